This is an optimization exercise on Yosys and OpenROAD, whose aim is small area, a short achievable clock period and few clock cycles per item, not a production implementation.
Where RTL was checked, it was by simulation tests only, not by an equivalence proof against the original.
Order is by start time. A run may have started before the one above it ended, and the first run may already hold edits.
The series may have gaps, and a smaller design here may also do less where the tests do not look.
The RTL of runs 4 to 6, 9, 17 and 18 was laid out without a check of its function.

**flow/design.v**
```verilog
module lzc #(
  parameter int unsigned WIDTH = 2,
  parameter bit          MODE  = 1'b0,   
  parameter int unsigned CNT_WIDTH = (WIDTH > 1) ? $clog2(WIDTH) : 1
) (
  input  logic [WIDTH-1:0]     in_i,
  output logic [CNT_WIDTH-1:0] cnt_o,
  output logic                 empty_o
);
  always_comb begin
    cnt_o = '0;
    if (MODE) begin
      for (int i = 0; i < WIDTH; i++) begin
        if (in_i[i]) cnt_o = CNT_WIDTH'(WIDTH - 1 - i);
      end
    end else begin
      for (int i = WIDTH - 1; i >= 0; i--) begin
        if (in_i[i]) cnt_o = CNT_WIDTH'(i);
      end
    end
  end
  assign empty_o = ~(|in_i);
endmodule
module stream_arbiter #(
  parameter int unsigned DW    = 32,
  parameter int unsigned N_INP = 2
) (
  input  logic                   clk_i,
  input  logic                   rst_ni,
  input  logic [N_INP*DW-1:0]    inp_data_i,
  input  logic [N_INP-1:0]       inp_valid_i,
  output logic [N_INP-1:0]       inp_ready_o,
  output logic [DW-1:0]          oup_data_o,
  output logic                   oup_valid_o,
  input  logic                   oup_ready_i
);
  logic lock_q, lock_d;    
  logic sel_q;             
  logic sel;
  assign sel = lock_q ? sel_q : inp_valid_i[1];
  assign oup_valid_o = inp_valid_i[sel];
  assign oup_data_o  = sel ? inp_data_i[2*DW-1:DW] : inp_data_i[DW-1:0];
  assign inp_ready_o[0] = oup_ready_i & ~sel;
  assign inp_ready_o[1] = oup_ready_i & sel;
  assign lock_d = oup_valid_o & ~oup_ready_i;
  always_ff @(posedge clk_i or negedge rst_ni) begin
    if (!rst_ni) begin
      lock_q <= 1'b0;
      sel_q  <= 1'b0;
    end else begin
      lock_q <= lock_d;
      sel_q  <= sel;
    end
  end
endmodule
module snitch_shared_muldiv #(
  parameter int unsigned IdWidth = 8,
  parameter int unsigned DataWidth = 32
) (
  input  logic                clk_i,
  input  logic                rst_ni,
  input  logic  [31:0]        acc_qaddr_i,   
  input  logic  [IdWidth-1:0] acc_qid_i,
  input  logic  [31:0]        acc_qdata_op_i,   
  input  logic [DataWidth-1:0] acc_qdata_arga_i,
  input  logic [DataWidth-1:0] acc_qdata_argb_i,
  input  logic [DataWidth-1:0] acc_qdata_argc_i,
  input  logic                acc_qvalid_i,
  output logic                acc_qready_o,
  output logic [DataWidth-1:0] acc_pdata_o,
  output logic [IdWidth-1:0]  acc_pid_o,
  output logic                acc_perror_o,
  output logic                acc_pvalid_o,
  input  logic                acc_pready_i
);
  typedef struct packed {
    logic [31:0] result;
    logic [IdWidth-1:0] id;
  } result_t;
  logic div_valid_op, div_ready_op;
  logic mul_valid_op, mul_ready_op;
  logic mul_valid, mul_ready;
  logic div_valid, div_ready;
  result_t div, mul, oup;
  always_comb begin
    mul_valid_op = 1'b0;
    div_valid_op = 1'b0;
    acc_qready_o = 1'b0;
    acc_perror_o = 1'b0;
    unique casez (acc_qdata_op_i)
      32'b0000001??????????000?????0110011  , 32'b0000001??????????001?????0110011  , 32'b0000001??????????010?????0110011  , 32'b0000001??????????011?????0110011  : begin
        mul_valid_op = acc_qvalid_i;
        acc_qready_o = mul_ready_op;
      end
      32'b0000001??????????100?????0110011  , 32'b0000001??????????101?????0110011  , 32'b0000001??????????110?????0110011  , 32'b0000001??????????111?????0110011  : begin
        div_valid_op = acc_qvalid_i;
        acc_qready_o = div_ready_op;
      end
      default: ;
    endcase
  end
  snitch_shared_muldiv_multiplier #(
    .Width     (32),
    .IdWidth   (IdWidth)
  ) i_multiplier (
    .clk_i,
    .rst_ni,
    .id_i       (acc_qid_i),
    .operator_i (acc_qdata_op_i),
    .operand_a_i(acc_qdata_arga_i[31:0]),
    .operand_b_i(acc_qdata_argb_i[31:0]),
    .valid_i    (mul_valid_op),
    .ready_o    (mul_ready_op),
    .result_o   (mul.result),
    .valid_o    (mul_valid),
    .ready_i    (mul_ready),
    .id_o       (mul.id)
  );
  snitch_shared_muldiv_serdiv #(
    .WIDTH     (32),
    .IdWidth   (IdWidth)
  ) i_div (
    .clk_i     (clk_i),
    .rst_ni    (rst_ni),
    .id_i      (acc_qid_i),
    .operator_i(acc_qdata_op_i),
    .op_a_i    (acc_qdata_arga_i[31:0]),
    .op_b_i    (acc_qdata_argb_i[31:0]),
    .in_vld_i  (div_valid_op),
    .in_rdy_o  (div_ready_op),
    .out_vld_o (div_valid),
    .out_rdy_i (div_ready),
    .id_o      (div.id),
    .res_o     (div.result)
  );
  stream_arbiter #(
    .DW    (32 + IdWidth),
    .N_INP (2)
  ) i_stream_arbiter (
    .clk_i,
    .rst_ni     (rst_ni),
    .inp_data_i ({div, mul}),
    .inp_valid_i({div_valid, mul_valid}),
    .inp_ready_o({div_ready, mul_ready}),
    .oup_data_o (oup),
    .oup_valid_o(acc_pvalid_o),
    .oup_ready_i(acc_pready_i)
  );
  assign acc_pdata_o = DataWidth'(oup.result);
  assign acc_pid_o   = oup.id;
endmodule
module snitch_shared_muldiv_multiplier #(
  parameter int unsigned Width   = 64,
  parameter int unsigned IdWidth = 5
) (
  input  logic               clk_i,
  input  logic               rst_ni,
  input  logic [IdWidth-1:0] id_i,
  input  logic [       31:0] operator_i,
  input  logic [  Width-1:0] operand_a_i,
  input  logic [  Width-1:0] operand_b_i,
  input  logic               valid_i,
  output logic               ready_o,
  output logic [  Width-1:0] result_o,
  output logic               valid_o,
  input  logic               ready_i,
  output logic [IdWidth-1:0] id_o
);
  logic [IdWidth-1:0] id_q;
  logic valid_d, valid_q;
  logic select_upper_q, select_upper_d;
  logic [2*Width-1:0] result_d, result_q;
  logic sign_a, sign_b;
  assign ready_o = ~valid_o | ready_i;
  always_comb begin
    sign_a = 1'b0;
    sign_b = 1'b0;
    unique casez (operator_i)
      32'b0000001??????????001?????0110011  : begin
        sign_a = 1'b1;
        sign_b = 1'b1;
        select_upper_d = 1'b1;
      end
      32'b0000001??????????011?????0110011  : begin
        select_upper_d = 1'b1;
      end
      32'b0000001??????????010?????0110011  : begin
        sign_a = 1'b1;
        select_upper_d = 1'b1;
      end
      default: begin   
        select_upper_d = 1'b0;
      end
    endcase
  end
  assign result_d = $signed(
      {operand_a_i[Width-1] & sign_a, operand_a_i}
  ) * $signed(
      {operand_b_i[Width-1] & sign_b, operand_b_i}
  );
  always_comb begin
    result_o = result_q[Width-1:0];
    if (select_upper_q) begin
      result_o = result_q[2*Width-1:Width];
    end
  end
  always_comb begin
    valid_d = valid_q;
    if (valid_q & ready_i) valid_d = 0;
    if (valid_i & ready_o) valid_d = 1;
  end
  always_ff @(posedge clk_i or negedge rst_ni) begin
    if (!rst_ni) valid_q <= '0;
    else valid_q <= valid_d;
  end
  always_ff @(posedge clk_i or negedge rst_ni) begin
    if (!rst_ni) id_q <= '0;
    else if (valid_i & ready_o) id_q <= id_i;
  end
  always_ff @(posedge clk_i or negedge rst_ni) begin
    if (!rst_ni) result_q <= '0;
    else if (valid_i & ready_o) result_q <= result_d;
  end
  always_ff @(posedge clk_i or negedge rst_ni) begin
    if (!rst_ni) select_upper_q <= '0;
    else if (valid_i & ready_o) select_upper_q <= select_upper_d;
  end
  assign id_o = id_q;
  assign valid_o = valid_q;
endmodule
module snitch_shared_muldiv_serdiv #(
  parameter int unsigned WIDTH   = 64,
  parameter int unsigned IdWidth = 5
) (
  input  logic               clk_i,
  input  logic               rst_ni,
  input  logic [IdWidth-1:0] id_i,
  input  logic [       31:0] operator_i,
  input  logic [  WIDTH-1:0] op_a_i,
  input  logic [  WIDTH-1:0] op_b_i,
  input  logic               in_vld_i,
  output logic               in_rdy_o,
  output logic               out_vld_o,
  input  logic               out_rdy_i,
  output logic [IdWidth-1:0] id_o,
  output logic [  WIDTH-1:0] res_o
);
  logic signed_op;
  logic rem;
  always_comb begin
    signed_op = 1'b0;
    rem = 1'b0;
    unique casez (operator_i)
      32'b0000001??????????100?????0110011  : begin
        signed_op = 1'b1;
      end
      32'b0000001??????????101?????0110011  : begin
      end
      32'b0000001??????????110?????0110011  : begin
        signed_op = 1'b1;
        rem = 1'b1;
      end
      32'b0000001??????????111?????0110011  : begin
        rem = 1'b1;
      end
      default: ;
    endcase
  end
  typedef enum logic [1:0] {
    IDLE,
    DIVIDE,
    FINISH
  } state_e;
  state_e state_d, state_q;
  logic [WIDTH-1:0] res_q, res_d;
  logic [WIDTH-1:0] op_a_q, op_a_d;
  logic [WIDTH-1:0] op_b_q, op_b_d;
  logic op_a_sign, op_b_sign;
  logic op_b_zero, op_b_zero_q, op_b_zero_d;
  logic [IdWidth-1:0] id_q, id_d;
  logic rem_sel_d, rem_sel_q;
  logic comp_inv_d, comp_inv_q;
  logic res_inv_d, res_inv_q;
  logic [WIDTH-1:0] add_mux;
  logic [WIDTH-1:0] add_out;
  logic [WIDTH-1:0] add_tmp;
  logic [WIDTH-1:0] b_mux;
  logic [WIDTH-1:0] out_mux;
  localparam int unsigned SHIFT_W  = $clog2(WIDTH+1);
  localparam int unsigned DSHIFT_W = $clog2(WIDTH+1) + 1;
  logic [$clog2(WIDTH+1)-1:0] cnt_q, cnt_d;
  logic cnt_zero;
  logic [WIDTH-1:0] lzc_a_input, lzc_b_input, op_b;
  logic [$clog2(WIDTH)-1:0] lzc_a_result, lzc_b_result;
  logic [$clog2(WIDTH+1)-1:0] shift_a;
  logic [  $clog2(WIDTH+1):0] div_shift;
  logic a_reg_en, b_reg_en, res_reg_en, ab_comp, pm_sel, load_en;
  logic lzc_a_no_one, lzc_b_no_one;
  logic div_res_zero_d, div_res_zero_q;
  assign op_b_zero   = (op_b_i == 0);
  assign op_a_sign   = op_a_i[$high(op_a_i)];
  assign op_b_sign   = op_b_i[$high(op_b_i)];
  assign lzc_a_input = (signed_op & op_a_sign) ? {~op_a_i[WIDTH-2:0], 1'b0} : op_a_i;
  assign lzc_b_input = (signed_op & op_b_sign) ? ~op_b_i : op_b_i;
  lzc #(
    .MODE (1),   
    .WIDTH(WIDTH)
  ) i_lzc_a (
    .in_i   (lzc_a_input),
    .cnt_o  (lzc_a_result),
    .empty_o(lzc_a_no_one)
  );
  lzc #(
    .MODE (1),   
    .WIDTH(WIDTH)
  ) i_lzc_b (
    .in_i   (lzc_b_input),
    .cnt_o  (lzc_b_result),
    .empty_o(lzc_b_no_one)
  );
  assign shift_a = (lzc_a_no_one) ? ((signed_op & op_a_sign) ? SHIFT_W'(WIDTH - 1) : SHIFT_W'(WIDTH))
                                   : SHIFT_W'(lzc_a_result);
  assign div_shift = (lzc_b_no_one) ? DSHIFT_W'(WIDTH)
                                   : DSHIFT_W'(lzc_b_result) - DSHIFT_W'(shift_a);
  assign op_b = op_b_i <<< $unsigned(div_shift);
  assign div_res_zero_d = (load_en) ? ($signed(div_shift) < 0) : div_res_zero_q;
  assign pm_sel = load_en & ~(signed_op & (op_a_sign ^ op_b_sign));
  assign add_mux = (load_en) ? op_a_i : op_b_q;
  assign b_mux = (load_en) ? op_b : {comp_inv_q, (op_b_q[$high(op_b_q):1])};
  assign out_mux = (rem_sel_q) ? op_a_q : res_q;
  assign res_o = (res_inv_q) ? -$signed(out_mux) : out_mux;
  assign ab_comp = ((op_a_q == op_b_q)
          | ((op_a_q > op_b_q) ^ comp_inv_q)) & ((|op_a_q) | op_b_zero_q);
  assign add_tmp = (load_en) ? 0 : op_a_q;
  assign add_out = (pm_sel) ? add_tmp + add_mux : add_tmp - $signed(add_mux);
  assign cnt_zero = (cnt_q == 0);
  assign cnt_d = (load_en) ? SHIFT_W'(div_shift) : (~cnt_zero) ? cnt_q - SHIFT_W'(1) : cnt_q;
  always_comb begin : p_fsm
    state_d    = state_q;
    in_rdy_o   = 1'b0;
    out_vld_o  = 1'b0;
    load_en    = 1'b0;
    a_reg_en   = 1'b0;
    b_reg_en   = 1'b0;
    res_reg_en = 1'b0;
    unique case (state_q)
      IDLE: begin
        in_rdy_o = 1'b1;
        if (in_vld_i) begin
          a_reg_en = 1'b1;
          b_reg_en = 1'b1;
          load_en  = 1'b1;
          state_d  = DIVIDE;
        end
      end
      DIVIDE: begin
        if (!div_res_zero_q) begin
          a_reg_en   = ab_comp;
          b_reg_en   = 1'b1;
          res_reg_en = 1'b1;
        end
        if (div_res_zero_q) begin
          out_vld_o = 1'b1;
          state_d   = FINISH;
          if (out_rdy_i) begin
            state_d = IDLE;
          end
        end else if (cnt_zero) begin
          state_d = FINISH;
        end
      end
      FINISH: begin
        out_vld_o = 1'b1;
        if (out_rdy_i) begin
          state_d = IDLE;
        end
      end
      default: state_d = IDLE;
    endcase
  end
  assign rem_sel_d = (load_en) ? rem : rem_sel_q;
  assign comp_inv_d = (load_en) ? signed_op & op_b_sign : comp_inv_q;
  assign op_b_zero_d = (load_en) ? op_b_zero : op_b_zero_q;
  assign res_inv_d = (load_en) ?
          (~op_b_zero | rem) & signed_op & (op_a_sign ^ op_b_sign) : res_inv_q;
  assign id_d = (load_en) ? id_i : id_q;
  assign id_o = id_q;
  assign op_a_d = (a_reg_en) ? add_out : op_a_q;
  assign op_b_d = (b_reg_en) ? b_mux : op_b_q;
  assign res_d = (load_en) ? '0 : (res_reg_en) ? {res_q[$high(res_q)-1:0], ab_comp} : res_q;
  always_ff @(posedge clk_i or negedge rst_ni) begin
    if (!rst_ni) state_q <= IDLE;
    else state_q <= state_d;
  end
  always_ff @(posedge clk_i or negedge rst_ni) begin
    if (!rst_ni) op_a_q <= '0;
    else op_a_q <= op_a_d;
  end
  always_ff @(posedge clk_i or negedge rst_ni) begin
    if (!rst_ni) op_b_q <= '0;
    else op_b_q <= op_b_d;
  end
  always_ff @(posedge clk_i or negedge rst_ni) begin
    if (!rst_ni) res_q <= '0;
    else res_q <= res_d;
  end
  always_ff @(posedge clk_i or negedge rst_ni) begin
    if (!rst_ni) cnt_q <= '0;
    else cnt_q <= cnt_d;
  end
  always_ff @(posedge clk_i or negedge rst_ni) begin
    if (!rst_ni) id_q <= '0;
    else id_q <= id_d;
  end
  always_ff @(posedge clk_i or negedge rst_ni) begin
    if (!rst_ni) rem_sel_q <= '0;
    else rem_sel_q <= rem_sel_d;
  end
  always_ff @(posedge clk_i or negedge rst_ni) begin
    if (!rst_ni) comp_inv_q <= '0;
    else comp_inv_q <= comp_inv_d;
  end
  always_ff @(posedge clk_i or negedge rst_ni) begin
    if (!rst_ni) res_inv_q <= '0;
    else res_inv_q <= res_inv_d;
  end
  always_ff @(posedge clk_i or negedge rst_ni) begin
    if (!rst_ni) op_b_zero_q <= '0;
    else op_b_zero_q <= op_b_zero_d;
  end
  always_ff @(posedge clk_i or negedge rst_ni) begin
    if (!rst_ni) div_res_zero_q <= '0;
    else div_res_zero_q <= div_res_zero_d;
  end
endmodule
```
**flow/run.sh**
```bash
#!/bin/bash
# synth_recipe.tcl (not shown) runs the flow's synth.tcl, then flattens the netlist and writes it again
# the make line also repeats each setting of config.mk as NAME=value (left out here)
make -C /OpenROAD-flow-scripts/flow DESIGN_CONFIG=/design/flow/config.mk WORK_HOME=/design/flow/orfs CLKGATE_MAP_FILE= SYNTH_SCRIPT=/design/flow/synth_recipe.tcl finish
```
**flow/config.mk**
```make
export PLATFORM = sky130hd
export DESIGN_NAME = snitch_shared_muldiv
export DESIGN_NICKNAME = snitch_shared_muldiv
export VERILOG_FILES = /design/flow/design.v
export SDC_FILE = /design/flow/constraint.sdc
export NUM_CORES = 4
export LEC_CHECK = 0
export CAP_MARGIN = 20
export CORE_MARGIN = 2
export CORE_UTILIZATION = 40
export SLEW_MARGIN = 20
```
**flow/constraint.sdc**
```tcl
create_clock -name core_clock -period 11.0 [get_ports {clk_i}]
set_input_delay 2.2000 -clock core_clock [delete_from_list [all_inputs] [get_ports {clk_i}]]
set_output_delay 2.2000 -clock core_clock [all_outputs]
set_load 0.01 [all_outputs]
```
==> results_dict.tcl, run 1 <==
set metrics [dict create \
    status "no timing/DRC/antenna violations" \
    post_synth_xor_area_fraction_pct 2.61 \
    gp_congestion 0.960 \
    grt_max_degree 99 \
    num-nets-final 8006 \
    finalWirelength_mm 188 \
    rr_startpoint "i_div.state_q[1]$_DFFE_PN0P_" \
    post-route-worst-setup-slack_ns 0.489 \
    placeableCoreArea_sq_um 136000 \
    gr-usage-met3_pct 4.96 \
    termination_of_the_worst_setup_path "i_multiplier.result_q[58]$_DFFE_PN0P_" \
    critPathMaxStageDelay_ns 0.63 \
    yosys.area.top_type "sky130_fd_sc_hd__fa_1" \
    clk_pin_slew_ns 0.08 \
    max-slew-margin-rel_pct 32.2 \
    tightest_slew_ns 0.988 \
    synthFlopType "sky130_fd_sc_hd__dfrtp_1" \
    arrival_ns 10.86 \
    std_cell_rows 135 \
    synth-simple-area-share_pct 17.7 \
    grtUsageTotal_pct 27.2 \
    clock-root-buffer "sky130_fd_sc_hd__clkbuf_16" \
    maxSlewViolCount 0 \
    clock_tree.buffer_depth 2 \
    grt_first_pass_wirelength_mm 290 \
    synth_top_area_share_pct 41.2 \
    ff_latch_area_sq_um 4830 \
    critical_path.startpoint "acc_qdata_op_i[31]" \
    largest_family_of_logic_cells_by_synthesized_area "adder cells" \
    cts_made_buffers 17 \
    h-tree-depth 4 \
    wl_per_cell_um 22.9 \
    area_of_the_multi_input_gates_sq_um 44400 \
    boundaryPins 215 \
    antenna_found_initial 12 \
    synth.most_common_cell "sky130_fd_sc_hd__nand2_1" \
    cts_tree "built" \
    gr-max-usage-layer "met2" \
    timing.final.hold_violations 0 \
    synth_area_leaders "sky130_fd_sc_hd__fa_1 41%, sky130_fd_sc_hd__dfrtp_1 8.8%, sky130_fd_sc_hd__nand2_1 8.4%" \
    drt_first_iter_violations 4172 \
    routed_via_density 5.53 \
    yosys_warnings 5 \
    setup_clock_skew_after_layout_ns 0.0196 \
    hold_class "reg2reg" \
    synth_compound_area_share_pct 9.82 \
    dieArea_sq_um 140000 \
    cap_viol_max_count 0 \
    avgSynthCellArea_sq_um 8.58 \
    cts-resized-gates 0 \
    maxClockFrequency_mhz 95.1 \
    worstSkewPairLatency_ns 0.51 \
    cts_hold_buffers_added 0 \
    overflow 0 \
    grt_use_met1_pct 37.1 \
    timing.critical_path.required_ns 11.35 \
    netlist_top_cells_count "1220 x sky130_fd_sc_hd__nand2_1, 1127 x sky130_fd_sc_hd__fa_1, 1069 x sky130_fd_sc_hd__inv_1" \
    number_of_remaining_drc_errors 0 \
    grt_pass1_vias 46800 \
    syn_inst 6375 \
    floorplan.die.height_um 374 \
    globalRouteMet2Util_pct 43.5 \
    dp_hpwl_mm 150 \
    synth.cell_area_sq_um 54700 \
    vias 45400 \
    async_reset_ff_share_pct 100 \
    timing.final.crit_period_ns 10.51 \
    synthDistinctLibCells 98 \
    r2r.worst_path.cells 23 \
    crit_slowest_cell "sky130_fd_sc_hd__fa_1" \
    crit_path_end_kind "flip-flop" \
    grt_setup_unrepaired "no" \
    crit_path_frequent_cell "sky130_fd_sc_hd__fa_1" \
    synth_seq_cells 193 \
    layout-drive-gt1-share_pct 7.68 \
    area_growth_pct 8.61 \
    setup_viol_count_final 0 \
    synth_seq_area_share_pct 8.83 \
    timing.reg2reg.setup_slack_ns 5.27 \
    layout_worst_path_cycle_share_pct 95.6 \
    sink_count_of_the_clock_tree 193 \
    detail_route.first_pass.iterations 6 \
    synth.area.mux_share_pct 3.03 \
    ant_nets 0 \
    postCtsSetupRepairBufs 0 \
    n_fill_cell 13300 \
    crit_fanout 18 \
    criticalPathCategory "in2reg" \
    port-buffer-count 134 \
    floorplan.die.width_um 374 \
    r2r_end "i_div.op_a_q[30]$_DFFE_PN0P_" \
    yosys.area_share.adder_pct 47.8 \
    synth-edff-count 0 \
    worst_setup_path_start_kind "primary input" \
    floorplan.initialDensity_pct 40.3 \
    mappedNetlistNets 7962 \
    pre_cts_setup_slack_ns -0.0374 \
]
## final cells by class
cell class	count	area share, %
diodes	4	0.0168
multi-input cells	4709	74.7
flip-flops and latches	193	8.13
inverters	1070	6.76
well taps	1781	3.75
repair buffers	428	5.66
clock buffers	21	0.792
clock inverters	11	0.236
## cell usage in the layout, fill, tap and decap left out, types with 13 or more instances in the layout
cell,synthesis,final
sky130_fd_sc_hd__o211ai_1,20,20
sky130_fd_sc_hd__ha_1,288,288
sky130_fd_sc_hd__clkbuf_16,0,17
sky130_fd_sc_hd__inv_1,1069,1069
sky130_fd_sc_hd__fa_1,1127,1127
sky130_fd_sc_hd__nor3_1,71,70
sky130_fd_sc_hd__xnor2_1,102,102
sky130_fd_sc_hd__a21o_1,58,58
sky130_fd_sc_hd__mux2_2,49,49
sky130_fd_sc_hd__dfrtp_1,193,191
sky130_fd_sc_hd__nor2_1,204,203
sky130_fd_sc_hd__o21ai_1,16,16
sky130_fd_sc_hd__nand3_1,64,63
sky130_fd_sc_hd__buf_4,3,283
sky130_fd_sc_hd__o22ai_1,14,14
sky130_fd_sc_hd__nor2b_1,48,47
sky130_fd_sc_hd__a31oi_1,36,36
sky130_fd_sc_hd__o31ai_1,28,28
sky130_fd_sc_hd__o21a_1,21,21
sky130_fd_sc_hd__o21bai_1,13,13
sky130_fd_sc_hd__a21oi_1,226,225
sky130_fd_sc_hd__nand4_1,45,45
sky130_fd_sc_hd__a211oi_1,24,24
sky130_fd_sc_hd__or3_1,18,17
sky130_fd_sc_hd__nand2_1,1220,1220
sky130_fd_sc_hd__nand2b_1,43,42
sky130_fd_sc_hd__and3_1,31,31
sky130_fd_sc_hd__buf_2,22,58
sky130_fd_sc_hd__nor4_1,40,40
sky130_fd_sc_hd__and2_1,263,263
sky130_fd_sc_hd__xor2_1,61,61
sky130_fd_sc_hd__mux2i_1,107,107
sky130_fd_sc_hd__clkdlybuf4s50_1,0,77
sky130_fd_sc_hd__o21ai_0,275,275
## worst min-delay path by stage
stage	start	endpoint	slack [ns]	cells past startpoint
detailed placement	i_div.id_q[4]$_DFFE_PN0P_	i_div.id_q[4]$_DFFE_PN0P_	0.45	2
floorplan	i_multiplier.result_q[0]$_DFFE_PN0P_	i_multiplier.result_q[0]$_DFFE_PN0P_	0.43	2
global placement	i_div.id_q[2]$_DFFE_PN0P_	i_div.id_q[2]$_DFFE_PN0P_	0.44	2
finish	i_multiplier.id_q[1]$_DFFE_PN0P_	i_multiplier.id_q[1]$_DFFE_PN0P_	0.47	2
global route	i_multiplier.id_q[6]$_DFFE_PN0P_	i_multiplier.id_q[6]$_DFFE_PN0P_	0.49	2
CTS	i_multiplier.result_q[4]$_DFFE_PN0P_	i_multiplier.result_q[4]$_DFFE_PN0P_	0.47	2
## sequential cells by signal (all words and copies together) (netlist names)
name,flops
i_div.op_a_q,32
i_div.op_b_zero_q,1
i_multiplier.id_q,8
i_stream_arbiter.lock_q,1
i_multiplier.result_q,64
i_div.div_res_zero_q,1
i_div.cnt_q,6
i_div.comp_inv_q,1
i_multiplier.valid_q,1
i_div.op_b_q,32
i_div.rem_sel_q,1
i_multiplier.select_upper_q,1
i_div.id_q,8
i_div.res_q,32
i_div.state_q,2
i_div.res_inv_q,1
i_stream_arbiter.sel_q,1
## stage by stage
stage	hold slack, ns	TNS, ns	cell area, sq um	instances	utilization [%]
after floorplan	0.431	0	54700	6375	-
after detailed placement	0.453	-0.0651	58800	8180	43.3
after global routing	0.492	0	59400	8213	43.8
after CTS	0.472	0	59400	8212	43.8
final	0.470	0	59400	8217	43.8
after global placement	0.443	-0.0493	58800	8178	43.3
## layer usage
layer  vias up  share of wire (%)
met3       286                8.9
li1      19900                  -
met5         -              0.012
met4         4                3.8
met2      2003                 46
met1     23200                 41
## logic make-up (layout without fill, tap and decap cells)
family,Yosys count,count (layout)
and+or+nand+nor,2111,2111
buffers and inverters,1473,1530
adders and majority gates,1415,1415
AOI/OAI and AO/OA,861,861
DFF,193,193
xor gates and xnor gates,163,163
muxes,158,158
other,1,5
## critical path: cells and delay by family
| kind | cells | cell delay, ns |
|---|---|---|
| AND/OR/NAND/NOR | 5 | 1.05 |
| AO/OA/AOI/OAI | 10 | 1.96 |
| buffers and inverters | 5 | 1.03 |
| XOR/XNOR | 1 | 0.17 |
| adder cells (fa/ha/maj) | 9 | 4.41 |
Testbench counts, summed over its fixed seeds: cycles 36,269, ops 8,000.
Power of run 1 is left out: the tool's default activity adds up to more than one toggle a clock period on the data nets, which glitch-free logic cannot reach.
==> run 2, diff against run 1 <==
==> flow/design.v (replaced) <==
module lzc #(
  parameter int unsigned WIDTH = 2,
  parameter bit          MODE  = 1'b0,   
  parameter int unsigned CNT_WIDTH = (WIDTH > 1) ? $clog2(WIDTH) : 1
) (
  input  logic [WIDTH-1:0]     in_i,
  output logic [CNT_WIDTH-1:0] cnt_o,
  output logic                 empty_o
);
  always_comb begin
    cnt_o = '0;
    if (MODE) begin
      for (int i = 0; i < WIDTH; i++) begin
        if (in_i[i]) cnt_o = CNT_WIDTH'(WIDTH - 1 - i);
      end
    end else begin
      for (int i = WIDTH - 1; i >= 0; i--) begin
        if (in_i[i]) cnt_o = CNT_WIDTH'(i);
      end
    end
  end
  assign empty_o = ~(|in_i);
endmodule
module stream_arbiter #(
  parameter int unsigned DW    = 32,
  parameter int unsigned N_INP = 2
) (
  input  logic                   clk_i,
  input  logic                   rst_ni,
  input  logic [N_INP*DW-1:0]    inp_data_i,
  input  logic [N_INP-1:0]       inp_valid_i,
  output logic [N_INP-1:0]       inp_ready_o,
  output logic [DW-1:0]          oup_data_o,
  output logic                   oup_valid_o,
  input  logic                   oup_ready_i
);
  logic lock_q, lock_d;    
  logic sel_q;             
  logic sel;
  assign sel = lock_q ? sel_q : inp_valid_i[1];
  assign oup_valid_o = inp_valid_i[sel];
  assign oup_data_o  = sel ? inp_data_i[2*DW-1:DW] : inp_data_i[DW-1:0];
  assign inp_ready_o[0] = oup_ready_i & ~sel;
  assign inp_ready_o[1] = oup_ready_i & sel;
  assign lock_d = oup_valid_o & ~oup_ready_i;
  always_ff @(posedge clk_i or negedge rst_ni) begin
    if (!rst_ni) begin
      lock_q <= 1'b0;
      sel_q  <= 1'b0;
    end else begin
      lock_q <= lock_d;
      sel_q  <= sel;
    end
  end
endmodule
module snitch_shared_muldiv #(
  parameter int unsigned IdWidth = 8,
  parameter int unsigned DataWidth = 32
) (
  input  logic                 clk_i,
  input  logic                 rst_ni,
  input  logic [31:0]          acc_qaddr_i,   
  input  logic [IdWidth-1:0]   acc_qid_i,
  input  logic [31:0]          acc_qdata_op_i,   
  input  logic [DataWidth-1:0] acc_qdata_arga_i,
  input  logic [DataWidth-1:0] acc_qdata_argb_i,
  input  logic [DataWidth-1:0] acc_qdata_argc_i,
  input  logic                 acc_qvalid_i,
  output logic                 acc_qready_o,
  output logic [DataWidth-1:0] acc_pdata_o,
  output logic [IdWidth-1:0]   acc_pid_o,
  output logic                 acc_perror_o,
  output logic                 acc_pvalid_o,
  input  logic                 acc_pready_i
);
  logic st_nega_q, st_norm_q, st_dstep_q, st_mstep_q, st_fix_q, st_resp_q;
  logic idle;
  assign idle = ~(st_nega_q | st_norm_q | st_dstep_q | st_mstep_q | st_fix_q | st_resp_q);
  logic [2:0] f3;
  assign f3 = acc_qdata_op_i[14:12];
  logic in_div, in_sdiv, in_negA, in_negB, in_msa;
  assign in_div  = f3[2];
  assign in_sdiv = f3[2] & ~f3[0];                  
  assign in_negA = in_sdiv & acc_qdata_arga_i[31];
  assign in_negB = in_sdiv & acc_qdata_argb_i[31];
  assign in_msa  = (f3 == 3'b001) | (f3 == 3'b010);  
  logic xtra_q;   
  logic div_q, rem_q, negA_q, negB_q, outH_q, mext_q, bzero_q;
  logic [IdWidth-1:0] id_q;
  logic [33:0] H_q;    
  logic [31:0] L_q;    
  logic [32:0] M_q;    
  logic        bprev_q;
  logic [4:0]  cnt_q;
  logic        xsel_h, xsel_l, invx;
  logic        yone, ytwo, invy, cin;
  logic [34:0] xop, yop, sum;
  assign xop = ({35{xsel_h}} & {H_q[33], H_q}) | ({35{xsel_l}} & {3'b000, L_q});
  assign yop = ({35{yone}} & {{2{M_q[32]}}, M_q}) | ({35{ytwo}} & {M_q[32], M_q, 1'b0});
  assign sum = (xop ^ {35{invx}}) + (yop ^ {35{invy}}) + {34'b0, cin};
  logic b1, b0, bneg, bone, btwo;
  assign b1   = L_q[1] & ~xtra_q;
  assign b0   = L_q[0] & ~xtra_q;
  assign bneg = b1;
  assign bone = b0 ^ bprev_q;
  assign btwo = (b1 & ~b0 & ~bprev_q) | (~b1 & b0 & bprev_q);
  logic [31:0] lzb_in;
  logic [4:0]  za, zb;
  logic        za_empty, zb_empty;
  logic [5:0]  sdiff;
  logic        bzero;
  assign lzb_in = L_q ^ {32{negB_q}};
  lzc #(.WIDTH(32), .MODE(1'b1)) i_lzc_a (.in_i(H_q[31:0]), .cnt_o(za), .empty_o(za_empty));
  lzc #(.WIDTH(32), .MODE(1'b1)) i_lzc_b (.in_i(lzb_in), .cnt_o(zb), .empty_o(zb_empty));
  logic [4:0] zb_eff;
  assign zb_eff = zb_empty ? 5'd31 : zb;
  assign bzero  = zb_empty & ~negB_q;
  assign sdiff = {1'b0, zb_eff} - (za_empty ? 6'd32 : {1'b0, za});
  logic [32:0] dshift;
  assign dshift = {negB_q, L_q} << sdiff[4:0];
  logic last_cnt;
  assign last_cnt = (cnt_q == 5'd0);
  always_comb begin
    xsel_h = 1'b0; xsel_l = 1'b0; invx = 1'b0;
    yone = 1'b0; ytwo = 1'b0; invy = 1'b0; cin = 1'b0;
    if (st_mstep_q) begin
      xsel_h = 1'b1;
      yone = bone; ytwo = btwo; invy = bneg; cin = bneg;
    end else if (st_dstep_q) begin
      xsel_h = 1'b1;
      yone = 1'b1; invy = ~negB_q; cin = ~negB_q;
    end else if (st_nega_q) begin
      xsel_h = 1'b1; invx = 1'b1; cin = 1'b1;
    end else if (st_fix_q) begin
      if (!rem_q) begin
        if (bzero_q) begin
          invy = 1'b1;   
        end else begin
          xsel_l = 1'b1; invx = negA_q ^ negB_q; cin = negA_q ^ negB_q;
        end
      end else begin
        xsel_h = 1'b1; invx = negA_q; cin = negA_q;
      end
    end
  end
  assign acc_qready_o = idle;
  assign acc_pvalid_o = st_resp_q;
  assign acc_perror_o = 1'b0;
  assign acc_pid_o    = id_q;
  assign acc_pdata_o  = outH_q ? H_q[31:0] : L_q;
  logic accept;
  assign accept = idle & acc_qvalid_i;
  logic qbit;
  assign qbit = ~sum[34];
  logic n_nega, n_norm, n_dstep, n_mstep, n_fix, n_resp;
  always_comb begin
    n_nega = 1'b0; n_norm = 1'b0; n_dstep = 1'b0; n_mstep = 1'b0; n_fix = 1'b0; n_resp = 1'b0;
    if (idle) begin
      if (acc_qvalid_i) begin
        if (!in_div) n_mstep = 1'b1;
        else if (in_negA) n_nega = 1'b1;
        else n_norm = 1'b1;
      end
    end
    if (st_nega_q) n_norm = 1'b1;
    if (st_norm_q) begin
      if (bzero) n_fix = div_q | negA_q;
      else if (sdiff[5]) n_fix = rem_q & negA_q;
      else n_dstep = 1'b1;
      if (!(n_fix | n_dstep)) n_resp = 1'b1;
    end
    if (st_dstep_q) begin
      if (!last_cnt) n_dstep = 1'b1;
      else if (rem_q ? negA_q : (negA_q ^ negB_q)) n_fix = 1'b1;
      else n_resp = 1'b1;
    end
    if (st_mstep_q) begin
      if (~xtra_q & (~last_cnt | mext_q)) n_mstep = 1'b1;
      else n_resp = 1'b1;
    end
    if (st_fix_q) n_resp = 1'b1;
    if (st_resp_q & ~acc_pready_i) n_resp = 1'b1;
  end
  always_ff @(posedge clk_i or negedge rst_ni) begin
    if (!rst_ni) begin
      st_nega_q <= 1'b0; st_norm_q <= 1'b0; st_dstep_q <= 1'b0;
      st_mstep_q <= 1'b0; st_fix_q <= 1'b0; st_resp_q <= 1'b0;
    end else begin
      st_nega_q <= n_nega; st_norm_q <= n_norm; st_dstep_q <= n_dstep;
      st_mstep_q <= n_mstep; st_fix_q <= n_fix; st_resp_q <= n_resp;
    end
  end
  always_ff @(posedge clk_i) begin
    if (idle) begin
      id_q    <= acc_qid_i;
      div_q   <= in_div;
      rem_q   <= f3[1];
      negA_q  <= in_negA;
      negB_q  <= in_negB;
      outH_q  <= (~in_div & (f3[1:0] != 2'b00)) | (in_div & f3[1]);
      mext_q  <= ~in_div & f3[1] & acc_qdata_argb_i[31];
      H_q     <= {{2{in_negA}}, acc_qdata_arga_i & {32{in_div}}};
      L_q     <= acc_qdata_argb_i;
      M_q     <= {acc_qdata_arga_i[31] & in_msa, acc_qdata_arga_i};
      bprev_q <= 1'b0;
      xtra_q  <= 1'b0;
      cnt_q   <= 5'd15;
    end
    if (st_nega_q) H_q <= sum[33:0];
    if (st_norm_q) begin
      M_q     <= dshift;
      L_q     <= '0;
      cnt_q   <= sdiff[4:0];
      bzero_q <= bzero;
    end
    if (st_dstep_q) begin
      if (qbit) H_q <= sum[33:0];
      L_q   <= {L_q[30:0], qbit};
      M_q   <= {M_q[32], M_q[32:1]};
      cnt_q <= cnt_q - 5'd1;
    end
    if (st_mstep_q) begin
      if (xtra_q) begin
        H_q     <= sum[33:0];
      end else begin
        H_q     <= {sum[34], sum[34:2]};
        L_q     <= {sum[1:0], L_q[31:2]};
        bprev_q <= L_q[1];
        cnt_q   <= cnt_q - 5'd1;
        if (last_cnt) xtra_q <= 1'b1;
      end
    end
    if (st_fix_q) begin
      if (!rem_q) L_q <= sum[31:0];
      else H_q <= sum[33:0];
    end
  end
endmodule
==> results_dict.tcl, run 2 <==
set metrics [dict create \
    timing.final.crit_period_ns 7.03 \
    synthFlopType "sky130_fd_sc_hd__dfxtp_1" \
    synth.cell_area_sq_um 13100 \
    drt_first_iter_violations 1601 \
    yosys_warnings 2 \
    tightest_slew_ns 1.01 \
    crit_path_end_kind "flip-flop" \
    floorplan.initialDensity_pct 40.3 \
    route.top_layer_used "met4" \
    crit_path_cell_trace "buf_4 -> clkinv_1 -> nor2_2 -> a21oi_1 -> a21o_2 -> xor2_1 -> fa_1 -> fa_1 -> a21o_1 -> a21oi_1 -> o21bai_1 -> a21oi_1 -> o21bai_1 -> a21o_1 -> nand4_1 -> and2_1 -> o31ai_2 -> a31o_4 -> a21oi_4 -> buf_4 -> mux2_2 -> a211oi_1" \
    syn_inst 1731 \
    worstSkewPairLatency_ns 0.45 \
    synth-edff-count 48 \
    antenna_found_initial 0 \
    area_growth_pct 15.6 \
    rr_startpoint "st_mstep_q$_DFF_PN0_" \
    grt_setup_unrepaired "no" \
    vias 14000 \
    layout-drive-gt1-share_pct 8.60 \
    placeableCoreArea_sq_um 32400 \
    max-slew-margin-rel_pct 32.4 \
    n_antenna_cell 0 \
    timing.reg2reg.setup_slack_ns 3.97 \
    largest_register_ff_count 34 \
    std_cell_rows 66 \
    maxSlewViolCount 0 \
    clock_tree.buffer_depth 2 \
    floorplan.die.width_um 185 \
    routed_via_density 6.39 \
    final_common_cell "sky130_fd_sc_hd__nand2_1" \
    biggest_registers_after_layout "H_q (34), M_q (33), L_q (32)" \
    detail_route.first_pass.iterations 6 \
    wl_per_cell_um 25.1 \
    cts-resized-gates 0 \
    cap_viol_max_count 0 \
    setup_viol_count_final 0 \
    synth.most_common_cell "sky130_fd_sc_hd__nand2_1" \
    num-nets-final 1958 \
    dieArea_sq_um 34100 \
    worst_setup_path_start_kind "flip-flop" \
    async_reset_ff_share_pct 4.72 \
    number_of_remaining_drc_errors 0 \
    cts_hold_buffers_added 0 \
    cts_tree "built" \
    grt_first_pass_wirelength_mm 80.9 \
    criticalPathCategory "reg2reg" \
    synth_area_leaders "sky130_fd_sc_hd__dfxtp_1 11%, sky130_fd_sc_hd__edfxtp_1 11%, sky130_fd_sc_hd__nand2_1 7.5%" \
    clk_pin_slew_ns 0.07 \
    critPathMaxStageDelay_ns 0.61 \
    worst-path-buf-inv 3 \
    wl_met2_mm 22.9 \
    avgSynthCellArea_sq_um 7.54 \
    yosys.area.top_type "sky130_fd_sc_hd__dfxtp_1" \
    cts_made_buffers 17 \
    r2r_end "H_q[17]$_DFF_P_" \
    met3_wirelength_mm 5.25 \
    dp_hpwl_mm 40.9 \
    netlist_top_cells_count "260 x sky130_fd_sc_hd__nand2_1, 133 x sky130_fd_sc_hd__nor2_1, 132 x sky130_fd_sc_hd__a21oi_1" \
    floorplan.die.height_um 185 \
    gp_congestion 0.973 \
    grt_pass1_vias 12700 \
    postCtsSetupRepairBufs 0 \
    grtUsageTotal_pct 32.1 \
    crit_slowest_cell "sky130_fd_sc_hd__clkinv_1" \
    arrival_ns 7.38 \
    status "no timing/DRC/antenna violations" \
    overflow 0 \
    h-tree-depth 4 \
    timing.final.hold_violations 0 \
    mappedNetlistNets 1946 \
    worstHoldStart "cnt_q[0]$_DFF_P_" \
    synthDistinctLibCells 70 \
    ant_nets 0 \
    crit_path_frequent_cell "sky130_fd_sc_hd__a21oi_1" \
    registers.top_by_ff_count "H_q" \
    tns_ns 0 \
    cpLargestDelayFamily "compound AO/OA/AOI/OAI gates" \
    holdPathEnd "cnt_q[0]$_DFF_P_" \
    layout.cells.most_common_list "259 x sky130_fd_sc_hd__nand2_1, 131 x sky130_fd_sc_hd__a21oi_1, 130 x sky130_fd_sc_hd__nor2_1" \
    setup_clock_skew_after_layout_ns 0.0248 \
    worst_hold_path_depth 1 \
    synth_top_area_share_pct 11.2 \
    sink_count_of_the_clock_tree 127 \
    boundaryPins 215 \
    drt-met1-wl_mm 23.1 \
    hold_class "reg2reg" \
    timing.critical_path.required_ns 11.35 \
    finalCoreUtilization_pct 46.6 \
    grt_max_degree 84 \
    synth_seq_area_share_pct 23.4 \
    port-buffer-count 120 \
    clock-root-buffer "sky130_fd_sc_hd__clkbuf_16" \
    maxClockFrequency_mhz 142 \
    r2r.worst_path.cells 22 \
    finalWirelength_mm 55.2 \
    crit_fanout 34 \
    layout_worst_path_cycle_share_pct 63.9 \
    synth_seq_cells 127 \
]
[run 2: layer usage]
| metal | up-vias | track usage [%] |
|---|---|---|
| li1 | 6381 | - |
| met1 | 6719 | 44.7 |
| met2 | 816 | 46.4 |
| met3 | 124 | 4.49 |
| met4 | 0 | 20.5 |
| met5 | - | 0 |
[run 2: layout make-up]
cell class,count,area [sq um]
fill,3341,17300
timing repair buffer,151,1430
clock buffer,18,439
inverter,46,174
tap,442,553
multi-input combinational,1400,9250
clock inverter,14,181
sequential,127,3050
[run 2: worst max-delay path by stage]
| stage | cells past startpoint | endpoint | startpoint |
|---|---|---|---|
| final | 22 | H_q[17]$_DFF_P_ | st_mstep_q$_DFF_PN0_ |
| after global placement | 25 | H_q[17]$_DFF_P_ | negB_q$_DFFE_PP_ |
| after detailed placement | 25 | H_q[17]$_DFF_P_ | negB_q$_DFFE_PP_ |
| after global routing | 25 | H_q[17]$_DFF_P_ | negB_q$_DFFE_PP_ |
| after CTS | 25 | H_q[17]$_DFF_P_ | negB_q$_DFFE_PP_ |
| after floorplan | 25 | H_q[17]$_DFF_P_ | negB_q$_DFFE_PP_ |
[run 2: cells by family (layout without fill, tap and decap cells)]
| group | after synthesis | in the layout | share of synthesized area [%] |
|---|---|---|---|
| buf+inv | 204 | 229 | 6.15 |
| fa+ha+maj | 43 | 43 | 4.29 |
| other cells | 1 | 1 | 0.0287 |
| compound gates | 578 | 578 | 29.3 |
| simple gates | 558 | 558 | 18.6 |
| xor+xnor | 111 | 111 | 7.45 |
| mux | 109 | 109 | 10.8 |
| flops | 127 | 127 | 23.4 |
[run 2: worst register-to-register path, cell delays in order, from the launching register on]
cell	delay (ns)
sky130_fd_sc_hd__dfrtp_1	0.32
sky130_fd_sc_hd__buf_4	0.33
sky130_fd_sc_hd__clkinv_1	0.62
sky130_fd_sc_hd__nor2_2	0.30
sky130_fd_sc_hd__a21oi_1	0.11
sky130_fd_sc_hd__a21o_2	0.55
sky130_fd_sc_hd__xor2_1	0.33
sky130_fd_sc_hd__fa_1	0.51
sky130_fd_sc_hd__fa_1	0.48
sky130_fd_sc_hd__a21o_1	0.19
sky130_fd_sc_hd__a21oi_1	0.25
sky130_fd_sc_hd__o21bai_1	0.14
sky130_fd_sc_hd__a21oi_1	0.25
sky130_fd_sc_hd__o21bai_1	0.10
sky130_fd_sc_hd__a21o_1	0.22
sky130_fd_sc_hd__nand4_1	0.11
sky130_fd_sc_hd__and2_1	0.23
sky130_fd_sc_hd__o31ai_2	0.19
sky130_fd_sc_hd__a31o_4	0.32
sky130_fd_sc_hd__a21oi_4	0.39
sky130_fd_sc_hd__buf_4	0.42
sky130_fd_sc_hd__mux2_2	0.39
sky130_fd_sc_hd__a211oi_1	0.19
[run 2: through the flow]
step	setup slack [ns]	area [sq um]	cells	hold WS (ns)
2_1_floorplan	5.82	13100	1731	0.466
3_3_place_gp	4.27	14500	2166	0.495
3_5_place_dp	4.19	14500	2166	0.500
4_1_cts	4.15	15100	2198	0.510
5_1_grt	3.66	15100	2198	0.534
6_report	3.97	15100	2198	0.516
Testbench counts for the RTL of run 2, summed over its fixed seeds: cycles 109,603, ops 8,000.
Power of run 2 is left out for the same reason.
==> run 3, diff against run 2 <==
==> flow/flow/run.sh (new file) <==
#!/bin/bash
set -e
sed 's/SETUP_SLACK_MARGIN=[0-9.]*/SETUP_SLACK_MARGIN=8/' standard.sh > standard_m.sh
bash standard_m.sh > standard.log 2>&1
==> flow/standard.sh (new file) <==
#!/bin/bash
# synth_recipe.tcl (not shown) runs the flow's synth.tcl, then flattens the netlist and writes it again
# the make line also repeats each setting of config.mk as NAME=value (left out here)
make -C /OpenROAD-flow-scripts/flow DESIGN_CONFIG=/design/flow/config.mk WORK_HOME=/design/flow/orfs CLKGATE_MAP_FILE= SYNTH_SCRIPT=/design/flow/synth_recipe.tcl "${@:-finish}"
--- a/flow/config.mk
+++ b/flow/config.mk
@@ -8,4 +8,5 @@
 export CAP_MARGIN = 20
 export CORE_MARGIN = 2
 export CORE_UTILIZATION = 40
+export SETUP_SLACK_MARGIN = 5
 export SLEW_MARGIN = 20
removed: flow/run.sh
==> results_dict.tcl, run 3 <==
set metrics [dict create \
    area_of_the_multi_input_gates_sq_um 11100 \
    layout.cells.most_common_list "247 x sky130_fd_sc_hd__nand2_1, 115 x sky130_fd_sc_hd__buf_4, 114 x sky130_fd_sc_hd__nor2_1" \
    tns_ns 0 \
    criticalPathCategory "reg2reg" \
    mappedNetlistNets 1946 \
    floorplan.die.width_um 185 \
    yosys_warnings 2 \
    overflow 0 \
    worst_setup_path_start_kind "flip-flop" \
    dp_hpwl_mm 40.2 \
    dieArea_sq_um 34100 \
    holdPathEnd "bprev_q$_DFF_P_" \
    placeableCoreArea_sq_um 32400 \
    clk_pin_slew_ns 0.07 \
    synth_top_area_share_pct 11.2 \
    boundaryPins 215 \
    routed_via_density 6.62 \
    synth-edff-count 48 \
    finalCoreUtilization_pct 59.8 \
    h-tree-depth 4 \
    finalWirelength_mm 65.4 \
    placed_cell_area_sq_um 14700 \
    synthDistinctLibCells 70 \
    timing.reg2reg.setup_slack_ns 5.63 \
    std_cell_rows 66 \
    r2r.worst_path.cells 23 \
    avgSynthCellArea_sq_um 7.54 \
    layout-drive-gt1-share_pct 32.1 \
    number_of_remaining_drc_errors 0 \
    post-route-worst-setup-slack_ns 5.63 \
    grt_setup_unrepaired "yes" \
    synth_area_leaders "sky130_fd_sc_hd__dfxtp_1 11%, sky130_fd_sc_hd__edfxtp_1 11%, sky130_fd_sc_hd__nand2_1 7.5%" \
    maxSlewViolCount 0 \
    async_reset_ff_share_pct 4.72 \
    yosys.area.top_type "sky130_fd_sc_hd__dfxtp_1" \
    n_fill_cell 2852 \
    tightest_slew_ns 1.19 \
    largest_register_ff_count 34 \
    syn_inst 1731 \
    final_design_area_no_fill_sq_um 19300 \
    registers.top_by_ff_count "H_q" \
    cap_viol_max_count 0 \
    rr_startpoint "negB_q$_DFFE_PP_" \
    timing.critical_path.required_ns 11.19 \
    synth.cell_area_sq_um 13100 \
    drt_first_iter_violations 2295 \
    crit_path_end_kind "flip-flop" \
    worstHoldStart "bprev_q$_DFF_P_" \
    worst_hold_path_depth 2 \
    cts_made_buffers 17 \
    critPathMaxStageDelay_ns 0.51 \
    ant_nets 0 \
    timing.final.hold_violations 0 \
    hold_class "reg2reg" \
    synth_seq_area_share_pct 23.4 \
    clock-root-buffer "sky130_fd_sc_hd__clkbuf_16" \
    status "no timing/DRC/antenna violations" \
    gp_congestion 0.970 \
    synthFlopType "sky130_fd_sc_hd__dfxtp_1" \
    sink_count_of_the_clock_tree 127 \
    timing.final.crit_period_ns 5.37 \
    clock_tree.buffer_depth 2 \
    port-buffer-count 120 \
    pre_cts_setup_slack_ns 4.24 \
    synth_seq_cells 127 \
    netlist_top_cells_count "260 x sky130_fd_sc_hd__nand2_1, 133 x sky130_fd_sc_hd__nor2_1, 132 x sky130_fd_sc_hd__a21oi_1" \
    crit_slowest_cell "sky130_fd_sc_hd__fa_2" \
    setup_clock_skew_after_layout_ns 0.0174 \
    ff_latch_area_sq_um 3100 \
    max-slew-margin-rel_pct 20.5 \
    grt_pass1_vias 14500 \
    vias 15800 \
    setup_viol_count_final 0 \
    cts_tree "built" \
    floorplan.initialDensity_pct 40.3 \
    layout_worst_path_cycle_share_pct 48.8 \
    crit_fanout 6 \
    detail_route.first_pass.iterations 6 \
    crit_path_cell_trace "buf_12 -> buf_4 -> buf_4 -> and3_4 -> o32ai_4 -> a22oi_2 -> o22ai_2 -> a21oi_2 -> o21bai_1 -> a2111oi_1 -> a41o_1 -> nor3_2 -> a21oi_2 -> a2111oi_2 -> ha_2 -> fa_2 -> buf_12 -> buf_16 -> mux4_2 -> mux2i_2 -> mux2i_1 -> a221o_1 -> mux2_2" \
    maxClockFrequency_mhz 186 \
    worstSkewPairLatency_ns 0.44 \
    final_common_cell "sky130_fd_sc_hd__nand2_1" \
    cts_hold_buffers_added 0 \
    biggest_registers_after_layout "H_q (34), M_q (33), L_q (32)" \
    r2r_end "M_q[19]$_DFFE_PP_" \
    floorplan.die.height_um 185 \
    area_growth_pct 48.3 \
    wl_per_cell_um 27.5 \
    grtUsageTotal_pct 36.7 \
    num-nets-final 2141 \
    antenna_found_initial 2 \
    grt_max_degree 63 \
    synth.most_common_cell "sky130_fd_sc_hd__nand2_1" \
    grt_first_pass_wirelength_mm 92.4 \
    arrival_ns 5.55 \
]
[run 3: how the worst max path moves through the flow]
stage,start,cells after the start,endpoint
2_1_floorplan,negB_q$_DFFE_PP_,21,M_q[18]$_DFFE_PP_
3_5_place_dp,st_mstep_q$_DFF_PN0_,23,H_q[17]$_DFF_P_
5_1_grt,negB_q$_DFFE_PP_,27,M_q[28]$_DFFE_PP_
4_1_cts,negB_q$_DFFE_PP_,22,M_q[19]$_DFFE_PP_
3_3_place_gp,st_mstep_q$_DFF_PN0_,23,H_q[17]$_DFF_P_
6_report,negB_q$_DFFE_PP_,23,M_q[19]$_DFFE_PP_
[run 3: per-stage QoR]
stage               hold WS, ns  instances
finish                    0.509       2382
global route              0.554       2381
CTS                       0.498       2323
detailed placement        0.480       2163
global placement          0.472       2163
floorplan                 0.453       1731
[run 3: layer usage]
| metal | global-route usage [%] | wire length [um] | share of wire, % | up-vias |
|---|---|---|---|---|
| li1 | - | - | - | 6756 |
| met1 | 48.4 | 24800 | 38 | 7551 |
| met2 | 55.3 | 27800 | 42 | 1199 |
| met3 | 8.28 | 8110 | 12 | 262 |
| met4 | 20.6 | 4710 | 7.2 | 2 |
| met5 | 0 | 13 | 0.020 | - |
[run 3: timing repair]
item	in CTS	in global routing
pin swaps	55	100
setup buffers	108	52
resized for setup	491	200
gates cloned	20	6
endpoints found under the setup margin	203	168
hold endpoints to repair	0	0
[run 3: cell families after synthesis]
kind of cell | Yosys count | share of synthesized area (%)
other cells | 1 | 0.0287
fa+ha+maj | 43 | 4.29
simple gates | 558 | 18.6
mux | 109 | 10.8
xor+xnor | 111 | 7.45
compound gates | 578 | 29.3
buf+inv | 204 | 6.15
flops | 127 | 23.4
[run 3: final cells by class]
| class | instances | share of cell area (%) |
|---|---|---|
| repair inverters | 2 | 0.0905 |
| clock buffers | 17 | 2.20 |
| inverters | 46 | 1.08 |
| repair buffers | 332 | 19.8 |
| diodes | 1 | 0.0129 |
| well taps | 442 | 2.86 |
| multi-input cells | 1400 | 57.1 |
| flip-flops and latches | 127 | 16.0 |
| clock inverters | 15 | 0.802 |
[run 3: worst max-delay path, delay by kind of cell (launching register included)]
family                     cells  cell delay [ns]
AOI/OAI and AO/OA             10             1.82
adders and majority gates      2             0.78
buffers and inverters          5             0.77
DFF                            1             0.45
muxes                          4             0.98
and+or+nand+nor                2             0.28
Power of run 3 is left out for the same reason.
==> run 4, diff against run 3 <==
==> flow/design.v (replaced) <==
module lzc #(
  parameter int unsigned WIDTH = 2,
  parameter bit          MODE  = 1'b0,   
  parameter int unsigned CNT_WIDTH = (WIDTH > 1) ? $clog2(WIDTH) : 1
) (
  input  logic [WIDTH-1:0]     in_i,
  output logic [CNT_WIDTH-1:0] cnt_o,
  output logic                 empty_o
);
  always_comb begin
    cnt_o = '0;
    if (MODE) begin
      for (int i = 0; i < WIDTH; i++) begin
        if (in_i[i]) cnt_o = CNT_WIDTH'(WIDTH - 1 - i);
      end
    end else begin
      for (int i = WIDTH - 1; i >= 0; i--) begin
        if (in_i[i]) cnt_o = CNT_WIDTH'(i);
      end
    end
  end
  assign empty_o = ~(|in_i);
endmodule
module stream_arbiter #(
  parameter int unsigned DW    = 32,
  parameter int unsigned N_INP = 2
) (
  input  logic                   clk_i,
  input  logic                   rst_ni,
  input  logic [N_INP*DW-1:0]    inp_data_i,
  input  logic [N_INP-1:0]       inp_valid_i,
  output logic [N_INP-1:0]       inp_ready_o,
  output logic [DW-1:0]          oup_data_o,
  output logic                   oup_valid_o,
  input  logic                   oup_ready_i
);
  logic lock_q, lock_d;    
  logic sel_q;             
  logic sel;
  assign sel = lock_q ? sel_q : inp_valid_i[1];
  assign oup_valid_o = inp_valid_i[sel];
  assign oup_data_o  = sel ? inp_data_i[2*DW-1:DW] : inp_data_i[DW-1:0];
  assign inp_ready_o[0] = oup_ready_i & ~sel;
  assign inp_ready_o[1] = oup_ready_i & sel;
  assign lock_d = oup_valid_o & ~oup_ready_i;
  always_ff @(posedge clk_i or negedge rst_ni) begin
    if (!rst_ni) begin
      lock_q <= 1'b0;
      sel_q  <= 1'b0;
    end else begin
      lock_q <= lock_d;
      sel_q  <= sel;
    end
  end
endmodule
module snitch_shared_muldiv #(
  parameter int unsigned IdWidth = 8,
  parameter int unsigned DataWidth = 32
) (
  input  logic                 clk_i,
  input  logic                 rst_ni,
  input  logic [31:0]          acc_qaddr_i,   
  input  logic [IdWidth-1:0]   acc_qid_i,
  input  logic [31:0]          acc_qdata_op_i,   
  input  logic [DataWidth-1:0] acc_qdata_arga_i,
  input  logic [DataWidth-1:0] acc_qdata_argb_i,
  input  logic [DataWidth-1:0] acc_qdata_argc_i,
  input  logic                 acc_qvalid_i,
  output logic                 acc_qready_o,
  output logic [DataWidth-1:0] acc_pdata_o,
  output logic [IdWidth-1:0]   acc_pid_o,
  output logic                 acc_perror_o,
  output logic                 acc_pvalid_o,
  input  logic                 acc_pready_i
);
  logic st_nega_q, st_norm_q, st_shift_q, st_dstep_q, st_mstep_q, st_fix_q, st_resp_q;
  logic idle;
  assign idle = ~(st_nega_q | st_norm_q | st_shift_q | st_dstep_q | st_mstep_q |
                  st_fix_q | st_resp_q);
  logic [2:0] f3;
  assign f3 = acc_qdata_op_i[14:12];
  logic in_div, in_sdiv, in_negA, in_negB;
  assign in_div  = f3[2];
  assign in_sdiv = f3[2] & ~f3[0];                         
  assign in_negA = in_sdiv & acc_qdata_arga_i[31];
  assign in_negB = in_sdiv & acc_qdata_argb_i[31];
  logic div_q, rem_q, negA_q, negB_q, sa_q, sb_q, outh_q, bzero_q, xtra_q, mext_q;
  logic [IdWidth-1:0] id_q;
  logic [33:0] H_q;    
  logic [31:0] L_q;    
  logic [32:0] M_q;    
  logic        bprev_q;
  logic [4:0]  cnt_q;  
  logic [4:0]  ksh_q;  
  logic        xsel_h, xsel_l, invx, yone, ytwo, invy, cin;
  logic        n_xh, n_xl, n_invx, n_one, n_two, n_invy, n_cin;
  logic [34:0] xop, yop, sum;
  assign xop = ({35{xsel_h}} & {H_q[33], H_q}) | ({35{xsel_l}} & {3'b000, L_q});
  assign yop = ({35{yone}} & {{2{M_q[32]}}, M_q}) | ({35{ytwo}} & {M_q[32], M_q, 1'b0});
  assign sum = (xop ^ {35{invx}}) + (yop ^ {35{invy}}) + {34'b0, cin};
  logic        xa, xb;
  logic [4:0]  za, zb;
  logic        za_empty, zb_empty;
  assign xa = ~div_q & sa_q & H_q[31];
  assign xb = div_q ? negB_q : (sb_q & L_q[31]);
  lzc #(.WIDTH(32), .MODE(1'b1)) i_lzc_a (.in_i(H_q[31:0] ^ {32{xa}}), .cnt_o(za), .empty_o(za_empty));
  lzc #(.WIDTH(32), .MODE(1'b1)) i_lzc_b (.in_i(L_q ^ {32{xb}}), .cnt_o(zb), .empty_o(zb_empty));
  logic [5:0] za6, zb6;
  assign za6 = za_empty ? 6'd32 : {1'b0, za};
  assign zb6 = zb_empty ? 6'd32 : {1'b0, zb};
  logic [5:0] sdiff;
  logic       bzero;
  assign sdiff = (zb_empty ? 6'd31 : {1'b0, zb}) - za6;
  assign bzero = zb_empty & ~negB_q;
  logic       swap;
  logic [5:0] zmin;
  logic [4:0] ndig;     
  assign swap = za6 > zb6;
  assign zmin = swap ? za6 : zb6;
  assign ndig = 5'((6'd34 - zmin) >> 1);
  logic       nfull;    
  assign nfull = (zmin < 6'd3);
  logic [31:0] fhi, flo, fout;
  logic [4:0]  fk;
  assign fk  = ksh_q;
  always_comb begin
    if (st_shift_q) begin             
      fhi = {1'b0, L_q[31:1]};
      flo = {L_q[0], 31'b0};
    end else if (outh_q) begin        
      fhi = {32{H_q[33]}};
      flo = H_q[31:0];
    end else begin                    
      fhi = H_q[31:0];
      flo = L_q;
    end
  end
  logic [47:0] f16;
  logic [39:0] f8;
  logic [35:0] f4;
  logic [33:0] f2;
  assign f16  = fk[4] ? {fhi, flo[31:16]}       : {fhi[15:0], flo};
  assign f8   = fk[3] ? f16[47:8]               : f16[39:0];
  assign f4   = fk[2] ? f8[39:4]                : f8[35:0];
  assign f2   = fk[1] ? f4[35:2]                : f4[33:0];
  assign fout = fk[0] ? f2[32:1]                : f2[31:0];
  logic last_cnt;
  assign last_cnt = (cnt_q == 5'd0);
  logic negq;
  assign negq = negA_q ^ negB_q;
  assign acc_qready_o = idle;
  assign acc_pvalid_o = st_resp_q;
  assign acc_perror_o = 1'b0;
  assign acc_pid_o    = id_q;
  assign acc_pdata_o  = fout;
  logic qbit;
  assign qbit = ~sum[34];
  logic n_nega, n_norm, n_shift, n_dstep, n_mstep, n_fix, n_resp;
  logic [31:0] l_next;
  logic        nb1, nb0, nbp;
  always_comb begin
    n_xh = 1'b0; n_xl = 1'b0; n_invx = 1'b0; n_one = 1'b0; n_two = 1'b0; n_invy = 1'b0; n_cin = 1'b0;
    if (st_norm_q) begin
      l_next = swap ? H_q[31:0] : L_q;
      nb1 = l_next[1]; nb0 = l_next[0]; nbp = 1'b0;
    end else begin
      l_next = L_q;
      nb1 = L_q[3] & ~last_cnt; nb0 = L_q[2] & ~last_cnt; nbp = L_q[1];
    end
    if (n_mstep) begin
      n_xh = 1'b1; n_invy = nb1; n_cin = nb1;
      n_one = nb0 ^ nbp;
      n_two = (nb1 & ~nb0 & ~nbp) | (~nb1 & nb0 & nbp);
    end
    if (n_dstep) begin
      n_xh = 1'b1; n_one = 1'b1; n_invy = ~negB_q; n_cin = ~negB_q;
    end
    if (n_nega) begin
      n_xh = 1'b1; n_invx = 1'b1; n_cin = 1'b1;
    end
    if (n_fix) begin
      if (rem_q) begin
        n_xh = 1'b1; n_invx = negA_q; n_cin = negA_q;
      end else if (st_norm_q & bzero) begin
        n_invy = 1'b1;   
      end else begin
        n_xl = 1'b1; n_invx = 1'b1; n_cin = 1'b1;
      end
    end
  end
  always_comb begin
    n_nega = 1'b0; n_norm = 1'b0; n_shift = 1'b0; n_dstep = 1'b0;
    n_mstep = 1'b0; n_fix = 1'b0; n_resp = 1'b0;
    if (idle & acc_qvalid_i) begin
      if (in_negA) n_nega = 1'b1;
      else n_norm = 1'b1;
    end
    if (st_nega_q) n_norm = 1'b1;
    if (st_norm_q) begin
      if (!div_q) n_mstep = 1'b1;
      else if (bzero) begin
        if (rem_q ? negA_q : 1'b1) n_fix = 1'b1;
        else n_resp = 1'b1;
      end else if (sdiff[5]) begin
        if (rem_q & negA_q) n_fix = 1'b1;
        else n_resp = 1'b1;
      end else n_shift = 1'b1;
    end
    if (st_shift_q) n_dstep = 1'b1;
    if (st_dstep_q) begin
      if (!last_cnt) n_dstep = 1'b1;
      else if (rem_q ? negA_q : negq) n_fix = 1'b1;
      else n_resp = 1'b1;
    end
    if (st_mstep_q) begin
      if (~xtra_q & (~last_cnt | mext_q)) n_mstep = 1'b1;
      else n_resp = 1'b1;
    end
    if (st_fix_q) n_resp = 1'b1;
    if (st_resp_q & ~acc_pready_i) n_resp = 1'b1;
  end
  always_ff @(posedge clk_i) begin
    xsel_h <= n_xh; xsel_l <= n_xl; invx <= n_invx;
    yone <= n_one; ytwo <= n_two; invy <= n_invy; cin <= n_cin;
  end
  always_ff @(posedge clk_i or negedge rst_ni) begin
    if (!rst_ni) begin
      st_nega_q <= 1'b0; st_norm_q <= 1'b0; st_shift_q <= 1'b0; st_dstep_q <= 1'b0;
      st_mstep_q <= 1'b0; st_fix_q <= 1'b0; st_resp_q <= 1'b0;
    end else begin
      st_nega_q <= n_nega; st_norm_q <= n_norm; st_shift_q <= n_shift; st_dstep_q <= n_dstep;
      st_mstep_q <= n_mstep; st_fix_q <= n_fix; st_resp_q <= n_resp;
    end
  end
  always_ff @(posedge clk_i) begin
    if (idle) begin
      id_q    <= acc_qid_i;
      div_q   <= in_div;
      rem_q   <= f3[1];
      negA_q  <= in_negA;
      negB_q  <= in_negB;
      sa_q    <= ~f3[1] | ~f3[0];                  
      sb_q    <= ~f3[1];                           
      outh_q  <= in_div ? f3[1] : (f3[1] | f3[0]);   
      H_q     <= {{2{in_negA}}, acc_qdata_arga_i};
      L_q     <= acc_qdata_argb_i;
      M_q     <= {acc_qdata_arga_i[31] & (~f3[1] | ~f3[0]), acc_qdata_arga_i};
    end
    if (st_nega_q) H_q <= sum[33:0];
    if (st_norm_q) begin
      if (div_q) begin
        cnt_q   <= sdiff[4:0];
        ksh_q   <= (bzero | sdiff[5]) ? 5'd0 : ~sdiff[4:0];
        bzero_q <= bzero;
        if (bzero | sdiff[5]) L_q <= '0;
      end else begin
        cnt_q   <= nfull ? 5'd15 : ndig - 5'd1;
        ksh_q   <= nfull ? 5'd0 : {4'(5'd16 - ndig), 1'b0};
        mext_q  <= (zmin == 6'd0);
        xtra_q  <= 1'b0;
        bprev_q <= 1'b0;
        H_q     <= '0;
        if (swap) begin
          L_q <= H_q[31:0];
          M_q <= {L_q[31] & sb_q, L_q};
        end
      end
    end
    if (st_shift_q) begin
      M_q <= {negB_q, fout};
      L_q <= '0;
      ksh_q <= 5'd0;
    end
    if (st_dstep_q) begin
      if (qbit) H_q <= sum[33:0];
      L_q   <= {L_q[30:0], qbit};
      M_q   <= {M_q[32], M_q[32:1]};
      cnt_q <= cnt_q - 5'd1;
    end
    if (st_mstep_q) begin
      if (xtra_q) begin
        H_q <= sum[33:0];
      end else begin
        H_q     <= {sum[34], sum[34:2]};
        L_q     <= {sum[1:0], L_q[31:2]};
        bprev_q <= L_q[1];
        cnt_q   <= cnt_q - 5'd1;
        if (last_cnt) xtra_q <= 1'b1;
      end
    end
    if (st_fix_q) begin
      if (rem_q) H_q <= sum[33:0];
      else L_q <= sum[31:0];
    end
  end
endmodule
==> flow/run.sh (new file) <==
#!/bin/bash
# synth_recipe.tcl (not shown) runs the flow's synth.tcl, then flattens the netlist and writes it again
# the make line also repeats each setting of config.mk as NAME=value (left out here)
make -C /OpenROAD-flow-scripts/flow DESIGN_CONFIG=/design/flow/config.mk WORK_HOME=/design/flow/orfs CLKGATE_MAP_FILE= SYNTH_SCRIPT=/design/flow/synth_recipe.tcl finish
removed: flow/flow/run.sh
removed: flow/standard.sh
==> results_dict.tcl, run 4 <==
set metrics [dict create \
    gp_congestion 0.980 \
    worst-path-buf-inv 2 \
    critPathMaxStageDelay_ns 0.56 \
    largest_family_of_logic_cells_by_synthesized_area "compound AO/OA/AOI/OAI gates" \
    final_common_cell "sky130_fd_sc_hd__nand2_1" \
    hold_class "reg2reg" \
    floorplan.die.height_um 205 \
    synth.most_common_cell "sky130_fd_sc_hd__nand2_1" \
    clock_tree.buffer_depth 2 \
    synth_compound_area_share_pct 33.7 \
    cpLargestDelayFamily "multiplexers" \
    cap_viol_max_count 0 \
    cts_hold_buffers_added 0 \
    crit_path_cell_trace "buf_12 -> and2_2 -> a21o_1 -> mux4_2 -> mux2i_1 -> mux2i_1 -> mux2_2 -> nand2_1 -> o21ai_0 -> clkdlybuf4s50_1" \
    setup_viol_count_final 0 \
    yosys.area.top_type "sky130_fd_sc_hd__dfxtp_1" \
    layout_worst_path_cycle_share_pct 54.4 \
    dp_hpwl_mm 55.4 \
    tightest_slew_ns 1.13 \
    worstSkewPairLatency_ns 0.47 \
    boundaryPins 215 \
    synthDistinctLibCells 96 \
    maxSlewViolCount 0 \
    netlist_top_cells_count "342 x sky130_fd_sc_hd__nand2_1, 214 x sky130_fd_sc_hd__a21oi_1, 181 x sky130_fd_sc_hd__clkbuf_1" \
    port-buffer-count 120 \
    grt_first_pass_wirelength_mm 109 \
    crit_path_frequent_cell "sky130_fd_sc_hd__mux2i_1" \
    detail_route.first_pass.iterations 6 \
    avgSynthCellArea_sq_um 7.09 \
    post_synth_xor_area_fraction_pct 5.77 \
    largest_register_ff_count 34 \
    registers.top_by_ff_count "H_q" \
    grt_max_degree 85 \
    status "no timing/DRC/antenna violations" \
    synth.cell_area_sq_um 16200 \
    timing.reg2reg.setup_slack_ns 5.13 \
    area_growth_pct 14.0 \
    std_cell_rows 73 \
    async_reset_ff_share_pct 5.00 \
    synth_area_leaders "sky130_fd_sc_hd__dfxtp_1 14%, sky130_fd_sc_hd__mux2i_1 9.4%, sky130_fd_sc_hd__nand2_1 7.9%" \
    grt_setup_unrepaired "yes" \
    number_of_remaining_drc_errors 0 \
    finalWirelength_mm 75.6 \
    synth-edff-count 17 \
    crit_fanout 56 \
    synth_seq_cells 140 \
    crit_slowest_cell "sky130_fd_sc_hd__clkdlybuf4s50_1" \
    antenna_found_initial 1 \
    floorplan.die.width_um 205 \
    grtUsageTotal_pct 34.9 \
    placeableCoreArea_sq_um 39800 \
    drt_first_iter_violations 2470 \
    yosys.area_share.adder_pct 4.14 \
    h-tree-depth 4 \
    clock-root-buffer "sky130_fd_sc_hd__clkbuf_16" \
    route.top_layer_used "met5" \
    arrival_ns 3.79 \
    synth_top_area_share_pct 14.3 \
    ant_nets 0 \
    syn_inst 2288 \
    wl_per_cell_um 26.9 \
    timing.critical_path.required_ns 8.80 \
    num-nets-final 2491 \
    setup_clock_skew_after_layout_ns 0.0183 \
    synth.area.mux_share_pct 11.0 \
    wl_met2_mm 31.6 \
    layout.cells.most_common_list "340 x sky130_fd_sc_hd__nand2_1, 214 x sky130_fd_sc_hd__a21oi_1, 168 x sky130_fd_sc_hd__o21ai_0" \
    dieArea_sq_um 42200 \
    sink_count_of_the_clock_tree 140 \
    crit_path_end_kind "output pin" \
    overflow 0 \
    yosys_warnings 2 \
    criticalPathCategory "reg2out" \
    cts_made_buffers 17 \
    synthFlopType "sky130_fd_sc_hd__dfxtp_1" \
    synth-simple-area-share_pct 19.8 \
    routed_via_density 6.63 \
    worst_setup_path_start_kind "flip-flop" \
    floorplan.initialDensity_pct 40.7 \
    layout-drive-gt1-share_pct 8.15 \
    drt-met1-wl_mm 31.5 \
    maxClockFrequency_mhz 167 \
    n_antenna_cell 0 \
    cts_tree "built" \
    grt_pass1_vias 16900 \
    fin_cells 2806 \
    synth_seq_area_share_pct 18.6 \
    timing.final.crit_period_ns 5.99 \
    met3_wirelength_mm 8.77 \
    n_fill_cell 4122 \
    clk_pin_slew_ns 0.07 \
    vias 18600 \
    mappedNetlistNets 2511 \
    tns_ns 0 \
    biggest_registers_after_layout "H_q (34), M_q (33), L_q (32)" \
    max-slew-margin-rel_pct 24.8 \
    place_inst 2755 \
    timing.final.hold_violations 0 \
]
-- run 4: final cells by class --
type	instances	area (sq um)	share of cell area, %
multi-input cells	1854	12200	66.0
flip-flops and latches	140	3030	16.4
repair buffers	180	1700	9.18
well taps	525	657	3.55
clock buffers	21	470	2.55
inverters	74	290	1.57
clock inverters	11	131	0.711
repair inverters	1	7.51	0.0406
-- run 4: what timing repair did --
| item | in CTS | in global routing |
|---|---|---|
| setup buffers | 9 | 7 |
| setup endpoints to repair | 39 | 45 |
| endpoints found under the hold margin | 0 | 0 |
| gates cloned | 1 | 2 |
| gates resized for setup | 19 | 31 |
-- run 4: layer usage --
metal | global-route usage, % | up-vias
met1 | 48.4 | 8825
met5 | 0 | -
li1 | - | 8391
met4 | 16.3 | 2
met2 | 51.2 | 1184
met3 | 7.70 | 205
-- run 4: worst reg2reg max path, delay by kind of cell, from the launching register on --
kind / cells / cell delay, ns
flip-flops: 1 / 0.61
AO/OA/AOI/OAI: 9 / 1.99
XOR/XNOR: 1 / 0.16
adder cells (fa/ha/maj): 3 / 0.75
buffers and inverters: 5 / 0.54
AND/OR/NAND/NOR: 5 / 1.72
-- run 4: final timing paths --
kind | start | to | depth (start not counted)
min in group asynchronous | rst_ni | st_shift_q$_DFF_PN0_ | 1
worst min-delay path | M_q[5]$_DFF_P_ | M_q[4]$_DFF_P_ | 2
max in group asynchronous | rst_ni | st_dstep_q$_DFF_PN0_ | 1
worst max-delay path | outh_q$_DFFE_PP_ | acc_pdata_o[17] | 10
worst max register to register | div_q$_DFFE_PP_ | cnt_q[2]$_DFF_P_ | 23
worst min register to register | M_q[5]$_DFF_P_ | M_q[4]$_DFF_P_ | 2
-- run 4: logic make-up (layout without fill, tap and decap cells) --
logic type | Yosys count | in the layout
other | 1 | 1
multiplexers | 173 | 173
flip-flops | 140 | 140
buffers and inverters | 296 | 287
XOR/XNOR | 106 | 106
AO/OA/AOI/OAI | 823 | 823
AND/OR/NAND/NOR | 697 | 699
adder cells (fa/ha/maj) | 52 | 52
-- run 4: per-stage QoR --
stage | area (sq um) | setup slack [ns] | util, % | hold WS (ns)
5_1_grt | 18500 | 4.93 | 46.4 | 0.533
2_1_floorplan | 16200 | 6.17 | - | 0.452
3_3_place_gp | 17600 | 4.62 | 44.2 | 0.488
6_report | 18500 | 5.01 | 46.4 | 0.506
4_1_cts | 18300 | 5.04 | 46.0 | 0.504
3_5_place_dp | 17600 | 4.63 | 44.2 | 0.494
Power of run 4 is left out for the same reason.
==> run 5, diff against run 4 <==
==> flow/flow/run.sh (new file) <==
#!/bin/bash
set -e
sed 's/SETUP_SLACK_MARGIN=[0-9.]*/SETUP_SLACK_MARGIN=6.5/' standard.sh > standard_m.sh
bash standard_m.sh > standard.log 2>&1
==> flow/standard.sh (new file) <==
#!/bin/bash
# synth_recipe.tcl (not shown) runs the flow's synth.tcl, then flattens the netlist and writes it again
# the make line also repeats each setting of config.mk as NAME=value (left out here)
make -C /OpenROAD-flow-scripts/flow DESIGN_CONFIG=/design/flow/config.mk WORK_HOME=/design/flow/orfs CLKGATE_MAP_FILE= SYNTH_SCRIPT=/design/flow/synth_recipe.tcl "${@:-finish}"
removed: flow/run.sh
==> results_dict.tcl, run 5 <==
set metrics [dict create \
    status "no timing/DRC/antenna violations" \
    timing.final.hold_violations 0 \
    async_reset_ff_share_pct 5.00 \
    routed_via_density 6.88 \
    ff_latch_area_sq_um 3070 \
    vias 20700 \
    finalWirelength_mm 90.0 \
    met3_wirelength_mm 12.2 \
    synth_area_leaders "sky130_fd_sc_hd__dfxtp_1 14%, sky130_fd_sc_hd__mux2i_1 9.4%, sky130_fd_sc_hd__nand2_1 7.9%" \
    wl_per_cell_um 29.9 \
    std_cell_rows 73 \
    synth-edff-count 17 \
    clock-root-buffer "sky130_fd_sc_hd__clkbuf_16" \
    cts_tree "built" \
    number_of_remaining_drc_errors 0 \
    arrival_ns 3.24 \
    layout-drive-gt1-share_pct 28.4 \
    synthFlopType "sky130_fd_sc_hd__dfxtp_1" \
    tns_ns 0 \
    worst_setup_path_start_kind "flip-flop" \
    num-nets-final 2697 \
    floorplan.die.height_um 205 \
    largest_register_ff_count 34 \
    cts_made_buffers 17 \
    final_common_cell "sky130_fd_sc_hd__nand2_1" \
    route.top_layer_used "met4" \
    wl_met2_mm 36.9 \
    yosys_warnings 2 \
    mappedNetlistNets 2511 \
    area_of_the_multi_input_gates_sq_um 13900 \
    synthDistinctLibCells 96 \
    grt_max_degree 71 \
    syn_inst 2288 \
    r2r.worst_path.cells 24 \
    grt_pass1_vias 19300 \
    placeableCoreArea_sq_um 39800 \
    biggest_registers_after_layout "H_q (34), M_q (33), L_q (32)" \
    netlist_top_cells_count "342 x sky130_fd_sc_hd__nand2_1, 214 x sky130_fd_sc_hd__a21oi_1, 181 x sky130_fd_sc_hd__clkbuf_1" \
    boundaryPins 215 \
    worstHoldStart "M_q[7]$_DFF_P_" \
    synth.most_common_cell "sky130_fd_sc_hd__nand2_1" \
    floorplan.initialDensity_pct 40.7 \
    n_fill_cell 3635 \
    detail_route.first_pass.iterations 8 \
    timing.reg2reg.setup_slack_ns 6.08 \
    crit_fanout 8 \
    port-buffer-count 120 \
    ant_nets 0 \
    finalCoreUtilization_pct 56.0 \
    dp_hpwl_mm 59.2 \
    h-tree-depth 4 \
    registers.top_by_ff_count "H_q" \
    maxClockFrequency_mhz 184 \
    layout.cells.most_common_list "309 x sky130_fd_sc_hd__nand2_1, 203 x sky130_fd_sc_hd__buf_4, 168 x sky130_fd_sc_hd__a21oi_1" \
    yosys.area.top_type "sky130_fd_sc_hd__dfxtp_1" \
    crit_path_end_kind "output pin" \
    tightest_slew_ns 1.19 \
    layout_worst_path_cycle_share_pct 49.4 \
    synth_seq_area_share_pct 18.6 \
    gp_congestion 1.03 \
    critical_path.startpoint "outh_q$_DFFE_PP_" \
    avgSynthCellArea_sq_um 7.09 \
    synth_seq_cells 140 \
    clk_pin_slew_ns 0.08 \
    rr_startpoint "div_q$_DFFE_PP_" \
    setup_viol_count_final 0 \
    grt_setup_unrepaired "yes" \
    drt_first_iter_violations 3267 \
    timing.final.crit_period_ns 5.44 \
    synth_top_area_share_pct 14.3 \
    drt-met1-wl_mm 32.3 \
    overflow 0 \
    grt_first_pass_wirelength_mm 126 \
    criticalPathCategory "reg2out" \
    r2r_end "cnt_q[3]$_DFF_P_" \
    sink_count_of_the_clock_tree 140 \
    area_growth_pct 37.6 \
    cap_viol_max_count 0 \
    termination_of_the_worst_setup_path "acc_pdata_o[23]" \
    floorplan.die.width_um 205 \
    max-slew-margin-rel_pct 20.5 \
    grtUsageTotal_pct 40.4 \
    timing.critical_path.required_ns 8.80 \
    synth.cell_area_sq_um 16200 \
    maxSlewViolCount 0 \
    dieArea_sq_um 42200 \
    antenna_found_initial 4 \
    worstSkewPairLatency_ns 0.48 \
    clock_tree.buffer_depth 2 \
    hold_class "reg2reg" \
    setup_clock_skew_after_layout_ns 0.0212 \
]
-- run 5: worst min-delay path by stage --
stage	cells past startpoint	to	slack, ns
2_1_floorplan	2	M_q[2]$_DFF_P_	0.45
3_3_place_gp	2	M_q[30]$_DFF_P_	0.48
3_5_place_dp	2	M_q[30]$_DFF_P_	0.48
4_1_cts	2	M_q[6]$_DFF_P_	0.49
5_1_grt	2	M_q[30]$_DFF_P_	0.53
6_report	2	M_q[6]$_DFF_P_	0.49
-- run 5: metal layers --
metal / vias to the layer above / GRT usage [%]
li1: 8810 / -
met1: 9812 / 49.2
met2: 1620 / 59.5
met3: 499 / 12.3
met4: 0 / 31.0
met5: - / 0
-- run 5: cell type report --
class,count,area share (%)
flip-flops and latches,140,13.8
inverters,74,1.43
clock inverters,13,0.589
multi-input cells,1855,62.3
repair inverters,1,0.0337
repair buffers,385,16.9
clock buffers,19,1.99
diodes,3,0.0337
well taps,525,2.94
-- run 5: logic make-up after synthesis --
logic type | count (synthesis) | synth area share, %
AOI/OAI and AO/OA | 823 | 33.7
and+or+nand+nor | 697 | 19.8
buffers and inverters | 296 | 7.05
muxes | 173 | 11.0
DFF | 140 | 18.6
xor gates and xnor gates | 106 | 5.77
adders and majority gates | 52 | 4.14
other | 1 | 0.0231
-- run 5: stage by stage --
step	instance area, sq um	setup WS, ns	instances	hold WS [ns]
2_1_floorplan	16300	6.39	2288	0.452
3_3_place_gp	17800	4.60	2770	0.484
3_5_place_dp	17800	4.57	2770	0.485
4_1_cts	21200	5.68	2974	0.494
5_1_grt	22300	5.52	3013	0.528
6_report	22300	5.56	3015	0.494
-- run 5: critical path: stages, from the launching register on --
cell	delay [ns]
sky130_fd_sc_hd__edfxtp_1	0.39
sky130_fd_sc_hd__buf_6	0.15
sky130_fd_sc_hd__buf_12	0.15
sky130_fd_sc_hd__clkinvlp_4	0.23
sky130_fd_sc_hd__buf_4	0.23
sky130_fd_sc_hd__a21oi_1	0.18
sky130_fd_sc_hd__o21ai_0	0.13
sky130_fd_sc_hd__mux2i_1	0.27
sky130_fd_sc_hd__nand2_1	0.11
sky130_fd_sc_hd__o21ai_2	0.12
sky130_fd_sc_hd__mux2i_2	0.12
sky130_fd_sc_hd__mux2i_1	0.25
sky130_fd_sc_hd__buf_4	0.17
sky130_fd_sc_hd__mux2i_2	0.08
sky130_fd_sc_hd__buf_2	0.17
-- run 5: what timing repair did --
item,CTS,global route
pin swaps,73,62
resized for setup,521,166
hold buffers,0,0
cloned,17,7
endpoints found under the setup margin,152,148
buffers inserted,155,31
Power of run 5 is left out for the same reason.
==> run 6, diff against run 5 <==
--- a/flow/design.v
+++ b/flow/design.v
@@ -77,49 +77,64 @@
   logic idle;
   assign idle = ~(st_nega_q | st_norm_q | st_shift_q | st_dstep_q | st_mstep_q |
                   st_fix_q | st_resp_q);
-  logic [2:0] f3;
-  assign f3 = acc_qdata_op_i[14:12];
-  logic in_div, in_sdiv, in_negA, in_negB;
+  logic [2:0]  f3;
+  logic [31:0] a_i, b_i;
+  assign f3  = acc_qdata_op_i[14:12];
+  assign a_i = acc_qdata_arga_i;
+  assign b_i = acc_qdata_argb_i;
+  logic in_div, in_sdiv, in_negA, in_negB, in_sa, in_sb;
   assign in_div  = f3[2];
   assign in_sdiv = f3[2] & ~f3[0];                         
-  assign in_negA = in_sdiv & acc_qdata_arga_i[31];
-  assign in_negB = in_sdiv & acc_qdata_argb_i[31];
-  logic div_q, rem_q, negA_q, negB_q, sa_q, sb_q, outh_q, bzero_q, xtra_q, mext_q;
+  assign in_negA = in_sdiv & a_i[31];
+  assign in_negB = in_sdiv & b_i[31];
+  assign in_sa   = ~f3[1] | ~f3[0];                        
+  assign in_sb   = ~f3[1];                                 
+  logic div_q, rem_q, negA_q, negB_q, outh_q, bzero_q, xtra_q, mext_q;
   logic [IdWidth-1:0] id_q;
   logic [33:0] H_q;    
   logic [31:0] L_q;    
   logic [32:0] M_q;    
-  logic        bprev_q;
   logic [4:0]  cnt_q;  
   logic [4:0]  ksh_q;  
-  logic        xsel_h, xsel_l, invx, yone, ytwo, invy, cin;
-  logic        n_xh, n_xl, n_invx, n_one, n_two, n_invy, n_cin;
-  logic [34:0] xop, yop, sum;
-  assign xop = ({35{xsel_h}} & {H_q[33], H_q}) | ({35{xsel_l}} & {3'b000, L_q});
-  assign yop = ({35{yone}} & {{2{M_q[32]}}, M_q}) | ({35{ytwo}} & {M_q[32], M_q, 1'b0});
-  assign sum = (xop ^ {35{invx}}) + (yop ^ {35{invy}}) + {34'b0, cin};
-  logic        xa, xb;
+  logic        xsel_h, xsel_l, invx, one0, two0, inv0, cin0, one1, two1, inv1;
+  logic        n_xh, n_xl, n_invx, n_one0, n_two0, n_inv0, n_cin0, n_one1, n_two1, n_inv1;
+  logic [36:0] xop, y0, y1, csa_s, csa_c, sum;
+  logic [36:0] msx;
+  assign msx = {{4{M_q[32]}}, M_q};
+  assign xop = (({37{xsel_h}} & {{3{H_q[33]}}, H_q}) | ({37{xsel_l}} & {5'b0, L_q})) ^ {37{invx}};
+  assign y0  = (({37{one0}} & msx) | ({37{two0}} & {msx[35:0], 1'b0})) ^ {37{inv0}};
+  assign y1  = (({37{one1}} & {msx[34:0], 2'b0}) | ({37{two1}} & {msx[33:0], 3'b0})) ^ {37{inv1}};
+  assign csa_s = xop ^ y0 ^ y1;
+  assign csa_c = {(xop[35:0] & y0[35:0]) | (xop[35:0] & y1[35:0]) | (y0[35:0] & y1[35:0]), inv1};
+  assign sum = csa_s + csa_c + {36'b0, cin0};
+  logic [31:0] sz_a, sz_b;
+  logic        sz_div, sz_negB, xa, xb;
+  assign sz_a    = idle ? a_i : H_q[31:0];
+  assign sz_b    = idle ? b_i : L_q;
+  assign sz_div  = idle ? in_div : 1'b1;
+  assign sz_negB = idle ? in_negB : negB_q;
+  assign xa = idle & ~in_div & in_sa & a_i[31];
+  assign xb = sz_div ? sz_negB : (in_sb & b_i[31]);
   logic [4:0]  za, zb;
   logic        za_empty, zb_empty;
-  assign xa = ~div_q & sa_q & H_q[31];
-  assign xb = div_q ? negB_q : (sb_q & L_q[31]);
-  lzc #(.WIDTH(32), .MODE(1'b1)) i_lzc_a (.in_i(H_q[31:0] ^ {32{xa}}), .cnt_o(za), .empty_o(za_empty));
-  lzc #(.WIDTH(32), .MODE(1'b1)) i_lzc_b (.in_i(L_q ^ {32{xb}}), .cnt_o(zb), .empty_o(zb_empty));
+  lzc #(.WIDTH(32), .MODE(1'b1)) i_lzc_a (.in_i(sz_a ^ {32{xa}}), .cnt_o(za), .empty_o(za_empty));
+  lzc #(.WIDTH(32), .MODE(1'b1)) i_lzc_b (.in_i(sz_b ^ {32{xb}}), .cnt_o(zb), .empty_o(zb_empty));
   logic [5:0] za6, zb6;
   assign za6 = za_empty ? 6'd32 : {1'b0, za};
   assign zb6 = zb_empty ? 6'd32 : {1'b0, zb};
   logic [5:0] sdiff;
-  logic       bzero;
+  logic       bzero, qzero;
   assign sdiff = (zb_empty ? 6'd31 : {1'b0, zb}) - za6;
-  assign bzero = zb_empty & ~negB_q;
+  assign bzero = zb_empty & ~sz_negB;
+  assign qzero = bzero | sdiff[5];
   logic       swap;
   logic [5:0] zmin;
-  logic [4:0] ndig;     
-  assign swap = za6 > zb6;
-  assign zmin = swap ? za6 : zb6;
-  assign ndig = 5'((6'd34 - zmin) >> 1);
-  logic       nfull;    
-  assign nfull = (zmin < 6'd3);
+  logic [3:0] nstep;    
+  assign swap  = za6 > zb6;
+  assign zmin  = swap ? za6 : zb6;
+  assign nstep = (zmin < 6'd3) ? 4'd8 : 4'((6'd36 - zmin) >> 2);
+  logic [31:0] mplier;
+  assign mplier = swap ? a_i : b_i;
   logic [31:0] fhi, flo, fout;
   logic [4:0]  fk;
   assign fk  = ksh_q;
@@ -154,58 +169,28 @@
   assign acc_pid_o    = id_q;
   assign acc_pdata_o  = fout;
   logic qbit;
-  assign qbit = ~sum[34];
+  assign qbit = ~sum[36];
   logic n_nega, n_norm, n_shift, n_dstep, n_mstep, n_fix, n_resp;
-  logic [31:0] l_next;
-  logic        nb1, nb0, nbp;
-  always_comb begin
-    n_xh = 1'b0; n_xl = 1'b0; n_invx = 1'b0; n_one = 1'b0; n_two = 1'b0; n_invy = 1'b0; n_cin = 1'b0;
-    if (st_norm_q) begin
-      l_next = swap ? H_q[31:0] : L_q;
-      nb1 = l_next[1]; nb0 = l_next[0]; nbp = 1'b0;
-    end else begin
-      l_next = L_q;
-      nb1 = L_q[3] & ~last_cnt; nb0 = L_q[2] & ~last_cnt; nbp = L_q[1];
-    end
-    if (n_mstep) begin
-      n_xh = 1'b1; n_invy = nb1; n_cin = nb1;
-      n_one = nb0 ^ nbp;
-      n_two = (nb1 & ~nb0 & ~nbp) | (~nb1 & nb0 & nbp);
-    end
-    if (n_dstep) begin
-      n_xh = 1'b1; n_one = 1'b1; n_invy = ~negB_q; n_cin = ~negB_q;
-    end
-    if (n_nega) begin
-      n_xh = 1'b1; n_invx = 1'b1; n_cin = 1'b1;
-    end
-    if (n_fix) begin
-      if (rem_q) begin
-        n_xh = 1'b1; n_invx = negA_q; n_cin = negA_q;
-      end else if (st_norm_q & bzero) begin
-        n_invy = 1'b1;   
-      end else begin
-        n_xl = 1'b1; n_invx = 1'b1; n_cin = 1'b1;
-      end
-    end
-  end
+  logic d_rem, d_negA;
+  assign d_rem  = idle ? f3[1] : rem_q;
+  assign d_negA = ~idle & negA_q;
   always_comb begin
     n_nega = 1'b0; n_norm = 1'b0; n_shift = 1'b0; n_dstep = 1'b0;
     n_mstep = 1'b0; n_fix = 1'b0; n_resp = 1'b0;
-    if (idle & acc_qvalid_i) begin
-      if (in_negA) n_nega = 1'b1;
-      else n_norm = 1'b1;
-    end
-    if (st_nega_q) n_norm = 1'b1;
-    if (st_norm_q) begin
-      if (!div_q) n_mstep = 1'b1;
-      else if (bzero) begin
-        if (rem_q ? negA_q : 1'b1) n_fix = 1'b1;
+    if ((idle & acc_qvalid_i & in_div & ~in_negA) | st_norm_q) begin
+      if (bzero) begin
+        if (d_rem ? d_negA : 1'b1) n_fix = 1'b1;
         else n_resp = 1'b1;
       end else if (sdiff[5]) begin
-        if (rem_q & negA_q) n_fix = 1'b1;
+        if (d_rem & d_negA) n_fix = 1'b1;
         else n_resp = 1'b1;
       end else n_shift = 1'b1;
     end
+    if (idle & acc_qvalid_i) begin
+      if (in_negA) n_nega = 1'b1;
+      else if (!in_div) n_mstep = 1'b1;
+    end
+    if (st_nega_q) n_norm = 1'b1;
     if (st_shift_q) n_dstep = 1'b1;
     if (st_dstep_q) begin
       if (!last_cnt) n_dstep = 1'b1;
@@ -219,9 +204,47 @@
     if (st_fix_q) n_resp = 1'b1;
     if (st_resp_q & ~acc_pready_i) n_resp = 1'b1;
   end
+  logic [4:0] nb;   
+  logic       fix_rem, fix_negA, fix_bzero;
+  assign fix_rem   = idle ? f3[1] : rem_q;
+  assign fix_negA  = idle ? in_negA : negA_q;
+  assign fix_bzero = (idle | st_norm_q) & bzero;
+  always_comb begin
+    n_xh = 1'b0; n_xl = 1'b0; n_invx = 1'b0;
+    n_one0 = 1'b0; n_two0 = 1'b0; n_inv0 = 1'b0; n_cin0 = 1'b0;
+    n_one1 = 1'b0; n_two1 = 1'b0; n_inv1 = 1'b0;
+    if (idle) nb = {mplier[3:0], 1'b0};
+    else if (last_cnt) nb = {4'b0000, L_q[3]};    
+    else nb = L_q[7:3];
+    if (n_mstep) begin
+      n_xh   = 1'b1;
+      n_inv0 = nb[2]; n_cin0 = nb[2];
+      n_one0 = nb[1] ^ nb[0];
+      n_two0 = (nb[2] & ~nb[1] & ~nb[0]) | (~nb[2] & nb[1] & nb[0]);
+      n_inv1 = nb[4];
+      n_one1 = nb[3] ^ nb[2];
+      n_two1 = (nb[4] & ~nb[3] & ~nb[2]) | (~nb[4] & nb[3] & nb[2]);
+    end
+    if (n_dstep) begin
+      n_xh = 1'b1; n_one0 = 1'b1; n_inv0 = ~negB_q; n_cin0 = ~negB_q;
+    end
+    if (n_nega) begin
+      n_xh = 1'b1; n_invx = 1'b1; n_cin0 = 1'b1;
+    end
+    if (n_fix) begin
+      if (fix_rem) begin
+        n_xh = 1'b1; n_invx = fix_negA; n_cin0 = fix_negA;
+      end else if (fix_bzero) begin
+        n_inv0 = 1'b1;   
+      end else begin
+        n_xl = 1'b1; n_invx = 1'b1; n_cin0 = 1'b1;
+      end
+    end
+  end
   always_ff @(posedge clk_i) begin
     xsel_h <= n_xh; xsel_l <= n_xl; invx <= n_invx;
-    yone <= n_one; ytwo <= n_two; invy <= n_invy; cin <= n_cin;
+    one0 <= n_one0; two0 <= n_two0; inv0 <= n_inv0; cin0 <= n_cin0;
+    one1 <= n_one1; two1 <= n_two1; inv1 <= n_inv1;
   end
   always_ff @(posedge clk_i or negedge rst_ni) begin
     if (!rst_ni) begin
@@ -239,33 +262,30 @@
       rem_q   <= f3[1];
       negA_q  <= in_negA;
       negB_q  <= in_negB;
-      sa_q    <= ~f3[1] | ~f3[0];                  
-      sb_q    <= ~f3[1];                           
       outh_q  <= in_div ? f3[1] : (f3[1] | f3[0]);   
-      H_q     <= {{2{in_negA}}, acc_qdata_arga_i};
-      L_q     <= acc_qdata_argb_i;
-      M_q     <= {acc_qdata_arga_i[31] & (~f3[1] | ~f3[0]), acc_qdata_arga_i};
-    end
-    if (st_nega_q) H_q <= sum[33:0];
-    if (st_norm_q) begin
-      if (div_q) begin
+      if (in_div) begin
+        H_q     <= {{2{in_negA}}, a_i};
+        L_q     <= (qzero & ~in_negA) ? 32'b0 : b_i;
         cnt_q   <= sdiff[4:0];
-        ksh_q   <= (bzero | sdiff[5]) ? 5'd0 : ~sdiff[4:0];
+        ksh_q   <= qzero ? 5'd0 : ~sdiff[4:0];
         bzero_q <= bzero;
-        if (bzero | sdiff[5]) L_q <= '0;
       end else begin
-        cnt_q   <= nfull ? 5'd15 : ndig - 5'd1;
-        ksh_q   <= nfull ? 5'd0 : {4'(5'd16 - ndig), 1'b0};
+        H_q     <= '0;
+        L_q     <= mplier;
+        M_q     <= swap ? {b_i[31] & in_sb, b_i} : {a_i[31] & in_sa, a_i};
+        cnt_q   <= {1'b0, nstep - 4'd1};
+        ksh_q   <= {3'(4'd8 - nstep), 2'b00};
         mext_q  <= (zmin == 6'd0);
         xtra_q  <= 1'b0;
-        bprev_q <= 1'b0;
-        H_q     <= '0;
-        if (swap) begin
-          L_q <= H_q[31:0];
-          M_q <= {L_q[31] & sb_q, L_q};
-        end
       end
     end
+    if (st_nega_q) H_q <= sum[33:0];
+    if (st_norm_q) begin
+      cnt_q   <= sdiff[4:0];
+      ksh_q   <= qzero ? 5'd0 : ~sdiff[4:0];
+      bzero_q <= bzero;
+      if (qzero) L_q <= '0;
+    end
     if (st_shift_q) begin
       M_q <= {negB_q, fout};
       L_q <= '0;
@@ -281,9 +301,8 @@
       if (xtra_q) begin
         H_q <= sum[33:0];
       end else begin
-        H_q     <= {sum[34], sum[34:2]};
-        L_q     <= {sum[1:0], L_q[31:2]};
-        bprev_q <= L_q[1];
+        H_q     <= {sum[36], sum[36:4]};
+        L_q     <= {sum[3:0], L_q[31:4]};
         cnt_q   <= cnt_q - 5'd1;
         if (last_cnt) xtra_q <= 1'b1;
       end
==> flow/run.sh (new file) <==
#!/bin/bash
# synth_recipe.tcl (not shown) runs the flow's synth.tcl, then flattens the netlist and writes it again
# the make line also repeats each setting of config.mk as NAME=value (left out here)
make -C /OpenROAD-flow-scripts/flow DESIGN_CONFIG=/design/flow/config.mk WORK_HOME=/design/flow/orfs CLKGATE_MAP_FILE= SYNTH_SCRIPT=/design/flow/synth_recipe.tcl finish
--- a/flow/config.mk
+++ b/flow/config.mk
@@ -5,6 +5,7 @@
 export SDC_FILE = /design/flow/constraint.sdc
 export NUM_CORES = 4
 export LEC_CHECK = 0
+export ABC_AREA = 1
 export CAP_MARGIN = 20
 export CORE_MARGIN = 2
 export CORE_UTILIZATION = 40
removed: flow/flow/run.sh
removed: flow/standard.sh
==> results_dict.tcl, run 6 <==
set metrics [dict create \
    clock-root-buffer "sky130_fd_sc_hd__clkbuf_16" \
    cts_tree "built" \
    largest_register_ff_count 34 \
    maxClockFrequency_mhz 149 \
    maxSlewViolCount 0 \
    placed_cell_area_sq_um 19300 \
    synth-edff-count 43 \
    synthDistinctLibCells 58 \
    clock_tree.buffer_depth 2 \
    timing.final.hold_violations 0 \
    layout.cells.most_common_list "469 x sky130_fd_sc_hd__nand2_1, 361 x sky130_fd_sc_hd__inv_1, 239 x sky130_fd_sc_hd__o21ai_0" \
    r2r_end "ksh_q[3]$_SDFFE_PP0N_" \
    sink_count_of_the_clock_tree 140 \
    yosys.area.top_type "sky130_fd_sc_hd__o21ai_0" \
    ant_nets 0 \
    setup_viol_count_final 0 \
    synth_compound_area_share_pct 31.1 \
    cap_viol_max_count 0 \
    layout_worst_path_cycle_share_pct 61.1 \
    floorplan.die.height_um 215 \
    grt_first_pass_wirelength_mm 138 \
    detail_route.first_pass.iterations 6 \
    syn_inst 2780 \
    final_design_area_no_fill_sq_um 23700 \
    synth.most_common_cell "sky130_fd_sc_hd__nand2_1" \
    synth_area_leaders "sky130_fd_sc_hd__o21ai_0 11%, sky130_fd_sc_hd__nand2_1 11%, sky130_fd_sc_hd__dfxtp_1 10%" \
    synth.cell_area_sq_um 17700 \
    timing.final.crit_period_ns 6.72 \
    worstHoldStart "cnt_q[4]$_DFF_P_" \
    synth_seq_cells 140 \
    finalWirelength_mm 98.2 \
    registers.top_by_ff_count "H_q" \
    grt_setup_unrepaired "yes" \
    grt_pass1_vias 20300 \
    number_of_remaining_drc_errors 0 \
    grt_max_degree 72 \
    dp_hpwl_mm 70.4 \
    biggest_registers_after_layout "H_q (34), M_q (33), L_q (32)" \
    boundaryPins 215 \
    routed_via_density 6.21 \
    timing.critical_path.required_ns 11.37 \
    overflow 0 \
    std_cell_rows 77 \
    antenna_found_initial 3 \
    wl_per_cell_um 27.6 \
    r2r.worst_path.cells 32 \
    worstSkewPairLatency_ns 0.47 \
    floorplan.initialDensity_pct 40.3 \
    tightest_slew_ns 1.28 \
    synth-simple-area-share_pct 18.0 \
    worst_hold_path_depth 2 \
    drt_first_iter_violations 3009 \
    status "no timing/DRC/antenna violations" \
    timing.hold.ws_ns 0.491 \
    arrival_ns 7.09 \
    cts_hold_buffers_added 0 \
    holdPathEnd "cnt_q[4]$_DFF_P_" \
    setup_clock_skew_after_layout_ns 0.0198 \
    placeableCoreArea_sq_um 44000 \
    mappedNetlistNets 3039 \
    cts_made_buffers 17 \
    timing.reg2reg.setup_slack_ns 4.41 \
    floorplan.die.width_um 215 \
    final_common_cell "sky130_fd_sc_hd__nand2_1" \
    grtUsageTotal_pct 40.8 \
    tns_ns 0 \
    max-slew-margin-rel_pct 14.7 \
    post_synth_xor_area_fraction_pct 9.97 \
    crit_fanout 6 \
    rr_startpoint "st_norm_q$_DFF_PN0_" \
    largest_family_of_logic_cells_by_synthesized_area "compound AO/OA/AOI/OAI gates" \
    num-nets-final 3210 \
    layout-drive-gt1-share_pct 20.9 \
    synth.area.mux_share_pct 1.86 \
    h-tree-depth 4 \
    port-buffer-count 120 \
    synth_top_area_share_pct 11.2 \
    crit_path_end_kind "flip-flop" \
    worst_setup_path_start_kind "primary input" \
    finalCoreUtilization_pct 53.8 \
    synth_seq_area_share_pct 18.4 \
    clk_pin_slew_ns 0.07 \
    dieArea_sq_um 46100 \
    yosys.area_share.adder_pct 7.74 \
    avgSynthCellArea_sq_um 6.38 \
    netlist_top_cells_count "507 x sky130_fd_sc_hd__nand2_1, 398 x sky130_fd_sc_hd__o21ai_0, 385 x sky130_fd_sc_hd__inv_1" \
    synthFlopType "sky130_fd_sc_hd__dfxtp_1" \
    yosys_warnings 2 \
    gp_congestion 1.02 \
    async_reset_ff_share_pct 5.00 \
    area_growth_pct 33.5 \
    criticalPathCategory "in2reg" \
    hold_class "reg2reg" \
    vias 22100 \
]
[run 6: cell count changes in the layout (fill, tap and decap cells not counted), moves of 66 or more]
cell / before / now
sky130_fd_sc_hd__nand2_1: 309 / 469
sky130_fd_sc_hd__o21ai_0: 120 / 239
sky130_fd_sc_hd__o21ai_1: 29 / 143
sky130_fd_sc_hd__xor2_1: 14 / 145
sky130_fd_sc_hd__inv_1: 57 / 361
sky130_fd_sc_hd__buf_4: 203 / 129
sky130_fd_sc_hd__mux2i_1: 84 / 18
sky130_fd_sc_hd__o22ai_1: 22 / 104
[run 6: worst max path at each step]
stage                          from                    end  cells after the start
3_5_place_dp     acc_qdata_op_i[14]        L_q[11]$_DFF_P_                     47
6_report       acc_qdata_argb_i[12]  ksh_q[3]$_SDFFE_PP0N_                     26
3_3_place_gp     acc_qdata_op_i[12]        L_q[11]$_DFF_P_                     47
2_1_floorplan    acc_qdata_op_i[12]         L_q[1]$_DFF_P_                     54
5_1_grt         acc_qdata_arga_i[3]  ksh_q[3]$_SDFFE_PP0N_                     48
4_1_cts          acc_qdata_op_i[13]  ksh_q[3]$_SDFFE_PP0N_                     53
[run 6: kinds of logic after synthesis]
family	count (synthesis)
multiplexers	33
other	1
flip-flops	140
adder cells (fa/ha/maj)	87
AO/OA/AOI/OAI	955
XOR/XNOR	202
AND/OR/NAND/NOR	784
buffers and inverters	578
[run 6: what timing repair did]
action | CTS | global route
buffers inserted | 93 | 53
pin swaps | 122 | 105
gates cloned | 14 | 7
endpoints found under the setup margin | 155 | 154
gates resized for setup | 453 | 305
[run 6: critical path, cell delays in order]
cell and delay (ns):
sky130_fd_sc_hd__clkdlybuf4s50_1 0.55, sky130_fd_sc_hd__o21ai_0 0.37, sky130_fd_sc_hd__xor2_1 0.22, sky130_fd_sc_hd__nand2_1 0.10, sky130_fd_sc_hd__nor2_1 0.14, sky130_fd_sc_hd__inv_1 0.07, sky130_fd_sc_hd__nor2_1 0.13, sky130_fd_sc_hd__inv_1 0.06
sky130_fd_sc_hd__nor2_1 0.32, sky130_fd_sc_hd__inv_2 0.09, sky130_fd_sc_hd__nor2_4 0.18, sky130_fd_sc_hd__inv_1 0.15, sky130_fd_sc_hd__ha_1 0.33, sky130_fd_sc_hd__nand2_1 0.10, sky130_fd_sc_hd__nor2_1 0.20, sky130_fd_sc_hd__nand3_4 0.32
sky130_fd_sc_hd__nand2_8 0.22, sky130_fd_sc_hd__buf_12 0.13, sky130_fd_sc_hd__nand2_2 0.05, sky130_fd_sc_hd__o21ai_4 0.10, sky130_fd_sc_hd__nand4_1 0.21, sky130_fd_sc_hd__nand2_4 0.13, sky130_fd_sc_hd__nand2_4 0.08, sky130_fd_sc_hd__ha_4 0.29
sky130_fd_sc_hd__a21oi_2 0.06, sky130_fd_sc_hd__a221oi_2 0.29
[run 6: layer usage]
| metal | wire length [um] | vias to the layer above | global-route usage (%) |
|---|---|---|---|
| li1 | - | 9798 | - |
| met1 | 37000 | 10500 | 50.5 |
| met2 | 41800 | 1430 | 62.7 |
| met3 | 9640 | 366 | 7.66 |
| met4 | 9830 | 2 | 31.6 |
| met5 | 15 | - | 0 |
[run 6: metrics by stage]
step           worst slack (ns)  instances
3_5_place_dp               2.11       3356
3_3_place_gp               2.07       3356
2_1_floorplan              4.74       2780
4_1_cts                    4.46       3495
6_report                   4.28       3558
5_1_grt                    4.04       3556
[run 6: cell type report]
cell class | instances | area, sq um
Timing Repair inverter | 2 | 15.0
Clock inverter | 15 | 129
Sequential cell | 140 | 3280
Antenna cell | 2 | 5.00
Inverter | 402 | 1570
Timing Repair Buffer | 314 | 3250
Clock buffer | 17 | 425
Fill cell | 4337 | 20300
Multi-Input combinational cell | 2074 | 14300
Tap cell | 592 | 741
Power of run 6 is left out for the same reason.
==> run 7, diff against run 6 <==
--- a/flow/design.v
+++ b/flow/design.v
@@ -77,19 +77,14 @@
   logic idle;
   assign idle = ~(st_nega_q | st_norm_q | st_shift_q | st_dstep_q | st_mstep_q |
                   st_fix_q | st_resp_q);
-  logic [2:0]  f3;
-  logic [31:0] a_i, b_i;
-  assign f3  = acc_qdata_op_i[14:12];
-  assign a_i = acc_qdata_arga_i;
-  assign b_i = acc_qdata_argb_i;
-  logic in_div, in_sdiv, in_negA, in_negB, in_sa, in_sb;
+  logic [2:0] f3;
+  assign f3 = acc_qdata_op_i[14:12];
+  logic in_div, in_sdiv, in_negA, in_negB;
   assign in_div  = f3[2];
   assign in_sdiv = f3[2] & ~f3[0];                         
-  assign in_negA = in_sdiv & a_i[31];
-  assign in_negB = in_sdiv & b_i[31];
-  assign in_sa   = ~f3[1] | ~f3[0];                        
-  assign in_sb   = ~f3[1];                                 
-  logic div_q, rem_q, negA_q, negB_q, outh_q, bzero_q, xtra_q, mext_q;
+  assign in_negA = in_sdiv & acc_qdata_arga_i[31];
+  assign in_negB = in_sdiv & acc_qdata_argb_i[31];
+  logic div_q, rem_q, negA_q, negB_q, sa_q, sb_q, outh_q, bzero_q, xtra_q, mext_q;
   logic [IdWidth-1:0] id_q;
   logic [33:0] H_q;    
   logic [31:0] L_q;    
@@ -107,34 +102,26 @@
   assign csa_s = xop ^ y0 ^ y1;
   assign csa_c = {(xop[35:0] & y0[35:0]) | (xop[35:0] & y1[35:0]) | (y0[35:0] & y1[35:0]), inv1};
   assign sum = csa_s + csa_c + {36'b0, cin0};
-  logic [31:0] sz_a, sz_b;
-  logic        sz_div, sz_negB, xa, xb;
-  assign sz_a    = idle ? a_i : H_q[31:0];
-  assign sz_b    = idle ? b_i : L_q;
-  assign sz_div  = idle ? in_div : 1'b1;
-  assign sz_negB = idle ? in_negB : negB_q;
-  assign xa = idle & ~in_div & in_sa & a_i[31];
-  assign xb = sz_div ? sz_negB : (in_sb & b_i[31]);
+  logic        xa, xb;
   logic [4:0]  za, zb;
   logic        za_empty, zb_empty;
-  lzc #(.WIDTH(32), .MODE(1'b1)) i_lzc_a (.in_i(sz_a ^ {32{xa}}), .cnt_o(za), .empty_o(za_empty));
-  lzc #(.WIDTH(32), .MODE(1'b1)) i_lzc_b (.in_i(sz_b ^ {32{xb}}), .cnt_o(zb), .empty_o(zb_empty));
+  assign xa = ~div_q & sa_q & H_q[31];
+  assign xb = div_q ? negB_q : (sb_q & L_q[31]);
+  lzc #(.WIDTH(32), .MODE(1'b1)) i_lzc_a (.in_i(H_q[31:0] ^ {32{xa}}), .cnt_o(za), .empty_o(za_empty));
+  lzc #(.WIDTH(32), .MODE(1'b1)) i_lzc_b (.in_i(L_q ^ {32{xb}}), .cnt_o(zb), .empty_o(zb_empty));
   logic [5:0] za6, zb6;
   assign za6 = za_empty ? 6'd32 : {1'b0, za};
   assign zb6 = zb_empty ? 6'd32 : {1'b0, zb};
   logic [5:0] sdiff;
-  logic       bzero, qzero;
+  logic       bzero;
   assign sdiff = (zb_empty ? 6'd31 : {1'b0, zb}) - za6;
-  assign bzero = zb_empty & ~sz_negB;
-  assign qzero = bzero | sdiff[5];
+  assign bzero = zb_empty & ~negB_q;
   logic       swap;
   logic [5:0] zmin;
   logic [3:0] nstep;    
   assign swap  = za6 > zb6;
   assign zmin  = swap ? za6 : zb6;
   assign nstep = (zmin < 6'd3) ? 4'd8 : 4'((6'd36 - zmin) >> 2);
-  logic [31:0] mplier;
-  assign mplier = swap ? a_i : b_i;
   logic [31:0] fhi, flo, fout;
   logic [4:0]  fk;
   assign fk  = ksh_q;
@@ -171,49 +158,12 @@
   logic qbit;
   assign qbit = ~sum[36];
   logic n_nega, n_norm, n_shift, n_dstep, n_mstep, n_fix, n_resp;
-  logic d_rem, d_negA;
-  assign d_rem  = idle ? f3[1] : rem_q;
-  assign d_negA = ~idle & negA_q;
-  always_comb begin
-    n_nega = 1'b0; n_norm = 1'b0; n_shift = 1'b0; n_dstep = 1'b0;
-    n_mstep = 1'b0; n_fix = 1'b0; n_resp = 1'b0;
-    if ((idle & acc_qvalid_i & in_div & ~in_negA) | st_norm_q) begin
-      if (bzero) begin
-        if (d_rem ? d_negA : 1'b1) n_fix = 1'b1;
-        else n_resp = 1'b1;
-      end else if (sdiff[5]) begin
-        if (d_rem & d_negA) n_fix = 1'b1;
-        else n_resp = 1'b1;
-      end else n_shift = 1'b1;
-    end
-    if (idle & acc_qvalid_i) begin
-      if (in_negA) n_nega = 1'b1;
-      else if (!in_div) n_mstep = 1'b1;
-    end
-    if (st_nega_q) n_norm = 1'b1;
-    if (st_shift_q) n_dstep = 1'b1;
-    if (st_dstep_q) begin
-      if (!last_cnt) n_dstep = 1'b1;
-      else if (rem_q ? negA_q : negq) n_fix = 1'b1;
-      else n_resp = 1'b1;
-    end
-    if (st_mstep_q) begin
-      if (~xtra_q & (~last_cnt | mext_q)) n_mstep = 1'b1;
-      else n_resp = 1'b1;
-    end
-    if (st_fix_q) n_resp = 1'b1;
-    if (st_resp_q & ~acc_pready_i) n_resp = 1'b1;
-  end
   logic [4:0] nb;   
-  logic       fix_rem, fix_negA, fix_bzero;
-  assign fix_rem   = idle ? f3[1] : rem_q;
-  assign fix_negA  = idle ? in_negA : negA_q;
-  assign fix_bzero = (idle | st_norm_q) & bzero;
   always_comb begin
     n_xh = 1'b0; n_xl = 1'b0; n_invx = 1'b0;
     n_one0 = 1'b0; n_two0 = 1'b0; n_inv0 = 1'b0; n_cin0 = 1'b0;
     n_one1 = 1'b0; n_two1 = 1'b0; n_inv1 = 1'b0;
-    if (idle) nb = {mplier[3:0], 1'b0};
+    if (st_norm_q) nb = {swap ? H_q[3:0] : L_q[3:0], 1'b0};
     else if (last_cnt) nb = {4'b0000, L_q[3]};    
     else nb = L_q[7:3];
     if (n_mstep) begin
@@ -232,15 +182,46 @@
       n_xh = 1'b1; n_invx = 1'b1; n_cin0 = 1'b1;
     end
     if (n_fix) begin
-      if (fix_rem) begin
-        n_xh = 1'b1; n_invx = fix_negA; n_cin0 = fix_negA;
-      end else if (fix_bzero) begin
+      if (rem_q) begin
+        n_xh = 1'b1; n_invx = negA_q; n_cin0 = negA_q;
+      end else if (st_norm_q & bzero) begin
         n_inv0 = 1'b1;   
       end else begin
         n_xl = 1'b1; n_invx = 1'b1; n_cin0 = 1'b1;
       end
     end
   end
+  always_comb begin
+    n_nega = 1'b0; n_norm = 1'b0; n_shift = 1'b0; n_dstep = 1'b0;
+    n_mstep = 1'b0; n_fix = 1'b0; n_resp = 1'b0;
+    if (idle & acc_qvalid_i) begin
+      if (in_negA) n_nega = 1'b1;
+      else n_norm = 1'b1;
+    end
+    if (st_nega_q) n_norm = 1'b1;
+    if (st_norm_q) begin
+      if (!div_q) n_mstep = 1'b1;
+      else if (bzero) begin
+        if (rem_q ? negA_q : 1'b1) n_fix = 1'b1;
+        else n_resp = 1'b1;
+      end else if (sdiff[5]) begin
+        if (rem_q & negA_q) n_fix = 1'b1;
+        else n_resp = 1'b1;
+      end else n_shift = 1'b1;
+    end
+    if (st_shift_q) n_dstep = 1'b1;
+    if (st_dstep_q) begin
+      if (!last_cnt) n_dstep = 1'b1;
+      else if (rem_q ? negA_q : negq) n_fix = 1'b1;
+      else n_resp = 1'b1;
+    end
+    if (st_mstep_q) begin
+      if (~xtra_q & (~last_cnt | mext_q)) n_mstep = 1'b1;
+      else n_resp = 1'b1;
+    end
+    if (st_fix_q) n_resp = 1'b1;
+    if (st_resp_q & ~acc_pready_i) n_resp = 1'b1;
+  end
   always_ff @(posedge clk_i) begin
     xsel_h <= n_xh; xsel_l <= n_xl; invx <= n_invx;
     one0 <= n_one0; two0 <= n_two0; inv0 <= n_inv0; cin0 <= n_cin0;
@@ -262,30 +243,32 @@
       rem_q   <= f3[1];
       negA_q  <= in_negA;
       negB_q  <= in_negB;
+      sa_q    <= ~f3[1] | ~f3[0];                  
+      sb_q    <= ~f3[1];                           
       outh_q  <= in_div ? f3[1] : (f3[1] | f3[0]);   
-      if (in_div) begin
-        H_q     <= {{2{in_negA}}, a_i};
-        L_q     <= (qzero & ~in_negA) ? 32'b0 : b_i;
+      H_q     <= {{2{in_negA}}, acc_qdata_arga_i};
+      L_q     <= acc_qdata_argb_i;
+      M_q     <= {acc_qdata_arga_i[31] & (~f3[1] | ~f3[0]), acc_qdata_arga_i};
+    end
+    if (st_nega_q) H_q <= sum[33:0];
+    if (st_norm_q) begin
+      if (div_q) begin
         cnt_q   <= sdiff[4:0];
-        ksh_q   <= qzero ? 5'd0 : ~sdiff[4:0];
+        ksh_q   <= (bzero | sdiff[5]) ? 5'd0 : ~sdiff[4:0];
         bzero_q <= bzero;
+        if (bzero | sdiff[5]) L_q <= '0;
       end else begin
-        H_q     <= '0;
-        L_q     <= mplier;
-        M_q     <= swap ? {b_i[31] & in_sb, b_i} : {a_i[31] & in_sa, a_i};
         cnt_q   <= {1'b0, nstep - 4'd1};
         ksh_q   <= {3'(4'd8 - nstep), 2'b00};
         mext_q  <= (zmin == 6'd0);
         xtra_q  <= 1'b0;
+        H_q     <= '0;
+        if (swap) begin
+          L_q <= H_q[31:0];
+          M_q <= {L_q[31] & sb_q, L_q};
+        end
       end
     end
-    if (st_nega_q) H_q <= sum[33:0];
-    if (st_norm_q) begin
-      cnt_q   <= sdiff[4:0];
-      ksh_q   <= qzero ? 5'd0 : ~sdiff[4:0];
-      bzero_q <= bzero;
-      if (qzero) L_q <= '0;
-    end
     if (st_shift_q) begin
       M_q <= {negB_q, fout};
       L_q <= '0;
==> results_dict.tcl, run 7 <==
set metrics [dict create \
    crit_path_end_kind "output pin" \
    cts_tree "built" \
    worstSkewPairLatency_ns 0.48 \
    std_cell_rows 76 \
    antenna_found_initial 3 \
    gp_congestion 1.00 \
    post-route-worst-setup-slack_ns 5.07 \
    grt_first_pass_wirelength_mm 122 \
    grtUsageTotal_pct 36.9 \
    worst_setup_path_start_kind "flip-flop" \
    mappedNetlistNets 2982 \
    crit_slowest_cell "sky130_fd_sc_hd__clkdlybuf4s50_1" \
    clock_tree.buffer_depth 2 \
    timing.final.hold_violations 0 \
    gr-max-usage-layer "met2" \
    finalCoreUtilization_pct 47.3 \
    synthFlopType "sky130_fd_sc_hd__dfxtp_1" \
    synth_seq_cells 143 \
    maxClockFrequency_mhz 169 \
    synth.cell_area_sq_um 17600 \
    synth_seq_area_share_pct 17.4 \
    timing.critical_path.required_ns 8.80 \
    ant_nets 0 \
    dieArea_sq_um 45700 \
    hold_class "reg2reg" \
    setup_viol_count_final 0 \
    num-nets-final 3020 \
    cts_made_buffers 17 \
    grt_setup_unrepaired "yes" \
    maxSlewViolCount 0 \
    layout_worst_path_cycle_share_pct 53.9 \
    yosys.area.top_type "sky130_fd_sc_hd__dfxtp_1" \
    h-tree-depth 4 \
    status "no timing/DRC/antenna violations" \
    routed_via_density 6.11 \
    clock-root-buffer "sky130_fd_sc_hd__clkbuf_16" \
    largest_register_ff_count 34 \
    crit_path_cell_trace "buf_12 -> inv_2 -> buf_16 -> nand2_8 -> clkinvlp_4 -> o21ai_0 -> o21ai_0 -> o21ai_1 -> mux2i_1 -> nand2_1 -> o21ai_0 -> nand2_1 -> o21ai_0 -> o21ai_1 -> clkdlybuf4s50_1" \
    sink_count_of_the_clock_tree 143 \
    wl_per_cell_um 25.7 \
    layout.cells.most_common_list "505 x sky130_fd_sc_hd__nand2_1, 355 x sky130_fd_sc_hd__inv_1, 261 x sky130_fd_sc_hd__o21ai_0" \
    synth-edff-count 17 \
    crit_path_frequent_cell "sky130_fd_sc_hd__o21ai_0" \
    place_inst 3278 \
    yosys_warnings 2 \
    final_common_cell "sky130_fd_sc_hd__nand2_1" \
    synth_top_area_share_pct 13.5 \
    tightest_slew_ns 0.964 \
    fin_cells 3359 \
    placeableCoreArea_sq_um 43300 \
    max-slew-margin-rel_pct 35.7 \
    critPathMaxStageDelay_ns 0.59 \
    boundaryPins 215 \
    layout-drive-gt1-share_pct 8.76 \
    synth_area_leaders "sky130_fd_sc_hd__dfxtp_1 14%, sky130_fd_sc_hd__nand2_1 11%, sky130_fd_sc_hd__xor2_1 9.2%" \
    arrival_ns 3.73 \
    port-buffer-count 120 \
    vias 20500 \
    synth.most_common_cell "sky130_fd_sc_hd__nand2_1" \
    biggest_registers_after_layout "H_q (34), M_q (33), L_q (32)" \
    overflow 0 \
    avgSynthCellArea_sq_um 6.46 \
    n_fill_cell 4509 \
    pre_cts_setup_slack_ns 3.91 \
    grt_pass1_vias 18500 \
    dp_hpwl_mm 62.7 \
    timing.final.crit_period_ns 5.93 \
    grt_use_met1_pct 46.8 \
    cts_hold_buffers_added 0 \
    netlist_top_cells_count "509 x sky130_fd_sc_hd__nand2_1, 364 x sky130_fd_sc_hd__inv_1, 311 x sky130_fd_sc_hd__o21ai_0" \
    n_antenna_cell 0 \
    setup_clock_skew_after_layout_ns 0.0147 \
    cap_viol_max_count 0 \
    registers.top_by_ff_count "H_q" \
    detail_route.first_pass.iterations 8 \
    criticalPathCategory "reg2out" \
    clk_pin_slew_ns 0.08 \
    finalWirelength_mm 86.2 \
    synthDistinctLibCells 59 \
    async_reset_ff_share_pct 4.90 \
    grt_max_degree 78 \
    area_growth_pct 16.3 \
    floorplan.die.height_um 214 \
    tns_ns 0 \
    floorplan.initialDensity_pct 40.7 \
    crit_fanout 33 \
    syn_inst 2723 \
    gr-usage-met3_pct 9.74 \
    globalRouteMet2Util_pct 55.6 \
    number_of_remaining_drc_errors 0 \
    drt_first_iter_violations 2501 \
    floorplan.die.width_um 214 \
]
## run 7: changes by cell type in the layout (fill, tap and decap cells not counted), moves of 35 or more
cell                              before  now
sky130_fd_sc_hd__o211ai_1             51  157
sky130_fd_sc_hd__o21ai_1             143   66
sky130_fd_sc_hd__buf_4               129   61
sky130_fd_sc_hd__o21ai_2              69   20
sky130_fd_sc_hd__clkdlybuf4s50_1      68  115
sky130_fd_sc_hd__nand2_1             469  505
sky130_fd_sc_hd__nand3_1              44   79
sky130_fd_sc_hd__xor2_1              145  180
## run 7: repair_timing
item / CTS / global route
endpoints found under the hold margin: 0 / 0
resized for setup: 66 / 89
endpoints found under the setup margin: 111 / 107
buffers inserted: 11 / 28
pin swaps: 3 / 22
cloned: 5 / 5
## run 7: worst paths after layout
path                                            from              endpoint  slack [ns]  depth (start not counted)
worst max-delay path            st_shift_q$_DFF_PN0_       acc_pdata_o[19]        5.07                         15
worst min-delay path                cnt_q[0]$_DFF_P_      cnt_q[0]$_DFF_P_        0.51                          1
worst max register to register        L_q[7]$_DFF_P_        H_q[3]$_DFF_P_        5.07                         29
worst min register to register      cnt_q[0]$_DFF_P_      cnt_q[0]$_DFF_P_        0.51                          1
max in group asynchronous                     rst_ni  st_dstep_q$_DFF_PN0_        8.69                          1
min in group asynchronous                     rst_ni   st_resp_q$_DFF_PN0_        2.01                          1
## run 7: final cells by class
type	instances	area, sq um	share of cell area, %
multi-input cells	2008	12600	61.4
inverters	391	1500	7.35
clock inverters	13	120	0.587
clock buffers	19	464	2.27
well taps	585	732	3.58
repair inverters	3	20.0	0.0979
flip-flops and latches	143	3090	15.1
repair buffers	197	1970	9.65
## run 7: logic make-up after synthesis
kind of cell    share of synthesized area [%]
compound gates                           33.0
simple gates                             17.2
buf+inv                                  12.7
xor+xnor                                 10.1
flops                                    17.4
fa+ha+maj                                7.81
mux                                      1.65
other cells                            0.0213
## run 7: layer usage
layer	share of wire, %	vias to the layer above
met5	0.015	-
met4	7.3	2
met3	12	290
met2	43	1261
met1	39	9560
li1	-	9397
## run 7: stage by stage
step                      hold slack, ns  cell area [sq um]
after floorplan                    0.453              17600
final                              0.510              20500
after CTS                          0.504              19900
after global routing               0.549              20500
after global placement             0.467              19000
after detailed placement           0.481              19000
## run 7: worst max-delay path: cells and delay by family, from the launching register on
family          cells  cell delay (ns)
flops               1             0.39
simple gates        3             0.36
compound gates      6             1.07
buf+inv             5             1.24
mux                 1             0.16
Testbench counts for the RTL of run 7, summed over its fixed seeds: cycles 68,118, ops 8,000.
Power of run 7 is left out for the same reason.
==> run 8, diff against run 7 <==
==> flow/flow/run.sh (new file) <==
#!/bin/bash
set -e
sed 's/SETUP_SLACK_MARGIN=[0-9.]*/SETUP_SLACK_MARGIN=6/' standard.sh > standard_m.sh
bash standard_m.sh > standard.log 2>&1
==> flow/standard.sh (new file) <==
#!/bin/bash
# synth_recipe.tcl (not shown) runs the flow's synth.tcl, then flattens the netlist and writes it again
# the make line also repeats each setting of config.mk as NAME=value (left out here)
make -C /OpenROAD-flow-scripts/flow DESIGN_CONFIG=/design/flow/config.mk WORK_HOME=/design/flow/orfs CLKGATE_MAP_FILE= SYNTH_SCRIPT=/design/flow/synth_recipe.tcl "${@:-finish}"
removed: flow/run.sh
==> results_dict.tcl, run 8 <==
set metrics [dict create \
    worstSkewPairLatency_ns 0.48 \
    yosys.area.top_type "sky130_fd_sc_hd__dfxtp_1" \
    synth_seq_area_share_pct 17.4 \
    timing.final.hold_violations 0 \
    placeableCoreArea_sq_um 43300 \
    cap_viol_max_count 0 \
    synth.cell_area_sq_um 17600 \
    netlist_top_cells_count "509 x sky130_fd_sc_hd__nand2_1, 364 x sky130_fd_sc_hd__inv_1, 311 x sky130_fd_sc_hd__o21ai_0" \
    grt_setup_unrepaired "yes" \
    cts_tree "built" \
    synth.most_common_cell "sky130_fd_sc_hd__nand2_1" \
    final_design_area_no_fill_sq_um 23900 \
    biggest_registers_after_layout "H_q (34), M_q (33), L_q (32)" \
    clock_tree.buffer_depth 2 \
    port-buffer-count 120 \
    finalCoreUtilization_pct 55.3 \
    setup_clock_skew_after_layout_ns 0.0108 \
    overflow 0 \
    crit_path_end_kind "flip-flop" \
    registers.top_by_ff_count "H_q" \
    async_reset_ff_share_pct 4.90 \
    layout-drive-gt1-share_pct 25.2 \
    finalWirelength_mm 93.5 \
    yosys_warnings 2 \
    n_antenna_cell 0 \
    layout.cells.most_common_list "462 x sky130_fd_sc_hd__nand2_1, 341 x sky130_fd_sc_hd__inv_1, 192 x sky130_fd_sc_hd__buf_4" \
    timing.critical_path.required_ns 11.38 \
    worst_hold_path_depth 1 \
    synth_seq_cells 143 \
    largest_register_ff_count 34 \
    boundaryPins 215 \
    tightest_slew_ns 1.04 \
    pre_cts_setup_slack_ns 3.91 \
    wl_per_cell_um 26.4 \
    grt_max_degree 70 \
    grt_first_pass_wirelength_mm 131 \
    synthFlopType "sky130_fd_sc_hd__dfxtp_1" \
    drt_first_iter_violations 3027 \
    sink_count_of_the_clock_tree 143 \
    timing.final.crit_period_ns 5.46 \
    clock-root-buffer "sky130_fd_sc_hd__clkbuf_16" \
    h-tree-depth 4 \
    status "no timing/DRC/antenna violations" \
    placed_cell_area_sq_um 19000 \
    floorplan.die.width_um 214 \
    maxClockFrequency_mhz 183 \
    floorplan.die.height_um 214 \
    final_common_cell "sky130_fd_sc_hd__nand2_1" \
    crit_fanout 5 \
    syn_inst 2723 \
    synth_top_area_share_pct 13.5 \
    std_cell_rows 76 \
    hold_class "reg2reg" \
    setup_viol_count_final 0 \
    synth-edff-count 17 \
    cts_made_buffers 17 \
    num-nets-final 3208 \
    r2r.worst_path.cells 28 \
    crit_path_frequent_cell "sky130_fd_sc_hd__a21boi_2" \
    routed_via_density 6.28 \
    synth_area_leaders "sky130_fd_sc_hd__dfxtp_1 14%, sky130_fd_sc_hd__nand2_1 11%, sky130_fd_sc_hd__xor2_1 9.2%" \
    arrival_ns 5.84 \
    mappedNetlistNets 2982 \
    grtUsageTotal_pct 39.6 \
    criticalPathCategory "reg2reg" \
    clk_pin_slew_ns 0.08 \
    area_growth_pct 36.0 \
    grt_pass1_vias 19900 \
    layout_worst_path_cycle_share_pct 49.6 \
    dieArea_sq_um 45700 \
    maxSlewViolCount 0 \
    antenna_found_initial 3 \
    critPathMaxStageDelay_ns 0.53 \
    avgSynthCellArea_sq_um 6.46 \
    post-route-worst-setup-slack_ns 5.54 \
    detail_route.first_pass.iterations 10 \
    ant_nets 0 \
    tns_ns 0 \
    number_of_remaining_drc_errors 0 \
    floorplan.initialDensity_pct 40.7 \
    vias 22300 \
    dp_hpwl_mm 62.7 \
    crit_slowest_cell "sky130_fd_sc_hd__dfxtp_1" \
    worst_setup_path_start_kind "flip-flop" \
    max-slew-margin-rel_pct 30.4 \
    gp_congestion 1.00 \
    synthDistinctLibCells 59 \
]
[run 8: worst max-delay path: cells and delay by family (launching register included)]
| family | cells | cell delay (ns) |
|---|---|---|
| buffers and inverters | 4 | 0.63 |
| xor gates and xnor gates | 2 | 0.38 |
| AOI/OAI and AO/OA | 13 | 1.95 |
| and+or+nand+nor | 7 | 0.99 |
| DFF | 1 | 0.53 |
| adders and majority gates | 2 | 0.88 |
[run 8: worst paths after layout]
path | to | startpoint | slack (ns)
worst max-delay path | H_q[14]$_DFF_P_ | L_q[8]$_DFF_P_ | 5.54
worst min-delay path | cnt_q[0]$_DFF_P_ | cnt_q[0]$_DFF_P_ | 0.53
worst max register to register | H_q[14]$_DFF_P_ | L_q[8]$_DFF_P_ | 5.54
worst min register to register | cnt_q[0]$_DFF_P_ | cnt_q[0]$_DFF_P_ | 0.53
max in group asynchronous | st_dstep_q$_DFF_PN0_ | rst_ni | 8.66
min in group asynchronous | st_resp_q$_DFF_PN0_ | rst_ni | 2.02
[run 8: metrics by stage]
step / std cells / hold slack [ns]
2_1_floorplan: 2723 / 0.453
3_3_place_gp: 3277 / 0.467
3_5_place_dp: 3278 / 0.481
4_1_cts: 3473 / 0.504
5_1_grt: 3547 / 0.542
6_report: 3547 / 0.527
[run 8: area by class of cell]
type / count / area (sq um)
well taps: 585 / 732
flip-flops and latches: 143 / 3110
clock inverters: 13 / 120
inverters: 391 / 1600
repair inverters: 7 / 51.3
clock buffers: 19 / 464
fillers: 4177 / 19300
multi-input cells: 2011 / 14100
repair buffers: 378 / 3760
[run 8: metal layers]
metal  track usage (%)  up-vias  part of all wire, %
met3              11.5      444                   12
met2              58.2     1506                   42
li1                  -     9801                    -
met5                 0        -                 0.11
met1              49.8    10500                   37
met4              27.7        4                  8.7
[run 8: kinds of logic (layout without fill, tap and decap cells)]
| group | Yosys count | in the layout | share of synthesized area [%] |
|---|---|---|---|
| other | 1 | 1 | 0.0213 |
| muxes | 29 | 29 | 1.65 |
| adders and majority gates | 87 | 87 | 7.81 |
| buffers and inverters | 575 | 808 | 12.7 |
| DFF | 143 | 143 | 17.4 |
| and+or+nand+nor | 744 | 749 | 17.2 |
| AOI/OAI and AO/OA | 942 | 943 | 33.0 |
| xor gates and xnor gates | 202 | 202 | 10.1 |
[run 8: repair_timing]
action | 4_1_cts | 5_1_grt
resized for setup | 515 | 314
gates cloned | 23 | 5
hold buffers | 0 | 0
setup endpoints to repair | 156 | 149
buffers inserted | 140 | 69
pin swaps | 67 | 118
Power of run 8 is left out for the same reason.
==> run 9, diff against run 8 <==
--- a/flow/design.v
+++ b/flow/design.v
@@ -73,10 +73,15 @@
   output logic                 acc_pvalid_o,
   input  logic                 acc_pready_i
 );
-  logic st_nega_q, st_norm_q, st_shift_q, st_dstep_q, st_mstep_q, st_fix_q, st_resp_q;
+  logic st_nega_q, st_norm_q, st_dstep_q, st_mstep_q, st_fix_q, st_done_q;
+  logic        ovalid_q;
+  logic [31:0] odata_q;
+  logic [IdWidth-1:0] oid_q;
+  logic        out_free;
+  assign out_free = ~ovalid_q | acc_pready_i;
   logic idle;
-  assign idle = ~(st_nega_q | st_norm_q | st_shift_q | st_dstep_q | st_mstep_q |
-                  st_fix_q | st_resp_q);
+  assign idle = ~(st_nega_q | st_norm_q | st_dstep_q | st_mstep_q |
+                  st_fix_q | (st_done_q & ~out_free));
   logic [2:0] f3;
   assign f3 = acc_qdata_op_i[14:12];
   logic in_div, in_sdiv, in_negA, in_negB;
@@ -124,9 +129,9 @@
   assign nstep = (zmin < 6'd3) ? 4'd8 : 4'((6'd36 - zmin) >> 2);
   logic [31:0] fhi, flo, fout;
   logic [4:0]  fk;
-  assign fk  = ksh_q;
+  assign fk  = st_norm_q ? ~sdiff[4:0] : ksh_q;
   always_comb begin
-    if (st_shift_q) begin             
+    if (st_norm_q) begin              
       fhi = {1'b0, L_q[31:1]};
       flo = {L_q[0], 31'b0};
     end else if (outh_q) begin        
@@ -151,13 +156,13 @@
   logic negq;
   assign negq = negA_q ^ negB_q;
   assign acc_qready_o = idle;
-  assign acc_pvalid_o = st_resp_q;
+  assign acc_pvalid_o = ovalid_q;
   assign acc_perror_o = 1'b0;
-  assign acc_pid_o    = id_q;
-  assign acc_pdata_o  = fout;
+  assign acc_pid_o    = oid_q;
+  assign acc_pdata_o  = odata_q;
   logic qbit;
   assign qbit = ~sum[36];
-  logic n_nega, n_norm, n_shift, n_dstep, n_mstep, n_fix, n_resp;
+  logic n_nega, n_norm, n_dstep, n_mstep, n_fix, n_done;
   logic [4:0] nb;   
   always_comb begin
     n_xh = 1'b0; n_xl = 1'b0; n_invx = 1'b0;
@@ -192,8 +197,8 @@
     end
   end
   always_comb begin
-    n_nega = 1'b0; n_norm = 1'b0; n_shift = 1'b0; n_dstep = 1'b0;
-    n_mstep = 1'b0; n_fix = 1'b0; n_resp = 1'b0;
+    n_nega = 1'b0; n_norm = 1'b0; n_dstep = 1'b0;
+    n_mstep = 1'b0; n_fix = 1'b0; n_done = 1'b0;
     if (idle & acc_qvalid_i) begin
       if (in_negA) n_nega = 1'b1;
       else n_norm = 1'b1;
@@ -203,24 +208,23 @@
       if (!div_q) n_mstep = 1'b1;
       else if (bzero) begin
         if (rem_q ? negA_q : 1'b1) n_fix = 1'b1;
-        else n_resp = 1'b1;
+        else n_done = 1'b1;
       end else if (sdiff[5]) begin
         if (rem_q & negA_q) n_fix = 1'b1;
-        else n_resp = 1'b1;
-      end else n_shift = 1'b1;
+        else n_done = 1'b1;
+      end else n_dstep = 1'b1;
     end
-    if (st_shift_q) n_dstep = 1'b1;
     if (st_dstep_q) begin
       if (!last_cnt) n_dstep = 1'b1;
       else if (rem_q ? negA_q : negq) n_fix = 1'b1;
-      else n_resp = 1'b1;
+      else n_done = 1'b1;
     end
     if (st_mstep_q) begin
       if (~xtra_q & (~last_cnt | mext_q)) n_mstep = 1'b1;
-      else n_resp = 1'b1;
+      else n_done = 1'b1;
     end
-    if (st_fix_q) n_resp = 1'b1;
-    if (st_resp_q & ~acc_pready_i) n_resp = 1'b1;
+    if (st_fix_q) n_done = 1'b1;
+    if (st_done_q & ~out_free) n_done = 1'b1;
   end
   always_ff @(posedge clk_i) begin
     xsel_h <= n_xh; xsel_l <= n_xl; invx <= n_invx;
@@ -229,14 +233,21 @@
   end
   always_ff @(posedge clk_i or negedge rst_ni) begin
     if (!rst_ni) begin
-      st_nega_q <= 1'b0; st_norm_q <= 1'b0; st_shift_q <= 1'b0; st_dstep_q <= 1'b0;
-      st_mstep_q <= 1'b0; st_fix_q <= 1'b0; st_resp_q <= 1'b0;
+      st_nega_q <= 1'b0; st_norm_q <= 1'b0; st_dstep_q <= 1'b0;
+      st_mstep_q <= 1'b0; st_fix_q <= 1'b0; st_done_q <= 1'b0;
+      ovalid_q <= 1'b0;
     end else begin
-      st_nega_q <= n_nega; st_norm_q <= n_norm; st_shift_q <= n_shift; st_dstep_q <= n_dstep;
-      st_mstep_q <= n_mstep; st_fix_q <= n_fix; st_resp_q <= n_resp;
+      st_nega_q <= n_nega; st_norm_q <= n_norm; st_dstep_q <= n_dstep;
+      st_mstep_q <= n_mstep; st_fix_q <= n_fix; st_done_q <= n_done;
+      if (st_done_q & out_free) ovalid_q <= 1'b1;
+      else if (acc_pready_i) ovalid_q <= 1'b0;
     end
   end
   always_ff @(posedge clk_i) begin
+    if (st_done_q & out_free) begin
+      odata_q <= fout;
+      oid_q   <= id_q;
+    end
     if (idle) begin
       id_q    <= acc_qid_i;
       div_q   <= in_div;
@@ -254,9 +265,10 @@
     if (st_norm_q) begin
       if (div_q) begin
         cnt_q   <= sdiff[4:0];
-        ksh_q   <= (bzero | sdiff[5]) ? 5'd0 : ~sdiff[4:0];
+        ksh_q   <= 5'd0;
         bzero_q <= bzero;
-        if (bzero | sdiff[5]) L_q <= '0;
+        M_q     <= {negB_q, fout};
+        L_q     <= '0;
       end else begin
         cnt_q   <= {1'b0, nstep - 4'd1};
         ksh_q   <= {3'(4'd8 - nstep), 2'b00};
@@ -269,11 +281,6 @@
         end
       end
     end
-    if (st_shift_q) begin
-      M_q <= {negB_q, fout};
-      L_q <= '0;
-      ksh_q <= 5'd0;
-    end
     if (st_dstep_q) begin
       if (qbit) H_q <= sum[33:0];
       L_q   <= {L_q[30:0], qbit};
==> flow/run.sh (new file) <==
#!/bin/bash
# synth_recipe.tcl (not shown) runs the flow's synth.tcl, then flattens the netlist and writes it again
# the make line also repeats each setting of config.mk as NAME=value (left out here)
make -C /OpenROAD-flow-scripts/flow DESIGN_CONFIG=/design/flow/config.mk WORK_HOME=/design/flow/orfs CLKGATE_MAP_FILE= SYNTH_SCRIPT=/design/flow/synth_recipe.tcl finish
removed: flow/flow/run.sh
removed: flow/standard.sh
==> results_dict.tcl, run 9 <==
set metrics [dict create \
    status "no timing/DRC/antenna violations" \
    gp_congestion 1.01 \
    synth-edff-count 60 \
    largest_register_ff_count 34 \
    clock_tree.buffer_depth 2 \
    sink_count_of_the_clock_tree 181 \
    critPathMaxStageDelay_ns 0.47 \
    place_inst 3362 \
    wl_per_cell_um 26.2 \
    crit_path_frequent_cell "sky130_fd_sc_hd__nand2_1" \
    n_antenna_cell 0 \
    finalWirelength_mm 91.3 \
    cts_tree "built" \
    synth_seq_area_share_pct 23.1 \
    number_of_remaining_drc_errors 0 \
    arrival_ns 6.63 \
    cap_viol_max_count 0 \
    timing.final.hold_violations 0 \
    floorplan.die.height_um 219 \
    yosys.area.top_type "sky130_fd_sc_hd__dfxtp_1" \
    registers.top_by_ff_count "H_q" \
    grt_setup_unrepaired "yes" \
    final_common_cell "sky130_fd_sc_hd__nand2_1" \
    num-nets-final 3138 \
    clk_pin_slew_ns 0.08 \
    synth_top_area_share_pct 12.4 \
    netlist_top_cells_count "566 x sky130_fd_sc_hd__nand2_1, 358 x sky130_fd_sc_hd__o21ai_0, 335 x sky130_fd_sc_hd__inv_1" \
    cpLargestDelayFamily "simple AND/OR/NAND/NOR gates" \
    tns_ns 0 \
    crit_slowest_cell "sky130_fd_sc_hd__edfxtp_1" \
    floorplan.die.width_um 219 \
    routed_via_density 6.13 \
    synth.most_common_cell "sky130_fd_sc_hd__nand2_1" \
    avgSynthCellArea_sq_um 6.65 \
    timing.critical_path.required_ns 11.40 \
    grt_pass1_vias 19500 \
    worst_setup_path_start_kind "flip-flop" \
    post-route-worst-setup-slack_ns 4.77 \
    vias 21400 \
    criticalPathCategory "reg2reg" \
    grt_max_degree 87 \
    placeableCoreArea_sq_um 45400 \
    detail_route.first_pass.iterations 7 \
    tightest_slew_ns 1.14 \
    layout_worst_path_cycle_share_pct 56.6 \
    setup_clock_skew_after_layout_ns 0.0114 \
    maxClockFrequency_mhz 161 \
    crit_path_end_kind "flip-flop" \
    grt_first_pass_wirelength_mm 130 \
    cts_made_buffers 17 \
    crit_fanout 7 \
    grtUsageTotal_pct 37.2 \
    ant_nets 0 \
    max-slew-margin-rel_pct 23.4 \
    setup_viol_count_final 0 \
    cts_hold_buffers_added 0 \
    yosys_warnings 2 \
    layout.cells.most_common_list "531 x sky130_fd_sc_hd__nand2_1, 319 x sky130_fd_sc_hd__inv_1, 275 x sky130_fd_sc_hd__o21ai_0" \
    overflow 0 \
    port-buffer-count 120 \
    synth_seq_cells 181 \
    clock-root-buffer "sky130_fd_sc_hd__clkbuf_16" \
    async_reset_ff_share_pct 3.87 \
    biggest_registers_after_layout "H_q (34), M_q (33)" \
    h-tree-depth 4 \
    drt_first_iter_violations 2952 \
    dp_hpwl_mm 67.2 \
    std_cell_rows 78 \
    timing.final.crit_period_ns 6.23 \
    layout-drive-gt1-share_pct 14.9 \
    hold_class "reg2reg" \
    floorplan.initialDensity_pct 40.6 \
    synthDistinctLibCells 59 \
    worst-path-buf-inv 10 \
    synth_area_leaders "sky130_fd_sc_hd__dfxtp_1 12%, sky130_fd_sc_hd__nand2_1 12%, sky130_fd_sc_hd__edfxtp_1 9.8%" \
    antenna_found_initial 2 \
    mappedNetlistNets 3030 \
    synthFlopType "sky130_fd_sc_hd__dfxtp_1" \
    dieArea_sq_um 47800 \
    synth.cell_area_sq_um 18400 \
    maxSlewViolCount 0 \
    worstSkewPairLatency_ns 0.48 \
    pre_cts_setup_slack_ns 2.80 \
    syn_inst 2770 \
    fin_cells 3491 \
    boundaryPins 215 \
    area_growth_pct 24.2 \
]
[run 9: cell count changes in the layout (fill, tap and decap cells not counted), sizes merged, moves of 36 or more]
cell,change
o211ai,-113
nand2,+60
buf,-143
inv,-39
a31oi,+36
edfxtp,+43
o22ai,+48
[run 9: area by class of cell]
| class | count | area [sq um] |
|---|---|---|
| inverters | 358 | 1410 |
| fillers | 4566 | 22500 |
| repair buffers | 255 | 2570 |
| well taps | 600 | 751 |
| flip-flops and latches | 181 | 4290 |
| multi-input cells | 2063 | 13200 |
| clock inverters | 15 | 188 |
| repair inverters | 2 | 15.0 |
| clock buffers | 17 | 425 |
[run 9: final timing paths]
kind	to	cells after the start	startpoint	slack, ns
max	M_q[7]$_DFF_P_	57	div_q$_DFFE_PP_	4.77
min	oid_q[7]$_DFFE_PP_	0	id_q[7]$_DFFE_PP_	0.42
max reg2reg	M_q[7]$_DFF_P_	57	div_q$_DFFE_PP_	4.77
min reg2reg	oid_q[7]$_DFFE_PP_	0	id_q[7]$_DFFE_PP_	0.42
max in group asynchronous	st_norm_q$_DFF_PN0_	1	rst_ni	8.75
min in group asynchronous	st_mstep_q$_DFF_PN0_	1	rst_ni	1.98
[run 9: kinds of logic after synthesis]
family          after synthesis  synth area share [%]
compound gates              924                  29.3
simple gates                831                  18.4
buf+inv                     529                  11.3
xor+xnor                    199                  9.46
flops                       181                  23.1
fa+ha+maj                    88                  7.52
mux                          17                 0.923
other cells                   1                0.0204
[run 9: layer usage]
| metal | global-route usage, % | up-vias | routed length (um) |
|---|---|---|---|
| met5 | 0 | - | 0 |
| met2 | 55.5 | 1330 | 39100 |
| met4 | 17.8 | 0 | 4630 |
| met1 | 50.7 | 10200 | 37400 |
| li1 | - | 9631 | - |
| met3 | 8.23 | 234 | 10200 |
[run 9: worst reg2reg max path: cells and delay by family (launching register included)]
kind                       cells  cell delay, ns
muxes                          1            0.12
DFF                            1            0.47
adders and majority gates      2            0.52
AOI/OAI and AO/OA              7            1.08
and+or+nand+nor               35            2.40
xor gates and xnor gates       2            0.31
buffers and inverters         10            1.25
[run 9: timing repair]
item	CTS	global route
setup buffers	41	45
resized for setup	203	178
setup endpoints to repair	142	130
cloned	8	3
pin swaps	18	43
[run 9: through the flow]
stage                     hold slack, ns  utilization, %  area (sq um)
final                              0.422            50.4         22900
after global routing               0.429            50.4         22900
after CTS                          0.425            47.9         21800
after detailed placement           0.406            44.1         20000
after global placement             0.401            44.1         20000
after floorplan                    0.400               -         18400
Power of run 9 is left out for the same reason.
==> run 10, diff against run 9 <==
--- a/flow/design.v
+++ b/flow/design.v
@@ -73,14 +73,14 @@
   output logic                 acc_pvalid_o,
   input  logic                 acc_pready_i
 );
-  logic st_nega_q, st_norm_q, st_dstep_q, st_mstep_q, st_fix_q, st_done_q;
+  logic st_nega_q, st_norm_q, st_shift_q, st_dstep_q, st_mstep_q, st_fix_q, st_done_q;
   logic        ovalid_q;
   logic [31:0] odata_q;
   logic [IdWidth-1:0] oid_q;
   logic        out_free;
   assign out_free = ~ovalid_q | acc_pready_i;
   logic idle;
-  assign idle = ~(st_nega_q | st_norm_q | st_dstep_q | st_mstep_q |
+  assign idle = ~(st_nega_q | st_norm_q | st_shift_q | st_dstep_q | st_mstep_q |
                   st_fix_q | (st_done_q & ~out_free));
   logic [2:0] f3;
   assign f3 = acc_qdata_op_i[14:12];
@@ -129,9 +129,9 @@
   assign nstep = (zmin < 6'd3) ? 4'd8 : 4'((6'd36 - zmin) >> 2);
   logic [31:0] fhi, flo, fout;
   logic [4:0]  fk;
-  assign fk  = st_norm_q ? ~sdiff[4:0] : ksh_q;
+  assign fk  = ksh_q;
   always_comb begin
-    if (st_norm_q) begin              
+    if (st_shift_q) begin             
       fhi = {1'b0, L_q[31:1]};
       flo = {L_q[0], 31'b0};
     end else if (outh_q) begin        
@@ -162,7 +162,7 @@
   assign acc_pdata_o  = odata_q;
   logic qbit;
   assign qbit = ~sum[36];
-  logic n_nega, n_norm, n_dstep, n_mstep, n_fix, n_done;
+  logic n_nega, n_norm, n_shift, n_dstep, n_mstep, n_fix, n_done;
   logic [4:0] nb;   
   always_comb begin
     n_xh = 1'b0; n_xl = 1'b0; n_invx = 1'b0;
@@ -197,7 +197,7 @@
     end
   end
   always_comb begin
-    n_nega = 1'b0; n_norm = 1'b0; n_dstep = 1'b0;
+    n_nega = 1'b0; n_norm = 1'b0; n_shift = 1'b0; n_dstep = 1'b0;
     n_mstep = 1'b0; n_fix = 1'b0; n_done = 1'b0;
     if (idle & acc_qvalid_i) begin
       if (in_negA) n_nega = 1'b1;
@@ -212,8 +212,9 @@
       end else if (sdiff[5]) begin
         if (rem_q & negA_q) n_fix = 1'b1;
         else n_done = 1'b1;
-      end else n_dstep = 1'b1;
+      end else n_shift = 1'b1;
     end
+    if (st_shift_q) n_dstep = 1'b1;
     if (st_dstep_q) begin
       if (!last_cnt) n_dstep = 1'b1;
       else if (rem_q ? negA_q : negq) n_fix = 1'b1;
@@ -233,11 +234,11 @@
   end
   always_ff @(posedge clk_i or negedge rst_ni) begin
     if (!rst_ni) begin
-      st_nega_q <= 1'b0; st_norm_q <= 1'b0; st_dstep_q <= 1'b0;
+      st_nega_q <= 1'b0; st_norm_q <= 1'b0; st_shift_q <= 1'b0; st_dstep_q <= 1'b0;
       st_mstep_q <= 1'b0; st_fix_q <= 1'b0; st_done_q <= 1'b0;
       ovalid_q <= 1'b0;
     end else begin
-      st_nega_q <= n_nega; st_norm_q <= n_norm; st_dstep_q <= n_dstep;
+      st_nega_q <= n_nega; st_norm_q <= n_norm; st_shift_q <= n_shift; st_dstep_q <= n_dstep;
       st_mstep_q <= n_mstep; st_fix_q <= n_fix; st_done_q <= n_done;
       if (st_done_q & out_free) ovalid_q <= 1'b1;
       else if (acc_pready_i) ovalid_q <= 1'b0;
@@ -265,10 +266,9 @@
     if (st_norm_q) begin
       if (div_q) begin
         cnt_q   <= sdiff[4:0];
-        ksh_q   <= 5'd0;
+        ksh_q   <= (bzero | sdiff[5]) ? 5'd0 : ~sdiff[4:0];
         bzero_q <= bzero;
-        M_q     <= {negB_q, fout};
-        L_q     <= '0;
+        if (bzero | sdiff[5]) L_q <= '0;
       end else begin
         cnt_q   <= {1'b0, nstep - 4'd1};
         ksh_q   <= {3'(4'd8 - nstep), 2'b00};
@@ -281,6 +281,11 @@
         end
       end
     end
+    if (st_shift_q) begin
+      M_q <= {negB_q, fout};
+      L_q <= '0;
+      ksh_q <= 5'd0;
+    end
     if (st_dstep_q) begin
       if (qbit) H_q <= sum[33:0];
       L_q   <= {L_q[30:0], qbit};
==> results_dict.tcl, run 10 <==
set metrics [dict create \
    maxSlewViolCount 0 \
    yosys.area.top_type "sky130_fd_sc_hd__dfxtp_1" \
    placeableCoreArea_sq_um 46600 \
    layout_worst_path_cycle_share_pct 53.3 \
    dieArea_sq_um 48800 \
    ant_nets 0 \
    gr-max-usage-layer "met2" \
    setup_viol_count_final 0 \
    vias 20900 \
    synth.most_common_cell "sky130_fd_sc_hd__nand2_1" \
    termination_of_the_worst_setup_path "H_q[9]$_DFF_P_" \
    largest_register_ff_count 34 \
    clock_tree.buffer_depth 2 \
    synth_seq_cells 184 \
    cts_hold_buffers_added 0 \
    h-tree-depth 4 \
    cts_made_buffers 17 \
    grt_first_pass_wirelength_mm 127 \
    timing.final.hold_violations 0 \
    gr-usage-met3_pct 6.89 \
    drt_first_iter_violations 2769 \
    area_growth_pct 12.8 \
    port-buffer-count 120 \
    mappedNetlistNets 3006 \
    crit_path_end_kind "flip-flop" \
    timing.final.crit_period_ns 5.86 \
    layout.cells.most_common_list "465 x sky130_fd_sc_hd__nand2_1, 357 x sky130_fd_sc_hd__inv_1, 291 x sky130_fd_sc_hd__o21ai_0" \
    grt_max_degree 89 \
    biggest_registers_after_layout "H_q (34), M_q (33)" \
    rr_startpoint "L_q[11]$_DFF_P_" \
    timing.critical_path.required_ns 11.33 \
    overflow 0 \
    antenna_found_initial 2 \
    pre_cts_setup_slack_ns 3.62 \
    sink_count_of_the_clock_tree 184 \
    boundaryPins 215 \
    clock-root-buffer "sky130_fd_sc_hd__clkbuf_16" \
    clk_pin_slew_ns 0.09 \
    std_cell_rows 79 \
    synth_seq_area_share_pct 22.8 \
    cap_viol_max_count 0 \
    critical_path.startpoint "L_q[11]$_DFF_P_" \
    arrival_ns 6.19 \
    registers.top_by_ff_count "H_q" \
    floorplan.initialDensity_pct 40.5 \
    routed_via_density 6.19 \
    criticalPathCategory "reg2reg" \
    yosys_warnings 2 \
    grt_use_met1_pct 44.9 \
    timing.reg2reg.setup_slack_ns 5.14 \
    synth_area_leaders "sky130_fd_sc_hd__dfxtp_1 13%, sky130_fd_sc_hd__nand2_1 9.3%, sky130_fd_sc_hd__edfxtp_1 9.1%" \
    globalRouteMet2Util_pct 53.2 \
    maxClockFrequency_mhz 171 \
    synthFlopType "sky130_fd_sc_hd__dfxtp_1" \
    worstSkewPairLatency_ns 0.51 \
    r2r.worst_path.cells 21 \
    n_fill_cell 4886 \
    setup_clock_skew_after_layout_ns 0.0194 \
    number_of_remaining_drc_errors 0 \
    grtUsageTotal_pct 34.8 \
    grt_pass1_vias 19000 \
    netlist_top_cells_count "468 x sky130_fd_sc_hd__nand2_1, 364 x sky130_fd_sc_hd__inv_1, 291 x sky130_fd_sc_hd__o21ai_0" \
    max-slew-margin-rel_pct 17.0 \
    status "no timing/DRC/antenna violations" \
    synth-edff-count 57 \
    r2r_end "H_q[9]$_DFF_P_" \
    syn_inst 2747 \
    gp_congestion 1.04 \
    cts_tree "built" \
    detail_route.first_pass.iterations 6 \
    dp_hpwl_mm 66.1 \
    synthDistinctLibCells 62 \
    avgSynthCellArea_sq_um 6.86 \
    synth_top_area_share_pct 12.6 \
    finalWirelength_mm 88.9 \
    worst_setup_path_start_kind "flip-flop" \
    final_common_cell "sky130_fd_sc_hd__nand2_1" \
    tns_ns 0 \
    async_reset_ff_share_pct 4.35 \
    floorplan.die.width_um 221 \
    layout-drive-gt1-share_pct 5.98 \
    synth.cell_area_sq_um 18800 \
    post-route-worst-setup-slack_ns 5.14 \
    num-nets-final 3024 \
    wl_per_cell_um 26.3 \
    crit_fanout 24 \
    hold_class "reg2reg" \
    grt_setup_unrepaired "yes" \
    floorplan.die.height_um 221 \
    tightest_slew_ns 1.23 \
]
-- run 10: through the flow --
stage / util [%] / instance area [sq um] / cells / hold WS, ns
after floorplan: - / 18800 / 2747 / 0.400
final: 45.6 / 21300 / 3386 / 0.422
after CTS: 45.1 / 21000 / 3364 / 0.425
after detailed placement: 43.6 / 20300 / 3327 / 0.407
after global placement: 43.6 / 20300 / 3327 / 0.403
after global routing: 45.6 / 21200 / 3385 / 0.445
-- run 10: how the worst min path moves through the flow --
stage	to	depth (start not counted)	from	slack, ns
detailed placement	oid_q[5]$_DFFE_PP_	0	id_q[5]$_DFFE_PP_	0.41
global route	oid_q[5]$_DFFE_PP_	0	id_q[5]$_DFFE_PP_	0.45
finish	oid_q[5]$_DFFE_PP_	0	id_q[5]$_DFFE_PP_	0.42
floorplan	oid_q[0]$_DFFE_PP_	0	id_q[0]$_DFFE_PP_	0.40
CTS	oid_q[5]$_DFFE_PP_	0	id_q[5]$_DFFE_PP_	0.43
global placement	oid_q[7]$_DFFE_PP_	0	id_q[7]$_DFFE_PP_	0.40
-- run 10: cell type report --
cell class	count	area, sq um	share of cell area, %
Timing Repair Buffer	176	1660	7.81
Clock inverter	15	174	0.818
Timing Repair inverter	3	20.0	0.0942
Multi-Input combinational cell	1996	12400	58.5
Sequential cell	184	4300	20.2
Tap cell	607	759	3.57
Clock buffer	17	425	2.00
Inverter	387	1480	6.96
Antenna cell	1	2.50	0.0118
-- run 10: cell families (layout without fill, tap and decap cells) --
| kind of cell | count (synthesis) | count (layout) | share of synthesized area [%] |
|---|---|---|---|
| AO/OA/AOI/OAI | 938 | 939 | 30.7 |
| flip-flops | 184 | 184 | 22.8 |
| other | 1 | 2 | 0.0199 |
| multiplexers | 34 | 34 | 1.81 |
| AND/OR/NAND/NOR | 729 | 732 | 15.8 |
| buffers and inverters | 571 | 598 | 11.9 |
| adder cells (fa/ha/maj) | 87 | 87 | 7.29 |
| XOR/XNOR | 203 | 203 | 9.60 |
-- run 10: timing repair --
item                       in CTS  in global routing
buffers inserted                4                 15
pin swaps                       1                  5
cloned                          1                  6
resized for setup              10                 18
setup endpoints to repair      78                 54
-- run 10: layer usage --
| layer | wire [um] | up-vias |
|---|---|---|
| met1 | 34700 | 9846 |
| met3 | 9130 | 269 |
| met5 | 0 | - |
| met2 | 38900 | 1326 |
| met4 | 6150 | 0 |
| li1 | - | 9504 |
-- run 10: worst max-delay path: stages (launching register included) --
cell,delay [ns]
sky130_fd_sc_hd__dfxtp_1,0.59
sky130_fd_sc_hd__inv_1,0.27
sky130_fd_sc_hd__o22ai_1,0.62
sky130_fd_sc_hd__xor2_1,0.17
sky130_fd_sc_hd__fa_1,0.52
sky130_fd_sc_hd__inv_1,0.04
sky130_fd_sc_hd__ha_1,0.35
sky130_fd_sc_hd__nand2_1,0.08
sky130_fd_sc_hd__o21ai_0,0.25
sky130_fd_sc_hd__a21oi_1,0.07
sky130_fd_sc_hd__o21ai_0,0.36
sky130_fd_sc_hd__nand2_1,0.11
sky130_fd_sc_hd__o2111ai_1,0.18
sky130_fd_sc_hd__xor2_1,0.27
sky130_fd_sc_hd__nand2_1,0.08
sky130_fd_sc_hd__buf_4,0.24
sky130_fd_sc_hd__nand2_1,0.09
sky130_fd_sc_hd__inv_1,0.16
sky130_fd_sc_hd__nor2_1,0.22
sky130_fd_sc_hd__buf_4,0.29
sky130_fd_sc_hd__nand2_1,0.08
sky130_fd_sc_hd__a32oi_1,0.60
Testbench counts for the RTL of run 10, summed over its fixed seeds: cycles 60,134, ops 8,000.
Power of run 10 is left out for the same reason.
==> run 11, diff against run 10 <==
--- a/flow/config.mk
+++ b/flow/config.mk
@@ -8,6 +8,6 @@
 export ABC_AREA = 1
 export CAP_MARGIN = 20
 export CORE_MARGIN = 2
-export CORE_UTILIZATION = 40
+export CORE_UTILIZATION = 55
 export SETUP_SLACK_MARGIN = 5
 export SLEW_MARGIN = 20
==> results_dict.tcl, run 11 <==
set metrics [dict create \
    worstHoldStart "id_q[6]$_DFFE_PP_" \
    overflow 0 \
    clock_tree.buffer_depth 2 \
    synth_seq_cells 184 \
    cpLargestDelayFamily "compound AO/OA/AOI/OAI gates" \
    area_growth_pct 11.9 \
    vias 21700 \
    layout-drive-gt1-share_pct 5.91 \
    status "no timing/DRC/antenna violations" \
    synth.cell_area_sq_um 18800 \
    synth_area_leaders "sky130_fd_sc_hd__dfxtp_1 13%, sky130_fd_sc_hd__nand2_1 9.3%, sky130_fd_sc_hd__edfxtp_1 9.1%" \
    floorplan.die.width_um 189 \
    drt_first_iter_violations 3596 \
    synth.most_common_cell "sky130_fd_sc_hd__nand2_1" \
    synth_seq_area_share_pct 22.8 \
    maxClockFrequency_mhz 170 \
    async_reset_ff_share_pct 4.35 \
    registers.top_by_ff_count "H_q" \
    timing.final.crit_period_ns 5.89 \
    worst-path-buf-inv 3 \
    crit_slowest_cell "sky130_fd_sc_hd__o22ai_1" \
    cts_hold_buffers_added 0 \
    boundaryPins 215 \
    syn_inst 2747 \
    cap_viol_max_count 0 \
    finalWirelength_mm 84.6 \
    worstSkewPairLatency_ns 0.48 \
    biggest_registers_after_layout "H_q (34), M_q (33)" \
    cts_tree "built" \
    placeableCoreArea_sq_um 33600 \
    arrival_ns 6.25 \
    layout.cells.most_common_list "465 x sky130_fd_sc_hd__nand2_1, 357 x sky130_fd_sc_hd__inv_1, 291 x sky130_fd_sc_hd__o21ai_0" \
    max-slew-margin-rel_pct 21.5 \
    netlist_top_cells_count "468 x sky130_fd_sc_hd__nand2_1, 364 x sky130_fd_sc_hd__inv_1, 291 x sky130_fd_sc_hd__o21ai_0" \
    ant_nets 0 \
    synthFlopType "sky130_fd_sc_hd__dfxtp_1" \
    yosys.area.top_type "sky130_fd_sc_hd__dfxtp_1" \
    dp_hpwl_mm 60.8 \
    rr_startpoint "L_q[7]$_DFF_P_" \
    synthDistinctLibCells 62 \
    timing.final.hold_violations 0 \
    number_of_remaining_drc_errors 0 \
    n_antenna_cell 0 \
    timing.reg2reg.setup_slack_ns 5.11 \
    n_fill_cell 3095 \
    sink_count_of_the_clock_tree 184 \
    worst_setup_path_start_kind "flip-flop" \
    area_of_the_multi_input_gates_sq_um 12500 \
    tightest_slew_ns 1.17 \
    dieArea_sq_um 35700 \
    clock-root-buffer "sky130_fd_sc_hd__clkbuf_16" \
    critical_path.startpoint "L_q[7]$_DFF_P_" \
    critPathMaxStageDelay_ns 0.60 \
    crit_fanout 24 \
    crit_path_frequent_cell "sky130_fd_sc_hd__inv_1" \
    floorplan.initialDensity_pct 56.0 \
    std_cell_rows 67 \
    detail_route.first_pass.iterations 9 \
    clk_pin_slew_ns 0.08 \
    grt_max_degree 89 \
    layout_worst_path_cycle_share_pct 53.6 \
    grt_pass1_vias 19700 \
    num-nets-final 3021 \
    routed_via_density 6.72 \
    setup_viol_count_final 0 \
    floorplan.die.height_um 189 \
    final_common_cell "sky130_fd_sc_hd__nand2_1" \
    gp_congestion 1.02 \
    criticalPathCategory "reg2reg" \
    synth-edff-count 57 \
    ff_latch_area_sq_um 4300 \
    wl_per_cell_um 26.2 \
    mappedNetlistNets 3006 \
    largest_register_ff_count 34 \
    h-tree-depth 4 \
    crit_path_cell_trace "inv_1 -> o22ai_1 -> xor2_1 -> fa_1 -> inv_1 -> ha_1 -> nand2_1 -> o21ai_0 -> a21oi_1 -> o21ai_0 -> nand2_1 -> o2111ai_1 -> xor2_1 -> nand2_2 -> nand2_4 -> inv_1 -> a32o_1 -> a211oi_1 -> a21oi_1" \
    antenna_found_initial 1 \
    yosys_warnings 2 \
    avgSynthCellArea_sq_um 6.86 \
    hold_class "reg2reg" \
    grt_first_pass_wirelength_mm 122 \
    synth_top_area_share_pct 12.6 \
    port-buffer-count 120 \
    crit_path_end_kind "flip-flop" \
    grtUsageTotal_pct 45.9 \
    maxSlewViolCount 0 \
    timing.critical_path.required_ns 11.35 \
    tns_ns 0 \
    setup_clock_skew_after_layout_ns 0.0202 \
    cts_made_buffers 17 \
    grt_setup_unrepaired "no" \
]
-- run 11: cell count changes in the layout (fill, tap and decap cells not counted), moves of 2 or more --
cell	change
sky130_fd_sc_hd__bufinv_16	+2
sky130_fd_sc_hd__clkinvlp_4	+3
sky130_fd_sc_hd__clkinvlp_2	-2
sky130_fd_sc_hd__clkinv_8	-3
sky130_fd_sc_hd__buf_4	-5
sky130_fd_sc_hd__clkinv_1	+2
-- run 11: path summary, 6_finish.rpt --
path / to / cells after the start
setup / recovery: H_q[31]$_DFF_P_ / 19
hold / removal: oid_q[6]$_DFFE_PP_ / 0
setup reg to reg: H_q[31]$_DFF_P_ / 19
hold reg to reg: oid_q[6]$_DFFE_PP_ / 0
max in group asynchronous: st_shift_q$_DFF_PN0_ / 1
min in group asynchronous: st_nega_q$_DFF_PN0_ / 1
-- run 11: layout make-up --
| type | instances | share of cell area, % |
|---|---|---|
| timing repair buffer | 172 | 7.78 |
| sequential | 184 | 20.4 |
| clock inverter | 15 | 0.861 |
| tap | 448 | 2.66 |
| clock buffer | 17 | 2.02 |
| inverter | 387 | 7.02 |
| timing repair inverter | 4 | 0.142 |
| multi-input combinational | 1996 | 59.1 |
-- run 11: cell families (layout without fill, tap and decap cells) --
family / after synthesis / in the layout / synth area share (%)
AOI/OAI and AO/OA: 938 / 939 / 30.7
and+or+nand+nor: 729 / 732 / 15.8
buffers and inverters: 571 / 595 / 11.9
xor gates and xnor gates: 203 / 203 / 9.60
DFF: 184 / 184 / 22.8
adders and majority gates: 87 / 87 / 7.29
muxes: 34 / 34 / 1.81
other: 1 / 1 / 0.0199
-- run 11: repair_timing --
| item | 4_1_cts | 5_1_grt |
|---|---|---|
| setup endpoints to repair | 76 | 79 |
| pin swaps | 1 | 4 |
| buffers inserted | 3 | 19 |
| gates cloned | 1 | 7 |
| gates resized for setup | 8 | 28 |
-- run 11: worst register-to-register path, delay by kind of cell (launching register included) --
kind	cells	cell delay, ns
AO/OA/AOI/OAI	8	2.24
XOR/XNOR	2	0.51
adder cells (fa/ha/maj)	2	0.85
buffers and inverters	3	0.61
flip-flops	1	0.57
AND/OR/NAND/NOR	4	1.01
-- run 11: metrics by stage --
step           instance area, sq um  instances  worst slack (ns)  hold slack (ns)  util, %
5_1_grt                       21100       3223              4.95            0.433     62.7
4_1_cts                       20800       3197              4.96            0.422     61.7
6_report                      21100       3223              5.11            0.420     62.7
3_3_place_gp                  20100       3160              4.12            0.402     59.7
3_5_place_dp                  20100       3161              3.95            0.405     59.7
2_1_floorplan                 18800       2747              5.10            0.400        -
-- run 11: per-layer routing --
metal  track usage, %  share of wire, %  wire length [um]
met4             35.3               9.6              8140
met1             56.6                35             29900
met3             11.8                14             11500
met2             68.2                41             35100
met5             2.20             0.021                18
Power of run 11 is left out for the same reason.
==> run 12, diff against run 11 <==
==> flow/flow/run.sh (new file) <==
#!/bin/bash
set -e
sed 's/SETUP_SLACK_MARGIN=[0-9.]*/SETUP_SLACK_MARGIN=5.5/' standard.sh > standard_m.sh
bash standard_m.sh > standard.log 2>&1
==> flow/standard.sh (new file) <==
#!/bin/bash
# synth_recipe.tcl (not shown) runs the flow's synth.tcl, then flattens the netlist and writes it again
# the make line also repeats each setting of config.mk as NAME=value (left out here)
make -C /OpenROAD-flow-scripts/flow DESIGN_CONFIG=/design/flow/config.mk WORK_HOME=/design/flow/orfs CLKGATE_MAP_FILE= SYNTH_SCRIPT=/design/flow/synth_recipe.tcl "${@:-finish}"
--- a/flow/config.mk
+++ b/flow/config.mk
@@ -8,6 +8,6 @@
 export ABC_AREA = 1
 export CAP_MARGIN = 20
 export CORE_MARGIN = 2
-export CORE_UTILIZATION = 55
+export CORE_UTILIZATION = 40
 export SETUP_SLACK_MARGIN = 5
 export SLEW_MARGIN = 20
removed: flow/run.sh
==> results_dict.tcl, run 12 <==
set metrics [dict create \
    largest_register_ff_count 34 \
    synth.cell_area_sq_um 18800 \
    dieArea_sq_um 48800 \
    clk_pin_slew_ns 0.08 \
    yosys.area.top_type "sky130_fd_sc_hd__dfxtp_1" \
    final_common_cell "sky130_fd_sc_hd__nand2_1" \
    avgSynthCellArea_sq_um 6.86 \
    finalWirelength_mm 94.7 \
    grt_first_pass_wirelength_mm 133 \
    synthFlopType "sky130_fd_sc_hd__dfxtp_1" \
    registers.top_by_ff_count "H_q" \
    timing.final.hold_violations 0 \
    placeableCoreArea_sq_um 46600 \
    synth_seq_area_share_pct 22.8 \
    crit_fanout 3 \
    tightest_slew_ns 1.04 \
    gp_congestion 0.998 \
    cts_made_buffers 17 \
    clock_tree.buffer_depth 2 \
    layout_worst_path_cycle_share_pct 49.2 \
    pre_cts_setup_slack_ns 3.43 \
    mappedNetlistNets 3006 \
    floorplan.die.height_um 221 \
    vias 21300 \
    dp_hpwl_mm 69.7 \
    max-slew-margin-rel_pct 30.3 \
    port-buffer-count 120 \
    cts_hold_buffers_added 0 \
    worstSkewPairLatency_ns 0.51 \
    status "no timing/DRC/antenna violations" \
    ant_nets 0 \
    wl_per_cell_um 27.5 \
    detail_route.first_pass.iterations 6 \
    async_reset_ff_share_pct 4.35 \
    overflow 0 \
    setup_viol_count_final 0 \
    synth_top_area_share_pct 12.6 \
    synth_area_leaders "sky130_fd_sc_hd__dfxtp_1 13%, sky130_fd_sc_hd__nand2_1 9.3%, sky130_fd_sc_hd__edfxtp_1 9.1%" \
    synthDistinctLibCells 62 \
    num-nets-final 3081 \
    area_of_the_multi_input_gates_sq_um 13000 \
    antenna_found_initial 3 \
    routed_via_density 6.19 \
    netlist_top_cells_count "468 x sky130_fd_sc_hd__nand2_1, 364 x sky130_fd_sc_hd__inv_1, 291 x sky130_fd_sc_hd__o21ai_0" \
    clock-root-buffer "sky130_fd_sc_hd__clkbuf_16" \
    hold_class "reg2reg" \
    grtUsageTotal_pct 37.1 \
    drt_first_iter_violations 2457 \
    h-tree-depth 4 \
    crit_path_end_kind "output pin" \
    boundaryPins 215 \
    layout-drive-gt1-share_pct 11.3 \
    maxSlewViolCount 0 \
    synth_seq_cells 184 \
    timing.hold.ws_ns 0.422 \
    arrival_ns 3.21 \
    tns_ns 0 \
    floorplan.initialDensity_pct 40.5 \
    std_cell_rows 79 \
    grt_max_degree 89 \
    grt_pass1_vias 19400 \
    maxClockFrequency_mhz 185 \
    setup_clock_skew_after_layout_ns 0.0149 \
    synth.most_common_cell "sky130_fd_sc_hd__nand2_1" \
    grt_setup_unrepaired "yes" \
    n_fill_cell 4753 \
    sink_count_of_the_clock_tree 184 \
    criticalPathCategory "in2out" \
    floorplan.die.width_um 221 \
    synth-edff-count 57 \
    cts_tree "built" \
    yosys_warnings 2 \
    ff_latch_area_sq_um 4320 \
    area_growth_pct 19.3 \
    biggest_registers_after_layout "H_q (34), M_q (33)" \
    layout.cells.most_common_list "447 x sky130_fd_sc_hd__nand2_1, 350 x sky130_fd_sc_hd__inv_1, 279 x sky130_fd_sc_hd__o21ai_0" \
    worst_setup_path_start_kind "primary input" \
    finalCoreUtilization_pct 48.3 \
    timing.final.crit_period_ns 5.41 \
    timing.critical_path.required_ns 8.80 \
    timing.reg2reg.setup_slack_ns 5.61 \
    post-route-worst-setup-slack_ns 5.59 \
    cap_viol_max_count 0 \
    syn_inst 2747 \
    number_of_remaining_drc_errors 0 \
]
==> run 12: cell counts after synthesis <==
Identical to the previous run, type by type.
==> run 12: stage by stage <==
step	area, sq um	std cells
finish	22500	3445
global route	22500	3444
CTS	21400	3394
detailed placement	20300	3331
global placement	20300	3331
floorplan	18800	2747
==> run 12: final timing paths <==
path,startpoint,end,depth (start not counted)
setup / recovery,acc_pready_i,acc_qready_o,6
hold / removal,id_q[7]$_DFFE_PP_,oid_q[7]$_DFFE_PP_,0
setup reg to reg,div_q$_DFFE_PP_,L_q[14]$_DFF_P_,51
hold reg to reg,id_q[7]$_DFFE_PP_,oid_q[7]$_DFFE_PP_,0
max in group asynchronous,rst_ni,st_shift_q$_DFF_PN0_,1
min in group asynchronous,rst_ni,st_nega_q$_DFF_PN0_,1
==> run 12: per-layer routing <==
layer / part of all wire (%) / vias to the layer above / GRT usage, %
met4: 6.5 / 2 / 20.9
met1: 40 / 10200 / 46.7
li1: - / 9624 / -
met5: 0.013 / - / 0
met3: 8.6 / 300 / 7.08
met2: 45 / 1217 / 59.4
==> run 12: layout make-up <==
class | count | area share [%]
multi-input cells | 1997 | 57.9
flip-flops and latches | 184 | 19.2
repair buffers | 231 | 9.93
inverters | 387 | 6.64
well taps | 607 | 3.38
clock buffers | 19 | 2.02
clock inverters | 13 | 0.707
repair inverters | 4 | 0.134
diodes | 3 | 0.0334
==> run 12: logic make-up (layout without fill, tap and decap cells) <==
kind of cell / after synthesis / in the layout / synth area share (%)
AND/OR/NAND/NOR: 729 / 733 / 15.8
flip-flops: 184 / 184 / 22.8
XOR/XNOR: 203 / 203 / 9.60
AO/OA/AOI/OAI: 938 / 939 / 30.7
buffers and inverters: 571 / 654 / 11.9
multiplexers: 34 / 34 / 1.81
adder cells (fa/ha/maj): 87 / 87 / 7.29
other: 1 / 4 / 0.0199
==> run 12: timing repair <==
item                                    CTS  global route
resized for setup                        38           162
gates cloned                              8             2
endpoints found under the setup margin  108            99
pin swaps                                 7            57
buffers inserted                         23            46
==> run 12: worst max-delay path: stages <==
cell                              delay (ns)
sky130_fd_sc_hd__clkdlybuf4s50_1        0.45
sky130_fd_sc_hd__inv_1                  0.08
sky130_fd_sc_hd__nand3_2                0.09
sky130_fd_sc_hd__nand2_1                0.09
sky130_fd_sc_hd__nor2_4                 0.15
sky130_fd_sc_hd__buf_2                  0.14
Power of run 12 is left out for the same reason.
==> run 13, diff against run 12 <==
==> flow/run.sh (new file) <==
#!/bin/bash
# synth_recipe.tcl (not shown) runs the flow's synth.tcl, then flattens the netlist and writes it again
# the make line also repeats each setting of config.mk as NAME=value (left out here)
make -C /OpenROAD-flow-scripts/flow DESIGN_CONFIG=/design/flow/config.mk WORK_HOME=/design/flow/orfs CLKGATE_MAP_FILE= SYNTH_SCRIPT=/design/flow/synth_recipe.tcl finish
--- a/flow/config.mk
+++ b/flow/config.mk
@@ -5,7 +5,6 @@
 export SDC_FILE = /design/flow/constraint.sdc
 export NUM_CORES = 4
 export LEC_CHECK = 0
-export ABC_AREA = 1
 export CAP_MARGIN = 20
 export CORE_MARGIN = 2
 export CORE_UTILIZATION = 40
removed: flow/flow/run.sh
removed: flow/standard.sh
==> results_dict.tcl, run 13 <==
set metrics [dict create \
    max-slew-margin-rel_pct 24.6 \
    dieArea_sq_um 50400 \
    tns_ns 0 \
    avgSynthCellArea_sq_um 7.79 \
    crit_path_frequent_cell "sky130_fd_sc_hd__clkdlybuf4s50_1" \
    setup_viol_count_final 0 \
    clock_tree.buffer_depth 2 \
    biggest_registers_after_layout "H_q (34), M_q (33)" \
    overflow 0 \
    tightest_slew_ns 1.13 \
    h-tree-depth 4 \
    registers.top_by_ff_count "H_q" \
    routed_via_density 6.72 \
    final_common_cell "sky130_fd_sc_hd__nand2_1" \
    grt_max_degree 77 \
    crit_fanout 4 \
    placeableCoreArea_sq_um 47800 \
    synth_area_leaders "sky130_fd_sc_hd__dfxtp_1 12%, sky130_fd_sc_hd__edfxtp_1 8.8%, sky130_fd_sc_hd__mux2i_1 7.8%" \
    cap_viol_max_count 0 \
    floorplan.initialDensity_pct 40.6 \
    floorplan.die.width_um 224 \
    layout-drive-gt1-share_pct 7.92 \
    gr-usage-met3_pct 6.78 \
    synth_top_area_share_pct 12.3 \
    synth.cell_area_sq_um 19400 \
    vias 20800 \
    critPathMaxStageDelay_ns 0.53 \
    synth_seq_area_share_pct 22.1 \
    globalRouteMet2Util_pct 49.0 \
    detail_route.first_pass.iterations 6 \
    n_fill_cell 4790 \
    maxSlewViolCount 0 \
    yosys_warnings 2 \
    clk_pin_slew_ns 0.07 \
    crit_path_cell_trace "clkdlybuf4s50_1 -> inv_1 -> a31oi_4 -> nand3_4 -> clkinv_8 -> clkdlybuf4s50_1" \
    hold_class "reg2reg" \
    setup_clock_skew_after_layout_ns 0.0256 \
    gr-max-usage-layer "met2" \
    finalWirelength_mm 85.7 \
    arrival_ns 3.70 \
    cts_hold_buffers_added 0 \
    layout_worst_path_cycle_share_pct 53.7 \
    drt_first_iter_violations 3006 \
    grt_use_met1_pct 45.4 \
    ant_nets 0 \
    maxClockFrequency_mhz 169 \
    antenna_found_initial 3 \
    grt_setup_unrepaired "no" \
    synth_seq_cells 184 \
    netlist_top_cells_count "262 x sky130_fd_sc_hd__nand2_1, 205 x sky130_fd_sc_hd__a21oi_1, 193 x sky130_fd_sc_hd__clkbuf_1" \
    criticalPathCategory "in2out" \
    boundaryPins 215 \
    synth.most_common_cell "sky130_fd_sc_hd__nand2_1" \
    area_growth_pct 11.4 \
    port-buffer-count 120 \
    layout.cells.most_common_list "260 x sky130_fd_sc_hd__nand2_1, 205 x sky130_fd_sc_hd__a21oi_1, 151 x sky130_fd_sc_hd__mux2i_1" \
    status "no timing/DRC/antenna violations" \
    syn_inst 2496 \
    grtUsageTotal_pct 33.2 \
    gp_congestion 1.01 \
    number_of_remaining_drc_errors 0 \
    std_cell_rows 80 \
    synthDistinctLibCells 87 \
    wl_per_cell_um 27.7 \
    async_reset_ff_share_pct 4.35 \
    dp_hpwl_mm 61.7 \
    floorplan.die.height_um 224 \
    worst_setup_path_start_kind "primary input" \
    largest_register_ff_count 34 \
    yosys.area.top_type "sky130_fd_sc_hd__dfxtp_1" \
    crit_slowest_cell "sky130_fd_sc_hd__clkdlybuf4s50_1" \
    cts_made_buffers 17 \
    synth-edff-count 57 \
    timing.critical_path.required_ns 8.80 \
    cpLargestDelayFamily "buffers and inverters" \
    sink_count_of_the_clock_tree 184 \
    timing.final.hold_violations 0 \
    worst-path-buf-inv 4 \
    timing.final.crit_period_ns 5.90 \
    cts_tree "built" \
    crit_path_end_kind "output pin" \
    grt_first_pass_wirelength_mm 126 \
    grt_pass1_vias 19200 \
    num-nets-final 2721 \
    worstSkewPairLatency_ns 0.50 \
    clock-root-buffer "sky130_fd_sc_hd__clkbuf_16" \
    mappedNetlistNets 2755 \
    synthFlopType "sky130_fd_sc_hd__dfxtp_1" \
]
## run 13: cell count changes after synthesis, moves of 33 or more
cell / previous run / this run
sky130_fd_sc_hd__a211o_1: 0 / 36
sky130_fd_sc_hd__a211oi_1: 6 / 43
sky130_fd_sc_hd__a21o_1: 1 / 34
sky130_fd_sc_hd__a22oi_1: 46 / 102
sky130_fd_sc_hd__clkbuf_1: 139 / 193
sky130_fd_sc_hd__inv_1: 364 / 123
sky130_fd_sc_hd__mux2_2: 0 / 48
sky130_fd_sc_hd__mux2i_1: 34 / 151
sky130_fd_sc_hd__nand2_1: 468 / 262
sky130_fd_sc_hd__o211ai_1: 137 / 23
sky130_fd_sc_hd__o21ai_0: 291 / 145
sky130_fd_sc_hd__o221ai_1: 48 / 10
sky130_fd_sc_hd__o22ai_1: 113 / 29
sky130_fd_sc_hd__xor2_1: 182 / 115
## run 13: repair_timing
item                                    in CTS  in global routing
endpoints found under the setup margin       2                 51
pin swaps                                    2                  1
gates cloned                                 1                  2
resized for setup                            5                  7
buffers inserted                             2                  7
## run 13: path summary, 6_finish.rpt
check	startpoint	slack, ns	end	cells past startpoint
worst max-delay path	acc_pready_i	5.10	acc_qready_o	6
worst min-delay path	id_q[2]$_DFFE_PP_	0.42	oid_q[2]$_DFFE_PP_	0
worst max register to register	H_q[2]$_DFF_P_	5.17	L_q[14]$_DFF_P_	17
worst min register to register	id_q[2]$_DFFE_PP_	0.42	oid_q[2]$_DFFE_PP_	0
max in group asynchronous	rst_ni	8.71	st_shift_q$_DFF_PN0_	1
min in group asynchronous	rst_ni	1.99	st_done_q$_DFF_PN0_	1
## run 13: per-layer routing
layer / part of all wire [%] / wire length [um] / vias to the layer above
li1: - / - / 9096
met1: 41 / 35100 / 10000
met2: 42 / 35800 / 1400
met3: 11 / 9570 / 261
met4: 6.0 / 5180 / 0
met5: 0 / 0 / -
## run 13: worst reg2reg max path, stage by stage (launching register included)
cell and delay (ns):
sky130_fd_sc_hd__dfxtp_1 0.56, sky130_fd_sc_hd__or4_1 0.64, sky130_fd_sc_hd__nor3b_1 0.30, sky130_fd_sc_hd__a2bb2o_1 0.39
sky130_fd_sc_hd__nor3_2 0.34, sky130_fd_sc_hd__a21oi_1 0.12, sky130_fd_sc_hd__and2_1 0.25, sky130_fd_sc_hd__ha_1 0.30
sky130_fd_sc_hd__nor2b_1 0.13, sky130_fd_sc_hd__o21a_1 0.11, sky130_fd_sc_hd__o21a_1 0.14, sky130_fd_sc_hd__nand3_1 0.09
sky130_fd_sc_hd__o22ai_1 0.47, sky130_fd_sc_hd__or2_2 0.42, sky130_fd_sc_hd__nor2_1 0.26, sky130_fd_sc_hd__nor3_4 0.66
sky130_fd_sc_hd__o21ai_0 0.24, sky130_fd_sc_hd__a31o_2 0.31
## run 13: final cells by class
cell class	instances	area, sq um	share of cell area [%]
repair inverters	1	8.76	0.0404
multi-input cells	1950	13800	63.9
clock inverters	10	96.3	0.445
clock buffers	22	475	2.20
inverters	127	489	2.26
repair buffers	181	1660	7.68
diodes	2	5.00	0.0231
flip-flops and latches	184	4310	19.9
well taps	615	769	3.55
## run 13: through the flow
stage	std cells	hold slack, ns	area, sq um	worst slack, ns	util (%)
2_1_floorplan	2496	0.400	19400	5.24	-
3_3_place_gp	3046	0.401	20900	4.22	43.8
3_5_place_dp	3046	0.407	20900	4.20	43.8
4_1_cts	3081	0.424	21600	5.00	45.1
5_1_grt	3091	0.429	21700	5.01	45.3
6_report	3092	0.422	21700	5.10	45.3
## run 13: cell families after synthesis
group                      Yosys count  synth area share, %
AOI/OAI and AO/OA                  847                 29.6
muxes                              205                 11.2
adders and majority gates           88                 7.12
other                                1               0.0193
and+or+nand+nor                    657                 16.0
DFF                                184                 22.1
buffers and inverters              364                 7.19
xor gates and xnor gates           150                 6.76
Power of run 13 is left out for the same reason.
==> run 14, diff against run 13 <==
--- a/flow/config.mk
+++ b/flow/config.mk
@@ -5,8 +5,9 @@
 export SDC_FILE = /design/flow/constraint.sdc
 export NUM_CORES = 4
 export LEC_CHECK = 0
+export ABC_AREA = 1
 export CAP_MARGIN = 20
 export CORE_MARGIN = 2
 export CORE_UTILIZATION = 40
-export SETUP_SLACK_MARGIN = 5
+export SETUP_SLACK_MARGIN = 4.5
 export SLEW_MARGIN = 20
==> results_dict.tcl, run 14 <==
set metrics [dict create \
    tightest_slew_ns 1.26 \
    clock-root-buffer "sky130_fd_sc_hd__clkbuf_16" \
    dp_hpwl_mm 67.0 \
    biggest_registers_after_layout "H_q (34), M_q (33)" \
    route.top_layer_used "met5" \
    timing.hold.ws_ns 0.424 \
    tns_ns 0 \
    setup_clock_skew_after_layout_ns 0.0250 \
    crit_fanout 19 \
    std_cell_rows 79 \
    vias 20800 \
    criticalPathCategory "reg2reg" \
    crit_path_frequent_cell "sky130_fd_sc_hd__nand2_1" \
    wl_per_cell_um 26.4 \
    antenna_found_initial 5 \
    drt-met1-wl_mm 35.0 \
    drt_first_iter_violations 2855 \
    cts_tree "built" \
    cts_made_buffers 17 \
    synth_seq_cells 184 \
    area_growth_pct 12.4 \
    grt_setup_unrepaired "no" \
    netlist_top_cells_count "468 x sky130_fd_sc_hd__nand2_1, 364 x sky130_fd_sc_hd__inv_1, 291 x sky130_fd_sc_hd__o21ai_0" \
    setup_viol_count_final 0 \
    synth.most_common_cell "sky130_fd_sc_hd__nand2_1" \
    num-nets-final 3013 \
    floorplan.die.height_um 221 \
    synth_area_leaders "sky130_fd_sc_hd__dfxtp_1 13%, sky130_fd_sc_hd__nand2_1 9.3%, sky130_fd_sc_hd__edfxtp_1 9.1%" \
    maxClockFrequency_mhz 170 \
    overflow 0 \
    clk_pin_slew_ns 0.08 \
    crit_path_end_kind "flip-flop" \
    gp_congestion 1.02 \
    floorplan.initialDensity_pct 40.5 \
    grtUsageTotal_pct 35.1 \
    maxSlewViolCount 0 \
    ant_nets 0 \
    max-slew-margin-rel_pct 14.8 \
    crit_slowest_cell "sky130_fd_sc_hd__edfxtp_1" \
    yosys_warnings 2 \
    synthDistinctLibCells 62 \
    synth_top_area_share_pct 12.6 \
    async_reset_ff_share_pct 4.35 \
    placeableCoreArea_sq_um 46600 \
    avgSynthCellArea_sq_um 6.86 \
    synth.cell_area_sq_um 18800 \
    synth_seq_area_share_pct 22.8 \
    largest_register_ff_count 34 \
    wl_met2_mm 39.0 \
    cts_hold_buffers_added 0 \
    timing.reg2reg.setup_slack_ns 5.11 \
    clock_tree.buffer_depth 2 \
    registers.top_by_ff_count "H_q" \
    timing.final.hold_violations 0 \
    grt_pass1_vias 19200 \
    detail_route.first_pass.iterations 8 \
    grt_first_pass_wirelength_mm 128 \
    worst_setup_path_start_kind "flip-flop" \
    layout-drive-gt1-share_pct 5.31 \
    cap_viol_max_count 0 \
    grt_max_degree 93 \
    critPathMaxStageDelay_ns 0.52 \
    layout_worst_path_cycle_share_pct 53.6 \
    floorplan.die.width_um 221 \
    final_common_cell "sky130_fd_sc_hd__nand2_1" \
    layout.cells.most_common_list "466 x sky130_fd_sc_hd__nand2_1, 360 x sky130_fd_sc_hd__inv_1, 291 x sky130_fd_sc_hd__o21ai_0" \
    synthFlopType "sky130_fd_sc_hd__dfxtp_1" \
    boundaryPins 215 \
    finalWirelength_mm 89.0 \
    port-buffer-count 120 \
    h-tree-depth 4 \
    status "no timing/DRC/antenna violations" \
    yosys.area.top_type "sky130_fd_sc_hd__dfxtp_1" \
    dieArea_sq_um 48800 \
    routed_via_density 6.17 \
    number_of_remaining_drc_errors 0 \
    met3_wirelength_mm 8.34 \
    synth-edff-count 57 \
    mappedNetlistNets 3006 \
    timing.critical_path.required_ns 11.37 \
    syn_inst 2747 \
    sink_count_of_the_clock_tree 184 \
    worstSkewPairLatency_ns 0.51 \
    arrival_ns 6.26 \
    hold_class "reg2reg" \
    timing.final.crit_period_ns 5.89 \
]
-- run 14: changes by cell type in the layout (fill, tap and decap cells not counted), sizes merged, moves of 48 or more --
cell / change
a22oi: -55
inv: +252
mux2: -48
mux2i: -118
nand2: +213
o211ai: +114
o21ai: +171
o22ai: +85
xor2: +71
-- run 14: repair_timing --
item                                    in CTS  in global routing
pin swaps                                    1                  3
buffers inserted                             0                 11
resized for setup                            5                  9
endpoints found under the setup margin      31                 36
cloned                                       1                  2
-- run 14: cell type report --
type / count / area (sq um)
Antenna cell: 3 / 7.51
Clock buffer: 17 / 425
Clock inverter: 15 / 206
Fill cell: 4843 / 25400
Inverter: 387 / 1460
Multi-Input combinational cell: 1995 / 12400
Sequential cell: 184 / 4300
Tap cell: 607 / 759
Timing Repair Buffer: 169 / 1600
-- run 14: path summary, 6_finish.rpt --
check / cells after the start / endpoint / start
worst max-delay path: 49 / ksh_q[3]$_SDFFE_PP0P_ / div_q$_DFFE_PP_
worst min-delay path: 0 / oid_q[0]$_DFFE_PP_ / id_q[0]$_DFFE_PP_
worst min register to register: 0 / oid_q[0]$_DFFE_PP_ / id_q[0]$_DFFE_PP_
min in group asynchronous: 1 / st_nega_q$_DFF_PN0_ / rst_ni
worst max register to register: 49 / ksh_q[3]$_SDFFE_PP0P_ / div_q$_DFFE_PP_
max in group asynchronous: 1 / st_shift_q$_DFF_PN0_ / rst_ni
-- run 14: critical path: cells and delay by family, from the launching register on --
kind | cells | cell delay [ns]
fa+ha+maj | 2 | 0.45
simple gates | 38 | 2.92
compound gates | 4 | 0.92
xor+xnor | 2 | 0.45
buf+inv | 3 | 0.46
flops | 1 | 0.52
-- run 14: per-layer routing --
layer	track usage (%)	up-vias
met5	0	-
met4	23.3	4
met3	6.41	281
met2	54.2	1243
met1	44.7	9812
li1	-	9482
-- run 14: through the flow --
step / util, % / instance area [sq um] / setup slack, ns / instances
floorplan: - / 18800 / 4.88 / 2747
global placement: 43.7 / 20300 / 3.46 / 3327
CTS: 45.1 / 21000 / 4.60 / 3360
global route: 45.4 / 21200 / 4.53 / 3374
finish: 45.5 / 21200 / 5.11 / 3377
detailed placement: 43.7 / 20300 / 3.42 / 3327
-- run 14: kinds of logic (layout without fill, tap and decap cells) --
| kind of cell | Yosys count | count (layout) | share of synthesized area (%) |
|---|---|---|---|
| multiplexers | 34 | 34 | 1.81 |
| adder cells (fa/ha/maj) | 87 | 87 | 7.29 |
| AO/OA/AOI/OAI | 938 | 939 | 30.7 |
| buffers and inverters | 571 | 588 | 11.9 |
| AND/OR/NAND/NOR | 729 | 731 | 15.8 |
| flip-flops | 184 | 184 | 22.8 |
| XOR/XNOR | 203 | 203 | 9.60 |
| other | 1 | 4 | 0.0199 |
Power of run 14 is left out for the same reason.
==> run 15, diff against run 14 <==
--- a/flow/design.v
+++ b/flow/design.v
@@ -303,8 +303,8 @@
       end
     end
     if (st_fix_q) begin
-      if (rem_q) H_q <= sum[33:0];
-      else L_q <= sum[31:0];
+      H_q    <= sum[33:0];
+      outh_q <= 1'b1;
     end
   end
 endmodule
--- a/flow/config.mk
+++ b/flow/config.mk
@@ -9,5 +9,5 @@
 export CAP_MARGIN = 20
 export CORE_MARGIN = 2
 export CORE_UTILIZATION = 40
-export SETUP_SLACK_MARGIN = 4.5
+export SETUP_SLACK_MARGIN = 5
 export SLEW_MARGIN = 20
==> results_dict.tcl, run 15 <==
set metrics [dict create \
    drt-met1-wl_mm 34.2 \
    route.top_layer_used "met4" \
    clk_pin_slew_ns 0.08 \
    synth.cell_area_sq_um 18700 \
    synth_top_area_share_pct 12.8 \
    yosys.area.top_type "sky130_fd_sc_hd__dfxtp_1" \
    placeableCoreArea_sq_um 46400 \
    post-route-worst-setup-slack_ns 5.17 \
    worst-path-buf-inv 5 \
    avgSynthCellArea_sq_um 6.89 \
    worstSkewPairLatency_ns 0.51 \
    cts_hold_buffers_added 0 \
    floorplan.initialDensity_pct 40.4 \
    timing.critical_path.required_ns 8.80 \
    antenna_found_initial 1 \
    cpLargestDelayFamily "buffers and inverters" \
    finalWirelength_mm 81.7 \
    hold_class "reg2reg" \
    routed_via_density 6.04 \
    synthFlopType "sky130_fd_sc_hd__dfxtp_1" \
    max-slew-margin-rel_pct 21.0 \
    n_antenna_cell 0 \
    cap_viol_max_count 0 \
    synth-edff-count 56 \
    worst_hold_path_depth 0 \
    drt_first_iter_violations 3072 \
    yosys_warnings 2 \
    registers.top_by_ff_count "H_q" \
    clock-root-buffer "sky130_fd_sc_hd__clkbuf_16" \
    synth_seq_area_share_pct 22.9 \
    syn_inst 2718 \
    synthDistinctLibCells 70 \
    grt_max_degree 77 \
    clock_tree.buffer_depth 2 \
    async_reset_ff_share_pct 4.35 \
    pre_cts_setup_slack_ns 4.02 \
    layout_worst_path_cycle_share_pct 53.0 \
    netlist_top_cells_count "525 x sky130_fd_sc_hd__nand2_1, 331 x sky130_fd_sc_hd__inv_1, 283 x sky130_fd_sc_hd__o21ai_0" \
    wl_per_cell_um 24.4 \
    crit_fanout 26 \
    grt_first_pass_wirelength_mm 119 \
    grt_pass1_vias 18100 \
    layout-drive-gt1-share_pct 6.54 \
    grt_setup_unrepaired "yes" \
    ant_nets 0 \
    cts_tree "built" \
    tns_ns 0 \
    setup_viol_count_final 0 \
    maxClockFrequency_mhz 172 \
    r2r.worst_path.cells 26 \
    h-tree-depth 4 \
    boundaryPins 215 \
    arrival_ns 3.63 \
    final_common_cell "sky130_fd_sc_hd__nand2_1" \
    critPathMaxStageDelay_ns 0.45 \
    floorplan.die.width_um 220 \
    vias 20200 \
    floorplan.die.height_um 220 \
    std_cell_rows 79 \
    synth.most_common_cell "sky130_fd_sc_hd__nand2_1" \
    overflow 0 \
    biggest_registers_after_layout "H_q (34), M_q (33)" \
    maxSlewViolCount 0 \
    grtUsageTotal_pct 33.2 \
    cts_made_buffers 17 \
    crit_path_end_kind "output pin" \
    tightest_slew_ns 1.17 \
    detail_route.first_pass.iterations 7 \
    timing.final.hold_violations 0 \
    port-buffer-count 120 \
    setup_clock_skew_after_layout_ns 0.0200 \
    dp_hpwl_mm 59.8 \
    gp_congestion 0.964 \
    wl_met2_mm 35.3 \
    mappedNetlistNets 2977 \
    area_growth_pct 12.8 \
    number_of_remaining_drc_errors 0 \
    worst_setup_path_start_kind "primary input" \
    synth_seq_cells 184 \
    num-nets-final 2985 \
    crit_path_cell_trace "clkdlybuf4s50_1 -> inv_1 -> nand3_1 -> nand3_4 -> buf_16 -> inv_16 -> dlygate4sd2_1" \
    layout.cells.most_common_list "523 x sky130_fd_sc_hd__nand2_1, 328 x sky130_fd_sc_hd__inv_1, 283 x sky130_fd_sc_hd__o21ai_0" \
    fin_cells 3346 \
    synth_area_leaders "sky130_fd_sc_hd__dfxtp_1 13%, sky130_fd_sc_hd__nand2_1 11%, sky130_fd_sc_hd__edfxtp_1 9.0%" \
    timing.final.crit_period_ns 5.83 \
    worst-path-stages 7 \
    dieArea_sq_um 48600 \
    n_fill_cell 4763 \
    place_inst 3297 \
    met3_wirelength_mm 7.52 \
    status "no timing/DRC/antenna violations" \
    largest_register_ff_count 34 \
    timing.hold.ws_ns 0.424 \
    criticalPathCategory "in2out" \
    crit_slowest_cell "sky130_fd_sc_hd__clkdlybuf4s50_1" \
    sink_count_of_the_clock_tree 184 \
]
[run 15: what timing repair did]
action                                  in CTS  in global routing
endpoints found under the setup margin      25                 86
gates resized for setup                     13                 14
setup buffers                                2                  7
cloned                                       5                  2
pin swaps                                    1                  2
[run 15: worst paths after layout]
path	start	to	slack [ns]
setup / recovery	acc_pready_i	acc_qready_o	5.17
hold / removal	id_q[0]$_DFFE_PP_	oid_q[0]$_DFFE_PP_	0.42
setup reg to reg	L_q[1]$_DFF_P_	H_q[31]$_DFF_P_	5.37
hold reg to reg	id_q[0]$_DFFE_PP_	oid_q[0]$_DFFE_PP_	0.42
max in group asynchronous	rst_ni	st_dstep_q$_DFF_PN0_	8.57
min in group asynchronous	rst_ni	st_norm_q$_DFF_PN0_	2.04
[run 15: final cells by class]
type	count	area (sq um)	area share (%)
timing repair inverter	2	16.3	0.0769
timing repair buffer	165	1660	7.87
sequential	184	4290	20.3
multi-input combinational	2003	12500	58.9
inverter	353	1360	6.43
clock inverter	14	164	0.775
tap	607	759	3.59
clock buffer	18	439	2.08
[run 15: metal layers]
metal,global-route usage [%],vias to the layer above
li1,-,9336
met1,44.8,9504
met2,50.6,1162
met3,5.48,205
met4,17.8,0
met5,0,-
[run 15: cells by family (layout without fill, tap and decap cells)]
family,Yosys count,in the layout,share of synthesized area (%)
adders and majority gates,87,87,7.33
xor gates and xnor gates,203,203,9.57
buffers and inverters,533,552,11.2
AOI/OAI and AO/OA,877,877,29.4
DFF,184,184,22.9
other,1,1,0.0200
and+or+nand+nor,792,794,17.4
muxes,41,41,2.19
[run 15: per-stage QoR]
stage                     cell area, sq um  utilization (%)
after floorplan                      18700                -
after global placement               20200             43.6
final                                21100             45.6
after detailed placement             20200             43.6
after global routing                 21100             45.6
after CTS                            21000             45.3
Testbench counts for the RTL of run 15, summed over its fixed seeds: cycles 60,134, ops 8,000.
Power of run 15 is left out for the same reason.
==> run 16, diff against run 15 <==
--- a/flow/config.mk
+++ b/flow/config.mk
@@ -9,5 +9,6 @@
 export CAP_MARGIN = 20
 export CORE_MARGIN = 2
 export CORE_UTILIZATION = 40
+export CTS_BUF_LIST = sky130_fd_sc_hd__clkbuf_4 sky130_fd_sc_hd__clkbuf_8
 export SETUP_SLACK_MARGIN = 5
 export SLEW_MARGIN = 20
==> results_dict.tcl, run 16 <==
set metrics [dict create \
    wl_met2_mm 35.0 \
    floorplan.die.width_um 220 \
    vias 20200 \
    cts_made_buffers 17 \
    pre_cts_setup_slack_ns 4.02 \
    max-slew-margin-rel_pct 24.7 \
    port-buffer-count 120 \
    netlist_top_cells_count "525 x sky130_fd_sc_hd__nand2_1, 331 x sky130_fd_sc_hd__inv_1, 283 x sky130_fd_sc_hd__o21ai_0" \
    criticalPathCategory "in2out" \
    drt-met1-wl_mm 33.7 \
    biggest_registers_after_layout "H_q (34), M_q (33)" \
    clock_tree.buffer_depth 2 \
    cts_tree "built" \
    finalWirelength_mm 81.7 \
    met3_wirelength_mm 7.89 \
    worst_setup_path_start_kind "primary input" \
    cap_viol_max_count 0 \
    synth.cell_area_sq_um 18700 \
    n_antenna_cell 0 \
    setup_viol_count_final 0 \
    boundaryPins 215 \
    std_cell_rows 79 \
    overflow 0 \
    synthFlopType "sky130_fd_sc_hd__dfxtp_1" \
    routed_via_density 6.04 \
    grt_setup_unrepaired "yes" \
    avgSynthCellArea_sq_um 6.89 \
    num-nets-final 2984 \
    grt_max_degree 77 \
    grtUsageTotal_pct 33.2 \
    placeableCoreArea_sq_um 46400 \
    n_fill_cell 4780 \
    timing.critical_path.required_ns 8.80 \
    synth_top_area_share_pct 12.8 \
    mappedNetlistNets 2977 \
    yosys.area.top_type "sky130_fd_sc_hd__dfxtp_1" \
    number_of_remaining_drc_errors 0 \
    grt_pass1_vias 18100 \
    h-tree-depth 4 \
    maxClockFrequency_mhz 171 \
    dieArea_sq_um 48600 \
    tightest_slew_ns 1.12 \
    hold_class "reg2reg" \
    largest_register_ff_count 34 \
    ant_nets 0 \
    layout_worst_path_cycle_share_pct 53.0 \
    sink_count_of_the_clock_tree 184 \
    antenna_found_initial 1 \
    wl_per_cell_um 24.4 \
    r2r_end "H_q[28]$_DFF_P_" \
    layout.cells.most_common_list "523 x sky130_fd_sc_hd__nand2_1, 328 x sky130_fd_sc_hd__inv_1, 283 x sky130_fd_sc_hd__o21ai_0" \
    arrival_ns 3.63 \
    final_common_cell "sky130_fd_sc_hd__nand2_1" \
    timing.reg2reg.setup_slack_ns 5.34 \
    critical_path.startpoint "acc_pready_i" \
    setup_clock_skew_after_layout_ns 0.0312 \
    worstHoldStart "id_q[0]$_DFFE_PP_" \
    gp_congestion 0.964 \
    floorplan.initialDensity_pct 40.4 \
    worst_hold_path_depth 0 \
    syn_inst 2718 \
    area_of_the_multi_input_gates_sq_um 12400 \
    route.top_layer_used "met5" \
    synth_seq_cells 184 \
    dp_hpwl_mm 59.8 \
    synth_area_leaders "sky130_fd_sc_hd__dfxtp_1 13%, sky130_fd_sc_hd__nand2_1 11%, sky130_fd_sc_hd__edfxtp_1 9.0%" \
    synth_seq_area_share_pct 22.9 \
    status "no timing/DRC/antenna violations" \
    ff_latch_area_sq_um 4290 \
    timing.final.crit_period_ns 5.83 \
    holdPathEnd "oid_q[0]$_DFFE_PP_" \
    floorplan.die.height_um 220 \
    drt_first_iter_violations 2937 \
    async_reset_ff_share_pct 4.35 \
    layout-drive-gt1-share_pct 6.50 \
    detail_route.first_pass.iterations 6 \
    r2r.worst_path.cells 20 \
    synth.most_common_cell "sky130_fd_sc_hd__nand2_1" \
    crit_fanout 26 \
    post-route-worst-setup-slack_ns 5.17 \
    synth-edff-count 56 \
    worstSkewPairLatency_ns 0.60 \
    synthDistinctLibCells 70 \
    registers.top_by_ff_count "H_q" \
    grt_first_pass_wirelength_mm 118 \
    maxSlewViolCount 0 \
    crit_path_end_kind "output pin" \
    rr_startpoint "H_q[11]$_DFF_P_" \
    yosys_warnings 2 \
    tns_ns 0 \
    timing.final.hold_violations 0 \
    area_growth_pct 11.7 \
    clock-root-buffer "sky130_fd_sc_hd__clkbuf_8" \
    clk_pin_slew_ns 0.11 \
]
-- run 16: what timing repair did --
action | 4_1_cts | 5_1_grt
gates resized for setup | 13 | 13
pin swaps | 1 | 2
endpoints found under the setup margin | 25 | 89
cloned | 5 | 2
hold buffers | 0 | 0
setup buffers | 2 | 6
-- run 16: worst max-delay path, cell delays in order --
cell and delay (ns):
sky130_fd_sc_hd__clkdlybuf4s50_1 0.45, sky130_fd_sc_hd__inv_1 0.08, sky130_fd_sc_hd__nand3_1 0.15, sky130_fd_sc_hd__nand3_4 0.11, sky130_fd_sc_hd__buf_16 0.21, sky130_fd_sc_hd__inv_16 0.12, sky130_fd_sc_hd__dlygate4sd2_1 0.29
-- run 16: cells by family after synthesis --
kind of cell / synth area share (%)
other: 0.0200
AOI/OAI and AO/OA: 29.4
xor gates and xnor gates: 9.57
buffers and inverters: 11.2
muxes: 2.19
adders and majority gates: 7.33
DFF: 22.9
and+or+nand+nor: 17.4
-- run 16: layout make-up --
cell class	instances	area share [%]
multi-input cells	2003	59.4
flip-flops and latches	184	20.5
repair buffers	164	7.91
inverters	353	6.49
well taps	607	3.63
clock buffers	18	1.18
clock inverters	14	0.783
repair inverters	2	0.0777
-- run 16: per-stage QoR --
step / std cells / area (sq um) / utilization (%) / hold WS, ns
6_report: 3345 / 20900 / 45.2 / 0.432
5_1_grt: 3345 / 20900 / 45.2 / 0.446
3_5_place_dp: 3297 / 20200 / 43.6 / 0.407
4_1_cts: 3336 / 20800 / 44.9 / 0.435
2_1_floorplan: 2718 / 18700 / - / 0.400
3_3_place_gp: 3296 / 20200 / 43.6 / 0.403
-- run 16: worst max-delay path by stage --
stage	depth (start not counted)	to
after CTS	27	H_q[32]$_DFF_P_
after detailed placement	7	acc_qready_o
after floorplan	6	acc_qready_o
after global routing	45	L_q[28]$_DFF_P_
final	7	acc_qready_o
after global placement	7	acc_qready_o
-- run 16: metal layers --
layer | global-route usage, % | vias to the layer above
li1 | - | 9339
met3 | 5.69 | 215
met1 | 44.7 | 9464
met4 | 18.4 | 2
met2 | 50.3 | 1191
met5 | 0 | -
Power of run 16 is left out for the same reason.
==> run 17, diff against run 16 <==
--- a/flow/design.v
+++ b/flow/design.v
@@ -74,11 +74,8 @@
   input  logic                 acc_pready_i
 );
   logic st_nega_q, st_norm_q, st_shift_q, st_dstep_q, st_mstep_q, st_fix_q, st_done_q;
-  logic        ovalid_q;
-  logic [31:0] odata_q;
-  logic [IdWidth-1:0] oid_q;
   logic        out_free;
-  assign out_free = ~ovalid_q | acc_pready_i;
+  assign out_free = acc_pready_i;
   logic idle;
   assign idle = ~(st_nega_q | st_norm_q | st_shift_q | st_dstep_q | st_mstep_q |
                   st_fix_q | (st_done_q & ~out_free));
@@ -156,10 +153,10 @@
   logic negq;
   assign negq = negA_q ^ negB_q;
   assign acc_qready_o = idle;
-  assign acc_pvalid_o = ovalid_q;
+  assign acc_pvalid_o = st_done_q;
   assign acc_perror_o = 1'b0;
-  assign acc_pid_o    = oid_q;
-  assign acc_pdata_o  = odata_q;
+  assign acc_pid_o    = id_q;
+  assign acc_pdata_o  = fout;
   logic qbit;
   assign qbit = ~sum[36];
   logic n_nega, n_norm, n_shift, n_dstep, n_mstep, n_fix, n_done;
@@ -236,19 +233,12 @@
     if (!rst_ni) begin
       st_nega_q <= 1'b0; st_norm_q <= 1'b0; st_shift_q <= 1'b0; st_dstep_q <= 1'b0;
       st_mstep_q <= 1'b0; st_fix_q <= 1'b0; st_done_q <= 1'b0;
-      ovalid_q <= 1'b0;
     end else begin
       st_nega_q <= n_nega; st_norm_q <= n_norm; st_shift_q <= n_shift; st_dstep_q <= n_dstep;
       st_mstep_q <= n_mstep; st_fix_q <= n_fix; st_done_q <= n_done;
-      if (st_done_q & out_free) ovalid_q <= 1'b1;
-      else if (acc_pready_i) ovalid_q <= 1'b0;
     end
   end
   always_ff @(posedge clk_i) begin
-    if (st_done_q & out_free) begin
-      odata_q <= fout;
-      oid_q   <= id_q;
-    end
     if (idle) begin
       id_q    <= acc_qid_i;
       div_q   <= in_div;
--- a/flow/config.mk
+++ b/flow/config.mk
@@ -9,6 +9,5 @@
 export CAP_MARGIN = 20
 export CORE_MARGIN = 2
 export CORE_UTILIZATION = 40
-export CTS_BUF_LIST = sky130_fd_sc_hd__clkbuf_4 sky130_fd_sc_hd__clkbuf_8
 export SETUP_SLACK_MARGIN = 5
 export SLEW_MARGIN = 20
==> results_dict.tcl, run 17 <==
set metrics [dict create \
    criticalPathCategory "reg2out" \
    sink_count_of_the_clock_tree 143 \
    floorplan.die.height_um 213 \
    area_growth_pct 15.7 \
    synth.cell_area_sq_um 17500 \
    cpLargestDelayFamily "compound AO/OA/AOI/OAI gates" \
    port-buffer-count 120 \
    synth_seq_cells 143 \
    tns_ns 0 \
    wl_met2_mm 35.5 \
    synth_top_area_share_pct 13.7 \
    worst_setup_path_start_kind "flip-flop" \
    vias 20400 \
    placeableCoreArea_sq_um 43200 \
    clk_pin_slew_ns 0.08 \
    yosys.area.top_type "sky130_fd_sc_hd__dfxtp_1" \
    std_cell_rows 76 \
    worst-path-buf-inv 3 \
    crit_slowest_cell "sky130_fd_sc_hd__clkdlybuf4s50_1" \
    synthDistinctLibCells 64 \
    num-nets-final 2996 \
    number_of_remaining_drc_errors 0 \
    overflow 0 \
    place_inst 3257 \
    drt_first_iter_violations 3119 \
    layout_worst_path_cycle_share_pct 54.7 \
    floorplan.die.width_um 213 \
    cap_viol_max_count 0 \
    h-tree-depth 4 \
    grt_first_pass_wirelength_mm 122 \
    timing.final.hold_violations 0 \
    final_common_cell "sky130_fd_sc_hd__nand2_1" \
    grt_max_degree 86 \
    crit_path_end_kind "output pin" \
    synthFlopType "sky130_fd_sc_hd__dfxtp_1" \
    layout-drive-gt1-share_pct 8.04 \
    mappedNetlistNets 2970 \
    ant_nets 0 \
    synth_area_leaders "sky130_fd_sc_hd__dfxtp_1 14%, sky130_fd_sc_hd__nand2_1 11%, sky130_fd_sc_hd__xor2_1 9.4%" \
    dieArea_sq_um 45500 \
    maxSlewViolCount 0 \
    final_design_area_no_fill_sq_um 20300 \
    syn_inst 2711 \
    layout.cells.most_common_list "489 x sky130_fd_sc_hd__nand2_1, 322 x sky130_fd_sc_hd__inv_1, 266 x sky130_fd_sc_hd__o21ai_0" \
    registers.top_by_ff_count "H_q" \
    yosys_warnings 2 \
    avgSynthCellArea_sq_um 6.46 \
    netlist_top_cells_count "494 x sky130_fd_sc_hd__nand2_1, 327 x sky130_fd_sc_hd__inv_1, 317 x sky130_fd_sc_hd__o21ai_0" \
    detail_route.first_pass.iterations 7 \
    arrival_ns 3.82 \
    grt_setup_unrepaired "yes" \
    biggest_registers_after_layout "H_q (34), M_q (33), L_q (32)" \
    cts_hold_buffers_added 0 \
    route.top_layer_used "met4" \
    finalCoreUtilization_pct 46.9 \
    placed_cell_area_sq_um 18900 \
    cts_tree "built" \
    synth_seq_area_share_pct 17.5 \
    crit_path_frequent_cell "sky130_fd_sc_hd__o21ai_0" \
    critPathMaxStageDelay_ns 0.61 \
    timing.final.crit_period_ns 6.02 \
    async_reset_ff_share_pct 4.90 \
    boundaryPins 215 \
    antenna_found_initial 0 \
    tightest_slew_ns 1.10 \
    max-slew-margin-rel_pct 26.3 \
    drt-met1-wl_mm 33.6 \
    n_antenna_cell 0 \
    timing.critical_path.required_ns 8.80 \
    wl_per_cell_um 25.0 \
    largest_register_ff_count 34 \
    finalWirelength_mm 83.5 \
    setup_viol_count_final 0 \
    gp_congestion 0.955 \
    crit_fanout 19 \
    routed_via_density 6.12 \
    floorplan.initialDensity_pct 40.6 \
    grtUsageTotal_pct 36.2 \
    synth.most_common_cell "sky130_fd_sc_hd__nand2_1" \
    met3_wirelength_mm 8.57 \
    worstSkewPairLatency_ns 0.45 \
    setup_clock_skew_after_layout_ns 0.0137 \
    clock_tree.buffer_depth 2 \
    fin_cells 3335 \
    grt_pass1_vias 18600 \
    maxClockFrequency_mhz 166 \
    cts_made_buffers 17 \
    dp_hpwl_mm 61.0 \
    crit_path_cell_trace "buf_12 -> nand2_1 -> nand2_8 -> clkinvlp_4 -> o21ai_0 -> o21ai_0 -> o22ai_1 -> mux2i_1 -> o21ai_0 -> mux2i_1 -> o21ai_0 -> clkdlybuf4s50_1" \
    synth-edff-count 16 \
    hold_class "reg2reg" \
    clock-root-buffer "sky130_fd_sc_hd__clkbuf_16" \
    status "no timing/DRC/antenna violations" \
]
==> run 17: changes by cell type in the layout (fill, tap and decap cells not counted), moves of 18 or more <==
cell,delta
sky130_fd_sc_hd__clkbuf_16,+19
sky130_fd_sc_hd__o21ai_1,+61
sky130_fd_sc_hd__a21oi_1,+32
sky130_fd_sc_hd__edfxtp_1,-40
sky130_fd_sc_hd__nand2_1,-34
sky130_fd_sc_hd__clkbuf_8,-18
sky130_fd_sc_hd__a31oi_1,-19
sky130_fd_sc_hd__a21oi_2,+18
==> run 17: logic make-up (layout without fill, tap and decap cells) <==
group	after synthesis	after routing	share of synthesized area, %
buf+inv	531	566	12.0
compound gates	940	940	32.3
mux	37	37	2.12
other cells	1	1	0.0214
xor+xnor	204	204	10.2
flops	143	143	17.5
fa+ha+maj	87	87	7.85
simple gates	768	772	18.0
==> run 17: cell type report <==
type	instances	area [sq um]
Tap cell	585	732
Multi-Input combinational cell	2041	12600
Clock inverter	14	159
Inverter	344	1320
Timing Repair inverter	7	47.5
Clock buffer	18	450
Sequential cell	143	3070
Fill cell	4560	22900
Timing Repair Buffer	183	1860
==> run 17: path summary, 6_finish.rpt <==
| check | from | endpoint | slack [ns] | cells after the start |
|---|---|---|---|---|
| max in group asynchronous | rst_ni | st_dstep_q$_DFF_PN0_ | 8.62 | 1 |
| hold / removal | cnt_q[0]$_DFF_P_ | cnt_q[0]$_DFF_P_ | 0.52 | 1 |
| hold reg to reg | cnt_q[0]$_DFF_P_ | cnt_q[0]$_DFF_P_ | 0.52 | 1 |
| min in group asynchronous | rst_ni | st_dstep_q$_DFF_PN0_ | 2.05 | 1 |
| setup / recovery | outh_q$_SDFFE_PP1P_ | acc_pdata_o[24] | 4.98 | 12 |
| setup reg to reg | L_q[5]$_DFF_P_ | H_q[18]$_DFF_P_ | 5.29 | 31 |
==> run 17: metrics by stage <==
stage,setup slack [ns],hold slack (ns)
final,4.98,0.522
after global routing,4.80,0.554
after CTS,5.00,0.526
after detailed placement,4.03,0.515
after global placement,4.02,0.507
after floorplan,5.13,0.477
==> run 17: repair_timing <==
item | 4_1_cts | 5_1_grt
cloned | 10 | 4
setup buffers | 5 | 27
pin swaps | 2 | 8
endpoints found under the setup margin | 120 | 143
resized for setup | 59 | 86
==> run 17: routing by layer <==
layer  vias up  global-route usage [%]
li1       9294                       -
met3       265                    5.79
met5         -                       0
met1      9515                    48.2
met2      1334                    55.3
met4         0                    20.9
Power of run 17 is left out for the same reason.
==> run 18, diff against run 17 <==
--- a/flow/design.v
+++ b/flow/design.v
@@ -156,7 +156,7 @@
   assign acc_pvalid_o = st_done_q;
   assign acc_perror_o = 1'b0;
   assign acc_pid_o    = id_q;
-  assign acc_pdata_o  = fout;
+  assign acc_pdata_o  = f4[31:0];
   logic qbit;
   assign qbit = ~sum[36];
   logic n_nega, n_norm, n_shift, n_dstep, n_mstep, n_fix, n_done;
==> results_dict.tcl, run 18 <==
set metrics [dict create \
    clock_tree.buffer_depth 2 \
    critical_path.startpoint "st_shift_q$_DFF_PN0_" \
    num-nets-final 3011 \
    crit_fanout 39 \
    layout-drive-gt1-share_pct 7.99 \
    vias 20400 \
    termination_of_the_worst_setup_path "acc_pdata_o[28]" \
    grt_pass1_vias 18400 \
    ff_latch_area_sq_um 3070 \
    synth_seq_cells 143 \
    crit_path_end_kind "output pin" \
    overflow 0 \
    placed_cell_area_sq_um 19100 \
    cts_tree "built" \
    timing.final.hold_violations 0 \
    port-buffer-count 120 \
    setup_viol_count_final 0 \
    synth-edff-count 16 \
    status "no timing/DRC/antenna violations" \
    synth_seq_area_share_pct 17.3 \
    floorplan.die.height_um 214 \
    largest_register_ff_count 34 \
    wl_per_cell_um 24.7 \
    maxSlewViolCount 0 \
    n_antenna_cell 0 \
    cts_made_buffers 17 \
    gp_congestion 0.988 \
    dp_hpwl_mm 61.7 \
    worstHoldStart "ksh_q[1]$_SDFFE_PP0P_" \
    worst_setup_path_start_kind "flip-flop" \
    r2r_end "H_q[6]$_DFF_P_" \
    max-slew-margin-rel_pct 28.6 \
    synthFlopType "sky130_fd_sc_hd__dfxtp_1" \
    routed_via_density 6.09 \
    syn_inst 2745 \
    synth.cell_area_sq_um 17700 \
    mappedNetlistNets 3004 \
    placeableCoreArea_sq_um 43900 \
    rr_startpoint "H_q[0]$_DFF_P_" \
    detail_route.first_pass.iterations 8 \
    final_design_area_no_fill_sq_um 20100 \
    area_growth_pct 13.6 \
    async_reset_ff_share_pct 4.90 \
    maxClockFrequency_mhz 168 \
    floorplan.die.width_um 214 \
    grt_first_pass_wirelength_mm 121 \
    tns_ns 0 \
    grt_max_degree 88 \
    avgSynthCellArea_sq_um 6.45 \
    synth.most_common_cell "sky130_fd_sc_hd__nand2_1" \
    yosys_warnings 2 \
    worstSkewPairLatency_ns 0.46 \
    biggest_registers_after_layout "H_q (34), M_q (33), L_q (32)" \
    synthDistinctLibCells 64 \
    floorplan.initialDensity_pct 40.3 \
    criticalPathCategory "reg2out" \
    netlist_top_cells_count "501 x sky130_fd_sc_hd__nand2_1, 337 x sky130_fd_sc_hd__inv_1, 292 x sky130_fd_sc_hd__o21ai_0" \
    antenna_found_initial 3 \
    registers.top_by_ff_count "H_q" \
    layout.cells.most_common_list "499 x sky130_fd_sc_hd__nand2_1, 331 x sky130_fd_sc_hd__inv_1, 279 x sky130_fd_sc_hd__o21ai_0" \
    cts_hold_buffers_added 0 \
    cap_viol_max_count 0 \
    r2r.worst_path.cells 34 \
    setup_clock_skew_after_layout_ns 0.0110 \
    timing.reg2reg.setup_slack_ns 5.31 \
    hold_class "reg2reg" \
    arrival_ns 3.76 \
    grt_setup_unrepaired "yes" \
    std_cell_rows 77 \
    number_of_remaining_drc_errors 0 \
    finalWirelength_mm 83.0 \
    fin_cells 3357 \
    area_of_the_multi_input_gates_sq_um 12700 \
    sink_count_of_the_clock_tree 143 \
    boundaryPins 215 \
    grtUsageTotal_pct 35.0 \
    dieArea_sq_um 46000 \
    place_inst 3299 \
    layout_worst_path_cycle_share_pct 54.2 \
    n_fill_cell 4679 \
    timing.hold.ws_ns 0.479 \
    clock-root-buffer "sky130_fd_sc_hd__clkbuf_16" \
    final_common_cell "sky130_fd_sc_hd__nand2_1" \
    timing.critical_path.required_ns 8.80 \
    h-tree-depth 4 \
    timing.final.crit_period_ns 5.96 \
    synth_area_leaders "sky130_fd_sc_hd__dfxtp_1 14%, sky130_fd_sc_hd__nand2_1 11%, sky130_fd_sc_hd__xor2_1 9.2%" \
    synth_top_area_share_pct 13.6 \
    drt_first_iter_violations 3314 \
    clk_pin_slew_ns 0.07 \
    ant_nets 0 \
    tightest_slew_ns 1.07 \
    yosys.area.top_type "sky130_fd_sc_hd__dfxtp_1" \
]
run 18: changes by cell type in the layout (fill, tap and decap cells not counted), sizes merged, moves of 11 or more:
cell / delta
a21oi: +41
mux2i: -19
o21ai: -19
clkdlybuf4s50: +18
dlymetal6s2s: -17
buf: -13
nor2: +12
o211ai: -12
nand2: +11
run 18: stage by stage:
stage | utilization, % | worst slack [ns]
2_1_floorplan | - | 5.22
3_3_place_gp | 43.4 | 4.62
3_5_place_dp | 43.4 | 4.55
4_1_cts | 45.0 | 4.90
5_1_grt | 45.8 | 4.89
6_report | 45.8 | 5.04
run 18: final cells by class:
cell class | instances | share of cell area (%)
timing repair inverter | 5 | 0.137
multi-input combinational | 2065 | 63.0
tap | 592 | 3.68
sequential | 143 | 15.3
inverter | 353 | 6.79
clock buffer | 24 | 2.44
timing repair buffer | 167 | 8.15
clock inverter | 8 | 0.510
run 18: cells by family (layout without fill, tap and decap cells):
group	count (synthesis)	in the layout	share of synthesized area (%)
AND/OR/NAND/NOR	795	797	18.7
other	1	1	0.0212
flip-flops	143	143	17.3
buffers and inverters	539	557	12.1
AO/OA/AOI/OAI	958	958	33.0
adder cells (fa/ha/maj)	87	87	7.76
XOR/XNOR	204	204	10.2
multiplexers	18	18	1.02
run 18: metal layers:
metal | up-vias | GRT usage [%] | routed length (um) | part of all wire, %
met5 | - | 0 | 34 | 0.041
met4 | 6 | 18.0 | 4840 | 5.8
met3 | 234 | 5.30 | 7760 | 9.3
li1 | 9349 | - | - | -
met1 | 9557 | 47.4 | 34400 | 41
met2 | 1284 | 53.8 | 36000 | 43
run 18: worst min path at each step:
stage,to,cells after the start
floorplan,cnt_q[0]$_DFF_P_,1
global placement,ksh_q[1]$_SDFFE_PP0P_,2
detailed placement,ksh_q[1]$_SDFFE_PP0P_,2
CTS,ksh_q[1]$_SDFFE_PP0P_,2
global route,ksh_q[1]$_SDFFE_PP0P_,2
finish,ksh_q[1]$_SDFFE_PP0P_,2
run 18: repair_timing:
item | in CTS | in global routing
setup buffers | 2 | 15
pin swaps | 1 | 1
resized for setup | 24 | 37
cloned | 4 | 3
setup endpoints to repair | 86 | 99
run 18: critical path, cell delays in order (launching register included):
cell and delay, ns:
sky130_fd_sc_hd__dfrtp_1 0.35, sky130_fd_sc_hd__buf_8 0.30, sky130_fd_sc_hd__inv_2 0.11, sky130_fd_sc_hd__nand2_4 0.26
sky130_fd_sc_hd__clkinvlp_4 0.24, sky130_fd_sc_hd__o21ai_0 0.11, sky130_fd_sc_hd__o21ai_0 0.28, sky130_fd_sc_hd__o21ai_1 0.32
sky130_fd_sc_hd__o21ai_0 0.15, sky130_fd_sc_hd__or2_2 0.30, sky130_fd_sc_hd__o21ai_0 0.21, sky130_fd_sc_hd__clkdlybuf4s50_1 0.64
Power of run 18 is left out for the same reason.
==> run 19, diff against run 18 <==
--- a/flow/design.v
+++ b/flow/design.v
@@ -77,8 +77,8 @@
   logic        out_free;
   assign out_free = acc_pready_i;
   logic idle;
-  assign idle = ~(st_nega_q | st_norm_q | st_shift_q | st_dstep_q | st_mstep_q |
-                  st_fix_q | (st_done_q & ~out_free));
+  logic busy_q;   
+  assign idle = ~busy_q | (st_done_q & out_free);
   logic [2:0] f3;
   assign f3 = acc_qdata_op_i[14:12];
   logic in_div, in_sdiv, in_negA, in_negB;
@@ -233,9 +233,11 @@
     if (!rst_ni) begin
       st_nega_q <= 1'b0; st_norm_q <= 1'b0; st_shift_q <= 1'b0; st_dstep_q <= 1'b0;
       st_mstep_q <= 1'b0; st_fix_q <= 1'b0; st_done_q <= 1'b0;
+      busy_q <= 1'b0;
     end else begin
       st_nega_q <= n_nega; st_norm_q <= n_norm; st_shift_q <= n_shift; st_dstep_q <= n_dstep;
       st_mstep_q <= n_mstep; st_fix_q <= n_fix; st_done_q <= n_done;
+      busy_q <= n_nega | n_norm | n_shift | n_dstep | n_mstep | n_fix | n_done;
     end
   end
   always_ff @(posedge clk_i) begin
==> results_dict.tcl, run 19 <==
set metrics [dict create \
    synth_top_area_share_pct 13.9 \
    antenna_found_initial 0 \
    wl_per_cell_um 24.6 \
    synth.most_common_cell "sky130_fd_sc_hd__nand2_1" \
    placeableCoreArea_sq_um 42800 \
    critical_path.startpoint "outh_q$_SDFFE_PP1N_" \
    biggest_registers_after_layout "H_q (34), M_q (33), L_q (32)" \
    floorplan.die.height_um 212 \
    setup_clock_skew_after_layout_ns 0.0168 \
    maxClockFrequency_mhz 169 \
    yosys.area.top_type "sky130_fd_sc_hd__dfxtp_1" \
    clk_pin_slew_ns 0.07 \
    grt_pass1_vias 18000 \
    gp_congestion 1.00 \
    r2r.worst_path.cells 29 \
    worst_setup_path_start_kind "flip-flop" \
    num-nets-final 2954 \
    overflow 0 \
    r2r_end "H_q[33]$_DFF_P_" \
    cts_hold_buffers_added 0 \
    synth_seq_area_share_pct 17.9 \
    grt_setup_unrepaired "yes" \
    hold_class "reg2reg" \
    timing.critical_path.required_ns 8.80 \
    boundaryPins 215 \
    vias 20000 \
    port-buffer-count 120 \
    netlist_top_cells_count "506 x sky130_fd_sc_hd__nand2_1, 326 x sky130_fd_sc_hd__inv_1, 271 x sky130_fd_sc_hd__o21ai_0" \
    cap_viol_max_count 0 \
    clock_tree.buffer_depth 2 \
    crit_path_end_kind "output pin" \
    mappedNetlistNets 2937 \
    layout_worst_path_cycle_share_pct 53.9 \
    maxSlewViolCount 0 \
    final_common_cell "sky130_fd_sc_hd__nand2_1" \
    timing.hold.ws_ns 0.530 \
    floorplan.die.width_um 212 \
    layout-drive-gt1-share_pct 6.09 \
    status "no timing/DRC/antenna violations" \
    dp_hpwl_mm 58.8 \
    registers.top_by_ff_count "H_q" \
    async_reset_ff_share_pct 5.56 \
    timing.final.hold_violations 0 \
    synth-edff-count 16 \
    grtUsageTotal_pct 34.9 \
    worstSkewPairLatency_ns 0.47 \
    std_cell_rows 76 \
    cts_tree "built" \
    rr_startpoint "one0$_SDFF_PP1_" \
    grt_max_degree 89 \
    detail_route.first_pass.iterations 7 \
    number_of_remaining_drc_errors 0 \
    h-tree-depth 4 \
    synth.cell_area_sq_um 17200 \
    termination_of_the_worst_setup_path "acc_pdata_o[29]" \
    floorplan.initialDensity_pct 40.3 \
    ant_nets 0 \
    avgSynthCellArea_sq_um 6.44 \
    largest_register_ff_count 34 \
    setup_viol_count_final 0 \
    crit_fanout 76 \
    synthDistinctLibCells 65 \
    routed_via_density 6.14 \
    timing.reg2reg.setup_slack_ns 5.30 \
    criticalPathCategory "reg2out" \
    n_antenna_cell 0 \
    synth_area_leaders "sky130_fd_sc_hd__dfxtp_1 14%, sky130_fd_sc_hd__nand2_1 11%, sky130_fd_sc_hd__xor2_1 9.2%" \
    yosys_warnings 2 \
    area_growth_pct 13.7 \
    sink_count_of_the_clock_tree 144 \
    layout.cells.most_common_list "503 x sky130_fd_sc_hd__nand2_1, 320 x sky130_fd_sc_hd__inv_1, 258 x sky130_fd_sc_hd__o21ai_0" \
    cts_made_buffers 17 \
    syn_inst 2678 \
    timing.final.crit_period_ns 5.93 \
    tightest_slew_ns 1.10 \
    synth_seq_cells 144 \
    synthFlopType "sky130_fd_sc_hd__dfxtp_1" \
    dieArea_sq_um 44800 \
    clock-root-buffer "sky130_fd_sc_hd__clkbuf_16" \
    finalCoreUtilization_pct 45.8 \
    drt_first_iter_violations 2943 \
    grt_first_pass_wirelength_mm 116 \
    max-slew-margin-rel_pct 26.9 \
    finalWirelength_mm 79.9 \
    arrival_ns 3.73 \
    tns_ns 0 \
]
run 19: cell types whose count changed after synthesis, moves of 13 or more:
cell	previous run	this run
sky130_fd_sc_hd__a22oi_1	62	79
sky130_fd_sc_hd__a21oi_2	36	1
sky130_fd_sc_hd__o211ai_1	81	94
sky130_fd_sc_hd__nor2_1	160	134
sky130_fd_sc_hd__a31oi_1	23	44
sky130_fd_sc_hd__o21ai_0	292	271
sky130_fd_sc_hd__a221oi_1	24	4
sky130_fd_sc_hd__o21ai_2	17	4
run 19: area by class of cell:
type | instances | area [sq um]
multi-input combinational | 2007 | 12200
inverter | 347 | 1330
tap | 546 | 683
timing repair buffer | 173 | 1710
sequential | 144 | 3090
clock inverter | 14 | 130
clock buffer | 18 | 439
fill | 4521 | 23200
timing repair inverter | 5 | 37.5
run 19: kinds of logic (layout without fill, tap and decap cells):
group                    after synthesis  count (layout)  synth area share, %
multiplexers                          16              16                0.929
AO/OA/AOI/OAI                        924             924                 32.3
buffers and inverters                528             557                 12.0
other                                  1               1               0.0217
flip-flops                           144             144                 17.9
AND/OR/NAND/NOR                      773             774                 18.4
XOR/XNOR                             205             205                 10.5
adder cells (fa/ha/maj)               87              87                 7.97
run 19: metrics by stage:
step	setup WS [ns]	area, sq um	cells
finish	5.07	19600	3254
global route	4.89	19600	3254
CTS	5.05	19300	3228
detailed placement	4.68	18600	3190
global placement	4.71	18600	3190
floorplan	5.43	17200	2678
run 19: how the worst min path moves through the flow:
stage / startpoint / end / slack, ns / cells past startpoint
after global placement: cnt_q[0]$_DFF_P_ / cnt_q[0]$_DFF_P_ / 0.51 / 1
after CTS: cnt_q[0]$_DFF_P_ / cnt_q[0]$_DFF_P_ / 0.53 / 1
after detailed placement: cnt_q[0]$_DFF_P_ / cnt_q[0]$_DFF_P_ / 0.52 / 1
after global routing: cnt_q[0]$_DFF_P_ / cnt_q[0]$_DFF_P_ / 0.57 / 1
final: cnt_q[0]$_DFF_P_ / cnt_q[0]$_DFF_P_ / 0.53 / 1
after floorplan: cnt_q[0]$_DFF_P_ / cnt_q[0]$_DFF_P_ / 0.48 / 1
run 19: worst max-delay path, cell delays in order, from the launching register on:
cell	delay, ns
sky130_fd_sc_hd__dfxtp_2	0.34
sky130_fd_sc_hd__buf_12	0.26
sky130_fd_sc_hd__nand2_1	0.15
sky130_fd_sc_hd__nand2_4	0.22
sky130_fd_sc_hd__clkinvlp_4	0.27
sky130_fd_sc_hd__o21ai_0	0.14
sky130_fd_sc_hd__o21ai_1	0.21
sky130_fd_sc_hd__o21ai_1	0.25
sky130_fd_sc_hd__nor2_1	0.06
sky130_fd_sc_hd__a31oi_1	0.30
sky130_fd_sc_hd__nor2_1	0.08
sky130_fd_sc_hd__a31oi_1	0.32
sky130_fd_sc_hd__clkdlybuf4s50_1	0.63
run 19: layer usage:
metal	vias up	track usage (%)	share of wire (%)
li1	9189	-	-
met1	9349	47.7	41
met2	1245	53.8	44
met3	195	5.59	10
met4	0	16.4	5.5
met5	-	0	0
run 19: timing repair:
| item | CTS | global route |
|---|---|---|
| setup buffers | 4 | 21 |
| gates cloned | 2 | 5 |
| gates resized for setup | 16 | 36 |
| pin swaps | 1 | 1 |
| endpoints found under the setup margin | 75 | 123 |
Testbench counts for the RTL of run 19, summed over its fixed seeds: cycles 60,126, ops 8,000.
Power of run 19 is left out for the same reason.
==> run 20, diff against run 19 <==
==> flow/flow/run.sh (new file) <==
#!/bin/bash
set -e
sed 's/SETUP_SLACK_MARGIN=[0-9.]*/SETUP_SLACK_MARGIN=5.5/' standard.sh > standard_m.sh
bash standard_m.sh > standard.log 2>&1
==> flow/standard.sh (new file) <==
#!/bin/bash
# synth_recipe.tcl (not shown) runs the flow's synth.tcl, then flattens the netlist and writes it again
# the make line also repeats each setting of config.mk as NAME=value (left out here)
make -C /OpenROAD-flow-scripts/flow DESIGN_CONFIG=/design/flow/config.mk WORK_HOME=/design/flow/orfs CLKGATE_MAP_FILE= SYNTH_SCRIPT=/design/flow/synth_recipe.tcl "${@:-finish}"
removed: flow/run.sh
==> results_dict.tcl, run 20 <==
set metrics [dict create \
    floorplan.initialDensity_pct 40.3 \
    yosys.area.top_type "sky130_fd_sc_hd__dfxtp_1" \
    layout_worst_path_cycle_share_pct 49.8 \
    wl_per_cell_um 25.4 \
    cap_viol_max_count 0 \
    maxSlewViolCount 0 \
    port-buffer-count 120 \
    syn_inst 2678 \
    tns_ns 0 \
    r2r.worst_path.cells 20 \
    worst_hold_path_depth 1 \
    cpLargestDelayFamily "compound AO/OA/AOI/OAI gates" \
    vias 20500 \
    largest_register_ff_count 34 \
    num-nets-final 3003 \
    grtUsageTotal_pct 36.0 \
    synth_area_leaders "sky130_fd_sc_hd__dfxtp_1 14%, sky130_fd_sc_hd__nand2_1 11%, sky130_fd_sc_hd__xor2_1 9.2%" \
    sink_count_of_the_clock_tree 144 \
    boundaryPins 215 \
    gr-max-usage-layer "met2" \
    layout-drive-gt1-share_pct 11.9 \
    worstHoldStart "cnt_q[0]$_DFF_P_" \
    synth_top_area_share_pct 13.9 \
    r2r_end "H_q[12]$_DFF_P_" \
    grt_setup_unrepaired "yes" \
    netlist_top_cells_count "506 x sky130_fd_sc_hd__nand2_1, 326 x sky130_fd_sc_hd__inv_1, 271 x sky130_fd_sc_hd__o21ai_0" \
    timing.reg2reg.setup_slack_ns 5.58 \
    setup_clock_skew_after_layout_ns 0.0116 \
    crit_fanout 33 \
    routed_via_density 6.20 \
    finalWirelength_mm 83.7 \
    biggest_registers_after_layout "H_q (34), M_q (33), L_q (32)" \
    hold_class "reg2reg" \
    timing.critical_path.required_ns 8.80 \
    yosys_warnings 2 \
    timing.final.hold_violations 0 \
    dp_hpwl_mm 60.0 \
    mappedNetlistNets 2937 \
    floorplan.die.width_um 212 \
    worst-path-buf-inv 2 \
    holdPathEnd "cnt_q[0]$_DFF_P_" \
    tightest_slew_ns 1.12 \
    ant_nets 0 \
    gr-usage-met3_pct 5.52 \
    max-slew-margin-rel_pct 25.1 \
    synthDistinctLibCells 65 \
    crit_path_end_kind "output pin" \
    antenna_found_initial 1 \
    fin_cells 3303 \
    h-tree-depth 4 \
    synth.cell_area_sq_um 17200 \
    grt_max_degree 85 \
    drt_first_iter_violations 2762 \
    grt_pass1_vias 18200 \
    rr_startpoint "xsel_h$_DFF_P_" \
    critPathMaxStageDelay_ns 0.61 \
    clock-root-buffer "sky130_fd_sc_hd__clkbuf_16" \
    dieArea_sq_um 44800 \
    maxClockFrequency_mhz 183 \
    worstSkewPairLatency_ns 0.47 \
    area_growth_pct 20.6 \
    place_inst 3189 \
    synth_seq_area_share_pct 17.9 \
    cts_made_buffers 17 \
    floorplan.die.height_um 212 \
    async_reset_ff_share_pct 5.56 \
    synthFlopType "sky130_fd_sc_hd__dfxtp_1" \
    synth.most_common_cell "sky130_fd_sc_hd__nand2_1" \
    worst-path-stages 10 \
    detail_route.first_pass.iterations 6 \
    cts_tree "built" \
    synth_seq_cells 144 \
    crit_slowest_cell "sky130_fd_sc_hd__clkdlybuf4s50_1" \
    arrival_ns 3.28 \
    crit_path_cell_trace "clkbuf_8 -> a21oi_1 -> o21ai_0 -> o21ai_0 -> o21ai_0 -> nor2_1 -> a31oi_1 -> nand2_1 -> o21ai_1 -> clkdlybuf4s50_1" \
    crit_path_frequent_cell "sky130_fd_sc_hd__o21ai_0" \
    overflow 0 \
    grt_first_pass_wirelength_mm 119 \
    avgSynthCellArea_sq_um 6.44 \
    std_cell_rows 76 \
    placeableCoreArea_sq_um 42800 \
    globalRouteMet2Util_pct 53.7 \
    worst_setup_path_start_kind "flip-flop" \
    number_of_remaining_drc_errors 0 \
    setup_viol_count_final 0 \
    clk_pin_slew_ns 0.06 \
    synth-edff-count 16 \
    criticalPathCategory "reg2out" \
    clock_tree.buffer_depth 2 \
    status "no timing/DRC/antenna violations" \
    registers.top_by_ff_count "H_q" \
    layout.cells.most_common_list "478 x sky130_fd_sc_hd__nand2_1, 312 x sky130_fd_sc_hd__inv_1, 246 x sky130_fd_sc_hd__o21ai_0" \
    gp_congestion 0.983 \
    grt_use_met1_pct 48.3 \
    timing.final.crit_period_ns 5.48 \
    final_common_cell "sky130_fd_sc_hd__nand2_1" \
    n_antenna_cell 0 \
]
-- run 20: cell types whose count changed in the layout (fill, tap and decap cells not counted), sizes merged --
cell and change:
dlymetal6s2s +1, clkbuf +1, nand2 +4, buf +38, clkdlybuf4s50 -2, dlygate4sd2 +1
inv +2, clkinvlp +6, clkinv -2
-- run 20: metal layers --
layer / vias to the layer above / wire length [um]
li1: 9288 / -
met3: 257 / 8570
met1: 9611 / 33500
met5: - / 10
met4: 2 / 6250
met2: 1331 / 35400
-- run 20: cells by family (layout without fill, tap and decap cells) --
logic type,after synthesis,count (layout),synth area share [%]
adders and majority gates,87,87,7.97
AOI/OAI and AO/OA,924,924,32.3
xor gates and xnor gates,205,205,10.5
muxes,16,16,0.929
DFF,144,144,17.9
buffers and inverters,528,602,12.0
other,1,1,0.0217
and+or+nand+nor,773,778,18.4
-- run 20: layout make-up --
| cell class | instances | area (sq um) |
|---|---|---|
| tap | 546 | 683 |
| timing repair buffer | 213 | 2080 |
| multi-input combinational | 2011 | 12900 |
| fill | 4369 | 22000 |
| sequential | 144 | 3100 |
| timing repair inverter | 10 | 70.1 |
| inverter | 347 | 1360 |
| clock inverter | 15 | 149 |
| clock buffer | 17 | 425 |
-- run 20: how the worst max path moves through the flow --
| stage | start | endpoint |
|---|---|---|
| floorplan | acc_pready_i | acc_qready_o |
| global placement | one1$_SDFF_PP0_ | H_q[30]$_DFF_P_ |
| detailed placement | div_q$_DFFE_PN_ | L_q[31]$_DFF_P_ |
| CTS | H_q[33]$_DFF_P_ | acc_pdata_o[28] |
| global route | div_q$_DFFE_PN_ | ksh_q[3]$_SDFFE_PP0P_ |
| finish | st_shift_q$_DFF_PN0_ | acc_pdata_o[19] |
-- run 20: timing repair --
action	in CTS	in global routing
setup endpoints to repair	145	138
hold buffers	0	0
endpoints found under the hold margin	0	0
pin swaps	4	46
setup buffers	16	50
gates cloned	11	5
resized for setup	59	174
-- run 20: stage by stage --
step | area [sq um] | hold slack [ns] | utilization, % | setup WS [ns]
6_report | 20800 | 0.525 | 48.6 | 5.52
2_1_floorplan | 17300 | 0.477 | - | 5.64
5_1_grt | 20800 | 0.555 | 48.6 | 5.30
4_1_cts | 19600 | 0.526 | 45.9 | 5.47
3_5_place_dp | 18600 | 0.515 | 43.4 | 4.59
3_3_place_gp | 18600 | 0.504 | 43.4 | 4.60
Power of run 20 is left out for the same reason.
==> run 21, diff against run 20 <==
==> flow/flow/run.sh (replaced) <==
#!/bin/bash
set -e
sed 's/SETUP_SLACK_MARGIN=[0-9.]*/SETUP_SLACK_MARGIN=6/' standard.sh > standard_m.sh
bash standard_m.sh > standard.log 2>&1
==> results_dict.tcl, run 21 <==
set metrics [dict create \
    registers.top_by_ff_count "H_q" \
    crit_path_end_kind "flip-flop" \
    synth_top_area_share_pct 13.9 \
    fin_cells 3383 \
    worstSkewPairLatency_ns 0.47 \
    setup_clock_skew_after_layout_ns 0.0186 \
    placeableCoreArea_sq_um 42800 \
    tns_ns 0 \
    syn_inst 2678 \
    grt_max_degree 85 \
    grtUsageTotal_pct 37.2 \
    synth.cell_area_sq_um 17200 \
    worstHoldStart "cnt_q[0]$_DFF_P_" \
    floorplan.initialDensity_pct 40.3 \
    worst_hold_path_depth 1 \
    async_reset_ff_share_pct 5.56 \
    clock_tree.buffer_depth 2 \
    maxSlewViolCount 0 \
    floorplan.die.height_um 212 \
    synth_area_leaders "sky130_fd_sc_hd__dfxtp_1 14%, sky130_fd_sc_hd__nand2_1 11%, sky130_fd_sc_hd__xor2_1 9.2%" \
    layout_worst_path_cycle_share_pct 47.8 \
    max-slew-margin-rel_pct 23.1 \
    rr_startpoint "sa_q$_DFFE_PN_" \
    timing.final.hold_violations 0 \
    ant_nets 0 \
    dieArea_sq_um 44800 \
    synth_seq_area_share_pct 17.9 \
    biggest_registers_after_layout "H_q (34), M_q (33), L_q (32)" \
    detail_route.first_pass.iterations 6 \
    synth.most_common_cell "sky130_fd_sc_hd__nand2_1" \
    sink_count_of_the_clock_tree 144 \
    clk_pin_slew_ns 0.06 \
    finalWirelength_mm 88.3 \
    crit_slowest_cell "sky130_fd_sc_hd__edfxtp_1" \
    yosys_warnings 2 \
    std_cell_rows 76 \
    avgSynthCellArea_sq_um 6.44 \
    grt_pass1_vias 19000 \
    layout-drive-gt1-share_pct 19.4 \
    overflow 0 \
    vias 21100 \
    synthFlopType "sky130_fd_sc_hd__dfxtp_1" \
    floorplan.die.width_um 212 \
    netlist_top_cells_count "506 x sky130_fd_sc_hd__nand2_1, 326 x sky130_fd_sc_hd__inv_1, 271 x sky130_fd_sc_hd__o21ai_0" \
    synthDistinctLibCells 65 \
    area_growth_pct 31.0 \
    gp_congestion 0.981 \
    tightest_slew_ns 1.15 \
    crit_fanout 7 \
    timing.critical_path.required_ns 11.37 \
    r2r.worst_path.cells 30 \
    hold_class "reg2reg" \
    n_antenna_cell 0 \
    drt_first_iter_violations 3100 \
    wl_per_cell_um 26.1 \
    yosys.area.top_type "sky130_fd_sc_hd__dfxtp_1" \
    place_inst 3191 \
    boundaryPins 215 \
    synth_seq_cells 144 \
    cts_tree "built" \
    number_of_remaining_drc_errors 0 \
    largest_register_ff_count 34 \
    mappedNetlistNets 2937 \
    crit_path_frequent_cell "sky130_fd_sc_hd__inv_1" \
    clock-root-buffer "sky130_fd_sc_hd__clkbuf_16" \
    placed_cell_area_sq_um 18600 \
    synth-edff-count 16 \
    antenna_found_initial 0 \
    cts_hold_buffers_added 0 \
    routed_via_density 6.25 \
    dp_hpwl_mm 59.6 \
    status "no timing/DRC/antenna violations" \
    timing.reg2reg.setup_slack_ns 5.74 \
    final_design_area_no_fill_sq_um 22600 \
    critPathMaxStageDelay_ns 0.57 \
    cap_viol_max_count 0 \
    num-nets-final 3083 \
    grt_first_pass_wirelength_mm 123 \
    criticalPathCategory "reg2reg" \
    r2r_end "ksh_q[3]$_SDFFE_PP0P_" \
    port-buffer-count 120 \
    worst_setup_path_start_kind "flip-flop" \
    holdPathEnd "cnt_q[0]$_DFF_P_" \
    setup_viol_count_final 0 \
    grt_setup_unrepaired "yes" \
    arrival_ns 5.63 \
    final_common_cell "sky130_fd_sc_hd__nand2_1" \
    maxClockFrequency_mhz 190 \
    layout.cells.most_common_list "468 x sky130_fd_sc_hd__nand2_1, 311 x sky130_fd_sc_hd__inv_1, 207 x sky130_fd_sc_hd__o21ai_0" \
    h-tree-depth 4 \
    cts_made_buffers 17 \
    timing.final.crit_period_ns 5.26 \
]
## run 21: worst max path at each step
| stage | startpoint | slack [ns] | end | depth (start not counted) |
|---|---|---|---|---|
| after floorplan | acc_pready_i | 6.00 | acc_qready_o | 4 |
| after global placement | st_shift_q$_DFF_PN0_ | 4.41 | acc_pdata_o[29] | 12 |
| after detailed placement | st_shift_q$_DFF_PN0_ | 4.45 | acc_pdata_o[29] | 12 |
| after CTS | div_q$_DFFE_PN_ | 5.87 | cnt_q[1]$_DFF_P_ | 52 |
| after global routing | div_q$_DFFE_PN_ | 5.43 | ksh_q[3]$_SDFFE_PP0P_ | 53 |
| final | sa_q$_DFFE_PN_ | 5.74 | ksh_q[3]$_SDFFE_PP0P_ | 30 |
## run 21: per-stage QoR
stage	util [%]	hold slack, ns	setup WS [ns]
2_1_floorplan	-	0.477	6.00
3_3_place_gp	43.5	0.501	4.41
3_5_place_dp	43.5	0.506	4.45
4_1_cts	48.8	0.518	5.87
5_1_grt	52.8	0.554	5.43
6_report	52.8	0.516	5.74
## run 21: timing repair
item	in CTS	in global routing
endpoints found under the setup margin	153	143
gates cloned	16	14
setup buffers	79	51
pin swaps	53	81
resized for setup	257	279
## run 21: logic make-up (layout without fill, tap and decap cells)
family          count (synthesis)  after routing  synth area share (%)
flops                         144            144                  17.9
mux                            16             16                 0.929
buf+inv                       528            680                  12.0
compound gates                924            924                  32.3
simple gates                  773            780                  18.4
other cells                     1              1                0.0217
xor+xnor                      205            205                  10.5
fa+ha+maj                      87             87                  7.97
## run 21: cell type report
type	instances	area, sq um
Clock buffer	23	478
Clock inverter	9	155
Fill cell	4263	20200
Inverter	347	1410
Multi-Input combinational cell	2013	13700
Sequential cell	144	3140
Tap cell	546	683
Timing Repair Buffer	292	2980
Timing Repair inverter	9	66.3
## run 21: critical path, delay by kind of cell (launching register included)
family,cells,cell delay [ns]
AOI/OAI and AO/OA,5,0.93
and+or+nand+nor,13,1.82
buffers and inverters,9,1.07
adders and majority gates,2,0.56
xor gates and xnor gates,1,0.18
DFF,1,0.57
## run 21: layer usage
metal / share of wire [%] / global-route usage [%]
met1: 39 / 47.8
met2: 43 / 56.6
met3: 11 / 8.00
met4: 7.4 / 23.4
met5: 0.057 / 0
Power of run 21 is left out for the same reason.
==> run 22, diff against run 21 <==
--- a/flow/design.v
+++ b/flow/design.v
@@ -86,7 +86,7 @@
   assign in_sdiv = f3[2] & ~f3[0];                         
   assign in_negA = in_sdiv & acc_qdata_arga_i[31];
   assign in_negB = in_sdiv & acc_qdata_argb_i[31];
-  logic div_q, rem_q, negA_q, negB_q, sa_q, sb_q, outh_q, bzero_q, xtra_q, mext_q;
+  logic div_q, rem_q, negA_q, negB_q, sa_q, sb_q, outh_q, xtra_q, mext_q, first_q;
   logic [IdWidth-1:0] id_q;
   logic [33:0] H_q;    
   logic [31:0] L_q;    
@@ -118,12 +118,11 @@
   logic       bzero;
   assign sdiff = (zb_empty ? 6'd31 : {1'b0, zb}) - za6;
   assign bzero = zb_empty & ~negB_q;
+  logic [3:0] ma, mb;
   logic       swap;
-  logic [5:0] zmin;
-  logic [3:0] nstep;    
-  assign swap  = za6 > zb6;
-  assign zmin  = swap ? za6 : zb6;
-  assign nstep = (zmin < 6'd3) ? 4'd8 : 4'((6'd36 - zmin) >> 2);
+  assign ma   = (za6 < 6'd3) ? 4'd8 : 4'((6'd36 - za6) >> 2);
+  assign mb   = (zb6 < 6'd3) ? 4'd8 : 4'((6'd36 - zb6) >> 2);
+  assign swap = ({1'b0, ma} + 5'd1) < {1'b0, mb};
   logic [31:0] fhi, flo, fout;
   logic [4:0]  fk;
   assign fk  = ksh_q;
@@ -165,11 +164,12 @@
     n_xh = 1'b0; n_xl = 1'b0; n_invx = 1'b0;
     n_one0 = 1'b0; n_two0 = 1'b0; n_inv0 = 1'b0; n_cin0 = 1'b0;
     n_one1 = 1'b0; n_two1 = 1'b0; n_inv1 = 1'b0;
-    if (st_norm_q) nb = {swap ? H_q[3:0] : L_q[3:0], 1'b0};
-    else if (last_cnt) nb = {4'b0000, L_q[3]};    
+    if (idle) nb = {acc_qdata_argb_i[3:0], 1'b0};
+    else if (first_q & swap) nb = {H_q[3:0], 1'b0};
+    else if (~first_q & last_cnt) nb = {4'b0000, L_q[3]};    
     else nb = L_q[7:3];
     if (n_mstep) begin
-      n_xh   = 1'b1;
+      n_xh   = ~idle;   
       n_inv0 = nb[2]; n_cin0 = nb[2];
       n_one0 = nb[1] ^ nb[0];
       n_two0 = (nb[2] & ~nb[1] & ~nb[0]) | (~nb[2] & nb[1] & nb[0]);
@@ -197,13 +197,13 @@
     n_nega = 1'b0; n_norm = 1'b0; n_shift = 1'b0; n_dstep = 1'b0;
     n_mstep = 1'b0; n_fix = 1'b0; n_done = 1'b0;
     if (idle & acc_qvalid_i) begin
-      if (in_negA) n_nega = 1'b1;
+      if (!in_div) n_mstep = 1'b1;
+      else if (in_negA) n_nega = 1'b1;
       else n_norm = 1'b1;
     end
     if (st_nega_q) n_norm = 1'b1;
     if (st_norm_q) begin
-      if (!div_q) n_mstep = 1'b1;
-      else if (bzero) begin
+      if (bzero) begin
         if (rem_q ? negA_q : 1'b1) n_fix = 1'b1;
         else n_done = 1'b1;
       end else if (sdiff[5]) begin
@@ -218,7 +218,10 @@
       else n_done = 1'b1;
     end
     if (st_mstep_q) begin
-      if (~xtra_q & (~last_cnt | mext_q)) n_mstep = 1'b1;
+      if (first_q) begin
+        if (swap | (mb != 4'd1)) n_mstep = 1'b1;
+        else n_done = 1'b1;
+      end else if (~xtra_q & (~last_cnt | mext_q)) n_mstep = 1'b1;
       else n_done = 1'b1;
     end
     if (st_fix_q) n_done = 1'b1;
@@ -253,25 +256,14 @@
       H_q     <= {{2{in_negA}}, acc_qdata_arga_i};
       L_q     <= acc_qdata_argb_i;
       M_q     <= {acc_qdata_arga_i[31] & (~f3[1] | ~f3[0]), acc_qdata_arga_i};
+      first_q <= 1'b1;
+      xtra_q  <= 1'b0;
     end
     if (st_nega_q) H_q <= sum[33:0];
     if (st_norm_q) begin
-      if (div_q) begin
-        cnt_q   <= sdiff[4:0];
-        ksh_q   <= (bzero | sdiff[5]) ? 5'd0 : ~sdiff[4:0];
-        bzero_q <= bzero;
-        if (bzero | sdiff[5]) L_q <= '0;
-      end else begin
-        cnt_q   <= {1'b0, nstep - 4'd1};
-        ksh_q   <= {3'(4'd8 - nstep), 2'b00};
-        mext_q  <= (zmin == 6'd0);
-        xtra_q  <= 1'b0;
-        H_q     <= '0;
-        if (swap) begin
-          L_q <= H_q[31:0];
-          M_q <= {L_q[31] & sb_q, L_q};
-        end
-      end
+      cnt_q   <= sdiff[4:0];
+      ksh_q   <= (bzero | sdiff[5]) ? 5'd0 : ~sdiff[4:0];
+      if (bzero | sdiff[5]) L_q <= '0;
     end
     if (st_shift_q) begin
       M_q <= {negB_q, fout};
@@ -284,14 +276,27 @@
       M_q   <= {M_q[32], M_q[32:1]};
       cnt_q <= cnt_q - 5'd1;
     end
-    if (st_mstep_q) begin
+    if (st_mstep_q & first_q & swap) begin
+      first_q <= 1'b0;
+      cnt_q   <= {1'b0, ma - 4'd1};
+      ksh_q   <= {3'(4'd8 - ma), 2'b00};
+      mext_q  <= 1'b0;
+      H_q     <= '0;
+      L_q     <= H_q[31:0];
+      M_q     <= {L_q[31] & sb_q, L_q};
+    end else if (st_mstep_q) begin
+      if (first_q) begin
+        first_q <= 1'b0;
+        ksh_q   <= {3'(4'd8 - mb), 2'b00};
+        mext_q  <= (zb6 == 6'd0);
+      end
       if (xtra_q) begin
         H_q <= sum[33:0];
       end else begin
         H_q     <= {sum[36], sum[36:4]};
         L_q     <= {sum[3:0], L_q[31:4]};
-        cnt_q   <= cnt_q - 5'd1;
-        if (last_cnt) xtra_q <= 1'b1;
+        cnt_q   <= first_q ? {1'b0, mb - 4'd2} : cnt_q - 5'd1;
+        if (~first_q & last_cnt) xtra_q <= 1'b1;
       end
     end
     if (st_fix_q) begin
==> flow/flow/run.sh (replaced) <==
#!/bin/bash
set -e
sed 's/SETUP_SLACK_MARGIN=[0-9.]*/SETUP_SLACK_MARGIN=5.5/' standard.sh > standard_m.sh
bash standard_m.sh > standard.log 2>&1
==> results_dict.tcl, run 22 <==
set metrics [dict create \
    cpLargestDelayFamily "compound AO/OA/AOI/OAI gates" \
    mappedNetlistNets 2874 \
    registers.top_by_ff_count "H_q" \
    tns_ns 0 \
    r2r.worst_path.cells 31 \
    holdPathEnd "mext_q$_SDFFE_PP0P_" \
    dp_hpwl_mm 56.2 \
    floorplan.die.height_um 211 \
    syn_inst 2614 \
    grtUsageTotal_pct 33.5 \
    grt_first_pass_wirelength_mm 112 \
    worst_setup_path_start_kind "flip-flop" \
    async_reset_ff_share_pct 5.52 \
    timing.final.hold_violations 0 \
    overflow 0 \
    crit_path_end_kind "flip-flop" \
    largest_register_ff_count 34 \
    rr_startpoint "L_q[6]$_DFF_P_" \
    synth.most_common_cell "sky130_fd_sc_hd__nand2_1" \
    antenna_found_initial 1 \
    place_inst 3132 \
    worstHoldStart "mext_q$_SDFFE_PP0P_" \
    ant_nets 0 \
    worstSkewPairLatency_ns 0.46 \
    area_growth_pct 25.4 \
    biggest_registers_after_layout "H_q (34), M_q (33), L_q (32)" \
    synthFlopType "sky130_fd_sc_hd__dfxtp_1" \
    avgSynthCellArea_sq_um 6.57 \
    layout_worst_path_cycle_share_pct 50.7 \
    synth_area_leaders "sky130_fd_sc_hd__nand2_1 11%, sky130_fd_sc_hd__dfxtp_1 10%, sky130_fd_sc_hd__xor2_1 9.5%" \
    netlist_top_cells_count "495 x sky130_fd_sc_hd__nand2_1, 310 x sky130_fd_sc_hd__inv_1, 246 x sky130_fd_sc_hd__nor2_1" \
    floorplan.initialDensity_pct 40.8 \
    sink_count_of_the_clock_tree 145 \
    timing.reg2reg.setup_slack_ns 5.43 \
    hold_class "reg2reg" \
    wl_per_cell_um 24.5 \
    port-buffer-count 120 \
    yosys.area_share.adder_pct 8.07 \
    crit_slowest_cell "sky130_fd_sc_hd__dfxtp_1" \
    worst-path-buf-inv 4 \
    num-nets-final 2978 \
    vias 20200 \
    synth.area.mux_share_pct 1.63 \
    layout.cells.most_common_list "478 x sky130_fd_sc_hd__nand2_1, 294 x sky130_fd_sc_hd__inv_1, 208 x sky130_fd_sc_hd__nor2_1" \
    setup_viol_count_final 0 \
    synth_top_area_share_pct 10.8 \
    clock_tree.buffer_depth 2 \
    gp_congestion 0.994 \
    boundaryPins 215 \
    drt_first_iter_violations 2894 \
    maxSlewViolCount 0 \
    yosys_warnings 2 \
    fin_cells 3271 \
    synth-edff-count 47 \
    critPathMaxStageDelay_ns 0.53 \
    arrival_ns 5.95 \
    placed_cell_area_sq_um 18500 \
    timing.critical_path.required_ns 11.37 \
    crit_fanout 5 \
    cts_tree "built" \
    clock-root-buffer "sky130_fd_sc_hd__clkbuf_16" \
    std_cell_rows 75 \
    synth_compound_area_share_pct 28.0 \
    max-slew-margin-rel_pct 22.3 \
    largest_family_of_logic_cells_by_synthesized_area "compound AO/OA/AOI/OAI gates" \
    dieArea_sq_um 44600 \
    setup_clock_skew_after_layout_ns 0.0112 \
    yosys.area.top_type "sky130_fd_sc_hd__nand2_1" \
    cts_made_buffers 17 \
    worst_hold_path_depth 2 \
    placeableCoreArea_sq_um 42100 \
    r2r_end "H_q[0]$_DFF_P_" \
    synthDistinctLibCells 62 \
    h-tree-depth 4 \
    grt_setup_unrepaired "yes" \
    detail_route.first_pass.iterations 6 \
    maxClockFrequency_mhz 179 \
    final_common_cell "sky130_fd_sc_hd__nand2_1" \
    tightest_slew_ns 1.16 \
    routed_via_density 6.16 \
    layout-drive-gt1-share_pct 14.9 \
    grt_max_degree 94 \
    clk_pin_slew_ns 0.07 \
    timing.final.crit_period_ns 5.57 \
    status "no timing/DRC/antenna violations" \
    final_design_area_no_fill_sq_um 21500 \
    finalWirelength_mm 80.2 \
    synth-simple-area-share_pct 19.8 \
    synth_seq_cells 145 \
    criticalPathCategory "reg2reg" \
    number_of_remaining_drc_errors 0 \
    cts_hold_buffers_added 0 \
    grt_pass1_vias 18200 \
    post_synth_xor_area_fraction_pct 10.5 \
    floorplan.die.width_um 211 \
    critical_path.startpoint "L_q[6]$_DFF_P_" \
    worst-path-stages 31 \
    synth_seq_area_share_pct 19.9 \
    cap_viol_max_count 0 \
    synth.cell_area_sq_um 17200 \
]
run 22: cell count changes in the layout (fill, tap and decap cells not counted), moves of 30 or more:
| cell | previous run | this run |
|---|---|---|
| sky130_fd_sc_hd__a22oi_1 | 75 | 31 |
| sky130_fd_sc_hd__o211ai_1 | 94 | 37 |
| sky130_fd_sc_hd__o22ai_1 | 83 | 120 |
| sky130_fd_sc_hd__buf_4 | 121 | 78 |
| sky130_fd_sc_hd__clkdlybuf4s50_1 | 87 | 117 |
| sky130_fd_sc_hd__nor2_1 | 120 | 208 |
| sky130_fd_sc_hd__edfxtp_1 | 16 | 47 |
| sky130_fd_sc_hd__o21ai_1 | 45 | 88 |
| sky130_fd_sc_hd__a21oi_1 | 205 | 120 |
run 22: worst max path at each step:
stage | endpoint | slack, ns
2_1_floorplan | M_q[0]$_DFFE_PP_ | 5.50
3_3_place_gp | H_q[15]$_DFF_P_ | 3.72
3_5_place_dp | H_q[15]$_DFF_P_ | 3.56
4_1_cts | acc_pdata_o[24] | 5.46
5_1_grt | H_q[0]$_DFF_P_ | 5.12
6_report | H_q[0]$_DFF_P_ | 5.43
run 22: area by class of cell:
| cell class | count | area [sq um] |
|---|---|---|
| fillers | 4086 | 20600 |
| flip-flops and latches | 145 | 3430 |
| repair inverters | 12 | 123 |
| multi-input cells | 1971 | 12800 |
| diodes | 1 | 2.50 |
| clock buffers | 18 | 439 |
| clock inverters | 14 | 176 |
| well taps | 539 | 674 |
| inverters | 331 | 1340 |
| repair buffers | 240 | 2550 |
run 22: repair_timing:
item / in CTS / in global routing
resized for setup: 131 / 208
pin swaps: 17 / 58
setup endpoints to repair: 184 / 183
setup buffers: 26 / 49
gates cloned: 9 / 22
run 22: tightest hold or removal path, cell delays in order (launching register included):
cell	delay [ns]
sky130_fd_sc_hd__dfxtp_1	0.36
sky130_fd_sc_hd__a22oi_2	0.09
sky130_fd_sc_hd__inv_2	0.04
run 22: stage by stage:
stage / hold WS [ns] / setup slack, ns / util (%)
floorplan: 0.456 / 5.50 / -
global placement: 0.479 / 3.72 / 43.8
detailed placement: 0.492 / 3.56 / 43.8
CTS: 0.507 / 5.46 / 47.3
global route: 0.545 / 5.12 / 51.1
finish: 0.517 / 5.43 / 51.1
run 22: routing by layer:
layer / part of all wire [%] / up-vias / GRT usage (%)
met5: 0.069 / - / 0
met4: 5.5 / 6 / 14.0
met3: 12 / 274 / 7.88
met2: 43 / 1405 / 50.2
met1: 40 / 9425 / 46.0
li1: - / 9051 / -
run 22: kinds of logic after synthesis:
logic type | count (synthesis)
AO/OA/AOI/OAI | 800
XOR/XNOR | 205
adder cells (fa/ha/maj) | 88
buffers and inverters | 502
flip-flops | 145
multiplexers | 28
other | 1
AND/OR/NAND/NOR | 845
Testbench counts for the RTL of run 22, summed over its fixed seeds: cycles 57,940, ops 8,000.
Power of run 22 is left out for the same reason.
==> run 23, diff against run 22 <==
==> flow/run.sh (new file) <==
#!/bin/bash
# synth_recipe.tcl (not shown) runs the flow's synth.tcl, then flattens the netlist and writes it again
# the make line also repeats each setting of config.mk as NAME=value (left out here)
make -C /OpenROAD-flow-scripts/flow DESIGN_CONFIG=/design/flow/config.mk WORK_HOME=/design/flow/orfs CLKGATE_MAP_FILE= SYNTH_SCRIPT=/design/flow/synth_recipe.tcl finish
removed: flow/flow/run.sh
removed: flow/standard.sh
==> results_dict.tcl, run 23 <==
set metrics [dict create \
    status "no timing/DRC/antenna violations" \
    registers.top_by_ff_count "H_q" \
    floorplan.die.height_um 211 \
    setup_clock_skew_after_layout_ns 0.0117 \
    ant_nets 0 \
    synth-edff-count 47 \
    critical_path.startpoint "st_shift_q$_DFF_PN0_" \
    yosys.area.top_type "sky130_fd_sc_hd__nand2_1" \
    dp_hpwl_mm 56.8 \
    cts_hold_buffers_added 0 \
    floorplan.die.width_um 211 \
    setup_viol_count_final 0 \
    maxSlewViolCount 0 \
    antenna_found_initial 0 \
    synth_seq_area_share_pct 19.9 \
    syn_inst 2614 \
    maxClockFrequency_mhz 168 \
    grt_max_degree 96 \
    num-nets-final 2916 \
    tns_ns 0 \
    clock-root-buffer "sky130_fd_sc_hd__clkbuf_16" \
    biggest_registers_after_layout "H_q (34), M_q (33), L_q (32)" \
    avgSynthCellArea_sq_um 6.57 \
    max-slew-margin-rel_pct 21.0 \
    crit_path_cell_trace "buf_6 -> inv_1 -> buf_4 -> o21ai_0 -> o22ai_1 -> nor2_1 -> a31oi_1 -> nor2_1 -> a31oi_1 -> clkdlybuf4s50_1" \
    criticalPathCategory "reg2out" \
    layout_worst_path_cycle_share_pct 54.1 \
    crit_path_end_kind "output pin" \
    arrival_ns 3.76 \
    finalWirelength_mm 76.6 \
    synth_top_area_share_pct 10.8 \
    number_of_remaining_drc_errors 0 \
    synth_area_leaders "sky130_fd_sc_hd__nand2_1 11%, sky130_fd_sc_hd__dfxtp_1 10%, sky130_fd_sc_hd__xor2_1 9.5%" \
    clk_pin_slew_ns 0.06 \
    placeableCoreArea_sq_um 42100 \
    std_cell_rows 75 \
    routed_via_density 6.12 \
    overflow 0 \
    dieArea_sq_um 44600 \
    synth.most_common_cell "sky130_fd_sc_hd__nand2_1" \
    timing.final.crit_period_ns 5.96 \
    synthFlopType "sky130_fd_sc_hd__dfxtp_1" \
    synthDistinctLibCells 62 \
    async_reset_ff_share_pct 5.52 \
    netlist_top_cells_count "495 x sky130_fd_sc_hd__nand2_1, 310 x sky130_fd_sc_hd__inv_1, 246 x sky130_fd_sc_hd__nor2_1" \
    sink_count_of_the_clock_tree 145 \
    layout-drive-gt1-share_pct 8.62 \
    crit_slowest_cell "sky130_fd_sc_hd__clkdlybuf4s50_1" \
    cpLargestDelayFamily "compound AO/OA/AOI/OAI gates" \
    wl_per_cell_um 23.9 \
    clock_tree.buffer_depth 2 \
    largest_register_ff_count 34 \
    vias 19600 \
    critPathMaxStageDelay_ns 0.63 \
    cap_viol_max_count 0 \
    hold_class "reg2reg" \
    tightest_slew_ns 1.18 \
    cts_made_buffers 17 \
    h-tree-depth 4 \
    detail_route.first_pass.iterations 7 \
    port-buffer-count 120 \
    area_growth_pct 16.6 \
    rr_startpoint "L_q[5]$_DFF_P_" \
    n_fill_cell 4310 \
    synth.cell_area_sq_um 17200 \
    yosys_warnings 2 \
    layout.cells.most_common_list "489 x sky130_fd_sc_hd__nand2_1, 302 x sky130_fd_sc_hd__inv_1, 241 x sky130_fd_sc_hd__nor2_1" \
    timing.final.hold_violations 0 \
    drt_first_iter_violations 2883 \
    worst-path-buf-inv 4 \
    gp_congestion 0.979 \
    grtUsageTotal_pct 32.9 \
    grt_setup_unrepaired "no" \
    boundaryPins 215 \
    worstHoldStart "mext_q$_SDFFE_PP0P_" \
    cts_tree "built" \
    floorplan.initialDensity_pct 40.8 \
    synth_seq_cells 145 \
    worstSkewPairLatency_ns 0.47 \
    timing.critical_path.required_ns 8.80 \
    grt_pass1_vias 17600 \
    worst_setup_path_start_kind "flip-flop" \
    grt_first_pass_wirelength_mm 110 \
    n_antenna_cell 0 \
    final_common_cell "sky130_fd_sc_hd__nand2_1" \
    mappedNetlistNets 2874 \
    crit_fanout 30 \
]
[run 23: kinds of logic after synthesis]
family                     synth area share (%)
AOI/OAI and AO/OA                          28.0
xor gates and xnor gates                   10.5
adders and majority gates                  8.07
buffers and inverters                      12.0
DFF                                        19.9
muxes                                      1.63
other                                    0.0218
and+or+nand+nor                            19.8
[run 23: area by class of cell]
type                            instances  area (sq um)  share of cell area [%]
Clock buffer                           17           425                    2.13
Timing Repair Buffer                  188          1920                    9.61
Multi-Input combinational cell       1969         12000                    60.1
Timing Repair inverter                  4          35.0                   0.175
Clock inverter                         15           188                   0.938
Sequential cell                       145          3440                    17.2
Tap cell                              539           674                    3.37
Inverter                              331          1300                    6.51
[run 23: through the flow]
step | cell area [sq um] | std cells | util (%) | worst slack, ns | hold WS (ns)
after floorplan | 17200 | 2614 | - | 5.44 | 0.456
after global placement | 18500 | 3135 | 43.9 | 4.12 | 0.478
after detailed placement | 18500 | 3135 | 43.9 | 4.01 | 0.483
after CTS | 19300 | 3175 | 45.8 | 5.00 | 0.499
after global routing | 20000 | 3208 | 47.5 | 4.96 | 0.532
final | 20000 | 3208 | 47.5 | 5.04 | 0.501
[run 23: worst paths after layout]
| kind | to | slack, ns | cells past startpoint |
|---|---|---|---|
| max | acc_pdata_o[15] | 5.04 | 10 |
| min | mext_q$_SDFFE_PP0P_ | 0.50 | 2 |
| max reg2reg | H_q[14]$_DFF_P_ | 5.17 | 31 |
| min reg2reg | mext_q$_SDFFE_PP0P_ | 0.50 | 2 |
| max in group asynchronous | st_shift_q$_DFF_PN0_ | 8.72 | 1 |
| min in group asynchronous | busy_q$_DFF_PN0_ | 2.01 | 1 |
[run 23: repair_timing]
action	CTS	global route
setup buffers	5	26
resized for setup	29	103
setup endpoints to repair	167	167
gates cloned	3	7
pin swaps	2	17
[run 23: worst register-to-register path: cells and delay by family (launching register included)]
| kind | cells | cell delay (ns) |
|---|---|---|
| buffers and inverters | 4 | 0.66 |
| XOR/XNOR | 2 | 0.22 |
| adder cells (fa/ha/maj) | 2 | 0.83 |
| AO/OA/AOI/OAI | 18 | 3.02 |
| AND/OR/NAND/NOR | 5 | 0.50 |
| flip-flops | 1 | 0.51 |
[run 23: layer usage]
layer | up-vias | wire [um] | track usage (%)
li1 | 8928 | - | -
met4 | 0 | 3530 | 12.0
met5 | - | 0 | 0
met1 | 9252 | 31500 | 46.0
met3 | 221 | 8870 | 6.94
met2 | 1246 | 32600 | 49.9
Power of run 23 is left out for the same reason.
==> run 24, diff against run 23 <==
==> flow/design.v: back to that of run 19 <==
==> flow/flow/run.sh (new file) <==
#!/bin/bash
set -e
sed 's/SETUP_SLACK_MARGIN=[0-9.]*/SETUP_SLACK_MARGIN=5.4/' standard.sh > standard_m.sh
bash standard_m.sh > standard.log 2>&1
==> flow/standard.sh (new file) <==
#!/bin/bash
# synth_recipe.tcl (not shown) runs the flow's synth.tcl, then flattens the netlist and writes it again
# the make line also repeats each setting of config.mk as NAME=value (left out here)
make -C /OpenROAD-flow-scripts/flow DESIGN_CONFIG=/design/flow/config.mk WORK_HOME=/design/flow/orfs CLKGATE_MAP_FILE= SYNTH_SCRIPT=/design/flow/synth_recipe.tcl "${@:-finish}"
removed: flow/run.sh
==> results_dict.tcl, run 24 <==
set metrics [dict create \
    timing.final.crit_period_ns 5.67 \
    layout-drive-gt1-share_pct 10.0 \
    syn_inst 2678 \
    yosys.area_share.adder_pct 7.97 \
    timing.final.hold_violations 0 \
    hold_class "reg2reg" \
    finalWirelength_mm 82.4 \
    antenna_found_initial 0 \
    cts_made_buffers 17 \
    place_inst 3190 \
    worst_hold_path_depth 1 \
    layout_worst_path_cycle_share_pct 51.5 \
    rr_startpoint "L_q[3]$_DFF_P_" \
    vias 20400 \
    grt_pass1_vias 18400 \
    num-nets-final 2987 \
    setup_viol_count_final 0 \
    timing.reg2reg.setup_slack_ns 5.59 \
    crit_path_end_kind "output pin" \
    clock_tree.buffer_depth 2 \
    arrival_ns 3.47 \
    drt_first_iter_violations 2738 \
    biggest_registers_after_layout "H_q (34), M_q (33), L_q (32)" \
    yosys_warnings 2 \
    synthFlopType "sky130_fd_sc_hd__dfxtp_1" \
    tightest_slew_ns 1.07 \
    crit_path_cell_trace "buf_12 -> nand2_1 -> nand2_8 -> clkinvlp_4 -> buf_4 -> o21ai_0 -> o21ai_0 -> o21ai_1 -> nand2_1 -> nand2_1 -> nand2_1 -> o21ai_1 -> clkdlybuf4s50_1" \
    number_of_remaining_drc_errors 0 \
    crit_path_frequent_cell "sky130_fd_sc_hd__nand2_1" \
    wl_per_cell_um 25.1 \
    port-buffer-count 120 \
    final_common_cell "sky130_fd_sc_hd__nand2_1" \
    maxClockFrequency_mhz 176 \
    largest_register_ff_count 34 \
    max-slew-margin-rel_pct 28.8 \
    synth.area.mux_share_pct 0.929 \
    dp_hpwl_mm 58.8 \
    r2r_end "H_q[31]$_DFF_P_" \
    synth_seq_cells 144 \
    timing.critical_path.required_ns 8.80 \
    synth_seq_area_share_pct 17.9 \
    synth_area_leaders "sky130_fd_sc_hd__dfxtp_1 14%, sky130_fd_sc_hd__nand2_1 11%, sky130_fd_sc_hd__xor2_1 9.2%" \
    grt_first_pass_wirelength_mm 119 \
    detail_route.first_pass.iterations 10 \
    h-tree-depth 4 \
    setup_clock_skew_after_layout_ns 0.0147 \
    mappedNetlistNets 2937 \
    routed_via_density 6.22 \
    largest_family_of_logic_cells_by_synthesized_area "compound AO/OA/AOI/OAI gates" \
    holdPathEnd "cnt_q[0]$_DFF_P_" \
    clk_pin_slew_ns 0.07 \
    worst_setup_path_start_kind "flip-flop" \
    synth-simple-area-share_pct 18.4 \
    crit_fanout 19 \
    worstHoldStart "cnt_q[0]$_DFF_P_" \
    dieArea_sq_um 44800 \
    fin_cells 3287 \
    std_cell_rows 76 \
    synth.cell_area_sq_um 17200 \
    synth_top_area_share_pct 13.9 \
    synth.most_common_cell "sky130_fd_sc_hd__nand2_1" \
    placeableCoreArea_sq_um 42800 \
    overflow 0 \
    grt_max_degree 89 \
    sink_count_of_the_clock_tree 144 \
    area_growth_pct 18.8 \
    clock-root-buffer "sky130_fd_sc_hd__clkbuf_16" \
    gp_congestion 1.00 \
    criticalPathCategory "reg2out" \
    netlist_top_cells_count "506 x sky130_fd_sc_hd__nand2_1, 326 x sky130_fd_sc_hd__inv_1, 271 x sky130_fd_sc_hd__o21ai_0" \
    floorplan.die.height_um 212 \
    tns_ns 0 \
    avgSynthCellArea_sq_um 6.44 \
    r2r.worst_path.cells 29 \
    cts_tree "built" \
    synth-edff-count 16 \
    ant_nets 0 \
    crit_slowest_cell "sky130_fd_sc_hd__clkdlybuf4s50_1" \
    status "no timing/DRC/antenna violations" \
    yosys.area.top_type "sky130_fd_sc_hd__dfxtp_1" \
    async_reset_ff_share_pct 5.56 \
    post_synth_xor_area_fraction_pct 10.5 \
    floorplan.initialDensity_pct 40.3 \
    registers.top_by_ff_count "H_q" \
    grtUsageTotal_pct 35.7 \
    worstSkewPairLatency_ns 0.47 \
    n_fill_cell 4427 \
    boundaryPins 215 \
    critPathMaxStageDelay_ns 0.62 \
    grt_setup_unrepaired "yes" \
    layout.cells.most_common_list "489 x sky130_fd_sc_hd__nand2_1, 315 x sky130_fd_sc_hd__inv_1, 246 x sky130_fd_sc_hd__o21ai_0" \
    n_antenna_cell 0 \
    synthDistinctLibCells 65 \
    floorplan.die.width_um 212 \
    cap_viol_max_count 0 \
    maxSlewViolCount 0 \
    synth_compound_area_share_pct 32.3 \
]
[run 24: cell types whose count changed in the layout (fill, tap and decap cells not counted), moves of 31 or more]
cell and delta:
sky130_fd_sc_hd__a21oi_1 +97, sky130_fd_sc_hd__nor2_1 -112, sky130_fd_sc_hd__o211ai_1 +57, sky130_fd_sc_hd__dfxtp_1 +33
sky130_fd_sc_hd__o21ai_1 -49, sky130_fd_sc_hd__a22oi_1 +48, sky130_fd_sc_hd__edfxtp_1 -31
[run 24: routing by layer]
| metal | GRT usage (%) | wire length (um) | up-vias | part of all wire, % |
|---|---|---|---|---|
| met5 | 0 | 0 | - | 0 |
| met4 | 18.6 | 4870 | 0 | 5.9 |
| met3 | 6.30 | 8660 | 220 | 11 |
| met2 | 54.4 | 35600 | 1348 | 43 |
| met1 | 48.2 | 33300 | 9590 | 40 |
| li1 | - | - | 9274 | - |
[run 24: worst max-delay path by stage]
stage / from / endpoint / slack (ns) / depth (start not counted)
after floorplan: acc_pready_i / acc_qready_o / 5.43 / 4
after global placement: div_q$_DFFE_PN_ / L_q[31]$_DFF_P_ / 4.71 / 48
after detailed placement: one1$_SDFF_PP0_ / H_q[4]$_DFF_P_ / 4.68 / 20
after CTS: outh_q$_SDFFE_PP1N_ / acc_pdata_o[28] / 5.30 / 11
after global routing: div_q$_DFFE_PN_ / cnt_q[1]$_DFF_P_ / 5.20 / 53
final: outh_q$_SDFFE_PP1N_ / acc_pdata_o[14] / 5.33 / 13
[run 24: worst max-delay path, delay by kind of cell (launching register included)]
family / cells / cell delay (ns)
buffers and inverters: 4 / 1.22
AO/OA/AOI/OAI: 4 / 0.77
AND/OR/NAND/NOR: 5 / 0.58
flip-flops: 1 / 0.43
[run 24: metrics by stage]
step	cell area, sq um	hold slack [ns]	setup WS, ns	util (%)
finish	20500	0.529	5.33	47.9
detailed placement	18600	0.517	4.68	43.5
floorplan	17200	0.477	5.43	-
global placement	18600	0.506	4.71	43.5
global route	20500	0.567	5.20	47.9
CTS	19600	0.531	5.30	45.8
[run 24: cells by family after synthesis]
| logic type | after synthesis |
|---|---|
| buf+inv | 528 |
| flops | 144 |
| compound gates | 924 |
| xor+xnor | 205 |
| other cells | 1 |
| mux | 16 |
| fa+ha+maj | 87 |
| simple gates | 773 |
[run 24: final cells by class]
type	instances	area (sq um)	share of cell area, %
Clock buffer	18	439	2.14
Clock inverter	14	130	0.635
Inverter	347	1360	6.62
Multi-Input combinational cell	2009	12700	61.8
Sequential cell	144	3100	15.1
Tap cell	546	683	3.34
Timing Repair Buffer	202	2060	10.1
Timing Repair inverter	7	50.0	0.244
[run 24: repair_timing]
action                                  in CTS  in global routing
setup buffers                               16                 34
hold buffers                                 0                  0
endpoints found under the setup margin     132                137
pin swaps                                    4                 34
gates resized for setup                     61                122
gates cloned                                 9                  6
Testbench counts for the RTL of run 24, summed over its fixed seeds: cycles 60,126, ops 8,000.
Power of run 24 is left out for the same reason.

## static timing again, ports no longer ideal
In the flow no input, the clock included, has a driving cell. The finished layouts below were timed again as built, in two steps.
Step 1 sets driving cells, clkbuf_16 on the clock port and buf_2 on the other inputs (assumed; they add their load-dependent delay and slew).
Step 2 moves the port delays by t, midway between the first and last clock arrival at a register: inputs arrive t later, outputs are due t later. That takes back most of the time a late clock gives input paths.
a / b / c = ideal ports / drivers / drivers and shift; a / b = the first two.
| run | t, ns | slack for setup (ns) | worst setup path after step 2 | worst register clock-pin slew, ns | worst data-port slew with drivers (ns) |
|---|---|---|---|---|---|
| run 1 | 0.559 | 0.489 / 0.521 / -0.038 | input to register | 0.09 / 0.09 | 0.17 |
| run 2 | 0.492 | 3.975 / 3.975 / 3.975 | register to register | 0.08 / 0.08 | 0.04 |
| run 3 | 0.481 | 5.633 / 5.633 / 5.633 | register to register | 0.08 / 0.08 | 0.05 |
| run 4 | 0.515 | 5.011 / 4.953 / 5.128 | register to register | 0.08 / 0.08 | 0.06 |
| run 5 | 0.514 | 5.563 / 5.517 / 6.031 | register to output | 0.08 / 0.08 | 0.06 |
| run 6 | 0.512 | 4.276 / 4.293 / 3.781 | input to register | 0.08 / 0.08 | 0.07 |
| run 7 | 0.528 | 5.067 / 5.010 / 5.071 | register to register | 0.08 / 0.08 | 0.04 |
| run 8 | 0.542 | 5.542 / 5.542 / 5.542 | register to register | 0.08 / 0.08 | 0.04 |
| run 9 | 0.528 | 4.771 / 4.771 / 4.771 | register to register | 0.09 / 0.09 | 0.05 |
| run 10 | 0.556 | 5.138 / 5.127 / 5.127 | input to output | 0.09 / 0.09 | 0.05 |
| run 11 | 0.530 | 5.106 / 5.106 / 5.106 | register to register | 0.09 / 0.09 | 0.05 |
| run 12 | 0.555 | 5.587 / 5.560 / 5.358 | input to register | 0.08 / 0.08 | 0.05 |
| run 13 | 0.532 | 5.095 / 5.071 / 5.071 | input to output | 0.09 / 0.09 | 0.06 |
| run 14 | 0.562 | 5.108 / 5.108 / 5.108 | register to register | 0.10 / 0.10 | 0.06 |
| run 15 | 0.559 | 5.171 / 5.147 / 5.147 | input to output | 0.09 / 0.09 | 0.06 |
| run 16 | 0.639 | 5.168 / 5.144 / 5.144 | input to output | 0.12 / 0.12 | 0.06 |
| run 17 | 0.501 | 4.984 / 4.930 / 5.162 | input to output | 0.08 / 0.08 | 0.04 |
| run 18 | 0.512 | 5.038 / 4.983 / 5.165 | input to output | 0.07 / 0.07 | 0.06 |
| run 19 | 0.517 | 5.070 / 5.012 / 5.067 | input to output | 0.08 / 0.08 | 0.05 |
| run 20 | 0.522 | 5.522 / 5.466 / 5.577 | register to register | 0.08 / 0.08 | 0.05 |
| run 21 | 0.518 | 5.738 / 5.738 / 5.712 | input to register | 0.07 / 0.07 | 0.05 |
| run 22 | 0.516 | 5.427 / 5.427 / 5.427 | register to register | 0.07 / 0.07 | 0.04 |
| run 23 | 0.523 | 5.044 / 4.987 / 5.175 | register to register | 0.07 / 0.07 | 0.04 |
| run 24 | 0.522 | 5.332 / 5.272 / 5.482 | input to output | 0.08 / 0.08 | 0.05 |
With both steps, setup timing fails in run 1, where it was met with ideal ports. For run 1, which loses most, drivers alone change the setup slack by +0.032 ns; drivers and shift together by -0.527 ns.
